This design comes from an exercise in tuning for small area and a short achievable clock period on the open sky130 flow, not from production work. Where RTL was checked, it was by simulation tests only, not by an equivalence proof against the original. The runs stand in the order in which they began. Some may have run side by side, so a run need not build on the results above it, and the first need not be the original design. The series may have gaps, and a smaller design here may also do less where the tests do not look. No functional check of the RTL was part of run 3.

### flow/run.sh
#!/bin/bash
# synth_recipe.tcl (not shown) runs the flow's synth.tcl, then flattens the netlist and writes it again
# the make line also repeats each setting of config.mk as NAME=value (left out here)
make -C /OpenROAD-flow-scripts/flow DESIGN_CONFIG=/design/flow/config.mk WORK_HOME=/design/flow/orfs CLKGATE_MAP_FILE= SYNTH_SCRIPT=/design/flow/synth_recipe.tcl finish
### flow/config.mk
export PLATFORM = sky130hd
export DESIGN_NAME = Posit_Multiplier
export DESIGN_NICKNAME = Posit_Multiplier
export VERILOG_FILES = /design/flow/design.v
export SDC_FILE = /design/flow/constraint.sdc
export NUM_CORES = 4
export LEC_CHECK = 0
export CAP_MARGIN = 20
export CORE_MARGIN = 2
export CORE_UTILIZATION = 40
export SLEW_MARGIN = 20
### flow/constraint.sdc
create_clock -name core_clock -period 60.0 [get_ports {clk}]
set_input_delay 12.0000 -clock core_clock [delete_from_list [all_inputs] [get_ports {clk}]]
set_output_delay 12.0000 -clock core_clock [all_outputs]
set_load 0.01 [all_outputs]
### flow/design.v
module twoscompl(a,out);
  parameter N = 16;
  input [N-1:0] a;
  output reg [N-1:0] out;
  reg [N-2:0]pseudo ;
  reg [N-2:0]pseudo2 ;
  always @*
    begin
      pseudo2 = a[N-2:0];
      pseudo = ~pseudo2+1'b1 ;
      if ( a[N-1] )
        begin
          out = { a[N-1] , pseudo };
        end
      else 
        out = a;
    end
endmodule
module twoscompl_k(a,out);
  parameter N = 32;  
  input [N-1:0] a;
  output reg [N-1:0] out;
  reg [N-2:0]pseudo ;
  reg [N-2:0]pseudo2 ;
  always @*
    begin
      pseudo2 = a[N-2:0];
      pseudo = ~pseudo2+1'b1 ;
      if ( a[N-1] )
        begin
          out = { a[N-1] , pseudo };
        end
      else 
        out = a;
    end
endmodule
module operand(expo_a,expo_b, k_a,k_b,carryx, final_expo,final_k);
  parameter N=16, ES=2;
  input [0:ES-1] expo_a;
  input [0:ES-1] expo_b;
  input [0:31]k_a;
  input [0:31]k_b;
  input carryx;
  output [0:ES-1]final_expo;
  output [0:31]final_k;
  wire [0:31]final_operand;
  wire [0:31] k_final ;
  wire [0:31] k_interim, k_interim2 , k_interim3 , k_interim5;
  wire [0:32] k_interim4 ;
  wire k_sign ;
  assign final_operand = expo_a+expo_b+carryx+(2**ES)*(k_a+k_b);
  assign final_expo = final_operand%(2**ES);
  twoscompl_k a1( final_operand , k_interim );
  assign k_sign = k_interim[0] ;
  assign k_interim2 = k_interim << 1'b1 ; 
  assign k_interim3 = k_interim2 >> (ES) ;
  assign k_interim4 = { k_sign , k_interim3}>> 1'b1 ;
  assign k_interim5 = k_interim4 [1:32] ;
  twoscompl_k a2(k_interim5, k_final);  
  assign final_k = { {ES{final_operand[0]}} , final_operand[0:31-ES] } ;
endmodule
module regime_bit_detector(inp, k, arr);
  parameter N=16;
  input [N-1:0]inp;
  output reg [31:0]k;
  output reg [9:0]arr;
  integer flag;
  integer count;
  integer i;
  always @*
    begin
      flag = 0;
      count = 0;
      arr = N-1;
      for(i=N-2; i>0; i=i-1)
        begin
          if (inp[i]==1'b1)
            begin
              if (flag==0)
                begin
                  count=count+1;
                  if (inp[i-1]==1'b0)
                    begin
                      flag=1;
                      arr=count+1'b1;                     
                    end
                end
            end
          else if (inp[i]==1'b0)
            begin
              if (flag==0)
                begin
                  count=count+1;
                  if (inp[i-1]==1'b1)
                    begin
                      flag=1;
                      arr=count+1'b1;
                    end
                end
            end
        end
      if (flag==0)
        count = count+1;
      if (inp[N-2]==1'b1)
        k = {1'b0,count-1'b1};
      else if (inp[N-2]==1'b0)
        k = {1'b1,~count+1'b1}; 
      else
        k = 32'b0;
    end
endmodule 
module mantisa(mantisa_a, mantisa_b, carryx, mantisa_out);
  parameter N=16 , ES=2 ;
  input [0:N-1]mantisa_a, mantisa_b;
  output carryx;
  output reg [0:N-1]mantisa_out;
  wire [0:N]x;
  wire [0:N]y;
  wire [0:2*N+1]z;
  assign x = {1'b1, mantisa_a[0:N-1] };
  assign y = {1'b1, mantisa_b[0:N-1] };
  assign z = x*y;
  assign carryx = z[0] ;
  always @*
    begin
      case (carryx)
        1'b1 : mantisa_out = z[1:N] ;
        default : mantisa_out = z[2:N+1]  ; 
      endcase
    end
endmodule
module k_to_regime(k,regime);
  parameter N= 16 ;
  input [0:31]k;
  output [0:N-1]regime ; 
  wire sign ;
  wire [0:31]magnitude ;
  wire [0:31]magnitude2 ;
  wire [0:31]magnitude3 ;
  reg [0:N-1]r ;
  assign sign =  k [0] ;
  twoscompl_k a1(k , magnitude3 );
  assign magnitude = magnitude3<<1;
  assign magnitude2 = magnitude>>1; 
  integer i;
  always @*
    begin
      for (i =0 ; i<N ; i=i+1)
        begin
          if (sign)
            r[i] = (magnitude2 == i) ;
          else
            r[i] = (i < magnitude2+1) ;
        end
    end
  assign regime = r  ;
endmodule
module sub_Posit_Multiplier(sign_a, sign_b,expo_a,expo_b, k_a,k_b,mantisa_a, mantisa_b, Final_posit);
  parameter N=16, ES =2;
  input sign_a,sign_b;
  input [0:ES-1] expo_a;
  input [0:ES-1] expo_b;
  input [0:31]k_a;
  input [0:31]k_b;
  input [0:N-1]mantisa_a, mantisa_b;
  wire carryx;
  wire sign_out;
  wire [0:ES-1]final_expo;
  wire [0:31]final_k;
  wire [0:N-1]mantisa_out;
  wire [0:N-1]regime_out ;
  wire [0:9]   final_regime_len ;
  wire [0:31]   dummy_k ;
  wire [0:N-1] A ;
  wire [0:N-1] A_rshift ;
  wire [0: 2*N +ES] A_big ;
  wire [0:2*N +ES] A_reqd ;
  output [0:N-1]Final_posit;
  xor x11(sign_out,sign_a,sign_b);
  mantisa     a1 (mantisa_a, mantisa_b, carryx, mantisa_out);
  operand     a2 (expo_a,expo_b, k_a,k_b,carryx, final_expo,final_k);
  k_to_regime a3 (final_k , regime_out) ;
  assign A = { sign_out , regime_out[0:N-2] } ;
  regime_bit_detector a4(A, dummy_k , final_regime_len) ;
  assign A_rshift = A>>(N - final_regime_len - 1'b1 );
  assign A_big = { A_rshift , final_expo , mantisa_out } ;
  assign A_reqd = A_big<<(N - final_regime_len ) ;
  assign Final_posit = A_reqd[0:N-1] ;
endmodule
module extraction(inpt, r, sign, exp,frac);
  parameter N=16,ES=2 ;
  input [N-1:0]inpt;
  input [9:0]r ;
  output sign;
  output [ES-1:0]exp;
  output [N-1:0]frac;
  wire [N-1:0]inpt1,inpt2 ;
  assign sign = inpt[N-1];
  assign inpt1 = inpt<<(1+r) ;
  assign exp = inpt1[N-1:N-ES];
  assign inpt2 = inpt1<<ES ;
  assign frac = inpt2;
endmodule 
module Posit_Multiplier(A1,B1,clk, reset,OUT);
  parameter N=16,ES=2;
  input [0:N-1] A1,B1 ;
  input clk, reset;
  output reg [0: N-1] OUT ;
  reg [0:N-1] a,b ;
  reg [0: N-1] out ;
  always@(posedge clk) begin
    if(reset) begin
      a<=32'b0;
      b<=32'b0;
      OUT<=32'b0;
    end
    else begin
      a<=A1;
      b<=B1;
      OUT<=out;
    end
  end
  wire sign_a,sign_b;
  wire [0:ES-1] expo_a;
  wire [0:ES-1] expo_b;
  wire [0:31] k_a;
  wire [0:31] k_b;
  wire [0:N-1] mantisa_a, mantisa_b;
  wire [0:N-1]Final_posit ;
  wire [0:N-1]Final_posit_perfect ;
  wire [0:N-1]A;
  wire [0:N-1]B;
  wire [0:9]r_a, r_b ;
  twoscompl a1(a,A);
  twoscompl a2(b,B);
  regime_bit_detector a3(A, k_a , r_a); 
  regime_bit_detector a4(B, k_b , r_b); 
  extraction a5(A, r_a, sign_a, expo_a, mantisa_a);
  extraction a6(B, r_b, sign_b, expo_b, mantisa_b);
  sub_Posit_Multiplier  a7(sign_a, sign_b,expo_a,expo_b, k_a,k_b,mantisa_a, mantisa_b, Final_posit);
  twoscompl a12(Final_posit,Final_posit_perfect);
    always @(*)
    begin
      if(a=='b0 || b=='b0)
        out = 'b0;
      else if((a[0]==1 && a[1:N-1]=='b0) || (b[0]==1 && b[1:N-1]=='b0) )
        out = 1'b1 << (N-1);  
      else
        begin
          out = Final_posit_perfect;
        end
    end
endmodule
==> results_dict.tcl, run 1 <==
set metrics [dict create \
    grt-ovfl-total 0 \
    grt_use_met3_pct 3.26 \
    yosysTopAreaCell "fa_1" \
    cts_tree "built" \
    dr.first_iter.drc_count 3758 \
    hold_path.class "reg2reg" \
    startpoint_type "flip-flop" \
    core_um2 79000 \
    die_w_um 286 \
    antenna_found_initial 1 \
    cpMaxStageDelayCell "xor2_4" \
    syn_inst 4662 \
    final_core_util_pct 42.4 \
    globalRouteMet2Util_pct 45.0 \
    hold_buffers 0 \
    drive_gt1_share_pct 4.91 \
    synth-seq-cells 48 \
    htreeDepth 2 \
    grt_pass1_vias 32934 \
    relSlewSlack_pct 21.1 \
    drc 0 \
    arrival_ns 43.92 \
    synth_edf_count 0 \
    finalWirelength_um 117000 \
    port_buffers 49 \
    fin_setup_tns_ns 0 \
    cts_buffers 5 \
    critical_path_class "reg2reg" \
    required_ns 60.18 \
    dp_cells 5585 \
    num_antenna_cells 0 \
    clock_path_buffers 2 \
    synth_common_cells "nand2_1 (544), nor2_1 (470), inv_1 (325)" \
    fillers 8473 \
    first_pass_iters 6 \
    max_freq_mhz 22.9 \
    worst_pin_slew_ns 1.18 \
    clock-sinks 48 \
    grt_max_degree 49 \
    io_pins 50 \
    area_growth_pct 4.92 \
    place_hpwl_um 93500 \
    setup_viol 0 \
    cts_root_buf "clkbuf_16" \
    avgSynthCellArea_um2 6.85 \
    die_h_um 286 \
    busiest_layer "met2" \
    post-synth-top-count-cell "nand2_1" \
    synth_area_leaders "fa_1 (11%), ha_1 (8.3%), xnor2_1 (7.5%)" \
    fp.dieArea_um2 82100 \
    holdWs_ns 0.783 \
    grtUsageMet1_pct 37.6 \
    max_stage_delay_ns 0.89 \
    path_clk_slew_ns 0.08 \
    vias 35281 \
    yosys.area.top_type_share_pct 10.5 \
    crit_top_cell "ha_1" \
    fin_nets 4957 \
    yosysWarnings 6 \
    post-cts-setup-buffers 0 \
    critical_path_peak_fanout 37 \
    num_rows 103 \
    status "complete, no violations" \
    min_period_over_period_pct 72.9 \
    fin_crit_ns 43.74 \
    cts_resized 0 \
    post_drt_wl_per_cell_um 20.9 \
    gp_congestion 0.994 \
    ys.flop_type "dfxtp_1" \
    end_kind "flip-flop" \
    start_util_pct 40.4 \
    grt_pass1_wl_um 185000 \
    maxCapViolations 0 \
    hold_viol 0 \
    insertion_delay_ns 0.31 \
    avgViaCountPerCell 6.31 \
    report.final.slew_viol_count 0 \
    syn_area_um2 31900 \
    rsz0062_at_grt "no" \
    postRouteAntennaNets 0 \
    fin_cells 5594 \
    fin_worst_skew_ns 0.0162 \
    seq_area_frac_synth_pct 3.01 \
    synth_async_sr_flop_share_pct 0 \
    synth.distinct_cells 122 \
    grt_use_total_pct 27.4 \
]
[sequential cells by signal (all words and copies together), names as in the netlist]
signal and count:
OUT 16, a 16, b 16
[per-layer routing]
metal  up-vias  share of wire (%)
met3       212                7.1
met4         0                3.1
li1      16638                  -
met1     16911                 44
met2      1520                 46
met5         -                  0
[placed cells by master (no fill, tap or decap), types with 76 or more instances in the layout]
| master | n |
|---|---|
| ha_1 | 212 |
| nand3_1 | 151 |
| inv_1 | 325 |
| a31oi_1 | 76 |
| nor3_1 | 146 |
| nor2_1 | 469 |
| a21oi_1 | 268 |
| nand2_1 | 544 |
| xor2_1 | 92 |
| xnor2_1 | 273 |
| o21ai_0 | 247 |
| fa_1 | 168 |
[stage by stage]
stage / instance area [um^2] / setup slack, ns
4_1_cts: 33500 / 16.88
2_1_floorplan: 31900 / 23.21
3_3_place_gp: 33300 / 18.08
3_5_place_dp: 33300 / 17.08
6_report: 33500 / 16.26
5_1_grt: 33500 / 13.07
[final timing paths]
| check | startpoint | endpoint | slack (ns) | depth (start not counted) |
|---|---|---|---|---|
| setup / recovery | b[15] | OUT[3] | 16.26 | 154 |
| hold / removal | a[1] | OUT[0] | 0.78 | 4 |
| setup reg to reg | b[15] | OUT[3] | 16.26 | 154 |
| hold reg to reg | a[1] | OUT[0] | 0.78 | 4 |
[critical path: cells and delay by family, from the launching register on]
kind / cells / cell delay (ns)
fa+ha+maj: 29 / 10.41
flops: 1 / 0.43
xor+xnor: 6 / 1.91
compound gates: 45 / 12.04
simple gates: 52 / 13.80
mux: 6 / 2.08
buf+inv: 16 / 2.85
[cells by family (layout without fill, tap and decap cells)]
group	count (synthesis)	in the layout	synth area share, %
flops	48	48	3.01
mux	113	113	3.87
xor+xnor	383	383	11.2
fa+ha+maj	384	384	19.0
simple gates	1889	1889	28.8
buf+inv	569	448	6.92
compound gates	1275	1275	27.2
other cells	1	4	0.0117
[cell type report]
cell class | count | area [um^2] | share of cell area, %
Sequential cell | 48 | 961 | 2.87
Multi-Input combinational cell | 4048 | 28800 | 86.2
Tap cell | 1050 | 1310 | 3.92
Inverter | 335 | 1260 | 3.76
Clock inverter | 3 | 68.8 | 0.206
Clock buffer | 5 | 125 | 0.374
Timing Repair Buffer | 105 | 911 | 2.72
Power of run 1 is not shown: default switching activity piles up to over one toggle a cycle in this logic, so the estimate is an artifact.
==> run 2, diff against run 1 <==
==> flow/design.v (replaced) <==
module pabs(input s, input [14:0] x, output reg [14:0] m);
  reg o;
  integer i;
  always @* begin
    o = 1'b0;
    for (i = 0; i < 15; i = i + 1) begin
      m[i] = x[i] ^ (s & o);
      o = o | x[i];
    end
  end
endmodule
module pdec(input [14:0] m, output [3:0] sh, output [1:0] e, output [10:0] f);
  wire [13:0] d = m[13:0] ^ {14{m[14]}};
  reg [3:0] n;
  integer i;
  always @* begin
    n = 4'd14;
    for (i = 0; i < 14; i = i + 1)
      if (d[i]) n = 13 - i;
  end
  wire [12:0] t = m[12:0] << n;
  assign sh = n;
  assign e = t[12:11];
  assign f = t[10:0];
endmodule
module prip #(parameter W = 8) (input [W-1:0] x, input [W-1:0] y, input ci, output [W-1:0] s);
  wire [W:0] c;
  assign c[0] = ci;
  genvar i;
  generate for (i = 0; i < W; i = i + 1) begin : g
    assign s[i] = x[i] ^ y[i] ^ c[i];
    assign c[i+1] = (x[i] & y[i]) | (x[i] & c[i]) | (y[i] & c[i]);
  end endgenerate
endmodule
module Posit_Multiplier(A1, B1, clk, reset, OUT);
  input [0:15] A1, B1;
  input clk, reset;
  output reg [0:15] OUT;
  reg [15:0] a, b;
  reg rst_d;
  wire [15:0] res;
  always @(posedge clk) begin
    a <= A1;
    b <= B1;
    rst_d <= reset;
    OUT <= res;
  end
  wire sa = a[15], sb = b[15];
  wire [14:0] ma, mb;
  pabs u_aa(sa, a[14:0], ma);
  pabs u_ab(sb, b[14:0], mb);
  wire [3:0] sha, shb;
  wire [1:0] ea, eb;
  wire [10:0] fa, fb;
  pdec u_da(ma, sha, ea, fa);
  pdec u_db(mb, shb, eb, fb);
  wire [12:0] r;
  pmul_core u_m(fa, fb, r);
  wire c = r[12] | r[11];                  
  wire p22 = ~r[11];                       
  wire [10:0] mant = c ? {p22, r[10:1]} : r[10:0];
  wire [3:0] sha_c = {sha[3:1], sha[0] & ~(&sha[3:1])};
  wire [3:0] shb_c = {shb[3:1], shb[0] & ~(&shb[3:1])};
  wire [6:0] sca = ma[14] ? {1'b0, sha_c, ea} : {1'b1, ~sha, ea};
  wire [6:0] scb = mb[14] ? {1'b0, shb_c, eb} : {1'b1, ~shb, eb};
  wire [7:0] sc;
  prip #(8) u_sc({sca[6], sca}, {scb[6], scb}, c, sc);
  wire neg = sc[7];                        
  wire [4:0] q = sc[6:2] ^ {5{neg}};       
  wire [1:0] fe = sc[1:0];
  wire za = ~|a[14:0];
  wire zb = ~|b[14:0];
  wire z = (za & ~sa) | (zb & ~sb) | reset | rst_d;
  wire n = ((za & sa) | (zb & sb)) & ~z;
  wire so = ~z & (n | (sa ^ sb));
  wire rb = ~neg & ~z & ~n;                
  wire frc = z | n | q[4];
  wire [14:0] vs = {~neg, neg, fe, mant};
  reg [14:0] body;
  always @* begin
    body = vs >> q[3:0];
    body = body | ({15{~neg}} & ~({15{1'b1}} >> q[3:0]));
    if (frc) body = {15{rb}};
  end
  wire [14:0] ob;
  pabs u_on(so, body, ob);
  assign res = {so, ob};
endmodule
module pmul_core(input [10:0] fa, input [10:0] fb, output [12:0] r);
  wire [120:0] pp;
  genvar gi, gj;
  generate for (gi = 0; gi < 11; gi = gi + 1) begin : g_i
    for (gj = 0; gj < 11; gj = gj + 1) begin : g_j
      assign pp[gi*11+gj] = fa[gi] & fb[gj];
    end
  end endgenerate
  wire n1, n2, n3, n4, n5, n6, n7, n8, n9, n10, n11, n12, n13, n14, n15, n16, n17, n18, n19, n20, n21, n22, n23, n24, n25, n26, n27, n28, n29, n30, n31, n32, n33, n34, n35, n36, n37, n38, n39, n40, n41, n42, n43, n44, n45, n46, n47, n48, n49, n50, n51, n52, n53, n54, n55, n56, n57, n58, n59, n60, n61, n62, n63, n64, n65, n66, n67, n68, n69, n70, n71, n72, n73, n74, n75, n76, n77, n78, n79, n80, n81, n82, n83, n84, n85, n86, n87, n88, n89, n90, n91, n92, n93, n94, n95, n96, n97, n98, n99, n100, n101, n102, n103, n104, n105, n106, n107, n108, n109, n110, n111, n112, n113, n114, n115, n116, n117, n118, n119, n120, n121, n122, n123, n124, n125, n126, n127, n128, n129, n130, n131, n132, n133, n134, n135, n136, n137, n138, n139, n140, n141, n142, n143, n144, n145, n146, n147, n148, n149, n150, n151, n152, n153, n154, n155, n156, n157, n158, n159, n160, n161, n162, n163, n164, n165, n166, n167, n168, n169, n170, n171, n172, n173, n174, n175, n176, n177, n178, n179, n180, n181, n182, n183, n184, n185, n186, n187, n188, n189, n190, n191, n192, n193, n194, n195, n196, n197, n198, n199, n200, n201, n202, n203, n204, n205, n206, n207, n208, n209, n210, n211, n212, n213, n214, n215, n216, n217, n218, n219, n220, n221, n222, n223, n224, n225, n226, n227, n228, n229, n230, n231, n232, n233, n234, n235, n236, n237, n238, n239, n240, n241, n242, n243, n244, n245, n246, n247, n248, n249, n250, n251, n252, n253, n254;
  assign n1 = pp[9] ^ pp[19];
  assign n2 = pp[9] & pp[19];
  assign n3 = pp[10] ^ pp[20] ^ pp[30];
  assign n4 = (pp[10] & pp[20]) | (pp[10] & pp[30]) | (pp[20] & pp[30]);
  assign n5 = pp[40] ^ pp[50];
  assign n6 = pp[40] & pp[50];
  assign n7 = pp[21] ^ pp[31] ^ pp[41];
  assign n8 = (pp[21] & pp[31]) | (pp[21] & pp[41]) | (pp[31] & pp[41]);
  assign n9 = pp[51] ^ pp[61] ^ pp[71];
  assign n10 = (pp[51] & pp[61]) | (pp[51] & pp[71]) | (pp[61] & pp[71]);
  assign n11 = pp[81] ^ pp[91];
  assign n12 = pp[81] & pp[91];
  assign n13 = pp[32] ^ pp[42] ^ pp[52];
  assign n14 = (pp[32] & pp[42]) | (pp[32] & pp[52]) | (pp[42] & pp[52]);
  assign n15 = pp[62] ^ pp[72] ^ pp[82];
  assign n16 = (pp[62] & pp[72]) | (pp[62] & pp[82]) | (pp[72] & pp[82]);
  assign n17 = pp[92] ^ pp[102];
  assign n18 = pp[92] & pp[102];
  assign n19 = pp[43] ^ pp[53] ^ pp[63];
  assign n20 = (pp[43] & pp[53]) | (pp[43] & pp[63]) | (pp[53] & pp[63]);
  assign n21 = pp[73] ^ pp[83] ^ pp[93];
  assign n22 = (pp[73] & pp[83]) | (pp[73] & pp[93]) | (pp[83] & pp[93]);
  assign n23 = pp[54] ^ pp[64] ^ pp[74];
  assign n24 = (pp[54] & pp[64]) | (pp[54] & pp[74]) | (pp[64] & pp[74]);
  assign n25 = pp[6] ^ pp[16];
  assign n26 = pp[6] & pp[16];
  assign n27 = pp[7] ^ pp[17] ^ pp[27];
  assign n28 = (pp[7] & pp[17]) | (pp[7] & pp[27]) | (pp[17] & pp[27]);
  assign n29 = pp[37] ^ pp[47];
  assign n30 = pp[37] & pp[47];
  assign n31 = pp[8] ^ pp[18] ^ pp[28];
  assign n32 = (pp[8] & pp[18]) | (pp[8] & pp[28]) | (pp[18] & pp[28]);
  assign n33 = pp[38] ^ pp[48] ^ pp[58];
  assign n34 = (pp[38] & pp[48]) | (pp[38] & pp[58]) | (pp[48] & pp[58]);
  assign n35 = pp[68] ^ pp[78];
  assign n36 = pp[68] & pp[78];
  assign n37 = n1 ^ pp[29] ^ pp[39];
  assign n38 = (n1 & pp[29]) | (n1 & pp[39]) | (pp[29] & pp[39]);
  assign n39 = pp[49] ^ pp[59] ^ pp[69];
  assign n40 = (pp[49] & pp[59]) | (pp[49] & pp[69]) | (pp[59] & pp[69]);
  assign n41 = pp[79] ^ pp[89] ^ pp[99];
  assign n42 = (pp[79] & pp[89]) | (pp[79] & pp[99]) | (pp[89] & pp[99]);
  assign n43 = n3 ^ n5 ^ pp[60];
  assign n44 = (n3 & n5) | (n3 & pp[60]) | (n5 & pp[60]);
  assign n45 = pp[70] ^ pp[80] ^ pp[90];
  assign n46 = (pp[70] & pp[80]) | (pp[70] & pp[90]) | (pp[80] & pp[90]);
  assign n47 = pp[100] ^ pp[110] ^ n2;
  assign n48 = (pp[100] & pp[110]) | (pp[100] & n2) | (pp[110] & n2);
  assign n49 = n7 ^ n9 ^ n11;
  assign n50 = (n7 & n9) | (n7 & n11) | (n9 & n11);
  assign n51 = pp[101] ^ pp[111] ^ fa[0];
  assign n52 = (pp[101] & pp[111]) | (pp[101] & fa[0]) | (pp[111] & fa[0]);
  assign n53 = fb[0] ^ n4 ^ n6;
  assign n54 = (fb[0] & n4) | (fb[0] & n6) | (n4 & n6);
  assign n55 = n13 ^ n15 ^ n17;
  assign n56 = (n13 & n15) | (n13 & n17) | (n15 & n17);
  assign n57 = pp[112] ^ fa[1] ^ fb[1];
  assign n58 = (pp[112] & fa[1]) | (pp[112] & fb[1]) | (fa[1] & fb[1]);
  assign n59 = n8 ^ n10 ^ n12;
  assign n60 = (n8 & n10) | (n8 & n12) | (n10 & n12);
  assign n61 = n19 ^ n21 ^ pp[103];
  assign n62 = (n19 & n21) | (n19 & pp[103]) | (n21 & pp[103]);
  assign n63 = pp[113] ^ fa[2] ^ fb[2];
  assign n64 = (pp[113] & fa[2]) | (pp[113] & fb[2]) | (fa[2] & fb[2]);
  assign n65 = n14 ^ n16 ^ n18;
  assign n66 = (n14 & n16) | (n14 & n18) | (n16 & n18);
  assign n67 = n23 ^ pp[84] ^ pp[94];
  assign n68 = (n23 & pp[84]) | (n23 & pp[94]) | (pp[84] & pp[94]);
  assign n69 = pp[104] ^ pp[114] ^ fa[3];
  assign n70 = (pp[104] & pp[114]) | (pp[104] & fa[3]) | (pp[114] & fa[3]);
  assign n71 = fb[3] ^ n20 ^ n22;
  assign n72 = (fb[3] & n20) | (fb[3] & n22) | (n20 & n22);
  assign n73 = pp[65] ^ pp[75] ^ pp[85];
  assign n74 = (pp[65] & pp[75]) | (pp[65] & pp[85]) | (pp[75] & pp[85]);
  assign n75 = pp[95] ^ pp[105] ^ pp[115];
  assign n76 = (pp[95] & pp[105]) | (pp[95] & pp[115]) | (pp[105] & pp[115]);
  assign n77 = fa[4] ^ fb[4] ^ n24;
  assign n78 = (fa[4] & fb[4]) | (fa[4] & n24) | (fb[4] & n24);
  assign n79 = pp[76] ^ pp[86] ^ pp[96];
  assign n80 = (pp[76] & pp[86]) | (pp[76] & pp[96]) | (pp[86] & pp[96]);
  assign n81 = pp[106] ^ pp[116] ^ fa[5];
  assign n82 = (pp[106] & pp[116]) | (pp[106] & fa[5]) | (pp[116] & fa[5]);
  assign n83 = pp[87] ^ pp[97] ^ pp[107];
  assign n84 = (pp[87] & pp[97]) | (pp[87] & pp[107]) | (pp[97] & pp[107]);
  assign n85 = pp[4] ^ pp[14];
  assign n86 = pp[4] & pp[14];
  assign n87 = pp[5] ^ pp[15] ^ pp[25];
  assign n88 = (pp[5] & pp[15]) | (pp[5] & pp[25]) | (pp[15] & pp[25]);
  assign n89 = pp[35] ^ pp[45];
  assign n90 = pp[35] & pp[45];
  assign n91 = n25 ^ pp[26] ^ pp[36];
  assign n92 = (n25 & pp[26]) | (n25 & pp[36]) | (pp[26] & pp[36]);
  assign n93 = pp[46] ^ pp[56] ^ pp[66];
  assign n94 = (pp[46] & pp[56]) | (pp[46] & pp[66]) | (pp[56] & pp[66]);
  assign n95 = n27 ^ n29 ^ pp[57];
  assign n96 = (n27 & n29) | (n27 & pp[57]) | (n29 & pp[57]);
  assign n97 = pp[67] ^ pp[77] ^ n26;
  assign n98 = (pp[67] & pp[77]) | (pp[67] & n26) | (pp[77] & n26);
  assign n99 = n31 ^ n33 ^ n35;
  assign n100 = (n31 & n33) | (n31 & n35) | (n33 & n35);
  assign n101 = pp[88] ^ n28 ^ n30;
  assign n102 = (pp[88] & n28) | (pp[88] & n30) | (n28 & n30);
  assign n103 = n37 ^ n39 ^ n41;
  assign n104 = (n37 & n39) | (n37 & n41) | (n39 & n41);
  assign n105 = n32 ^ n34 ^ n36;
  assign n106 = (n32 & n34) | (n32 & n36) | (n34 & n36);
  assign n107 = n43 ^ n45 ^ n47;
  assign n108 = (n43 & n45) | (n43 & n47) | (n45 & n47);
  assign n109 = n38 ^ n40 ^ n42;
  assign n110 = (n38 & n40) | (n38 & n42) | (n40 & n42);
  assign n111 = n49 ^ n51 ^ n53;
  assign n112 = (n49 & n51) | (n49 & n53) | (n51 & n53);
  assign n113 = n44 ^ n46 ^ n48;
  assign n114 = (n44 & n46) | (n44 & n48) | (n46 & n48);
  assign n115 = n55 ^ n57 ^ n59;
  assign n116 = (n55 & n57) | (n55 & n59) | (n57 & n59);
  assign n117 = n50 ^ n52 ^ n54;
  assign n118 = (n50 & n52) | (n50 & n54) | (n52 & n54);
  assign n119 = n61 ^ n63 ^ n65;
  assign n120 = (n61 & n63) | (n61 & n65) | (n63 & n65);
  assign n121 = n56 ^ n58 ^ n60;
  assign n122 = (n56 & n58) | (n56 & n60) | (n58 & n60);
  assign n123 = n67 ^ n69 ^ n71;
  assign n124 = (n67 & n69) | (n67 & n71) | (n69 & n71);
  assign n125 = n62 ^ n64 ^ n66;
  assign n126 = (n62 & n64) | (n62 & n66) | (n64 & n66);
  assign n127 = n73 ^ n75 ^ n77;
  assign n128 = (n73 & n75) | (n73 & n77) | (n75 & n77);
  assign n129 = n68 ^ n70 ^ n72;
  assign n130 = (n68 & n70) | (n68 & n72) | (n70 & n72);
  assign n131 = n79 ^ n81 ^ fb[5];
  assign n132 = (n79 & n81) | (n79 & fb[5]) | (n81 & fb[5]);
  assign n133 = n74 ^ n76 ^ n78;
  assign n134 = (n74 & n76) | (n74 & n78) | (n76 & n78);
  assign n135 = n83 ^ pp[117] ^ fa[6];
  assign n136 = (n83 & pp[117]) | (n83 & fa[6]) | (pp[117] & fa[6]);
  assign n137 = fb[6] ^ n80 ^ n82;
  assign n138 = (fb[6] & n80) | (fb[6] & n82) | (n80 & n82);
  assign n139 = pp[98] ^ pp[108] ^ pp[118];
  assign n140 = (pp[98] & pp[108]) | (pp[98] & pp[118]) | (pp[108] & pp[118]);
  assign n141 = fa[7] ^ fb[7] ^ n84;
  assign n142 = (fa[7] & fb[7]) | (fa[7] & n84) | (fb[7] & n84);
  assign n143 = pp[109] ^ pp[119] ^ fa[8];
  assign n144 = (pp[109] & pp[119]) | (pp[109] & fa[8]) | (pp[119] & fa[8]);
  assign n145 = pp[3] ^ pp[13];
  assign n146 = pp[3] & pp[13];
  assign n147 = n85 ^ pp[24] ^ pp[34];
  assign n148 = (n85 & pp[24]) | (n85 & pp[34]) | (pp[24] & pp[34]);
  assign n149 = n87 ^ n89 ^ pp[55];
  assign n150 = (n87 & n89) | (n87 & pp[55]) | (n89 & pp[55]);
  assign n151 = n91 ^ n93 ^ n88;
  assign n152 = (n91 & n93) | (n91 & n88) | (n93 & n88);
  assign n153 = n95 ^ n97 ^ n92;
  assign n154 = (n95 & n97) | (n95 & n92) | (n97 & n92);
  assign n155 = n99 ^ n101 ^ n96;
  assign n156 = (n99 & n101) | (n99 & n96) | (n101 & n96);
  assign n157 = n103 ^ n105 ^ n100;
  assign n158 = (n103 & n105) | (n103 & n100) | (n105 & n100);
  assign n159 = n107 ^ n109 ^ n104;
  assign n160 = (n107 & n109) | (n107 & n104) | (n109 & n104);
  assign n161 = n111 ^ n113 ^ n108;
  assign n162 = (n111 & n113) | (n111 & n108) | (n113 & n108);
  assign n163 = n115 ^ n117 ^ n112;
  assign n164 = (n115 & n117) | (n115 & n112) | (n117 & n112);
  assign n165 = n119 ^ n121 ^ n116;
  assign n166 = (n119 & n121) | (n119 & n116) | (n121 & n116);
  assign n167 = n123 ^ n125 ^ n120;
  assign n168 = (n123 & n125) | (n123 & n120) | (n125 & n120);
  assign n169 = n127 ^ n129 ^ n124;
  assign n170 = (n127 & n129) | (n127 & n124) | (n129 & n124);
  assign n171 = n131 ^ n133 ^ n128;
  assign n172 = (n131 & n133) | (n131 & n128) | (n133 & n128);
  assign n173 = n135 ^ n137 ^ n132;
  assign n174 = (n135 & n137) | (n135 & n132) | (n137 & n132);
  assign n175 = n139 ^ n141 ^ n136;
  assign n176 = (n139 & n141) | (n139 & n136) | (n141 & n136);
  assign n177 = n143 ^ fb[8] ^ n140;
  assign n178 = (n143 & fb[8]) | (n143 & n140) | (fb[8] & n140);
  assign n179 = pp[120] ^ fa[9] ^ fb[9];
  assign n180 = (pp[120] & fa[9]) | (pp[120] & fb[9]) | (fa[9] & fb[9]);
  assign n181 = pp[2] ^ pp[12];
  assign n182 = pp[2] & pp[12];
  assign n183 = n145 ^ pp[23] ^ pp[33];
  assign n184 = (n145 & pp[23]) | (n145 & pp[33]) | (pp[23] & pp[33]);
  assign n185 = n147 ^ pp[44] ^ n146;
  assign n186 = (n147 & pp[44]) | (n147 & n146) | (pp[44] & n146);
  assign n187 = n149 ^ n86 ^ n148;
  assign n188 = (n149 & n86) | (n149 & n148) | (n86 & n148);
  assign n189 = n151 ^ n90 ^ n150;
  assign n190 = (n151 & n90) | (n151 & n150) | (n90 & n150);
  assign n191 = n153 ^ n94 ^ n152;
  assign n192 = (n153 & n94) | (n153 & n152) | (n94 & n152);
  assign n193 = n155 ^ n98 ^ n154;
  assign n194 = (n155 & n98) | (n155 & n154) | (n98 & n154);
  assign n195 = n157 ^ n102 ^ n156;
  assign n196 = (n157 & n102) | (n157 & n156) | (n102 & n156);
  assign n197 = n159 ^ n106 ^ n158;
  assign n198 = (n159 & n106) | (n159 & n158) | (n106 & n158);
  assign n199 = n161 ^ n110 ^ n160;
  assign n200 = (n161 & n110) | (n161 & n160) | (n110 & n160);
  assign n201 = n163 ^ n114 ^ n162;
  assign n202 = (n163 & n114) | (n163 & n162) | (n114 & n162);
  assign n203 = n165 ^ n118 ^ n164;
  assign n204 = (n165 & n118) | (n165 & n164) | (n118 & n164);
  assign n205 = n167 ^ n122 ^ n166;
  assign n206 = (n167 & n122) | (n167 & n166) | (n122 & n166);
  assign n207 = n169 ^ n126 ^ n168;
  assign n208 = (n169 & n126) | (n169 & n168) | (n126 & n168);
  assign n209 = n171 ^ n130 ^ n170;
  assign n210 = (n171 & n130) | (n171 & n170) | (n130 & n170);
  assign n211 = n173 ^ n134 ^ n172;
  assign n212 = (n173 & n134) | (n173 & n172) | (n134 & n172);
  assign n213 = n175 ^ n138 ^ n174;
  assign n214 = (n175 & n138) | (n175 & n174) | (n138 & n174);
  assign n215 = n177 ^ n142 ^ n176;
  assign n216 = (n177 & n142) | (n177 & n176) | (n142 & n176);
  assign n217 = n179 ^ n144 ^ n178;
  assign n218 = (n179 & n144) | (n179 & n178) | (n144 & n178);
  assign n219 = fa[10] ^ fb[10] ^ n180;
  assign n220 = (fa[10] & fb[10]) | (fa[10] & n180) | (fb[10] & n180);
  assign n221 = pp[1] & pp[11];
  assign n222 = (n181 & pp[22]) | (n181 & n221) | (pp[22] & n221);
  assign n223 = (n183 & n182) | (n183 & n222) | (n182 & n222);
  assign n224 = (n185 & n184) | (n185 & n223) | (n184 & n223);
  assign n225 = (n187 & n186) | (n187 & n224) | (n186 & n224);
  assign n226 = (n189 & n188) | (n189 & n225) | (n188 & n225);
  assign n227 = (n191 & n190) | (n191 & n226) | (n190 & n226);
  assign n228 = (n193 & n192) | (n193 & n227) | (n192 & n227);
  assign n229 = (n195 & n194) | (n195 & n228) | (n194 & n228);
  assign n230 = (n197 & n196) | (n197 & n229) | (n196 & n229);
  assign n231 = n199 ^ n198 ^ n230;
  assign n232 = (n199 & n198) | (n199 & n230) | (n198 & n230);
  assign n233 = n201 ^ n200 ^ n232;
  assign n234 = (n201 & n200) | (n201 & n232) | (n200 & n232);
  assign n235 = n203 ^ n202 ^ n234;
  assign n236 = (n203 & n202) | (n203 & n234) | (n202 & n234);
  assign n237 = n205 ^ n204 ^ n236;
  assign n238 = (n205 & n204) | (n205 & n236) | (n204 & n236);
  assign n239 = n207 ^ n206 ^ n238;
  assign n240 = (n207 & n206) | (n207 & n238) | (n206 & n238);
  assign n241 = n209 ^ n208 ^ n240;
  assign n242 = (n209 & n208) | (n209 & n240) | (n208 & n240);
  assign n243 = n211 ^ n210 ^ n242;
  assign n244 = (n211 & n210) | (n211 & n242) | (n210 & n242);
  assign n245 = n213 ^ n212 ^ n244;
  assign n246 = (n213 & n212) | (n213 & n244) | (n212 & n244);
  assign n247 = n215 ^ n214 ^ n246;
  assign n248 = (n215 & n214) | (n215 & n246) | (n214 & n246);
  assign n249 = n217 ^ n216 ^ n248;
  assign n250 = (n217 & n216) | (n217 & n248) | (n216 & n248);
  assign n251 = n219 ^ n218 ^ n250;
  assign n252 = (n219 & n218) | (n219 & n250) | (n218 & n250);
  assign n253 = n220 ^ n252;
  assign n254 = n220 & n252;
  assign r[0] = n231;
  assign r[1] = n233;
  assign r[2] = n235;
  assign r[3] = n237;
  assign r[4] = n239;
  assign r[5] = n241;
  assign r[6] = n243;
  assign r[7] = n245;
  assign r[8] = n247;
  assign r[9] = n249;
  assign r[10] = n251;
  assign r[11] = n253;
  assign r[12] = n254;
endmodule
--- a/flow/config.mk
+++ b/flow/config.mk
@@ -5,6 +5,7 @@
 export SDC_FILE = /design/flow/constraint.sdc
 export NUM_CORES = 4
 export LEC_CHECK = 0
+export ABC_AREA = 1
 export CAP_MARGIN = 20
 export CORE_MARGIN = 2
 export CORE_UTILIZATION = 40
==> run 2 against run 1 <==
Compared with the run above:
- count of clock-buffer cells in the layout unchanged
- cell area is 72% lower
- sequential share of layout area is 7.8 points higher
- synthesized area decreased by 74%
- maximum frequency increased to 2.5 times the previous value
- synthesized cell count down 75%
- still clean on timing, DRC and antenna
- first-iteration DRC count is 84% lower
- sequential cell count is 1 higher
==> results_dict.tcl, run 2 <==
set metrics [dict create \
    fin_nets 1368 \
    cts_root_buf "clkbuf_16" \
    multi_input_area_um2 6320 \
    cpMaxStageDelayCell "ha_1" \
    grt-ovfl-total 0 \
    path_clk_slew_ns 0.08 \
    drive_gt1_share_pct 6.99 \
    fin_worst_skew_ns 0.0103 \
    final_area_um2 9230 \
    max_stage_delay_ns 0.62 \
    avgSynthCellArea_um2 7.16 \
    synth_area_leaders "fa_1 (28%), nand2_1 (13%), dfxtp_1 (12%)" \
    grt_use_total_pct 18.9 \
    fin_crit_ns 17.19 \
    critical_path_peak_fanout 19 \
    cts_buffers 5 \
    critical_path_class "reg2reg" \
    num_antenna_cells 0 \
    drc 0 \
    start_util_pct 41.1 \
    clock_path_buffers 2 \
    hold_path.class "reg2reg" \
    fillers 2062 \
    hold_buffers 0 \
    worst_pin_slew_ns 0.615 \
    grt_max_degree 20 \
    grt_pass1_wl_um 33700 \
    syn_inst 1170 \
    vias 7150 \
    post_drt_wl_per_cell_um 13.5 \
    largestRegisters "OUT x16, a x16, b x16" \
    layout_commonest_cell "nand2_1" \
    antenna_found_initial 0 \
    avgViaCountPerCell 4.86 \
    syn_area_um2 8380 \
    fin_setup_tns_ns 0 \
    synth.distinct_cells 60 \
    report.final.slew_viol_count 0 \
    die_h_um 149 \
    layout_common_cells "nand2_1 (285), inv_1 (215), fa_1 (117)" \
    seq_area_frac_synth_pct 11.7 \
    synth-seq-cells 49 \
    ys.flop_type "dfxtp_1" \
    clock-sinks 49 \
    required_ns 60.20 \
    status "complete, no violations" \
    fp.dieArea_um2 22100 \
    hold_viol 0 \
    cts_resized 0 \
    arrival_ns 17.39 \
    cts_tree "built" \
    relSlewSlack_pct 58.7 \
    min_period_over_period_pct 28.7 \
    yosys.area.top_type_share_pct 28.0 \
    place_hpwl_um 16700 \
    maxCapViolations 0 \
    dr.first_iter.drc_count 603 \
    insertion_delay_ns 0.31 \
    gp_congestion 0.904 \
    core_um2 20400 \
    area_growth_pct 10.2 \
    synth_common_cells "nand2_1 (285), inv_1 (215), fa_1 (117)" \
    fin_ws_ns 42.81 \
    yosysTopAreaCell "fa_1" \
    num_rows 52 \
    htreeDepth 2 \
    max_freq_mhz 58.2 \
    seqCellArea_um2 981 \
    rsz0062_at_grt "no" \
    setup_viol 0 \
    port_buffers 49 \
    first_pass_iters 5 \
    io_pins 50 \
    startpoint_type "flip-flop" \
    end_kind "flip-flop" \
    synth_async_sr_flop_share_pct 0 \
    yosysWarnings 3 \
    grt_pass1_vias 6889 \
    die_w_um 149 \
    post_dp_cell_area_um2 9050 \
    finalWirelength_um 19900 \
    postRouteAntennaNets 0 \
    post-synth-top-count-cell "nand2_1" \
    synth_edf_count 0 \
    holdWs_ns 0.872 \
    dp_slack_ns 42.86 \
    crit_top_cell "fa_1" \
    post-cts-setup-buffers 0 \
]
run 2: cell types whose count changed in the layout (fill, tap and decap cells not counted), moves of 67 or more:
cell	change
nor2_1	-355
mux2i_1	-67
inv_1	-110
o21ai_0	-169
nor2b_1	-69
nor3_1	-141
ha_1	-196
nand3_1	-121
a21oi_1	-248
nand2_1	-259
xnor2_1	-257
a31oi_1	-71
run 2: stage by stage:
stage / instances / util [%]
finish: 1472 / 45.3
global route: 1472 / 45.3
CTS: 1472 / 45.3
detailed placement: 1464 / 44.5
global placement: 1464 / 44.5
floorplan: 1170 / -
run 2: cell families (layout without fill, tap and decap cells):
| kind of cell | count (synthesis) | in the layout | share of synthesized area, % |
|---|---|---|---|
| and+or+nand+nor | 490 | 490 | 25.9 |
| buffers and inverters | 268 | 300 | 12.8 |
| AOI/OAI and AO/OA | 156 | 156 | 10.7 |
| adders and majority gates | 133 | 133 | 30.4 |
| xor gates and xnor gates | 68 | 68 | 7.81 |
| DFF | 49 | 49 | 11.7 |
| muxes | 6 | 6 | 0.717 |
run 2: final timing paths:
| kind | startpoint | endpoint | slack [ns] | cells after the start |
|---|---|---|---|---|
| hold / removal | rst_d | OUT[7] | 0.87 | 7 |
| hold reg to reg | rst_d | OUT[7] | 0.87 | 7 |
| setup reg to reg | b[0] | OUT[1] | 42.81 | 83 |
| setup / recovery | b[0] | OUT[1] | 42.81 | 83 |
run 2: area by class of cell:
class,count,area share [%]
timing repair buffer,50,5.40
clock inverter,3,0.542
sequential,49,10.6
tap,270,3.66
multi-input combinational,853,68.5
inverter,242,9.90
clock buffer,5,1.36
run 2: critical path, delay by kind of cell (launching register included):
kind | cells | cell delay [ns]
DFF | 1 | 0.39
buffers and inverters | 9 | 0.93
xor gates and xnor gates | 1 | 0.15
muxes | 1 | 0.28
and+or+nand+nor | 36 | 3.72
adders and majority gates | 25 | 9.78
AOI/OAI and AO/OA | 11 | 1.80
run 2: routing by layer:
metal / wire, um / track usage (%) / vias to the layer above / part of all wire [%]
li1: - / - / 3609 / -
met3: 897 / 2.36 / 23 / 4.5
met4: 247 / 3.48 / 0 / 1.2
met5: 0 / 0 / - / 0
met1: 9780 / 27.3 / 3324 / 49
met2: 8950 / 30.6 / 194 / 45
Power of run 2 is left out for the same reason.
==> run 3, diff against run 2 <==
--- a/flow/design.v
+++ b/flow/design.v
@@ -1,27 +1,34 @@
-module pabs(input s, input [14:0] x, output reg [14:0] m);
-  reg o;
-  integer i;
+module pabs(input s, input [14:0] x, output [14:0] m);
+  reg [14:0] p;
+  integer k;
   always @* begin
-    o = 1'b0;
-    for (i = 0; i < 15; i = i + 1) begin
-      m[i] = x[i] ^ (s & o);
-      o = o | x[i];
-    end
+    p = x;
+    for (k = 1; k < 15; k = k * 2)
+      p = p | (p << k);
   end
+  assign m = x ^ ({15{s}} & {p[13:0], 1'b0});
 endmodule
 module pdec(input [14:0] m, output [3:0] sh, output [1:0] e, output [10:0] f);
-  wire [13:0] d = m[13:0] ^ {14{m[14]}};
-  reg [3:0] n;
-  integer i;
-  always @* begin
-    n = 4'd14;
-    for (i = 0; i < 14; i = i + 1)
-      if (d[i]) n = 13 - i;
-  end
-  wire [12:0] t = m[12:0] << n;
-  assign sh = n;
-  assign e = t[12:11];
-  assign f = t[10:0];
+  wire [15:0] d = {m[13:0] ^ {14{m[14]}}, 2'b11};
+  wire [3:0] z4;
+  wire [1:0] c4 [0:3];
+  genvar i;
+  generate for (i = 0; i < 4; i = i + 1) begin : g4
+    wire [3:0] v = d[4*i+3:4*i];
+    assign z4[i] = ~|v;
+    assign c4[i] = v[3] ? 2'd0 : v[2] ? 2'd1 : v[1] ? 2'd2 : 2'd3;
+  end endgenerate
+  wire n3 = z4[3] & z4[2];
+  wire n2 = n3 ? z4[1] : z4[3];
+  wire [1:0] lo = n3 ? (z4[1] ? c4[0] : c4[1]) : (z4[3] ? c4[2] : c4[3]);
+  assign sh = {n3, n2, lo};
+  wire [12:0] t0 = m[12:0];
+  wire [12:0] t1 = sh[3] ? {t0[4:0], 8'b0} : t0;
+  wire [12:0] t2 = sh[2] ? {t1[8:0], 4'b0} : t1;
+  wire [12:0] t3 = sh[1] ? {t2[10:0], 2'b0} : t2;
+  wire [12:0] t4 = sh[0] ? {t3[11:0], 1'b0} : t3;
+  assign e = t4[12:11];
+  assign f = t4[10:0];
 endmodule
 module prip #(parameter W = 8) (input [W-1:0] x, input [W-1:0] y, input ci, output [W-1:0] s);
   wire [W:0] c;
@@ -36,19 +43,21 @@
   input [0:15] A1, B1;
   input clk, reset;
   output reg [0:15] OUT;
-  reg [15:0] a, b;
+  wire [14:0] ma_in, mb_in;
+  pabs u_aa(A1[0], A1[1:15], ma_in);
+  pabs u_ab(B1[0], B1[1:15], mb_in);
+  reg sa, sb;
+  reg [14:0] ma, mb;
   reg rst_d;
   wire [15:0] res;
   always @(posedge clk) begin
-    a <= A1;
-    b <= B1;
+    sa <= A1[0];
+    sb <= B1[0];
+    ma <= ma_in;
+    mb <= mb_in;
     rst_d <= reset;
-    OUT <= res;
+    OUT <= res & {16{~reset}};
   end
-  wire sa = a[15], sb = b[15];
-  wire [14:0] ma, mb;
-  pabs u_aa(sa, a[14:0], ma);
-  pabs u_ab(sb, b[14:0], mb);
   wire [3:0] sha, shb;
   wire [1:0] ea, eb;
   wire [10:0] fa, fb;
@@ -59,29 +68,28 @@
   wire c = r[12] | r[11];                  
   wire p22 = ~r[11];                       
   wire [10:0] mant = c ? {p22, r[10:1]} : r[10:0];
-  wire [3:0] sha_c = {sha[3:1], sha[0] & ~(&sha[3:1])};
-  wire [3:0] shb_c = {shb[3:1], shb[0] & ~(&shb[3:1])};
-  wire [6:0] sca = ma[14] ? {1'b0, sha_c, ea} : {1'b1, ~sha, ea};
-  wire [6:0] scb = mb[14] ? {1'b0, shb_c, eb} : {1'b1, ~shb, eb};
-  wire [7:0] sc;
-  prip #(8) u_sc({sca[6], sca}, {scb[6], scb}, c, sc);
+  wire [6:0] sca = {~ma[14], sha ^ {4{~ma[14]}}, ea};
+  wire [6:0] scb = {~mb[14], shb ^ {4{~mb[14]}}, eb};
+  wire [7:0] s0, s1;
+  prip #(8) u_sc({sca[6], sca}, {scb[6], scb}, 1'b0, s0);
+  assign s1 = s0 + 8'd1;
+  wire [7:0] sc = c ? s1 : s0;
   wire neg = sc[7];                        
   wire [4:0] q = sc[6:2] ^ {5{neg}};       
   wire [1:0] fe = sc[1:0];
-  wire za = ~|a[14:0];
-  wire zb = ~|b[14:0];
-  wire z = (za & ~sa) | (zb & ~sb) | reset | rst_d;
+  wire za = ~|ma;
+  wire zb = ~|mb;
+  wire z = (za & ~sa) | (zb & ~sb) | rst_d;
   wire n = ((za & sa) | (zb & sb)) & ~z;
   wire so = ~z & (n | (sa ^ sb));
   wire rb = ~neg & ~z & ~n;                
   wire frc = z | n | q[4];
-  wire [14:0] vs = {~neg, neg, fe, mant};
-  reg [14:0] body;
-  always @* begin
-    body = vs >> q[3:0];
-    body = body | ({15{~neg}} & ~({15{1'b1}} >> q[3:0]));
-    if (frc) body = {15{rb}};
-  end
+  wire [14:0] v0 = {~neg, neg, fe, mant};
+  wire [14:0] v1 = q[3] ? {{8{~neg}}, v0[14:8]} : v0;
+  wire [14:0] v2 = q[2] ? {{4{~neg}}, v1[14:4]} : v1;
+  wire [14:0] v3 = q[1] ? {{2{~neg}}, v2[14:2]} : v2;
+  wire [14:0] v4 = q[0] ? {~neg, v3[14:1]} : v3;
+  wire [14:0] body = frc ? {15{rb}} : v4;
   wire [14:0] ob;
   pabs u_on(so, body, ob);
   assign res = {so, ob};
@@ -94,7 +102,21 @@
       assign pp[gi*11+gj] = fa[gi] & fb[gj];
     end
   end endgenerate
-  wire n1, n2, n3, n4, n5, n6, n7, n8, n9, n10, n11, n12, n13, n14, n15, n16, n17, n18, n19, n20, n21, n22, n23, n24, n25, n26, n27, n28, n29, n30, n31, n32, n33, n34, n35, n36, n37, n38, n39, n40, n41, n42, n43, n44, n45, n46, n47, n48, n49, n50, n51, n52, n53, n54, n55, n56, n57, n58, n59, n60, n61, n62, n63, n64, n65, n66, n67, n68, n69, n70, n71, n72, n73, n74, n75, n76, n77, n78, n79, n80, n81, n82, n83, n84, n85, n86, n87, n88, n89, n90, n91, n92, n93, n94, n95, n96, n97, n98, n99, n100, n101, n102, n103, n104, n105, n106, n107, n108, n109, n110, n111, n112, n113, n114, n115, n116, n117, n118, n119, n120, n121, n122, n123, n124, n125, n126, n127, n128, n129, n130, n131, n132, n133, n134, n135, n136, n137, n138, n139, n140, n141, n142, n143, n144, n145, n146, n147, n148, n149, n150, n151, n152, n153, n154, n155, n156, n157, n158, n159, n160, n161, n162, n163, n164, n165, n166, n167, n168, n169, n170, n171, n172, n173, n174, n175, n176, n177, n178, n179, n180, n181, n182, n183, n184, n185, n186, n187, n188, n189, n190, n191, n192, n193, n194, n195, n196, n197, n198, n199, n200, n201, n202, n203, n204, n205, n206, n207, n208, n209, n210, n211, n212, n213, n214, n215, n216, n217, n218, n219, n220, n221, n222, n223, n224, n225, n226, n227, n228, n229, n230, n231, n232, n233, n234, n235, n236, n237, n238, n239, n240, n241, n242, n243, n244, n245, n246, n247, n248, n249, n250, n251, n252, n253, n254;
+  wire n1, n2, n3, n4, n5, n6, n7, n8, n9, n10, n11, n12, n13, n14, n15, n16, n17, n18, n19, n20;
+  wire n21, n22, n23, n24, n25, n26, n27, n28, n29, n30, n31, n32, n33, n34, n35, n36, n37, n38, n39, n40;
+  wire n41, n42, n43, n44, n45, n46, n47, n48, n49, n50, n51, n52, n53, n54, n55, n56, n57, n58, n59, n60;
+  wire n61, n62, n63, n64, n65, n66, n67, n68, n69, n70, n71, n72, n73, n74, n75, n76, n77, n78, n79, n80;
+  wire n81, n82, n83, n84, n85, n86, n87, n88, n89, n90, n91, n92, n93, n94, n95, n96, n97, n98, n99, n100;
+  wire n101, n102, n103, n104, n105, n106, n107, n108, n109, n110, n111, n112, n113, n114, n115, n116, n117, n118, n119, n120;
+  wire n121, n122, n123, n124, n125, n126, n127, n128, n129, n130, n131, n132, n133, n134, n135, n136, n137, n138, n139, n140;
+  wire n141, n142, n143, n144, n145, n146, n147, n148, n149, n150, n151, n152, n153, n154, n155, n156, n157, n158, n159, n160;
+  wire n161, n162, n163, n164, n165, n166, n167, n168, n169, n170, n171, n172, n173, n174, n175, n176, n177, n178, n179, n180;
+  wire n181, n182, n183, n184, n185, n186, n187, n188, n189, n190, n191, n192, n193, n194, n195, n196, n197, n198, n199, n200;
+  wire n201, n202, n203, n204, n205, n206, n207, n208, n209, n210, n211, n212, n213, n214, n215, n216, n217, n218, n219, n220;
+  wire n221, n222, n223, n224, n225, n226, n227, n228, n229, n230, n231, n232, n233, n234, n235, n236, n237, n238, n239, n240;
+  wire n241, n242, n243, n244, n245, n246, n247, n248, n249, n250, n251, n252, n253, n254, n255, n256, n257, n258, n259, n260;
+  wire n261, n262, n263, n264, n265, n266, n267, n268, n269, n270, n271, n272, n273, n274, n275, n276, n277, n278, n279, n280;
+  wire n281, n282, n283, n284, n285, n286, n287, n288, n289, n290, n291, n292;
   assign n1 = pp[9] ^ pp[19];
   assign n2 = pp[9] & pp[19];
   assign n3 = pp[10] ^ pp[20] ^ pp[30];
@@ -324,42 +346,80 @@
   assign n227 = (n191 & n190) | (n191 & n226) | (n190 & n226);
   assign n228 = (n193 & n192) | (n193 & n227) | (n192 & n227);
   assign n229 = (n195 & n194) | (n195 & n228) | (n194 & n228);
-  assign n230 = (n197 & n196) | (n197 & n229) | (n196 & n229);
-  assign n231 = n199 ^ n198 ^ n230;
-  assign n232 = (n199 & n198) | (n199 & n230) | (n198 & n230);
-  assign n233 = n201 ^ n200 ^ n232;
-  assign n234 = (n201 & n200) | (n201 & n232) | (n200 & n232);
-  assign n235 = n203 ^ n202 ^ n234;
-  assign n236 = (n203 & n202) | (n203 & n234) | (n202 & n234);
-  assign n237 = n205 ^ n204 ^ n236;
-  assign n238 = (n205 & n204) | (n205 & n236) | (n204 & n236);
-  assign n239 = n207 ^ n206 ^ n238;
-  assign n240 = (n207 & n206) | (n207 & n238) | (n206 & n238);
-  assign n241 = n209 ^ n208 ^ n240;
-  assign n242 = (n209 & n208) | (n209 & n240) | (n208 & n240);
-  assign n243 = n211 ^ n210 ^ n242;
-  assign n244 = (n211 & n210) | (n211 & n242) | (n210 & n242);
-  assign n245 = n213 ^ n212 ^ n244;
-  assign n246 = (n213 & n212) | (n213 & n244) | (n212 & n244);
-  assign n247 = n215 ^ n214 ^ n246;
-  assign n248 = (n215 & n214) | (n215 & n246) | (n214 & n246);
-  assign n249 = n217 ^ n216 ^ n248;
-  assign n250 = (n217 & n216) | (n217 & n248) | (n216 & n248);
-  assign n251 = n219 ^ n218 ^ n250;
-  assign n252 = (n219 & n218) | (n219 & n250) | (n218 & n250);
-  assign n253 = n220 ^ n252;
-  assign n254 = n220 & n252;
-  assign r[0] = n231;
-  assign r[1] = n233;
-  assign r[2] = n235;
-  assign r[3] = n237;
-  assign r[4] = n239;
-  assign r[5] = n241;
-  assign r[6] = n243;
-  assign r[7] = n245;
-  assign r[8] = n247;
-  assign r[9] = n249;
-  assign r[10] = n251;
-  assign r[11] = n253;
-  assign r[12] = n254;
+  assign n230 = n197 ^ n196;
+  assign n231 = n197 & n196;
+  assign n232 = n199 ^ n198;
+  assign n233 = n199 & n198;
+  assign n234 = n201 ^ n200;
+  assign n235 = n201 & n200;
+  assign n236 = n203 ^ n202;
+  assign n237 = n203 & n202;
+  assign n238 = n205 ^ n204;
+  assign n239 = n205 & n204;
+  assign n240 = n207 ^ n206;
+  assign n241 = n207 & n206;
+  assign n242 = n209 ^ n208;
+  assign n243 = n209 & n208;
+  assign n244 = n211 ^ n210;
+  assign n245 = n211 & n210;
+  assign n246 = n213 ^ n212;
+  assign n247 = n213 & n212;
+  assign n248 = n215 ^ n214;
+  assign n249 = n215 & n214;
+  assign n250 = n217 ^ n216;
+  assign n251 = n217 & n216;
+  assign n252 = n219 ^ n218;
+  assign n253 = n219 & n218;
+  assign n254 = n231 | (n230 & n229);
+  assign n255 = n233 | (n232 & n254);
+  assign n256 = n237 | (n236 & n235);
+  assign n257 = n236 & n234;
+  assign n258 = n241 | (n240 & n239);
+  assign n259 = n240 & n238;
+  assign n260 = n245 | (n244 & n243);
+  assign n261 = n244 & n242;
+  assign n262 = n249 | (n248 & n247);
+  assign n263 = n248 & n246;
+  assign n264 = n253 | (n252 & n251);
+  assign n265 = n252 & n250;
+  assign n266 = n256 | (n257 & n255);
+  assign n267 = n260 | (n261 & n258);
+  assign n268 = n261 & n259;
+  assign n269 = n264 | (n265 & n262);
+  assign n270 = n265 & n263;
+  assign n271 = n267 | (n268 & n266);
+  assign n272 = n269 | (n270 & n271);
+  assign n273 = n258 | (n259 & n266);
+  assign n274 = n262 | (n263 & n271);
+  assign n275 = n235 | (n234 & n255);
+  assign n276 = n239 | (n238 & n266);
+  assign n277 = n243 | (n242 & n273);
+  assign n278 = n247 | (n246 & n271);
+  assign n279 = n251 | (n250 & n274);
+  assign n280 = 1'b0 | (n220 & n272);
+  assign n281 = n232 ^ n254;
+  assign n282 = n234 ^ n255;
+  assign n283 = n236 ^ n275;
+  assign n284 = n238 ^ n266;
+  assign n285 = n240 ^ n276;
+  assign n286 = n242 ^ n273;
+  assign n287 = n244 ^ n277;
+  assign n288 = n246 ^ n271;
+  assign n289 = n248 ^ n278;
+  assign n290 = n250 ^ n274;
+  assign n291 = n252 ^ n279;
+  assign n292 = n220 ^ n272;
+  assign r[0] = n281;
+  assign r[1] = n282;
+  assign r[2] = n283;
+  assign r[3] = n284;
+  assign r[4] = n285;
+  assign r[5] = n286;
+  assign r[6] = n287;
+  assign r[7] = n288;
+  assign r[8] = n289;
+  assign r[9] = n290;
+  assign r[10] = n291;
+  assign r[11] = n292;
+  assign r[12] = n280;
 endmodule
==> flow/flow/run.sh (new file) <==
#!/bin/bash
# Layout flow: the standard flow (standard.sh) with three changes.
#  1. Synthesis skips Yosys's internal "abc -fast" before extract_fa, so the
#     full adders written in the RTL are extracted as written.
#  2. The final abc mapping uses flow/abc.script (area mapping under a delay
#     target) instead of ORFS's abc_area/abc_speed script.
#  3. Ports are buffered with sky130_fd_sc_hd__buf_1 cells.
# Registers and their names are those of the standard synthesis.
set -euo pipefail
here=$(pwd)
{
  head -n 1 synth_recipe.tcl
  cat flow/synth_overrides.tcl
  tail -n +2 synth_recipe.tcl
} > flow_synth.tcl
export ABC_SCRIPT_OVERRIDE="$here/flow/abc.script"
bash standard.sh SYNTH_SCRIPT="$here/flow_synth.tcl" \
  "BUFFER_PORTS_ARGS=-buffer_cell sky130_fd_sc_hd__buf_1" finish > flow_standard.log 2>&1
==> flow/flow/abc.script (new file) <==
strash
dch
map -D 1500
topo
==> flow/flow/synth_overrides.tcl (new file) <==
# Overrides for the standard flow's synthesis script (see run.sh).
proc synth {args} {
  if {[lsearch -exact $args "fine:"] >= 0} {
    yosys synth -nofsm -noshare -noabc {*}$args
  } else {
    yosys synth -nofsm -noshare {*}$args
  }
}
proc abc {args} {
  set i [lsearch -exact $args "-script"]
  if {$i >= 0 && [info exists ::env(ABC_SCRIPT_OVERRIDE)]} {
    lset args [expr {$i + 1}] $::env(ABC_SCRIPT_OVERRIDE)
  }
  yosys abc {*}$args
}
==> flow/standard.sh (new file) <==
#!/bin/bash
# synth_recipe.tcl (not shown) runs the flow's synth.tcl, then flattens the netlist and writes it again
# the make line also repeats each setting of config.mk as NAME=value (left out here)
make -C /OpenROAD-flow-scripts/flow DESIGN_CONFIG=/design/flow/config.mk WORK_HOME=/design/flow/orfs CLKGATE_MAP_FILE= SYNTH_SCRIPT=/design/flow/synth_recipe.tcl "${@:-finish}"
--- a/flow/config.mk
+++ b/flow/config.mk
@@ -5,7 +5,6 @@
 export SDC_FILE = /design/flow/constraint.sdc
 export NUM_CORES = 4
 export LEC_CHECK = 0
-export ABC_AREA = 1
 export CAP_MARGIN = 20
 export CORE_MARGIN = 2
 export CORE_UTILIZATION = 40
removed: flow/run.sh
==> run 3 against run 2 <==
Compared with the run above:
- critical endpoint is now mb[12]
- critical path depth down 72
- synthesized area up 2.7%
- largest cell class unchanged
- count of clock-buffer cells in the layout up 2
- via count up 20%
==> results_dict.tcl, run 3 <==
set metrics [dict create \
    status "complete, no violations" \
    fp.dieArea_um2 22700 \
    die_h_um 151 \
    hold_path.class "reg2reg" \
    start_util_pct 40.8 \
    relSlewSlack_pct 32.2 \
    synth_edf_count 0 \
    cts_root_buf "clkbuf_16" \
    syn_inst 1239 \
    fin_crit_ns 13.40 \
    num_rows 53 \
    min_period_over_period_pct 22.3 \
    fin_setup_tns_ns 0 \
    fin_nets 1480 \
    gp_congestion 0.901 \
    setup.worst_path.start "B1[14]" \
    place_hpwl_um 18600 \
    clock_path_buffers 2 \
    hold_viol 0 \
    whs_path_depth 4 \
    largestRegisters "OUT x16, ma x15, mb x15" \
    grt_use_total_pct 21.2 \
    avgSynthCellArea_um2 6.94 \
    end_kind "flip-flop" \
    met3_length_um 733 \
    largest_reg_flops 16 \
    cts_resized 0 \
    r2r-end "OUT[1]" \
    reg2reg_slack_ns 46.99 \
    layout_commonest_cell "nand2_1" \
    antenna_found_initial 0 \
    cts_tree "built" \
    worst_pin_slew_ns 1.01 \
    layout_common_cells "nand2_1 (262), nor2_1 (210), nand3_1 (134)" \
    grt_pass1_wl_um 39400 \
    r2r-start "ma[14]" \
    arrival_ns 13.62 \
    post_drt_wl_per_cell_um 14.5 \
    finalWirelength_um 22900 \
    required_ns 60.22 \
    die_w_um 151 \
    synth.distinct_cells 35 \
    top_register "OUT" \
    synth_common_cells "nand2_1 (262), nor2_1 (210), nand3_1 (134)" \
    avgViaCountPerCell 5.44 \
    fin_worst_skew_ns 0.00813 \
    yosysTopAreaCell "fa_1" \
    synth-seq-cells 49 \
    port_buffers 49 \
    grt_max_degree 34 \
    setup_viol 0 \
    ys.flop_type "dfxtp_1" \
    post-synth-top-count-cell "nand2_1" \
    core_um2 21100 \
    vias 8605 \
    critical_path_peak_fanout 3 \
    path_clk_slew_ns 0.06 \
    yosysWarnings 3 \
    synth_async_sr_flop_share_pct 0 \
    num_antenna_cells 0 \
    htreeDepth 2 \
    clock-sinks 49 \
    grt-ovfl-total 0 \
    first_pass_iters 7 \
    wl_met2_um 10800 \
    critical_path_class "in2reg" \
    postRouteAntennaNets 0 \
    report.final.slew_viol_count 0 \
    area_growth_pct 9.20 \
    yosys.area.top_type_share_pct 25.8 \
    syn_area_um2 8600 \
    cts_buffers 5 \
    ff2ff_path_depth 40 \
    dr.first_iter.drc_count 668 \
    wl_met1_um 10800 \
    whs_endpoint "OUT[1]" \
    maxCapViolations 0 \
    post-cts-setup-buffers 0 \
    insertion_delay_ns 0.30 \
    io_pins 50 \
    startpoint_type "input port" \
    max_freq_mhz 74.6 \
    hold_buffers 0 \
    fillers 2231 \
    drive_gt1_share_pct 2.68 \
    seq_area_frac_synth_pct 11.4 \
    synth_area_leaders "fa_1 (26%), nand2_1 (11%), dfxtp_1 (11%)" \
    hp-start "rst_d" \
    drc 0 \
    top_layer_used "met4" \
    grt_pass1_vias 8346 \
    rsz0062_at_grt "no" \
]
## run 3: changes by cell type after synthesis, sizes merged, moves of 7 or more
cell    delta
nand2     -36
clkinv    +98
nor4       +7
xor2      -24
o21ai     -20
clkbuf    -11
nor2      +77
buf       -15
nand4     +54
a21oi     +28
nand3     +99
ha        +12
a22oi     +14
inv      -238
## run 3: worst max-delay path: stages
cell      delay, ns
buf_1          0.09
nor2_1         0.15
clkinv_1       0.09
nor3_1         0.19
nand2_1        0.11
nor2_1         0.18
nand2_1        0.11
nor4_1         0.29
nor2_1         0.11
a21oi_1        0.16
xnor2_1        0.13
## run 3: cells by family after synthesis
group           Yosys count  synth area share [%]
compound gates          193                  13.1
flops                    49                  11.4
mux                       9                  1.05
buf+inv                 102                  4.45
fa+ha+maj               139                  29.9
simple gates            700                  35.3
xor+xnor                 47                  4.78
## run 3: worst max path at each step
stage,to,slack [ns],cells past startpoint
2_1_floorplan,ma[12],46.63,10
3_3_place_gp,ma[12],46.30,11
3_5_place_dp,mb[12],46.27,11
4_1_cts,OUT[1],46.49,40
5_1_grt,OUT[2],45.66,40
6_report,mb[12],46.60,11
## run 3: layout make-up
type,count,area [um^2],area share (%)
Sequential cell,49,982,10.5
Timing Repair Buffer,61,274,2.92
Multi-Input combinational cell,1088,7240,77.1
Clock inverter,1,30.0,0.320
Tap cell,275,344,3.66
Clock buffer,7,143,1.52
Inverter,102,383,4.07
## run 3: stage by stage
step | worst slack, ns | hold WS (ns) | instances | util (%) | area, um^2
after floorplan | 46.63 | 0.676 | 1239 | - | 8600
after CTS | 46.49 | 0.776 | 1583 | 44.6 | 9400
after detailed placement | 46.27 | 0.748 | 1575 | 43.7 | 9220
after global routing | 45.66 | 0.865 | 1583 | 44.6 | 9400
after global placement | 46.30 | 0.749 | 1575 | 43.7 | 9220
final | 46.60 | 0.756 | 1583 | 44.6 | 9400
## run 3: layer usage
layer  track usage (%)  vias up
li1                  -     4363
met1              28.6     4039
met2              36.3      172
met3              1.67       31
met4              6.03        0
met5                 0        -
Power of run 3 is left out for the same reason.
==> run 4, diff against run 3 <==
--- a/flow/design.v
+++ b/flow/design.v
@@ -8,6 +8,16 @@
   end
   assign m = x ^ ({15{s}} & {p[13:0], 1'b0});
 endmodule
+module pneg(input s, input [14:0] x, output [14:0] m);
+  reg [14:0] p;
+  integer k;
+  always @* begin
+    p = x;
+    for (k = 1; k < 15; k = k * 2)
+      p = p | (p << k);
+  end
+  assign m = x ^ ({15{s}} & {p[13:0], 1'b0});
+endmodule
 module pdec(input [14:0] m, output [3:0] sh, output [1:0] e, output [10:0] f);
   wire [15:0] d = {m[13:0] ^ {14{m[14]}}, 2'b11};
   wire [3:0] z4;
@@ -67,16 +77,15 @@
   pmul_core u_m(fa, fb, r);
   wire c = r[12] | r[11];                  
   wire p22 = ~r[11];                       
-  wire [10:0] mant = c ? {p22, r[10:1]} : r[10:0];
   wire [6:0] sca = {~ma[14], sha ^ {4{~ma[14]}}, ea};
   wire [6:0] scb = {~mb[14], shb ^ {4{~mb[14]}}, eb};
-  wire [7:0] s0, s1;
+  wire [7:0] s0;
   prip #(8) u_sc({sca[6], sca}, {scb[6], scb}, 1'b0, s0);
-  assign s1 = s0 + 8'd1;
-  wire [7:0] sc = c ? s1 : s0;
-  wire neg = sc[7];                        
-  wire [4:0] q = sc[6:2] ^ {5{neg}};       
-  wire [1:0] fe = sc[1:0];
+  wire neg = s0[7];                        
+  wire [4:0] q = s0[6:2] ^ {5{neg}};       
+  wire [1:0] fe = s0[1:0];
+  wire f3 = &fe;                           
+  wire m1 = &s0[7:2];                      
   wire za = ~|ma;
   wire zb = ~|mb;
   wire z = (za & ~sa) | (zb & ~sb) | rst_d;
@@ -84,14 +93,26 @@
   wire so = ~z & (n | (sa ^ sb));
   wire rb = ~neg & ~z & ~n;                
   wire frc = z | n | q[4];
-  wire [14:0] v0 = {~neg, neg, fe, mant};
+  reg [14:0] v0;
+  always @* begin
+    if (!c)
+      v0 = {~neg, neg, fe, r[10:0]};
+    else if (!f3)
+      v0 = {~neg, neg, fe[1] ^ fe[0], ~fe[0], p22, r[10:1]};
+    else if (!neg)
+      v0 = {5'b11000, p22, r[10:2]};
+    else if (m1)
+      v0 = {4'b1000, p22, r[10:1]};
+    else
+      v0 = {3'b100, p22, r[10:0]};
+  end
   wire [14:0] v1 = q[3] ? {{8{~neg}}, v0[14:8]} : v0;
   wire [14:0] v2 = q[2] ? {{4{~neg}}, v1[14:4]} : v1;
   wire [14:0] v3 = q[1] ? {{2{~neg}}, v2[14:2]} : v2;
   wire [14:0] v4 = q[0] ? {~neg, v3[14:1]} : v3;
   wire [14:0] body = frc ? {15{rb}} : v4;
   wire [14:0] ob;
-  pabs u_on(so, body, ob);
+  pneg u_on(so, body, ob);
   assign res = {so, ob};
 endmodule
 module pmul_core(input [10:0] fa, input [10:0] fb, output [12:0] r);
==> flow/flow/run.sh (replaced) <==
#!/bin/bash
# Layout flow: the standard flow (standard.sh) with these changes.
#  1. Synthesis skips Yosys's internal "abc -fast" before extract_fa, so the
#     full adders written in the RTL are extracted as written.
#  2. The final abc mapping uses flow/abc_area.script (area mapping), except
#     for the modules in FLOW_FAST_MODULES, which keep their hierarchy until
#     the standard flow's script flattens the design and are mapped with
#     flow/abc_fast.script (delay mapping).
#  3. Ports are buffered with sky130_fd_sc_hd__buf_1 cells.
# Registers and their names are those of the standard synthesis.
set -euo pipefail
here=$(pwd)
{
  head -n 1 synth_recipe.tcl
  cat flow/synth_overrides.tcl
  tail -n +2 synth_recipe.tcl
} > flow_synth.tcl
export FLOW_ABC_AREA="$here/flow/abc_area.script"
export FLOW_ABC_FAST="$here/flow/abc_fast.script"
export FLOW_FAST_MODULES="pabs"
bash standard.sh SYNTH_SCRIPT="$here/flow_synth.tcl" \
  "BUFFER_PORTS_ARGS=-buffer_cell sky130_fd_sc_hd__buf_1" finish > flow_standard.log 2>&1
==> flow/flow/abc_area.script (new file) <==
strash
dch
map -a
topo
==> flow/flow/abc_fast.script (new file) <==
strash
map
topo
==> flow/flow/synth_overrides.tcl (replaced) <==
# Overrides for the standard flow's synthesis script (see run.sh).
# synth: the fine stage runs without Yosys's internal "abc -fast", so that
# extract_fa sees the full adders as the RTL writes them.  Modules listed in
# FLOW_FAST_MODULES keep their hierarchy until the end of synthesis (the standard flow's
# script flattens everything before writing the netlist).
proc synth {args} {
  if {[lsearch -exact $args "fine:"] >= 0} {
    yosys synth -nofsm -noshare -noabc {*}$args
  } else {
    if {[info exists ::env(FLOW_FAST_MODULES)]} {
      foreach m $::env(FLOW_FAST_MODULES) {
        yosys setattr -mod -set keep_hierarchy 1 $m
      }
    }
    yosys synth -nofsm -noshare {*}$args
  }
}
# abc: modules in FLOW_FAST_MODULES are mapped with FLOW_ABC_FAST, the rest
# with FLOW_ABC_AREA.
proc abc {args} {
  set i [lsearch -exact $args "-script"]
  if {$i < 0 || ![info exists ::env(FLOW_ABC_AREA)]} {
    yosys abc {*}$args
    return
  }
  set rest [list]
  if {[info exists ::env(FLOW_FAST_MODULES)]} {
    foreach m $::env(FLOW_FAST_MODULES) {
      if {[lindex [yosys select -count $m] 0] == 0} { continue }
      set a $args
      lset a [expr {$i + 1}] $::env(FLOW_ABC_FAST)
      yosys abc {*}$a $m
    }
    set rest [list $::env(DESIGN_NAME)]
  }
  set a $args
  lset a [expr {$i + 1}] $::env(FLOW_ABC_AREA)
  yosys abc {*}$a {*}$rest
}
removed: flow/flow/abc.script
==> run 4 against run 3 <==
Compared with the run above:
- die area decreased by 7.2%
- utilization decreased by 0.29 points
- count of clock-buffer cells in the layout shrank 2
- sequential share of layout area increased by 0.90 points
- first-iteration DRC count down 37%
- hold slack better by 0.11 ns
- highest routed layer unchanged
- critical path type is now reg2reg
- largest cell class unchanged
==> results_dict.tcl, run 4 <==
set metrics [dict create \
    dp_slack_ns 46.55 \
    largest_reg_flops 16 \
    cts_tree "built" \
    layout_common_cells "nor2_1 (245), nand2_1 (220), clkinv_1 (111), fa_1 (111), o21ai_0 (91)" \
    place_hpwl_um 16900 \
    max_stage_delay_ns 0.82 \
    synth_area_leaders "fa_1 (28%), dfxtp_1 (12%), nor2_1 (12%)" \
    grt_max_degree 23 \
    yosysTopAreaCell "fa_1" \
    drive_gt1_share_pct 1.53 \
    hold_path.class "reg2reg" \
    yosys.area.top_type_share_pct 27.9 \
    cts_buffers 5 \
    hold_viol 0 \
    synth-seq-cells 49 \
    num_rows 51 \
    first_pass_iters 5 \
    cts_resized 0 \
    io_pins 50 \
    finalWirelength_um 20800 \
    setup_viol 0 \
    r2r-start "mb[14]" \
    htreeDepth 2 \
    drc 0 \
    hp-start "rst_d" \
    cts_root_buf "clkbuf_16" \
    post_drt_wl_per_cell_um 14.4 \
    r2r-end "OUT[1]" \
    max_freq_mhz 75.0 \
    insertion_delay_ns 0.29 \
    vias 7597 \
    die_w_um 145 \
    synth_async_sr_flop_share_pct 0 \
    die_h_um 145 \
    report.final.slew_viol_count 0 \
    path_clk_slew_ns 0.07 \
    arrival_ns 13.56 \
    area_growth_pct 8.51 \
    largestRegisters "OUT x16, ma x15, mb x15" \
    post-synth-top-count-cell "nor2_1" \
    post_dp_cell_area_um2 8500 \
    reg2reg_slack_ns 46.68 \
    avgSynthCellArea_um2 7.14 \
    hold_buffers 0 \
    holdWs_ns 0.867 \
    fin_ws_ns 46.68 \
    num_antenna_cells 0 \
    syn_area_um2 7970 \
    critical_path_peak_fanout 17 \
    grt_use_total_pct 20.3 \
    worst_pin_slew_ns 0.921 \
    crit_top_cell "nand2_1" \
    gp_congestion 0.904 \
    start_util_pct 40.8 \
    top_register "OUT" \
    fin_worst_skew_ns 0.0101 \
    final_area_um2 8640 \
    status "complete, no violations" \
    fp.dieArea_um2 21100 \
    relSlewSlack_pct 38.4 \
    synth_edf_count 0 \
    port_buffers 49 \
    syn_inst 1115 \
    dr.first_iter.drc_count 419 \
    yosysWarnings 4 \
    grt_pass1_wl_um 36200 \
    min_period_over_period_pct 22.2 \
    synth.distinct_cells 35 \
    startpoint_type "flip-flop" \
    cpMaxStageDelayCell "dfxtp_1" \
    grt-ovfl-total 0 \
    core_um2 19500 \
    ff2ff_path_depth 56 \
    avgViaCountPerCell 5.28 \
    rsz0062_at_grt "no" \
    fin_setup_tns_ns 0 \
    whs_endpoint "OUT[9]" \
    layout_commonest_cell "nor2_1" \
    clock-sinks 49 \
    critical_path_class "reg2reg" \
    ys.flop_type "dfxtp_1" \
    maxCapViolations 0 \
    fin_nets 1347 \
    grt_pass1_vias 7482 \
    antenna_found_initial 0 \
    fin_crit_ns 13.32 \
    seq_area_frac_synth_pct 12.3 \
    post-cts-setup-buffers 0 \
    whs_path_depth 6 \
    required_ns 60.24 \
    end_kind "flip-flop" \
    clock_path_buffers 2 \
    postRouteAntennaNets 0 \
    synth_common_cells "nor2_1 (245), nand2_1 (220), clkinv_1 (111), fa_1 (111), o21ai_0 (92)" \
]
run 4: modules after synthesis, one instance, submodules excluded:
| module | flops+latches | cell area, um^2 |
|---|---|---|
| Posit_Multiplier | 49 | 7130 |
| pabs | 0 | 417 |
run 4: routing by layer:
metal	track usage, %	routed length (um)	vias to the layer above
met5	0	0	-
met3	0.818	743	37
li1	-	-	3826
met4	7.70	684	0
met2	34.1	9600	182
met1	27.9	9730	3552
run 4: cells by family after synthesis:
kind of cell | synth area share, %
simple gates | 26.4
flops | 12.3
xor+xnor | 5.06
mux | 1.01
fa+ha+maj | 32.5
compound gates | 17.4
buf+inv | 5.42
run 4: through the flow:
step	std cells	util, %
2_1_floorplan	1115	-
3_3_place_gp	1431	43.5
3_5_place_dp	1431	43.5
4_1_cts	1439	44.3
5_1_grt	1439	44.3
6_report	1439	44.3
run 4: area by class of cell:
class	instances	area, um^2
clock inverters	3	22.5
repair buffers	53	214
well taps	265	332
clock buffers	5	125
flip-flops and latches	49	981
inverters	111	417
fillers	2126	10900
multi-input cells	953	6550
run 4: worst max path at each step:
stage                     slack [ns]  endpoint  startpoint
final                          46.68    OUT[1]      mb[14]
after floorplan                47.30    ma[14]      A1[14]
after CTS                      46.77    OUT[1]      mb[14]
after detailed placement       46.55     ma[5]       A1[0]
after global placement         46.56     ma[5]       A1[0]
after global routing           45.19    OUT[1]      mb[14]
run 4: critical path, delay by kind of cell, from the launching register on:
family          cells  cell delay (ns)
simple gates       21             3.84
fa+ha+maj           8             3.54
compound gates     19             2.83
buf+inv             8             2.21
flops               1             0.82
Power of run 4 is left out for the same reason.
==> run 5, diff against run 4 <==
--- a/flow/config.mk
+++ b/flow/config.mk
@@ -5,7 +5,7 @@
 export SDC_FILE = /design/flow/constraint.sdc
 export NUM_CORES = 4
 export LEC_CHECK = 0
-export CAP_MARGIN = 20
+export CAP_MARGIN = 90
 export CORE_MARGIN = 2
 export CORE_UTILIZATION = 40
-export SLEW_MARGIN = 20
+export SLEW_MARGIN = 90
==> run 5 against run 4 <==
Compared with the run above:
- the run now fails in global routing
- synthesized area unchanged
- synthesized cell count unchanged
==> results_dict.tcl, run 5 <==
set metrics [dict create \
    status "did not finish" \
    synth-simple-area-share_pct 26.4 \
    cts_resized 0 \
    synth_compound_area_share_pct 17.4 \
    post-cts-setup-buffers 0 \
    synth_common_cells "nor2_1 (245), nand2_1 (220), clkinv_1 (111), fa_1 (111), o21ai_0 (92)" \
    grt_max_degree 19 \
    seq_area_frac_synth_pct 12.3 \
    post_dp_cell_area_um2 16500 \
    synth.distinct_cells 35 \
    synth_async_sr_flop_share_pct 0 \
    synth_xor_area_share_pct 5.06 \
    stop_error "[ERROR DPL-0038] Utilization greater than 100%, impossible to legalize" \
    syn_inst 1115 \
    haltStage "global routing" \
    synth_area_leaders "fa_1 (28%), dfxtp_1 (12%), nor2_1 (12%)" \
    clock-sinks 49 \
    yosysWarnings 4 \
    gp_congestion 0.904 \
    start_util_pct 40.8 \
    avgSynthCellArea_um2 7.14 \
    num_rows 51 \
    place_hpwl_um 40700 \
    htreeDepth 2 \
    syn_area_um2 7970 \
    port_buffers 49 \
    ys.flop_type "dfxtp_1" \
    synth-seq-cells 49 \
    cts_buffers 5 \
    die_h_um 145 \
    clock_path_buffers 2 \
    hold_buffers 0 \
    synth_edf_count 0 \
    cts_root_buf "clkbuf_16" \
    io_pins 50 \
    post-synth-top-count-cell "nor2_1" \
    die_w_um 145 \
    yosys.area.top_type_share_pct 27.9 \
    synth_top_family_by_area "adder cells" \
    yosys-mux-area-fraction_pct 1.01 \
    yosysTopAreaCell "fa_1" \
    yosys.area_share.adder_pct 32.5 \
]
-- run 5: kinds of logic after synthesis --
group / Yosys count
AOI/OAI and AO/OA: 233
and+or+nand+nor: 526
buffers and inverters: 113
muxes: 8
adders and majority gates: 140
DFF: 49
xor gates and xnor gates: 46
-- run 5: worst max path at each step --
stage,startpoint,endpoint,slack (ns)
after global placement,A1[0],ma[5],46.56
after CTS,mb[14],OUT[1],34.10
after floorplan,A1[14],ma[14],47.30
after detailed placement,mb[14],OUT[1],34.45
-- run 5: Yosys stat by module (local to each module, per instance) --
| module | flops+latches | times used | area [um^2] |
|---|---|---|---|
| Posit_Multiplier | 49 | 1 | 7130 |
| pabs | 0 | 2 | 417 |
-- run 5: through the flow --
step	setup WS [ns]	hold slack (ns)	instances	util, %
global placement	46.56	0.871	1431	43.5
CTS	34.10	1.17	1911	85.4
detailed placement	34.45	1.14	1903	84.6
floorplan	47.30	0.703	1115	-
==> run 6, diff against run 5 <==
--- a/flow/config.mk
+++ b/flow/config.mk
@@ -5,7 +5,7 @@
 export SDC_FILE = /design/flow/constraint.sdc
 export NUM_CORES = 4
 export LEC_CHECK = 0
-export CAP_MARGIN = 90
+export CAP_MARGIN = 60
 export CORE_MARGIN = 2
 export CORE_UTILIZATION = 40
-export SLEW_MARGIN = 90
+export SLEW_MARGIN = 60
==> run 6 against run 5 <==
Compared with the run above:
- the run now finishes clean
- synthesized cell count stayed put
- synthesized area stayed put
==> results_dict.tcl, run 6 <==
set metrics [dict create \
    synth_top_family_by_area "adder cells" \
    clock_path_buffers 2 \
    path_clk_slew_ns 0.06 \
    synth.distinct_cells 35 \
    fin_ws_ns 47.23 \
    core_um2 19500 \
    whs_path_depth 5 \
    synth_compound_area_share_pct 17.4 \
    place_hpwl_um 16800 \
    vias 7638 \
    reg2reg_slack_ns 47.58 \
    port_buffers 49 \
    area_growth_pct 9.55 \
    required_ns 48.00 \
    fin_nets 1348 \
    synth_common_cells "nor2_1 (245), nand2_1 (220), clkinv_1 (111), fa_1 (111), o21ai_0 (92)" \
    grt_use_total_pct 20.4 \
    dp_cells 1431 \
    globalRouteMet2Util_pct 33.8 \
    num_antenna_cells 0 \
    r2r-end "OUT[1]" \
    grtUsageMet1_pct 27.8 \
    r2r-start "mb[14]" \
    fin_cells 1440 \
    status "complete, no violations" \
    syn_inst 1115 \
    synth_area_leaders "fa_1 (28%), dfxtp_1 (12%), nor2_1 (12%)" \
    ys.flop_type "dfxtp_1" \
    postRouteAntennaNets 0 \
    whs_endpoint "OUT[0]" \
    max_freq_mhz 78.3 \
    hold_path.class "reg2reg" \
    busiest_layer "met2" \
    gp_congestion 0.904 \
    num_rows 51 \
    ff2ff_path_depth 53 \
    rsz0062_at_grt "no" \
    startpoint_type "flip-flop" \
    fin_crit_ns 12.77 \
    min_period_over_period_pct 21.3 \
    grt-ovfl-total 0 \
    cts_buffers 5 \
    final_area_um2 8730 \
    yosys.area.top_type_share_pct 27.9 \
    yosys.area_share.adder_pct 32.5 \
    hold_buffers 0 \
    post-cts-setup-buffers 0 \
    die_w_um 145 \
    finalWirelength_um 20800 \
    post_drt_wl_per_cell_um 14.5 \
    io_pins 50 \
    htreeDepth 2 \
    grt_max_degree 23 \
    antenna_found_initial 0 \
    largestRegisters "OUT x16, ma x15, mb x15" \
    avgViaCountPerCell 5.30 \
    first_pass_iters 5 \
    cpLargestDelayFamily "flip-flops" \
    relSlewSlack_pct 65.7 \
    end_kind "output pin" \
    avgSynthCellArea_um2 7.14 \
    drive_gt1_share_pct 2.47 \
    yosysTopAreaCell "fa_1" \
    largest_reg_flops 16 \
    cpMaxStageDelayCell "dfxtp_1" \
    top_register "OUT" \
    fin_worst_skew_ns 0.00811 \
    synth-simple-area-share_pct 26.4 \
    post-synth-top-count-cell "nor2_1" \
    dr.first_iter.drc_count 520 \
    worst_pin_slew_ns 0.510 \
    drc 0 \
    cts_root_buf "clkbuf_16" \
    max_stage_delay_ns 0.33 \
    yosys-mux-area-fraction_pct 1.01 \
    crit_buf_inv 1 \
    fin_setup_tns_ns 0 \
    layout_commonest_cell "nor2_1" \
    grt_use_met3_pct 1.54 \
    critical_path_peak_fanout 1 \
    arrival_ns 0.77 \
    maxCapViolations 0 \
    synth_xor_area_share_pct 5.06 \
    crit_chain "buf_1" \
    hp-start "rst_d" \
    yosysWarnings 4 \
    insertion_delay_ns 0.29 \
    synth-seq-cells 49 \
    synth_async_sr_flop_share_pct 0 \
    fp.dieArea_um2 21100 \
    synth_edf_count 0 \
    setup_viol 0 \
    critical_path_class "reg2out" \
    syn_area_um2 7970 \
    die_h_um 145 \
    hold_viol 0 \
    fillers 2108 \
    report.final.slew_viol_count 0 \
    cts_tree "built" \
    layout_common_cells "nor2_1 (241), nand2_1 (220), clkinv_1 (111), fa_1 (111), o21ai_0 (88)" \
    seq_area_frac_synth_pct 12.3 \
    grt_pass1_wl_um 36300 \
    grt_pass1_vias 7552 \
    cts_resized 0 \
    post_dp_cell_area_um2 8510 \
    clock-sinks 49 \
    dp_slack_ns 46.92 \
    start_util_pct 40.8 \
]
[run 6: cell counts after synthesis]
No cell type changed its count.
[run 6: stage by stage]
step | util, % | hold slack [ns]
2_1_floorplan | - | 0.703
3_3_place_gp | 43.5 | 0.871
3_5_place_dp | 43.6 | 0.847
4_1_cts | 44.6 | 0.868
5_1_grt | 44.7 | 0.909
6_report | 44.7 | 0.838
[run 6: how the worst max path moves through the flow]
stage,startpoint,end,cells after the start
after global placement,A1[0],ma[5],4
after CTS,reset,OUT[13],4
after global routing,mb[14],OUT[1],56
after detailed placement,reset,OUT[13],4
after floorplan,A1[14],ma[14],4
final,OUT[3],OUT[3],1
[run 6: area by class of cell]
| cell class | instances | area, um^2 | share of cell area (%) |
|---|---|---|---|
| clock inverter | 3 | 65.1 | 0.746 |
| tap | 265 | 332 | 3.80 |
| sequential | 49 | 983 | 11.3 |
| inverter | 111 | 417 | 4.77 |
| multi-input combinational | 953 | 6580 | 75.4 |
| clock buffer | 5 | 125 | 1.43 |
| timing repair buffer | 54 | 221 | 2.54 |
[run 6: Yosys stat by module, one instance, submodules excluded]
module            cells inside  flops+latches  cell area (um^2)  times used
Posit_Multiplier           951             49              7130           1
pabs                        82              0               417           2
[run 6: routing by layer]
metal	share of wire (%)	up-vias
met2	46	225
met4	3.7	0
li1	-	3834
met5	0	-
met1	46	3533
met3	4.7	46
[run 6: logic make-up (layout without fill, tap and decap cells)]
kind of cell               Yosys count  count (layout)
xor gates and xnor gates            46              46
muxes                                8               8
adders and majority gates          140             140
and+or+nand+nor                    526             526
DFF                                 49              49
AOI/OAI and AO/OA                  233             233
buffers and inverters              113             173
Power of run 6 is left out for the same reason.
==> run 7, diff against run 6 <==
==> flow/flow/abc_area.script (replaced) <==
strash
dch
amap
strash
dch
amap
topo
==> run 7 against run 6 <==
Compared with the run above:
- still clean on timing, DRC and antenna
- sequential share of layout area grew 0.56 points
- routed wire length shrank 3.4%
- via count shrank 5.1%
- register-to-register slack lost 0.52 ns
- non-clock buffer count grew 1
- hold slack lost 0.12 ns
- critical path depth grew 51
- cell count shrank 11%
- global-route usage grew 0.69 points
- maximum frequency shrank 1.3%
- cell area shrank 4.7%
- die area shrank 4.8%
- highest routed layer unchanged
==> results_dict.tcl, run 7 <==
set metrics [dict create \
    antenna_found_initial 0 \
    min_period_over_period_pct 21.6 \
    post_drt_wl_per_cell_um 15.8 \
    first_pass_iters 5 \
    final_area_um2 8310 \
    hp-start "rst_d" \
    syn_inst 982 \
    max_freq_mhz 77.3 \
    cts_buffers 5 \
    cts_root_buf "clkbuf_16" \
    fin_nets 1216 \
    fin_setup_tns_ns 0 \
    post-synth-top-count-cell "nor2_1" \
    post-cts-setup-buffers 0 \
    synth_async_sr_flop_share_pct 0 \
    largest_reg_flops 16 \
    cts_resized 0 \
    setup_viol 0 \
    layout_commonest_cell "nor2_1" \
    core_um2 18600 \
    rsz0062_at_grt "no" \
    layout_common_cells "nor2_1 (256), fa_1 (111), clkinv_1 (102)" \
    cts_tree "built" \
    hold_buffers 0 \
    worst_pin_slew_ns 0.543 \
    synth_edf_count 0 \
    report.final.slew_viol_count 0 \
    status "complete, no violations" \
    avgViaCountPerCell 5.68 \
    insertion_delay_ns 0.29 \
    drc 0 \
    synth-seq-cells 49 \
    hold_viol 0 \
    clock-sinks 49 \
    grt_pass1_wl_um 34800 \
    arrival_ns 13.14 \
    ys.flop_type "dfxtp_1" \
    cpMaxStageDelayCell "dfxtp_2" \
    postRouteAntennaNets 0 \
    die_h_um 142 \
    grt_max_degree 21 \
    num_rows 50 \
    critical_path_peak_fanout 20 \
    yosys.area.top_type_share_pct 29.4 \
    required_ns 60.20 \
    die_w_um 142 \
    clock_path_buffers 2 \
    port_buffers 49 \
    place_hpwl_um 16300 \
    area_growth_pct 9.82 \
    seq_area_frac_synth_pct 13.0 \
    reg2reg_slack_ns 47.06 \
    fin_worst_skew_ns 0.00906 \
    end_kind "flip-flop" \
    synth_area_leaders "fa_1 (29%), dfxtp_1 (13%), nor2_1 (13%)" \
    gp_congestion 0.890 \
    dr.first_iter.drc_count 424 \
    drive_gt1_share_pct 2.49 \
    relSlewSlack_pct 63.8 \
    start_util_pct 40.6 \
    fin_crit_ns 12.95 \
    top_register "OUT" \
    vias 7252 \
    critical_path_class "reg2reg" \
    r2r-start "mb[14]" \
    grt_use_total_pct 21.1 \
    holdWs_ns 0.720 \
    yosysWarnings 4 \
    maxCapViolations 0 \
    path_clk_slew_ns 0.07 \
    synth.distinct_cells 45 \
    hold_path.class "reg2reg" \
    finalWirelength_um 20100 \
    startpoint_type "flip-flop" \
    grt_pass1_vias 7035 \
    setup.worst_path.start "mb[14]" \
    fp.dieArea_um2 20000 \
    grt-ovfl-total 0 \
    yosysTopAreaCell "fa_1" \
    io_pins 50 \
    post_dp_cell_area_um2 8110 \
    largestRegisters "OUT x16, ma x15, mb x15" \
    avgSynthCellArea_um2 7.71 \
    num_antenna_cells 0 \
    max_stage_delay_ns 0.56 \
    synth_common_cells "nor2_1 (258), fa_1 (111), clkinv_1 (102)" \
    syn_area_um2 7570 \
    htreeDepth 2 \
]
run 7: changes by cell type after synthesis, sizes merged, moves of 9 or more:
cell	before	now
nor2	245	258
a22oi	8	21
clkinv	111	102
o22ai	5	80
xor2	35	4
o21ai	92	34
o32a	0	9
nand2	220	82
o22a	1	14
a21oi	53	39
a211oi	2	16
run 7: final cells by class:
class / count / area [um^2]
fill: 1926 / 10300
multi-input combinational: 829 / 6250
sequential: 49 / 983
inverter: 102 / 383
tap: 234 / 293
timing repair buffer: 55 / 230
clock buffer: 7 / 143
clock inverter: 1 / 30.0
run 7: per-module statistics from Yosys, one instance, submodules excluded:
| module | area, um^2 | copies in the design | flops+latches |
|---|---|---|---|
| Posit_Multiplier | 6740 | 1 | 49 |
| pabs | 417 | 2 | 0 |
run 7: cells by family after synthesis:
family                   after synthesis  share of synthesized area [%]
flip-flops                            49                           13.0
adder cells (fa/ha/maj)              140                           34.1
AND/OR/NAND/NOR                      398                           21.5
XOR/XNOR                              10                           1.16
buffers and inverters                104                           5.26
AO/OA/AOI/OAI                        281                           25.0
run 7: worst max-delay path: cells and delay by family (launching register included):
kind | cells | cell delay (ns)
adders and majority gates | 8 | 3.51
and+or+nand+nor | 12 | 1.91
DFF | 1 | 0.56
AOI/OAI and AO/OA | 24 | 4.67
buffers and inverters | 8 | 2.20
run 7: through the flow:
stage               setup WS [ns]  util [%]  std cells
detailed placement          46.85      43.5       1268
floorplan                   47.30         -        982
CTS                         46.76      44.4       1276
global placement            46.41      43.3       1268
global route                45.64      44.6       1277
finish                      47.06      44.6       1277
run 7: routing by layer:
layer	GRT usage (%)	up-vias	part of all wire (%)
li1	-	3608	-
met1	28.8	3449	46
met2	36.4	166	48
met3	1.65	29	3.3
met4	5.58	0	2.2
met5	0	-	0
run 7: final timing paths:
path | to | cells after the start
min reg2reg | OUT[0] | 4
max | OUT[1] | 52
min | OUT[0] | 4
max reg2reg | OUT[1] | 52
Power of run 7 is left out for the same reason.
==> run 8, diff against run 7 <==
--- a/flow/flow/run.sh
+++ b/flow/flow/run.sh
@@ -17,6 +17,6 @@
 } > flow_synth.tcl
 export FLOW_ABC_AREA="$here/flow/abc_area.script"
 export FLOW_ABC_FAST="$here/flow/abc_fast.script"
-export FLOW_FAST_MODULES="pabs"
+export FLOW_FAST_MODULES="pabs pdec"
 bash standard.sh SYNTH_SCRIPT="$here/flow_synth.tcl" \
   "BUFFER_PORTS_ARGS=-buffer_cell sky130_fd_sc_hd__buf_1" finish > flow_standard.log 2>&1
==> run 8 against run 7 <==
Compared with the run above:
- sequential share of layout area down 0.88 points
- maximum frequency grew 1.1%
- register-to-register slack gained 0.23 ns
- synthesized cell count up 17%
- setup slack better by 0.15 ns
- first-iteration DRC count is 12% higher
- utilization fell by 0.32 points
- global-route usage decreased by 0.46 points
- cell count rose by 16%
- routed wire length grew 7.4%
- count of clock-buffer cells in the layout unchanged
- clock skew shrank 0.0026 ns
- critical endpoint is now OUT[1]
- highest routed layer unchanged
==> results_dict.tcl, run 8 <==
set metrics [dict create \
    grt_pass1_vias 7719 \
    crit_chain "buf_1" \
    startpoint_type "flip-flop" \
    io_pins 50 \
    fp.dieArea_um2 21700 \
    post-synth-top-count-cell "nor2_1" \
    antenna_found_initial 0 \
    vias 8037 \
    clock_path_buffers 2 \
    grt_max_degree 34 \
    rsz0062_at_grt "no" \
    clock-sinks 49 \
    synth_edf_count 0 \
    setup_viol 0 \
    fillers 2083 \
    die_w_um 147 \
    yosysWarnings 4 \
    finalWirelength_um 21600 \
    fin_setup_tns_ns 0 \
    cts_tree "built" \
    seq_area_frac_synth_pct 11.9 \
    critical_path_peak_fanout 1 \
    hold_viol 0 \
    grt_use_total_pct 20.7 \
    arrival_ns 0.80 \
    post_drt_wl_per_cell_um 14.6 \
    hold_path.class "reg2reg" \
    port_buffers 49 \
    synth.distinct_cells 44 \
    fin_nets 1381 \
    status "complete, no violations" \
    largest_reg_flops 16 \
    relSlewSlack_pct 64.9 \
    insertion_delay_ns 0.29 \
    postRouteAntennaNets 0 \
    hold_buffers 0 \
    synth_area_leaders "fa_1 (27%), dfxtp_1 (12%), nor2_1 (11%)" \
    max_stage_delay_ns 0.35 \
    drc 0 \
    min_period_over_period_pct 21.3 \
    cts_buffers 5 \
    grt-ovfl-total 0 \
    grt_pass1_wl_um 37400 \
    ys.flop_type "dfxtp_1" \
    post-cts-setup-buffers 0 \
    dr.first_iter.drc_count 473 \
    max_freq_mhz 78.1 \
    yosysTopAreaCell "fa_1" \
    start_util_pct 40.7 \
    avgViaCountPerCell 5.44 \
    end_kind "output pin" \
    cpMaxStageDelayCell "dfxtp_1" \
    crit_buf_inv 1 \
    core_um2 20200 \
    maxCapViolations 0 \
    worst_pin_slew_ns 0.522 \
    required_ns 48.00 \
    fin_crit_ns 12.80 \
    largestRegisters "OUT x16, ma x15, mb x15" \
    report.final.slew_viol_count 0 \
    num_antenna_cells 0 \
    top_register "OUT" \
    layout_commonest_cell "nor2_1" \
    drive_gt1_share_pct 2.32 \
    yosys.area.top_type_share_pct 27.0 \
    path_clk_slew_ns 0.06 \
    fin_worst_skew_ns 0.00651 \
    die_h_um 147 \
    gp_congestion 0.860 \
    area_growth_pct 8.80 \
    syn_area_um2 8230 \
    synth_async_sr_flop_share_pct 0 \
    place_hpwl_um 17600 \
    cts_root_buf "clkbuf_16" \
    htreeDepth 2 \
    num_rows 52 \
    critical_path_class "reg2out" \
    first_pass_iters 5 \
    layout_common_cells "nor2_1 (229), nand2_1 (224), fa_1 (111)" \
    syn_inst 1151 \
    synth-seq-cells 49 \
    synth_common_cells "nor2_1 (236), nand2_1 (224), fa_1 (111)" \
    cts_resized 0 \
    avgSynthCellArea_um2 7.15 \
    cpLargestDelayFamily "flip-flops" \
]
==> run 8: per-module statistics from Yosys, one instance, submodules excluded <==
module | times used | cell area (um^2) | flops+latches
pdec | 2 | 886 | 0
pabs | 2 | 417 | 0
Posit_Multiplier | 1 | 5630 | 49
==> run 8: per-stage QoR <==
stage	std cells	hold slack, ns	setup slack, ns	utilization, %	area [um^2]
CTS	1478	0.786	47.18	44.3	8960
global placement	1468	0.836	46.61	43.2	8740
detailed placement	1470	0.776	46.98	43.4	8790
floorplan	1151	0.731	47.30	-	8230
global route	1478	0.909	45.82	44.3	8960
finish	1478	0.790	47.20	44.3	8960
==> run 8: final cells by class <==
cell class,instances,area [um^2],share of cell area [%]
clock inverter,1,30.0,0.335
timing repair buffer,55,230,2.57
inverter,105,394,4.40
sequential,49,981,10.9
clock buffer,7,143,1.59
tap,270,338,3.77
multi-input combinational,991,6840,76.4
==> run 8: cell families after synthesis <==
logic type | count (synthesis) | share of synthesized area, %
buffers and inverters | 111 | 5.33
XOR/XNOR | 38 | 4.04
AO/OA/AOI/OAI | 258 | 19.6
AND/OR/NAND/NOR | 555 | 27.7
adder cells (fa/ha/maj) | 140 | 31.4
flip-flops | 49 | 11.9
==> run 8: final timing paths <==
kind	end	start	slack [ns]	depth (start not counted)
worst max-delay path	OUT[1]	OUT[1]	47.20	1
worst min-delay path	OUT[11]	rst_d	0.79	5
worst max register to register	OUT[1]	mb[14]	47.28	50
worst min register to register	OUT[11]	rst_d	0.79	5
==> run 8: layer usage <==
| metal | track usage, % | wire, um | vias to the layer above |
|---|---|---|---|
| li1 | - | - | 4046 |
| met1 | 28.1 | 9820 | 3761 |
| met2 | 35.5 | 10400 | 196 |
| met3 | 0.895 | 797 | 34 |
| met4 | 6.92 | 603 | 0 |
| met5 | 0 | 0 | - |
Power of run 8 is left out for the same reason.
==> run 9, diff against run 8 <==
--- a/flow/flow/run.sh
+++ b/flow/flow/run.sh
@@ -17,6 +17,6 @@
 } > flow_synth.tcl
 export FLOW_ABC_AREA="$here/flow/abc_area.script"
 export FLOW_ABC_FAST="$here/flow/abc_fast.script"
-export FLOW_FAST_MODULES="pabs pdec"
+export FLOW_FAST_MODULES="pabs"
 bash standard.sh SYNTH_SCRIPT="$here/flow_synth.tcl" \
-  "BUFFER_PORTS_ARGS=-buffer_cell sky130_fd_sc_hd__buf_1" finish > flow_standard.log 2>&1
+  "BUFFER_PORTS_ARGS=-buffer_cell sky130_fd_sc_hd__buf_1" SETUP_SLACK_MARGIN=47.1 finish > flow_standard.log 2>&1
--- a/flow/config.mk
+++ b/flow/config.mk
@@ -5,7 +5,7 @@
 export SDC_FILE = /design/flow/constraint.sdc
 export NUM_CORES = 4
 export LEC_CHECK = 0
-export CAP_MARGIN = 60
+export CAP_MARGIN = 20
 export CORE_MARGIN = 2
 export CORE_UTILIZATION = 40
-export SLEW_MARGIN = 60
+export SLEW_MARGIN = 20
==> run 9 against run 8 <==
Compared with the run above:
- hold slack worse by 0.072 ns
- count of clock-buffer cells in the layout up 1
- largest cell class unchanged
- synthesized area down 8.1%
- clock skew up 0.0032 ns
- critical path type unchanged
- critical path depth unchanged
- first-iteration DRC count down 16%
==> results_dict.tcl, run 9 <==
set metrics [dict create \
    cts_tree "built" \
    core_um2 18600 \
    synth_xor_area_share_pct 1.16 \
    port_buffers 49 \
    fp.dieArea_um2 20000 \
    synth-simple-area-share_pct 21.5 \
    fin_worst_skew_ns 0.00967 \
    num_antenna_cells 0 \
    synth-seq-cells 49 \
    crit_buf_inv 1 \
    largestRegisters "OUT x16, ma x15, mb x15" \
    gp_congestion 0.890 \
    max_freq_mhz 78.3 \
    grt_max_degree 21 \
    syn_area_um2 7570 \
    worst_pin_slew_ns 0.977 \
    avgViaCountPerCell 5.72 \
    largest_reg_flops 16 \
    yosys.area_share.adder_pct 34.1 \
    post_dp_cell_area_um2 8070 \
    die_h_um 142 \
    grt_use_total_pct 21.0 \
    ys.flop_type "dfxtp_1" \
    antenna_found_initial 0 \
    max_stage_delay_ns 0.34 \
    grt_pass1_wl_um 34600 \
    arrival_ns 0.78 \
    syn_inst 982 \
    setup_viol 0 \
    yosys.area.top_type_share_pct 29.4 \
    fin_crit_ns 12.78 \
    post_drt_wl_per_cell_um 15.9 \
    num_rows 50 \
    postRouteAntennaNets 0 \
    min_period_over_period_pct 21.3 \
    critical_path_class "reg2out" \
    yosysTopAreaCell "fa_1" \
    dp_cells 1268 \
    status "complete, no violations" \
    clock_path_buffers 2 \
    vias 7339 \
    clock-sinks 49 \
    htreeDepth 2 \
    die_w_um 142 \
    synth_common_cells "nor2_1 (258), fa_1 (111), clkinv_1 (102)" \
    hold_viol 0 \
    critical_path_peak_fanout 1 \
    yosys-mux-area-fraction_pct 0 \
    required_ns 48.00 \
    cts_root_buf "clkbuf_16" \
    synth_async_sr_flop_share_pct 0 \
    end_kind "output pin" \
    rsz0062_at_grt "no" \
    grt_pass1_vias 7011 \
    synth.distinct_cells 45 \
    cts_buffers 5 \
    crit_chain "buf_1" \
    report.final.slew_viol_count 0 \
    maxCapViolations 0 \
    area_growth_pct 11.3 \
    start_util_pct 40.6 \
    layout_common_cells "nor2_1 (255), fa_1 (111), nand2_1 (82)" \
    grt-ovfl-total 0 \
    fin_cells 1283 \
    synth_top_family_by_area "adder cells" \
    relSlewSlack_pct 34.8 \
    hold_buffers 0 \
    layout_commonest_cell "nor2_1" \
    drive_gt1_share_pct 6.39 \
    seq_area_frac_synth_pct 13.0 \
    synth_area_leaders "fa_1 (29%), dfxtp_1 (13%), nor2_1 (13%)" \
    fillers 1952 \
    synth_edf_count 0 \
    post-synth-top-count-cell "nor2_1" \
    path_clk_slew_ns 0.07 \
    top_register "OUT" \
    drc 0 \
    hold_path.class "reg2reg" \
    fin_nets 1222 \
    dr.first_iter.drc_count 396 \
    cpLargestDelayFamily "flip-flops" \
    io_pins 50 \
    fin_setup_tns_ns 0 \
    cpMaxStageDelayCell "dfxtp_1" \
    final_area_um2 8420 \
    insertion_delay_ns 0.29 \
    startpoint_type "flip-flop" \
    place_hpwl_um 16300 \
    synth_compound_area_share_pct 25.0 \
    finalWirelength_um 20400 \
    first_pass_iters 5 \
    avgSynthCellArea_um2 7.71 \
    yosysWarnings 4 \
]
## run 9: cell count changes in the layout (fill, tap and decap cells not counted), moves of 12 or more
cell	delta
nand2_1	-142
clkinv_1	-30
o22ai_1	+50
nor2_1	+26
nand3_1	-12
o21ai_0	-54
xnor2_1	-24
inv_2	+18
nand4_1	-17
## run 9: stage by stage
stage | utilization (%) | hold WS, ns | setup slack (ns)
6_report | 45.2 | 0.719 | 47.22
5_1_grt | 45.2 | 0.819 | 47.11
4_1_cts | 44.2 | 0.726 | 47.20
3_5_place_dp | 43.3 | 0.712 | 46.32
3_3_place_gp | 43.3 | 0.722 | 46.41
2_1_floorplan | - | 0.823 | 47.30
## run 9: final cells by class
cell class                      instances  area, um^2  share of cell area [%]
Clock buffer                            8         136                    1.62
Timing Repair Buffer                   61         277                    3.28
Tap cell                              234         293                    3.48
Inverter                              102         423                    5.02
Sequential cell                        49         986                    11.7
Multi-Input combinational cell        829        6310                    74.9
## run 9: worst reg2reg max path, delay by kind of cell (launching register included)
| kind | cells | cell delay [ns] |
|---|---|---|
| adders and majority gates | 8 | 3.48 |
| buffers and inverters | 7 | 1.58 |
| DFF | 1 | 0.49 |
| AOI/OAI and AO/OA | 25 | 4.64 |
| and+or+nand+nor | 13 | 1.41 |
## run 9: what timing repair did
action                                  4_1_cts  5_1_grt
endpoints found under the setup margin       29       15
resized for setup                            13       49
setup buffers                                 0        7
pin swaps                                     0        1
## run 9: final timing paths
| check | start | endpoint | slack [ns] | cells past startpoint |
|---|---|---|---|---|
| setup / recovery | OUT[1] | OUT[1] | 47.22 | 1 |
| hold / removal | rst_d | OUT[0] | 0.72 | 4 |
| setup reg to reg | mb[14] | OUT[1] | 48.32 | 53 |
| hold reg to reg | rst_d | OUT[0] | 0.72 | 4 |
## run 9: logic make-up (layout without fill, tap and decap cells)
group | Yosys count | count (layout)
AOI/OAI and AO/OA | 281 | 281
xor gates and xnor gates | 10 | 10
adders and majority gates | 140 | 140
buffers and inverters | 104 | 171
DFF | 49 | 49
and+or+nand+nor | 398 | 398
## run 9: layer usage
layer  GRT usage [%]  wire, um
met1            28.9      9450
met2            36.1      9800
met3            1.32       697
met4            5.95       476
met5               0         0
## run 9: per-module statistics from Yosys (local to each module, per instance)
module            copies in the design  area, um^2  cells
pabs                                 2         417     82
Posit_Multiplier                     1        6740    818
Power of run 9 is left out for the same reason.
==> run 10, diff against run 9 <==
--- a/flow/config.mk
+++ b/flow/config.mk
@@ -5,7 +5,10 @@
 export SDC_FILE = /design/flow/constraint.sdc
 export NUM_CORES = 4
 export LEC_CHECK = 0
-export CAP_MARGIN = 20
+export CAP_MARGIN = 60
 export CORE_MARGIN = 2
 export CORE_UTILIZATION = 40
-export SLEW_MARGIN = 20
+export CTS_BUF_LIST = sky130_fd_sc_hd__clkbuf_8
+export CTS_CLUSTER_DIAMETER = 300
+export CTS_CLUSTER_SIZE = 50
+export SLEW_MARGIN = 60
==> run 10 against run 9 <==
Compared with the run above:
- still clean
- non-clock buffer count fell by 1
- die area did not move
- first-iteration DRC count fell by 4.5%
- sequential share of layout area rose by 0.073 points
- cell area fell by 0.37%
- clock skew rose by 0.0048 ns
- global-route usage rose by 0.14 points
- utilization fell by 0.17 points
- hold slack improved by 0.0092 ns
- critical path type unchanged
- highest routed layer unchanged
==> results_dict.tcl, run 10 <==
set metrics [dict create \
    clock_path_buffers 2 \
    synth_area_leaders "fa_1 (29%), dfxtp_1 (13%), nor2_1 (13%)" \
    postRouteAntennaNets 0 \
    critical_path_depth 1 \
    drc 0 \
    grt-ovfl-total 0 \
    min_period_over_period_pct 21.3 \
    largestRegisters "OUT x16, ma x15, mb x15" \
    critical_path_class "reg2out" \
    top_register "OUT" \
    grt_max_degree 21 \
    first_pass_iters 5 \
    seq_area_frac_synth_pct 13.0 \
    core_um2 18600 \
    rsz0062_at_grt "no" \
    reg2reg_slack_ns 48.30 \
    hold_viol 0 \
    endpoint "OUT[7]" \
    post_dp_cell_area_um2 8110 \
    cts_root_buf "clkbuf_8" \
    fin_crit_ns 12.79 \
    r2r-start "mb[14]" \
    post_drt_wl_per_cell_um 15.7 \
    worst_pin_slew_ns 0.498 \
    grt_use_total_pct 21.2 \
    dp_cells 1268 \
    syn_area_um2 7570 \
    avgSynthCellArea_um2 7.71 \
    ff2ff_path_depth 51 \
    ys.flop_type "dfxtp_1" \
    status "complete, no violations" \
    maxCapViolations 0 \
    crit_chain "buf_1" \
    gp_congestion 0.890 \
    startpoint_type "flip-flop" \
    htreeDepth 2 \
    start_util_pct 40.6 \
    cts_buffers 5 \
    whs_path_depth 4 \
    antenna_found_initial 0 \
    syn_inst 982 \
    clock-sinks 49 \
    area_growth_pct 10.9 \
    yosysWarnings 4 \
    arrival_ns 0.79 \
    synth.distinct_cells 45 \
    fin_worst_skew_ns 0.0144 \
    fin_cells 1282 \
    final_area_um2 8390 \
    post-synth-top-count-cell "nor2_1" \
    fin_nets 1221 \
    max_stage_delay_ns 0.33 \
    fillers 1932 \
    num_rows 50 \
    synth-seq-cells 49 \
    port_buffers 49 \
    crit_buf_inv 1 \
    cpLargestDelayFamily "flip-flops" \
    yosysTopAreaCell "fa_1" \
    avgViaCountPerCell 5.69 \
    cts_tree "built" \
    report.final.slew_viol_count 0 \
    io_pins 50 \
    yosys.area.top_type_share_pct 29.4 \
    required_ns 48.00 \
    hold_path.class "reg2reg" \
    setup_viol 0 \
    drive_gt1_share_pct 6.20 \
    die_h_um 142 \
    grt_pass1_vias 7057 \
    setup.worst_path.start "OUT[7]" \
    critical_path_peak_fanout 1 \
    fp.dieArea_um2 20000 \
    synth_edf_count 0 \
    insertion_delay_ns 0.31 \
    relSlewSlack_pct 66.5 \
    end_kind "output pin" \
    r2r-end "OUT[1]" \
    fin_setup_tns_ns 0 \
    cpMaxStageDelayCell "dfxtp_1" \
    place_hpwl_um 16300 \
    die_w_um 142 \
    vias 7290 \
    layout_commonest_cell "nor2_1" \
    largest_reg_flops 16 \
    path_clk_slew_ns 0.09 \
    final_core_util_pct 45.0 \
    layout_common_cells "nor2_1 (255), fa_1 (111), nand2_1 (82)" \
    synth_async_sr_flop_share_pct 0 \
    grt_pass1_wl_um 34900 \
    max_freq_mhz 78.2 \
    synth_common_cells "nor2_1 (258), fa_1 (111), clkinv_1 (102)" \
    finalWirelength_um 20200 \
    num_antenna_cells 0 \
    dr.first_iter.drc_count 378 \
]
==> run 10: cell types whose count changed in the layout (fill, tap and decap cells not counted), moves of 2 or more <==
cell / change
inv_4: -2
o22ai_1: +2
buf_4: -2
clkbuf_8: +6
a21oi_4: +2
clkbuf_16: -5
a21oi_1: -2
o22ai_2: -2
clkinv_1: +4
clkbuf_1: -3
==> run 10: metal layers <==
layer	vias to the layer above	GRT usage, %	wire length, um
met2	201	36.6	9770
met3	29	1.75	814
met4	0	5.58	437
met5	-	0	0
met1	3448	28.8	9150
li1	3612	-	-
==> run 10: worst min-delay path by stage <==
stage | to | slack (ns) | from
2_1_floorplan | OUT[0] | 0.82 | rst_d
3_3_place_gp | OUT[0] | 0.72 | rst_d
3_5_place_dp | OUT[0] | 0.72 | rst_d
4_1_cts | OUT[0] | 0.73 | rst_d
5_1_grt | OUT[0] | 0.82 | rst_d
6_report | OUT[0] | 0.73 | rst_d
==> run 10: cells by family (layout without fill, tap and decap cells) <==
group / after synthesis / after routing / synth area share [%]
XOR/XNOR: 10 / 10 / 1.16
AND/OR/NAND/NOR: 398 / 398 / 21.5
adder cells (fa/ha/maj): 140 / 140 / 34.1
AO/OA/AOI/OAI: 281 / 281 / 25.0
flip-flops: 49 / 49 / 13.0
buffers and inverters: 104 / 170 / 5.26
==> run 10: final cells by class <==
class | count | area [um^2] | area share (%)
Multi-Input combinational cell | 829 | 6320 | 75.4
Sequential cell | 49 | 988 | 11.8
Inverter | 102 | 402 | 4.79
Tap cell | 234 | 293 | 3.49
Timing Repair Buffer | 60 | 268 | 3.19
Clock buffer | 6 | 82.6 | 0.984
Clock inverter | 2 | 33.8 | 0.403
==> run 10: metrics by stage <==
stage	hold WS, ns	worst slack (ns)
final	0.728	47.21
after global routing	0.823	47.09
after CTS	0.731	47.18
after detailed placement	0.715	46.85
after global placement	0.722	46.41
after floorplan	0.823	47.30
==> run 10: what timing repair did <==
item | 4_1_cts | 5_1_grt
hold buffers | 0 | 0
endpoints found under the setup margin | 6 | 14
resized for setup | 4 | 40
setup buffers | 0 | 5
pin swaps | 0 | 2
==> run 10: per-module statistics from Yosys (local to each module, per instance) <==
module | area, um^2 | cells | copies in the design
Posit_Multiplier | 6740 | 818 | 1
pabs | 417 | 82 | 2
==> run 10: worst register-to-register path, delay by kind of cell, from the launching register on <==
kind	cells	cell delay, ns
simple gates	12	1.39
flops	1	0.50
buf+inv	7	1.81
fa+ha+maj	6	2.78
compound gates	26	5.15
Power of run 10 is left out for the same reason.
==> run 11, diff against run 10 <==
--- a/flow/config.mk
+++ b/flow/config.mk
@@ -8,7 +8,4 @@
 export CAP_MARGIN = 60
 export CORE_MARGIN = 2
 export CORE_UTILIZATION = 40
-export CTS_BUF_LIST = sky130_fd_sc_hd__clkbuf_8
-export CTS_CLUSTER_DIAMETER = 300
-export CTS_CLUSTER_SIZE = 50
 export SLEW_MARGIN = 60
==> run 11 against run 10 <==
Compared with the run above:
- maximum frequency is 0.16% higher
- global-route usage hardly changed
- first-iteration DRC count is 0.26% higher
- still clean on timing, DRC and antenna
- synthesized cell count stayed put
- sequential cell count stayed put
- critical path depth stayed put
- routed wire length is 0.63% higher
==> results_dict.tcl, run 11 <==
set metrics [dict create \
    report.final.slew_viol_count 0 \
    insertion_delay_ns 0.29 \
    reg2reg_slack_ns 48.30 \
    first_pass_iters 5 \
    crit_chain "buf_1" \
    synth-seq-cells 49 \
    area_growth_pct 11.6 \
    synth_common_cells "nor2_1 (258), fa_1 (111), clkinv_1 (102)" \
    port_buffers 49 \
    ys.flop_type "dfxtp_1" \
    start_util_pct 40.6 \
    place_hpwl_um 16300 \
    grt_use_total_pct 21.2 \
    hold_buffers 0 \
    maxCapViolations 0 \
    synth_area_leaders "fa_1 (29%), dfxtp_1 (13%), nor2_1 (13%)" \
    crit_buf_inv 1 \
    largest_reg_flops 16 \
    cts_tree "built" \
    path_clk_slew_ns 0.07 \
    setup_viol 0 \
    startpoint_type "flip-flop" \
    post_drt_wl_per_cell_um 15.8 \
    grt-ovfl-total 0 \
    layout_common_cells "nor2_1 (254), fa_1 (111), nand2_1 (82)" \
    finalWirelength_um 20300 \
    syn_area_um2 7570 \
    hold_path.class "reg2reg" \
    cpMaxStageDelayCell "dfxtp_1" \
    fin_worst_skew_ns 0.00842 \
    hp-start "rst_d" \
    critical_path_class "reg2out" \
    status "complete, no violations" \
    drive_gt1_share_pct 6.30 \
    gp_congestion 0.890 \
    num_rows 50 \
    dr.first_iter.drc_count 379 \
    yosys.area.top_type_share_pct 29.4 \
    critical_path_peak_fanout 1 \
    whs_endpoint "OUT[0]" \
    cts_buffers 5 \
    grt_max_degree 21 \
    synth_async_sr_flop_share_pct 0 \
    worst_pin_slew_ns 0.496 \
    arrival_ns 0.77 \
    relSlewSlack_pct 66.7 \
    synth.distinct_cells 45 \
    fillers 1922 \
    avgSynthCellArea_um2 7.71 \
    seq_area_frac_synth_pct 13.0 \
    clock-sinks 49 \
    vias 7262 \
    r2r-end "OUT[1]" \
    synth_edf_count 0 \
    fin_crit_ns 12.77 \
    fin_setup_tns_ns 0 \
    yosysTopAreaCell "fa_1" \
    drc 0 \
    top_register "OUT" \
    postRouteAntennaNets 0 \
    die_w_um 142 \
    grt_pass1_wl_um 34900 \
    hold_viol 0 \
    fp.dieArea_um2 20000 \
    layout_commonest_cell "nor2_1" \
    rsz0062_at_grt "no" \
    yosysWarnings 4 \
    clock_path_buffers 2 \
    max_stage_delay_ns 0.32 \
    core_um2 18600 \
    cts_root_buf "clkbuf_16" \
    whs_path_depth 4 \
    post-synth-top-count-cell "nor2_1" \
    r2r-start "mb[14]" \
    cpLargestDelayFamily "flip-flops" \
    end_kind "output pin" \
    htreeDepth 2 \
    required_ns 48.00 \
    antenna_found_initial 0 \
    max_freq_mhz 78.3 \
    io_pins 50 \
    fin_nets 1221 \
    min_period_over_period_pct 21.3 \
    largestRegisters "OUT x16, ma x15, mb x15" \
    avgViaCountPerCell 5.66 \
    syn_inst 982 \
    grt_pass1_vias 7052 \
    die_h_um 142 \
    num_antenna_cells 0 \
    ff2ff_path_depth 51 \
]
==> run 11: cell counts after synthesis <==
Identical to the previous run, type by type.
==> run 11: layout make-up <==
class | count | area, um^2 | area share [%]
inverters | 102 | 402 | 4.75
flip-flops and latches | 49 | 988 | 11.7
repair buffers | 60 | 268 | 3.17
well taps | 234 | 293 | 3.46
multi-input cells | 829 | 6330 | 74.9
clock buffers | 7 | 143 | 1.69
clock inverters | 1 | 30.0 | 0.355
==> run 11: through the flow <==
| step | utilization (%) | worst slack [ns] | instance area (um^2) | cells | hold slack, ns |
|---|---|---|---|---|---|
| after floorplan | - | 47.30 | 7570 | 982 | 0.823 |
| after detailed placement | 43.5 | 46.85 | 8110 | 1268 | 0.715 |
| final | 45.3 | 47.23 | 8450 | 1282 | 0.715 |
| after global routing | 45.3 | 47.09 | 8450 | 1282 | 0.818 |
| after CTS | 44.5 | 47.18 | 8300 | 1276 | 0.727 |
| after global placement | 43.3 | 46.41 | 8070 | 1268 | 0.722 |
==> run 11: how the worst max path moves through the flow <==
stage,depth (start not counted),endpoint,start
2_1_floorplan,4,ma[14],A1[14]
3_3_place_gp,50,OUT[1],mb[14]
3_5_place_dp,53,OUT[1],ma[14]
4_1_cts,55,OUT[1],ma[14]
5_1_grt,58,OUT[1],ma[14]
6_report,1,OUT[7],OUT[7]
==> run 11: kinds of logic (layout without fill, tap and decap cells) <==
group / Yosys count / after routing / share of synthesized area (%)
compound gates: 281 / 281 / 25.0
xor+xnor: 10 / 10 / 1.16
fa+ha+maj: 140 / 140 / 34.1
buf+inv: 104 / 170 / 5.26
flops: 49 / 49 / 13.0
simple gates: 398 / 398 / 21.5
==> run 11: per-layer routing <==
| metal | global-route usage, % | up-vias | part of all wire (%) |
|---|---|---|---|
| met5 | 0 | - | 0 |
| met2 | 36.6 | 181 | 48 |
| met4 | 5.58 | 0 | 2.3 |
| li1 | - | 3617 | - |
| met3 | 1.65 | 35 | 3.4 |
| met1 | 28.8 | 3429 | 46 |
==> run 11: what timing repair did <==
item                       4_1_cts  5_1_grt
resized for setup                4       41
hold endpoints to repair         0        0
setup buffers                    0        5
pin swaps                        0        2
setup endpoints to repair        6       15
==> run 11: per-module statistics from Yosys (local to each module, per instance) <==
module | copies in the design | flops+latches | cell area, um^2
pabs | 2 | 0 | 417
Posit_Multiplier | 1 | 49 | 6740
Power of run 11 is left out for the same reason.
==> run 12, diff against run 11 <==
--- a/flow/config.mk
+++ b/flow/config.mk
@@ -5,7 +5,10 @@
 export SDC_FILE = /design/flow/constraint.sdc
 export NUM_CORES = 4
 export LEC_CHECK = 0
-export CAP_MARGIN = 60
+export CAP_MARGIN = 20
 export CORE_MARGIN = 2
 export CORE_UTILIZATION = 40
-export SLEW_MARGIN = 60
+export CTS_BUF_LIST = sky130_fd_sc_hd__clkbuf_8
+export CTS_CLUSTER_DIAMETER = 300
+export CTS_CLUSTER_SIZE = 50
+export SLEW_MARGIN = 20
==> run 12 against run 11 <==
Compared with the run above:
- still clean
- cell count about the same
- sequential share of layout area grew 0.087 points
- global-route usage shrank 0.15 points
- critical path depth is the same
- count of clock-buffer cells in the layout fell by 2
- synthesized area unchanged
- cell area is 0.99% lower
- die area is the same
- synthesized cell count unchanged
- sequential cell count unchanged
- setup slack got worse by 0.031 ns
- hold slack improved by 0.012 ns
- critical endpoint is now OUT[1]
==> results_dict.tcl, run 12 <==
set metrics [dict create \
    worst_pin_slew_ns 0.974 \
    num_antenna_cells 0 \
    crit_chain "buf_1" \
    hold_buffers 0 \
    fin_worst_skew_ns 0.0147 \
    hp-start "rst_d" \
    top_register "OUT" \
    r2r-start "mb[14]" \
    fin_setup_tns_ns 0 \
    grt_max_degree 21 \
    cts_tree "built" \
    dp_slack_ns 46.32 \
    wl_met1_um 9440 \
    yosysWarnings 4 \
    path_clk_slew_ns 0.09 \
    synth_edf_count 0 \
    largestRegisters "OUT x16, ma x15, mb x15" \
    status "complete, no violations" \
    cts_buffers 5 \
    num_rows 50 \
    cpMaxStageDelayCell "dfxtp_1" \
    met3_length_um 731 \
    fin_nets 1222 \
    post_drt_wl_per_cell_um 15.9 \
    startpoint_type "flip-flop" \
    fin_crit_ns 12.80 \
    setup.worst_path.start "OUT[1]" \
    gp_congestion 0.890 \
    end_kind "output pin" \
    hold_path.class "reg2reg" \
    clock-sinks 49 \
    max_stage_delay_ns 0.35 \
    maxCapViolations 0 \
    crit_buf_inv 1 \
    clock_path_buffers 2 \
    max_freq_mhz 78.1 \
    core_um2 18600 \
    grt_use_total_pct 21.0 \
    cpLargestDelayFamily "flip-flops" \
    final_core_util_pct 44.9 \
    layout_commonest_cell "nor2_1" \
    avgSynthCellArea_um2 7.71 \
    drive_gt1_share_pct 6.39 \
    io_pins 50 \
    synth_area_leaders "fa_1 (29%), dfxtp_1 (13%), nor2_1 (13%)" \
    synth.distinct_cells 45 \
    relSlewSlack_pct 35.1 \
    fp.dieArea_um2 20000 \
    grt-ovfl-total 0 \
    ys.flop_type "dfxtp_1" \
    rsz0062_at_grt "no" \
    yosys.area.top_type_share_pct 29.4 \
    synth_async_sr_flop_share_pct 0 \
    seq_area_frac_synth_pct 13.0 \
    grt_pass1_vias 7012 \
    avgViaCountPerCell 5.73 \
    place_hpwl_um 16300 \
    die_w_um 142 \
    htreeDepth 2 \
    post-synth-top-count-cell "nor2_1" \
    drc 0 \
    cts_root_buf "clkbuf_8" \
    synth_common_cells "nor2_1 (258), fa_1 (111), clkinv_1 (102)" \
    die_h_um 142 \
    start_util_pct 40.6 \
    grt_pass1_wl_um 34600 \
    antenna_found_initial 0 \
    port_buffers 49 \
    postRouteAntennaNets 0 \
    layout_common_cells "nor2_1 (255), fa_1 (111), nand2_1 (82)" \
    required_ns 48.00 \
    finalWirelength_um 20500 \
    top_layer_used "met4" \
    wl_met2_um 9840 \
    syn_inst 982 \
    fin_ws_ns 47.20 \
    syn_area_um2 7570 \
    min_period_over_period_pct 21.3 \
    yosysTopAreaCell "fa_1" \
    area_growth_pct 10.5 \
    report.final.slew_viol_count 0 \
    critical_path_class "reg2out" \
    dr.first_iter.drc_count 430 \
    synth-seq-cells 49 \
    hold_viol 0 \
    setup_viol 0 \
    arrival_ns 0.80 \
    critical_path_peak_fanout 1 \
    first_pass_iters 5 \
    insertion_delay_ns 0.31 \
    largest_reg_flops 16 \
    vias 7356 \
]
run 12: cell counts after synthesis:
No cell type changed its count.
run 12: kinds of logic after synthesis:
| family | Yosys count | synth area share (%) |
|---|---|---|
| and+or+nand+nor | 398 | 21.5 |
| AOI/OAI and AO/OA | 281 | 25.0 |
| adders and majority gates | 140 | 34.1 |
| buffers and inverters | 104 | 5.26 |
| DFF | 49 | 13.0 |
| xor gates and xnor gates | 10 | 1.16 |
run 12: final timing paths:
path              endpoint  slack [ns]  cells past startpoint
setup / recovery    OUT[1]       47.20                      1
hold / removal      OUT[0]        0.73                      4
setup reg to reg    OUT[1]       48.30                     53
hold reg to reg     OUT[0]        0.73                      4
run 12: cell type report:
type | instances | area, um^2
Inverter | 102 | 423
Clock inverter | 3 | 11.3
Sequential cell | 49 | 986
Timing Repair Buffer | 61 | 277
Clock buffer | 5 | 68.8
Multi-Input combinational cell | 829 | 6310
Fill cell | 1963 | 10300
Tap cell | 234 | 293
run 12: through the flow:
step	area (um^2)	hold slack (ns)	instances
final	8370	0.727	1283
after CTS	8180	0.733	1276
after detailed placement	8070	0.712	1268
after global placement	8070	0.722	1268
after floorplan	7570	0.823	982
after global routing	8370	0.828	1283
run 12: what timing repair did:
item,4_1_cts,5_1_grt
setup endpoints to repair,29,15
gates resized for setup,13,49
buffers inserted,0,7
pin swaps,0,1
run 12: routing by layer:
metal | vias to the layer above | track usage, %
li1 | 3628 | -
met2 | 193 | 36.1
met5 | - | 0
met1 | 3505 | 28.8
met3 | 30 | 1.32
met4 | 0 | 5.95
run 12: modules after synthesis, one instance, submodules excluded:
module            cells inside  flip-flops and latches
Posit_Multiplier           818                      49
pabs                        82                       0
Power of run 12 is left out for the same reason.
==> run 13, diff against run 12 <==
--- a/flow/flow/run.sh
+++ b/flow/flow/run.sh
@@ -19,4 +19,4 @@
 export FLOW_ABC_FAST="$here/flow/abc_fast.script"
 export FLOW_FAST_MODULES="pabs"
 bash standard.sh SYNTH_SCRIPT="$here/flow_synth.tcl" \
-  "BUFFER_PORTS_ARGS=-buffer_cell sky130_fd_sc_hd__buf_1" SETUP_SLACK_MARGIN=47.1 finish > flow_standard.log 2>&1
+  "BUFFER_PORTS_ARGS=-buffer_cell sky130_fd_sc_hd__buf_1" SETUP_SLACK_MARGIN=46.9 finish > flow_standard.log 2>&1
==> run 13 against run 12 <==
Compared with the run above:
- maximum frequency is essentially flat
- first-iteration DRC count shrank 8.4%
- clock skew is essentially flat
- cell area shrank 0.55%
- register-to-register slack lost 0.17 ns
- largest cell class unchanged
- utilization shrank 0.25 points
- global-route usage is essentially flat
- via count is essentially flat
- hold slack gained 0.0055 ns
- non-clock buffer count is the same
==> results_dict.tcl, run 13 <==
set metrics [dict create \
    postRouteAntennaNets 0 \
    grt_pass1_wl_um 34600 \
    ys.flop_type "dfxtp_1" \
    top_register "OUT" \
    hold_buffers 0 \
    relSlewSlack_pct 35.0 \
    synth_async_sr_flop_share_pct 0 \
    required_ns 48.00 \
    layout_commonest_cell "nor2_1" \
    grt_use_total_pct 21.0 \
    dr.first_iter.drc_count 394 \
    critical_path_class "reg2out" \
    layout_common_cells "nor2_1 (255), fa_1 (111), nand2_1 (82)" \
    hp-start "rst_d" \
    crit_chain "buf_1" \
    num_antenna_cells 0 \
    fin_nets 1222 \
    first_pass_iters 5 \
    cts_root_buf "clkbuf_8" \
    fp.dieArea_um2 20000 \
    htreeDepth 2 \
    synth_common_cells "nor2_1 (258), fa_1 (111), clkinv_1 (102)" \
    largest_reg_flops 16 \
    seq_area_frac_synth_pct 13.0 \
    port_buffers 49 \
    yosysWarnings 4 \
    fin_setup_tns_ns 0 \
    yosysTopAreaCell "fa_1" \
    cts_buffers 5 \
    post_drt_wl_per_cell_um 15.9 \
    worst_pin_slew_ns 0.975 \
    area_growth_pct 9.92 \
    largestRegisters "OUT x16, ma x15, mb x15" \
    finalWirelength_um 20400 \
    min_period_over_period_pct 21.3 \
    clock-sinks 49 \
    drc 0 \
    avgSynthCellArea_um2 7.71 \
    whs_path_depth 4 \
    grt-ovfl-total 0 \
    cts_tree "built" \
    clock_path_buffers 2 \
    fin_crit_ns 12.80 \
    fin_worst_skew_ns 0.0149 \
    drive_gt1_share_pct 5.72 \
    antenna_found_initial 0 \
    setup.worst_path.start "OUT[1]" \
    num_rows 50 \
    max_freq_mhz 78.1 \
    ff2ff_path_depth 53 \
    synth_edf_count 0 \
    whs_endpoint "OUT[0]" \
    r2r-start "mb[14]" \
    hold_path.class "reg2reg" \
    place_hpwl_um 16300 \
    max_stage_delay_ns 0.35 \
    hold_viol 0 \
    cpLargestDelayFamily "flip-flops" \
    arrival_ns 0.80 \
    grt_pass1_vias 7012 \
    die_h_um 142 \
    critical_path_peak_fanout 1 \
    grt_max_degree 21 \
    r2r-end "OUT[1]" \
    insertion_delay_ns 0.31 \
    maxCapViolations 0 \
    synth.distinct_cells 45 \
    reg2reg_slack_ns 48.13 \
    fillers 1967 \
    vias 7360 \
    yosys.area.top_type_share_pct 29.4 \
    crit_buf_inv 1 \
    core_um2 18600 \
    synth-seq-cells 49 \
    rsz0062_at_grt "yes" \
    startpoint_type "flip-flop" \
    synth_area_leaders "fa_1 (29%), dfxtp_1 (13%), nor2_1 (13%)" \
    syn_area_um2 7570 \
    post-synth-top-count-cell "nor2_1" \
    cpMaxStageDelayCell "dfxtp_1" \
    syn_inst 982 \
    end_kind "output pin" \
    die_w_um 142 \
    avgViaCountPerCell 5.74 \
    path_clk_slew_ns 0.09 \
    start_util_pct 40.6 \
    report.final.slew_viol_count 0 \
    gp_congestion 0.890 \
    setup_viol 0 \
    io_pins 50 \
    status "complete, no violations" \
]
[run 13: worst max path at each step]
stage | cells past startpoint | to | slack [ns]
after floorplan | 4 | ma[14] | 47.30
after global routing | 53 | OUT[1] | 46.89
after detailed placement | 50 | OUT[1] | 46.32
after global placement | 50 | OUT[1] | 46.41
after CTS | 4 | mb[5] | 46.90
final | 1 | OUT[1] | 47.20
[run 13: cells by family after synthesis]
logic type,after synthesis,share of synthesized area (%)
AO/OA/AOI/OAI,281,25.0
AND/OR/NAND/NOR,398,21.5
flip-flops,49,13.0
XOR/XNOR,10,1.16
buffers and inverters,104,5.26
adder cells (fa/ha/maj),140,34.1
[run 13: metrics by stage]
stage	cell area, um^2	instances	hold WS [ns]	util (%)	setup slack (ns)
6_report	8320	1283	0.732	44.6	47.20
5_1_grt	8320	1283	0.828	44.6	46.89
4_1_cts	8170	1276	0.733	43.8	46.90
3_3_place_gp	8070	1268	0.722	43.3	46.41
3_5_place_dp	8070	1268	0.712	43.3	46.32
2_1_floorplan	7570	982	0.823	-	47.30
[run 13: Yosys stat by module (local to each module, per instance)]
module            flops+latches  cells  cell area, um^2  times used
pabs                          0     82              417           2
Posit_Multiplier             49    818             6740           1
[run 13: cell type report]
type	count	area (um^2)	share of cell area, %
flip-flops and latches	49	986	11.8
inverters	102	402	4.83
clock inverters	3	11.3	0.135
multi-input cells	829	6280	75.5
repair buffers	61	277	3.32
clock buffers	5	68.8	0.827
well taps	234	293	3.52
[run 13: repair_timing]
item                                    4_1_cts  5_1_grt
pin swaps                                     0        1
gates cloned                                  0        0
buffers inserted                              0        7
gates resized for setup                       9       41
endpoints found under the setup margin       11       23
hold endpoints to repair                      0        0
[run 13: routing by layer]
layer	vias up	global-route usage [%]	share of wire [%]
met5	-	0	0
met4	0	5.95	2.4
met3	34	1.32	3.1
met2	199	36.1	48
met1	3502	28.8	47
li1	3625	-	-
Power of run 13 is left out for the same reason.
==> run 14, diff against run 13 <==
--- a/flow/flow/run.sh
+++ b/flow/flow/run.sh
@@ -19,4 +19,4 @@
 export FLOW_ABC_FAST="$here/flow/abc_fast.script"
 export FLOW_FAST_MODULES="pabs"
 bash standard.sh SYNTH_SCRIPT="$here/flow_synth.tcl" \
-  "BUFFER_PORTS_ARGS=-buffer_cell sky130_fd_sc_hd__buf_1" SETUP_SLACK_MARGIN=46.9 finish > flow_standard.log 2>&1
+  "BUFFER_PORTS_ARGS=-buffer_cell sky130_fd_sc_hd__buf_1" SETUP_SLACK_MARGIN=47.1 finish > flow_standard.log 2>&1
--- a/flow/config.mk
+++ b/flow/config.mk
@@ -8,7 +8,7 @@
 export CAP_MARGIN = 20
 export CORE_MARGIN = 2
 export CORE_UTILIZATION = 40
-export CTS_BUF_LIST = sky130_fd_sc_hd__clkbuf_8
-export CTS_CLUSTER_DIAMETER = 300
+export CTS_BUF_LIST = sky130_fd_sc_hd__clkbuf_16
+export CTS_CLUSTER_DIAMETER = 500
 export CTS_CLUSTER_SIZE = 50
 export SLEW_MARGIN = 20
==> run 14 against run 13 <==
Compared with the run above:
- setup slack better by 0.025 ns
- cell area rose by 1.2%
- first-iteration DRC count down 0.51%
- register-to-register slack gained 0.19 ns
- cell count did not move
- via count decreased by 0.38%
- die area is the same
- non-clock buffer count is the same
==> results_dict.tcl, run 14 <==
set metrics [dict create \
    top_register "OUT" \
    core_um2 18600 \
    avgViaCountPerCell 5.71 \
    syn_area_um2 7570 \
    path_clk_slew_ns 0.07 \
    fin_nets 1222 \
    clock-sinks 49 \
    whs_endpoint "OUT[0]" \
    cpLargestDelayFamily "flip-flops" \
    drive_gt1_share_pct 6.39 \
    die_h_um 142 \
    first_pass_iters 5 \
    setup_viol 0 \
    max_stage_delay_ns 0.34 \
    critical_path_depth 1 \
    grt-ovfl-total 0 \
    drc 0 \
    cpMaxStageDelayCell "dfxtp_1" \
    hold_buffers 0 \
    maxCapViolations 0 \
    synth_common_cells "nor2_1 (258), fa_1 (111), clkinv_1 (102)" \
    ff2ff_path_depth 53 \
    dr.first_iter.drc_count 392 \
    vias 7332 \
    avgSynthCellArea_um2 7.71 \
    finalWirelength_um 20400 \
    clock_path_buffers 2 \
    cts_tree "built" \
    cts_root_buf "clkbuf_16" \
    final_core_util_pct 45.2 \
    r2r-start "mb[14]" \
    grt_pass1_vias 7011 \
    synth_area_leaders "fa_1 (29%), dfxtp_1 (13%), nor2_1 (13%)" \
    relSlewSlack_pct 35.1 \
    gp_congestion 0.890 \
    seq_area_frac_synth_pct 13.0 \
    crit_chain "buf_1" \
    insertion_delay_ns 0.29 \
    synth-seq-cells 49 \
    hold_viol 0 \
    end_kind "output pin" \
    rsz0062_at_grt "no" \
    layout_commonest_cell "nor2_1" \
    yosysWarnings 4 \
    num_rows 50 \
    final_area_um2 8420 \
    cts_buffers 5 \
    grt_pass1_wl_um 34600 \
    critical_path_peak_fanout 1 \
    ys.flop_type "dfxtp_1" \
    post_drt_wl_per_cell_um 15.9 \
    hp-start "rst_d" \
    layout_common_cells "nor2_1 (255), fa_1 (111), nand2_1 (82)" \
    synth.distinct_cells 45 \
    whs_path_depth 4 \
    synth_async_sr_flop_share_pct 0 \
    port_buffers 49 \
    largest_reg_flops 16 \
    arrival_ns 0.78 \
    required_ns 48.00 \
    critical_path_class "reg2out" \
    min_period_over_period_pct 21.3 \
    htreeDepth 2 \
    synth_edf_count 0 \
    antenna_found_initial 0 \
    startpoint_type "flip-flop" \
    status "complete, no violations" \
    fin_setup_tns_ns 0 \
    yosys.area.top_type_share_pct 29.4 \
    fin_crit_ns 12.78 \
    report.final.slew_viol_count 0 \
    area_growth_pct 11.3 \
    max_freq_mhz 78.3 \
    yosysTopAreaCell "fa_1" \
    post_dp_cell_area_um2 8070 \
    hold_path.class "reg2reg" \
    num_antenna_cells 0 \
    largestRegisters "OUT x16, ma x15, mb x15" \
    grt_max_degree 21 \
    io_pins 50 \
    syn_inst 982 \
    start_util_pct 40.6 \
    post-synth-top-count-cell "nor2_1" \
    postRouteAntennaNets 0 \
    fin_worst_skew_ns 0.00972 \
    worst_pin_slew_ns 0.974 \
    place_hpwl_um 16300 \
    crit_buf_inv 1 \
    grt_use_total_pct 21.0 \
    reg2reg_slack_ns 48.32 \
    die_w_um 142 \
    fp.dieArea_um2 20000 \
    r2r-end "OUT[1]" \
]
[run 14: logic make-up (layout without fill, tap and decap cells)]
| logic type | count (synthesis) | in the layout | share of synthesized area, % |
|---|---|---|---|
| adder cells (fa/ha/maj) | 140 | 140 | 34.1 |
| AND/OR/NAND/NOR | 398 | 398 | 21.5 |
| flip-flops | 49 | 49 | 13.0 |
| buffers and inverters | 104 | 171 | 5.26 |
| AO/OA/AOI/OAI | 281 | 281 | 25.0 |
| XOR/XNOR | 10 | 10 | 1.16 |
[run 14: per-layer routing]
metal / up-vias / GRT usage, % / part of all wire [%]
met4: 0 / 5.95 / 2.3
met5: - / 0 / 0
met1: 3502 / 28.9 / 46
li1: 3628 / - / -
met3: 30 / 1.32 / 3.3
met2: 172 / 36.1 / 48
[run 14: modules after synthesis (local to each module, per instance)]
module	cells	area [um^2]	flops+latches	copies in the design
Posit_Multiplier	818	6740	49	1
pabs	82	417	0	2
[run 14: worst max-delay path by stage]
| stage | start | slack (ns) | end |
|---|---|---|---|
| floorplan | A1[14] | 47.30 | ma[14] |
| global placement | mb[14] | 46.41 | OUT[1] |
| detailed placement | mb[14] | 46.32 | OUT[1] |
| CTS | ma[14] | 47.20 | OUT[1] |
| global route | B1[15] | 47.11 | mb[14] |
| finish | OUT[1] | 47.22 | OUT[1] |
[run 14: repair_timing]
item	in CTS	in global routing
resized for setup	13	49
buffers inserted	0	7
setup endpoints to repair	29	15
pin swaps	0	1
[run 14: cell type report]
class	instances	area, um^2
clock buffers	5	125
clock inverters	3	11.3
fillers	1952	10200
inverters	102	423
multi-input cells	829	6310
flip-flops and latches	49	986
well taps	234	293
repair buffers	61	277
[run 14: through the flow]
step,cells,hold WS [ns],setup WS [ns]
finish,1283,0.724,47.22
global route,1283,0.819,47.11
CTS,1276,0.726,47.20
detailed placement,1268,0.712,46.32
global placement,1268,0.722,46.41
floorplan,982,0.823,47.30
Power of run 14 is left out for the same reason.
==> run 15, diff against run 14 <==
--- a/flow/flow/run.sh
+++ b/flow/flow/run.sh
@@ -19,4 +19,4 @@
 export FLOW_ABC_FAST="$here/flow/abc_fast.script"
 export FLOW_FAST_MODULES="pabs"
 bash standard.sh SYNTH_SCRIPT="$here/flow_synth.tcl" \
-  "BUFFER_PORTS_ARGS=-buffer_cell sky130_fd_sc_hd__buf_1" SETUP_SLACK_MARGIN=47.1 finish > flow_standard.log 2>&1
+  "BUFFER_PORTS_ARGS=-buffer_cell sky130_fd_sc_hd__buf_1" SETUP_SLACK_MARGIN=46.5 finish > flow_standard.log 2>&1
--- a/flow/config.mk
+++ b/flow/config.mk
@@ -8,7 +8,7 @@
 export CAP_MARGIN = 20
 export CORE_MARGIN = 2
 export CORE_UTILIZATION = 40
-export CTS_BUF_LIST = sky130_fd_sc_hd__clkbuf_16
-export CTS_CLUSTER_DIAMETER = 500
+export CTS_BUF_LIST = sky130_fd_sc_hd__clkbuf_8
+export CTS_CLUSTER_DIAMETER = 300
 export CTS_CLUSTER_SIZE = 50
 export SLEW_MARGIN = 20
==> run 15 against run 14 <==
Compared with the run above:
- still clean on timing, DRC and antenna
- non-clock buffer count increased by 9
- synthesized area is the same
- via count increased by 0.79%
- sequential share of layout area increased by 0.12 points
- hold slack improved by 0.0071 ns
- count of clock-buffer cells in the layout did not move
- global-route usage down 0.094 points
- register-to-register slack got worse by 0.51 ns
- utilization decreased by 0.46 points
- die area unchanged
- critical path type is now in2reg
- highest routed layer unchanged
==> results_dict.tcl, run 15 <==
set metrics [dict create \
    dr.first_iter.drc_count 452 \
    cts_root_buf "clkbuf_8" \
    vias 7390 \
    post_drt_wl_per_cell_um 15.7 \
    worst_pin_slew_ns 0.976 \
    path_clk_slew_ns 0.09 \
    reg2reg_slack_ns 47.81 \
    gp_congestion 0.890 \
    syn_area_um2 7570 \
    crit_chain "buf_1 > clkinv_1 > a31oi_1 > xor2_1" \
    syn_inst 982 \
    rsz0062_at_grt "no" \
    drive_gt1_share_pct 5.67 \
    largestRegisters "OUT x16, ma x15, mb x15" \
    top_register "OUT" \
    startpoint_type "input port" \
    r2r-end "OUT[1]" \
    critical_path_class "in2reg" \
    drc 0 \
    ff2ff_path_depth 52 \
    max_stage_delay_ns 0.50 \
    clock_path_buffers 2 \
    finalWirelength_um 20300 \
    cts_buffers 5 \
    synth.distinct_cells 45 \
    fin_setup_tns_ns 0 \
    ys.flop_type "dfxtp_1" \
    die_h_um 142 \
    fillers 1961 \
    setup_viol 0 \
    post_dp_cell_area_um2 8070 \
    critical_path_peak_fanout 17 \
    end_kind "flip-flop" \
    synth_edf_count 0 \
    place_hpwl_um 16300 \
    endpoint "ma[5]" \
    r2r-start "mb[14]" \
    relSlewSlack_pct 34.9 \
    clock-sinks 49 \
    fin_crit_ns 13.11 \
    report.final.slew_viol_count 0 \
    avgSynthCellArea_um2 7.71 \
    avgViaCountPerCell 5.72 \
    grt_use_total_pct 21.0 \
    first_pass_iters 5 \
    synth_async_sr_flop_share_pct 0 \
    final_core_util_pct 44.7 \
    required_ns 60.23 \
    cts_tree "built" \
    area_growth_pct 10.1 \
    seq_area_frac_synth_pct 13.0 \
    fin_nets 1231 \
    num_antenna_cells 0 \
    hold_viol 0 \
    layout_common_cells "nor2_1 (256), fa_1 (111), nand2_1 (82)" \
    num_rows 50 \
    cpMaxStageDelayCell "buf_1" \
    synth-seq-cells 49 \
    grt_pass1_wl_um 34500 \
    min_period_over_period_pct 21.9 \
    largest_reg_flops 16 \
    postRouteAntennaNets 0 \
    layout_commonest_cell "nor2_1" \
    antenna_found_initial 0 \
    status "complete, no violations" \
    max_freq_mhz 76.3 \
    port_buffers 49 \
    htreeDepth 2 \
    synth_common_cells "nor2_1 (258), fa_1 (111), clkinv_1 (102)" \
    maxCapViolations 0 \
    grt_max_degree 21 \
    grt_pass1_vias 6991 \
    io_pins 50 \
    synth_area_leaders "fa_1 (29%), dfxtp_1 (13%), nor2_1 (13%)" \
    yosys.area.top_type_share_pct 29.4 \
    fp.dieArea_um2 20000 \
    insertion_delay_ns 0.31 \
    die_w_um 142 \
    final_area_um2 8340 \
    start_util_pct 40.6 \
    post-synth-top-count-cell "nor2_1" \
    arrival_ns 13.34 \
    yosysWarnings 4 \
    fin_worst_skew_ns 0.0154 \
    hold_buffers 0 \
    hold_path.class "reg2reg" \
    setup.worst_path.start "A1[0]" \
    grt-ovfl-total 0 \
    yosysTopAreaCell "fa_1" \
    core_um2 18600 \
]
[run 15: cell counts after synthesis]
Identical to the previous run, type by type.
[run 15: through the flow]
step / hold slack (ns) / worst slack, ns / cells
floorplan: 0.823 / 47.30 / 982
global placement: 0.722 / 46.41 / 1268
detailed placement: 0.712 / 46.32 / 1268
CTS: 0.733 / 46.52 / 1276
global route: 0.828 / 46.55 / 1292
finish: 0.731 / 46.89 / 1292
[run 15: cells by family (layout without fill, tap and decap cells)]
group	after synthesis	count (layout)	share of synthesized area, %
DFF	49	49	13.0
AOI/OAI and AO/OA	281	281	25.0
and+or+nand+nor	398	398	21.5
buffers and inverters	104	180	5.26
adders and majority gates	140	140	34.1
xor gates and xnor gates	10	10	1.16
[run 15: cell type report]
type / instances / area, um^2 / area share, %
Tap cell: 234 / 293 / 3.51
Multi-Input combinational cell: 829 / 6230 / 74.8
Sequential cell: 49 / 986 / 11.8
Timing Repair Buffer: 70 / 342 / 4.10
Inverter: 102 / 403 / 4.83
Clock buffer: 5 / 68.8 / 0.825
Clock inverter: 3 / 11.3 / 0.135
[run 15: how the worst min path moves through the flow]
stage                      from  endpoint  slack [ns]  cells after the start
after CTS                 rst_d    OUT[0]        0.73                      4
after floorplan           rst_d    OUT[0]        0.82                      3
after detailed placement  rst_d    OUT[0]        0.71                      4
final                     rst_d    OUT[0]        0.73                      4
after global routing      rst_d    OUT[0]        0.83                      4
after global placement    rst_d    OUT[0]        0.72                      4
[run 15: repair_timing]
action | 4_1_cts | 5_1_grt
pin swaps | 0 | 1
endpoints found under the setup margin | 5 | 15
buffers inserted | 0 | 16
resized for setup | 2 | 35
[run 15: Yosys stat by module, one instance, submodules excluded]
module | cells | flip-flops and latches | cell area, um^2 | copies in the design
Posit_Multiplier | 818 | 49 | 6740 | 1
pabs | 82 | 0 | 417 | 2
[run 15: critical path: cells and delay by family]
family	cells	cell delay (ns)
AOI/OAI and AO/OA	1	0.28
xor gates and xnor gates	1	0.17
buffers and inverters	2	0.89
[run 15: layer usage]
metal / up-vias / GRT usage, % / part of all wire (%)
li1: 3647 / - / -
met1: 3505 / 28.9 / 46
met2: 210 / 35.8 / 48
met3: 28 / 1.32 / 3.8
met4: 0 / 5.95 / 2.2
met5: - / 0 / 0
Power of run 15 is left out for the same reason.
==> run 16, diff against run 15 <==
--- a/flow/flow/run.sh
+++ b/flow/flow/run.sh
@@ -19,4 +19,4 @@
 export FLOW_ABC_FAST="$here/flow/abc_fast.script"
 export FLOW_FAST_MODULES="pabs"
 bash standard.sh SYNTH_SCRIPT="$here/flow_synth.tcl" \
-  "BUFFER_PORTS_ARGS=-buffer_cell sky130_fd_sc_hd__buf_1" SETUP_SLACK_MARGIN=46.5 finish > flow_standard.log 2>&1
+  "BUFFER_PORTS_ARGS=-buffer_cell sky130_fd_sc_hd__buf_1" SETUP_SLACK_MARGIN=46.0 finish > flow_standard.log 2>&1
==> run 16 against run 15 <==
Compared with the run above:
- critical path depth did not move
- non-clock buffer count is 12 lower
- sequential cell count unchanged
- clock skew down 0.00071 ns
- routed wire length decreased by 0.56%
- global-route usage about the same
- count of clock-buffer cells in the layout unchanged
- critical endpoint unchanged
==> results_dict.tcl, run 16 <==
set metrics [dict create \
    largestRegisters "OUT x16, ma x15, mb x15" \
    critical_path_class "in2reg" \
    top_register "OUT" \
    port_buffers 49 \
    maxCapViolations 0 \
    grt_pass1_wl_um 34500 \
    end_kind "flip-flop" \
    fin_setup_tns_ns 0 \
    vias 7324 \
    critical_path_depth 4 \
    largest_reg_flops 16 \
    yosysWarnings 4 \
    hold_buffers 0 \
    startpoint_type "input port" \
    area_growth_pct 8.58 \
    io_pins 50 \
    crit_buf_inv 2 \
    hp-start "rst_d" \
    gp_congestion 0.890 \
    antenna_found_initial 0 \
    clock_path_buffers 2 \
    start_util_pct 40.6 \
    cpMaxStageDelayCell "buf_1" \
    yosys.area.top_type_share_pct 29.4 \
    first_pass_iters 5 \
    reg2reg_slack_ns 47.40 \
    ff2ff_path_depth 54 \
    syn_inst 982 \
    dr.first_iter.drc_count 391 \
    synth-seq-cells 49 \
    seq_area_frac_synth_pct 13.0 \
    die_h_um 142 \
    crit_chain "buf_1 > clkinv_1 > a31oi_1 > xor2_1" \
    path_clk_slew_ns 0.09 \
    relSlewSlack_pct 34.9 \
    whs_endpoint "OUT[0]" \
    htreeDepth 2 \
    layout_commonest_cell "nor2_1" \
    synth_area_leaders "fa_1 (29%), dfxtp_1 (13%), nor2_1 (13%)" \
    hold_path.class "reg2reg" \
    grt_max_degree 21 \
    max_stage_delay_ns 0.50 \
    cts_root_buf "clkbuf_8" \
    seqCellArea_um2 983 \
    synth_async_sr_flop_share_pct 0 \
    critical_path_peak_fanout 17 \
    layout_common_cells "nor2_1 (257), fa_1 (111), clkinv_1 (90)" \
    fin_nets 1219 \
    hold_viol 0 \
    core_um2 18600 \
    num_rows 50 \
    fin_worst_skew_ns 0.0147 \
    synth.distinct_cells 45 \
    synth_edf_count 0 \
    min_period_over_period_pct 21.9 \
    worst_pin_slew_ns 0.977 \
    max_freq_mhz 76.2 \
    finalWirelength_um 20200 \
    status "complete, no violations" \
    cpLargestDelayFamily "buffers and inverters" \
    avgSynthCellArea_um2 7.71 \
    clock-sinks 49 \
    report.final.slew_viol_count 0 \
    fillers 1964 \
    avgViaCountPerCell 5.72 \
    cts_buffers 5 \
    grt_use_total_pct 20.9 \
    post-synth-top-count-cell "nor2_1" \
    post_drt_wl_per_cell_um 15.8 \
    r2r-start "mb[14]" \
    whs_path_depth 4 \
    synth_common_cells "nor2_1 (258), fa_1 (111), clkinv_1 (102)" \
    fin_crit_ns 13.12 \
    yosysTopAreaCell "fa_1" \
    ys.flop_type "dfxtp_1" \
    multi_input_area_um2 6220 \
    syn_area_um2 7570 \
    num_antenna_cells 0 \
    required_ns 60.23 \
    insertion_delay_ns 0.31 \
    r2r-end "OUT[1]" \
    arrival_ns 13.35 \
    setup_viol 0 \
    grt-ovfl-total 0 \
    rsz0062_at_grt "no" \
    drc 0 \
    die_w_um 142 \
    place_hpwl_um 16300 \
    postRouteAntennaNets 0 \
    fp.dieArea_um2 20000 \
    grt_pass1_vias 6995 \
    drive_gt1_share_pct 3.15 \
    cts_tree "built" \
]
run 16: Yosys stat by module, one instance, submodules excluded:
module / area, um^2 / flip-flops and latches / times used / cells
Posit_Multiplier: 6740 / 49 / 1 / 818
pabs: 417 / 0 / 2 / 82
run 16: logic make-up (layout without fill, tap and decap cells):
logic type | Yosys count | after routing | share of synthesized area (%)
compound gates | 281 | 281 | 25.0
buf+inv | 104 | 168 | 5.26
simple gates | 398 | 398 | 21.5
fa+ha+maj | 140 | 140 | 34.1
xor+xnor | 10 | 10 | 1.16
flops | 49 | 49 | 13.0
run 16: final cells by class:
class	instances	share of cell area [%]
clock buffers	5	0.837
clock inverters	3	0.137
inverters	102	4.80
multi-input cells	829	75.6
flip-flops and latches	49	12.0
well taps	234	3.56
repair buffers	58	3.06
run 16: layer usage:
layer	GRT usage, %	wire length [um]	vias to the layer above
li1	-	-	3625
met3	1.32	708	28
met5	0	0	-
met4	5.95	438	0
met1	28.8	9400	3479
met2	35.8	9690	192
run 16: worst register-to-register path, delay by kind of cell, from the launching register on:
family / cells / cell delay (ns)
adder cells (fa/ha/maj): 8 / 3.52
AND/OR/NAND/NOR: 13 / 1.96
flip-flops: 1 / 0.59
AO/OA/AOI/OAI: 25 / 4.48
buffers and inverters: 8 / 1.99
run 16: worst max path at each step:
stage / from / endpoint / slack [ns]
after detailed placement: mb[14] / OUT[1] / 46.32
final: A1[0] / ma[5] / 46.88
after global placement: mb[14] / OUT[1] / 46.41
after CTS: mb[14] / OUT[1] / 46.27
after floorplan: A1[14] / ma[14] / 47.30
after global routing: ma[14] / OUT[1] / 45.98
run 16: stage by stage:
| stage | std cells | hold WS (ns) | worst slack, ns | area (um^2) | util [%] |
|---|---|---|---|---|---|
| after floorplan | 982 | 0.823 | 47.30 | 7570 | - |
| after global placement | 1268 | 0.722 | 46.41 | 8070 | 43.3 |
| after detailed placement | 1268 | 0.712 | 46.32 | 8070 | 43.3 |
| after CTS | 1276 | 0.733 | 46.27 | 8150 | 43.7 |
| after global routing | 1280 | 0.829 | 45.98 | 8220 | 44.1 |
| final | 1280 | 0.733 | 46.88 | 8220 | 44.1 |
run 16: timing repair:
action	in CTS	in global routing
setup endpoints to repair	0	14
endpoints found under the hold margin	0	0
gates resized for setup	0	19
buffers inserted	0	4
Power of run 16 is left out for the same reason.
==> run 17, diff against run 16 <==
--- a/flow/design.v
+++ b/flow/design.v
@@ -1,12 +1,21 @@
 module pabs(input s, input [14:0] x, output [14:0] m);
-  reg [14:0] p;
-  integer k;
-  always @* begin
-    p = x;
-    for (k = 1; k < 15; k = k * 2)
-      p = p | (p << k);
-  end
-  assign m = x ^ ({15{s}} & {p[13:0], 1'b0});
+  wire [15:0] xx = {1'b0, x};
+  wire [3:0] g;
+  wire [15:0] w;    
+  genvar i;
+  generate for (i = 0; i < 4; i = i + 1) begin : gg
+    assign g[i] = |xx[4*i+3:4*i];
+    assign w[4*i] = 1'b0;
+    assign w[4*i+1] = xx[4*i];
+    assign w[4*i+2] = xx[4*i] | xx[4*i+1];
+    assign w[4*i+3] = xx[4*i] | xx[4*i+1] | xx[4*i+2];
+  end endgenerate
+  wire [3:0] pg = {g[0] | g[1] | g[2], g[0] | g[1], g[0], 1'b0};
+  wire [15:0] o;
+  generate for (i = 0; i < 16; i = i + 1) begin : go
+    assign o[i] = s & (pg[i/4] | w[i]);
+  end endgenerate
+  assign m = x ^ o[14:0];
 endmodule
 module pneg(input s, input [14:0] x, output [14:0] m);
   reg [14:0] p;
--- a/flow/flow/run.sh
+++ b/flow/flow/run.sh
@@ -19,4 +19,4 @@
 export FLOW_ABC_FAST="$here/flow/abc_fast.script"
 export FLOW_FAST_MODULES="pabs"
 bash standard.sh SYNTH_SCRIPT="$here/flow_synth.tcl" \
-  "BUFFER_PORTS_ARGS=-buffer_cell sky130_fd_sc_hd__buf_1" SETUP_SLACK_MARGIN=46.0 finish > flow_standard.log 2>&1
+  "BUFFER_PORTS_ARGS=-buffer_cell sky130_fd_sc_hd__buf_1" SETUP_SLACK_MARGIN=47.3 finish > flow_standard.log 2>&1
==> run 17 against run 16 <==
Compared with the run above:
- largest cell class unchanged
- global-route usage shrank 0.60 points
- routed wire length shrank 2.9%
- hold slack worse by 0.025 ns
- maximum frequency grew 2.8%
- register-to-register slack improved by 0.94 ns
- critical path depth decreased by 3
- via count decreased by 3.3%
- first-iteration DRC count rose by 13%
- synthesized area fell by 2.4%
- cell area increased by 3.5%
- count of clock-buffer cells in the layout is the same
==> results_dict.tcl, run 17 <==
set metrics [dict create \
    clock-sinks 49 \
    insertion_delay_ns 0.32 \
    vias 7080 \
    synth-seq-cells 49 \
    r2r-start "mb[14]" \
    grt_use_total_pct 20.3 \
    setup_viol 0 \
    final_area_um2 8510 \
    synth_async_sr_flop_share_pct 0 \
    multi_input_area_um2 6230 \
    antenna_found_initial 0 \
    io_pins 50 \
    min_period_over_period_pct 21.3 \
    cts_tree "built" \
    fp.dieArea_um2 19600 \
    synth.distinct_cells 44 \
    avgViaCountPerCell 5.70 \
    largest_reg_flops 16 \
    syn_area_um2 7390 \
    yosysWarnings 3 \
    num_rows 49 \
    ys.flop_type "dfxtp_1" \
    clock_path_buffers 2 \
    cpLargestDelayFamily "flip-flops" \
    dr.first_iter.drc_count 441 \
    largestRegisters "OUT x16, ma x15, mb x15" \
    post_dp_cell_area_um2 7920 \
    max_freq_mhz 78.4 \
    synth_common_cells "nor2_1 (242), fa_1 (111), clkinv_1 (100)" \
    post-synth-top-count-cell "nor2_1" \
    hold_buffers 0 \
    grt_max_degree 21 \
    grt_pass1_vias 6795 \
    hp-start "rst_d" \
    reg2reg_slack_ns 48.34 \
    rsz0062_at_grt "yes" \
    die_w_um 140 \
    gp_congestion 0.915 \
    relSlewSlack_pct 39.0 \
    place_hpwl_um 15400 \
    start_util_pct 41.0 \
    port_buffers 49 \
    maxCapViolations 0 \
    required_ns 48.00 \
    first_pass_iters 7 \
    setup.worst_path.start "OUT[8]" \
    layout_commonest_cell "nor2_1" \
    fillers 1803 \
    fin_crit_ns 12.76 \
    critical_path_peak_fanout 1 \
    hold_path.class "reg2reg" \
    drc 0 \
    seq_area_frac_synth_pct 13.3 \
    yosysTopAreaCell "fa_1" \
    fin_setup_tns_ns 0 \
    top_register "OUT" \
    critical_path_class "reg2out" \
    area_growth_pct 15.2 \
    path_clk_slew_ns 0.10 \
    report.final.slew_viol_count 0 \
    htreeDepth 2 \
    startpoint_type "flip-flop" \
    postRouteAntennaNets 0 \
    die_h_um 140 \
    fin_cells 1242 \
    seqCellArea_um2 993 \
    core_um2 18000 \
    drive_gt1_share_pct 12.1 \
    num_antenna_cells 0 \
    crit_chain "buf_2" \
    avgSynthCellArea_um2 7.86 \
    cpMaxStageDelayCell "dfxtp_1" \
    hold_viol 0 \
    fin_worst_skew_ns 0.0148 \
    max_stage_delay_ns 0.33 \
    fin_nets 1186 \
    end_kind "output pin" \
    synth_edf_count 0 \
    dp_cells 1222 \
    synth_area_leaders "fa_1 (30%), dfxtp_1 (13%), nor2_1 (12%)" \
    status "complete, no violations" \
    finalWirelength_um 19600 \
    layout_common_cells "nor2_1 (230), fa_1 (111), o22ai_1 (74)" \
    cts_root_buf "clkbuf_8" \
    post_drt_wl_per_cell_um 15.8 \
    grt-ovfl-total 0 \
    arrival_ns 0.76 \
    cts_buffers 5 \
    crit_buf_inv 1 \
    grt_pass1_wl_um 33200 \
    worst_pin_slew_ns 0.915 \
    syn_inst 940 \
    yosys.area.top_type_share_pct 30.1 \
]
==> run 17: cell types whose count changed in the layout (fill, tap and decap cells not counted), sizes merged, moves of 6 or more <==
| cell | previous run | this run |
|---|---|---|
| nand2 | 82 | 62 |
| nor2 | 258 | 242 |
| clkinv | 90 | 77 |
| nand4 | 19 | 7 |
| o21ai | 34 | 42 |
| o21bai | 16 | 8 |
| clkbuf | 5 | 11 |
| inv | 12 | 18 |
| nor3 | 8 | 14 |
| o211ai | 14 | 8 |
==> run 17: final cells by class <==
class                      instances  share of cell area (%)
sequential                        49                    11.7
clock inverter                     3                   0.809
inverter                         100                    5.10
timing repair buffer              67                    4.98
multi-input combinational        789                    73.3
clock buffer                       5                   0.809
tap                              229                    3.37
==> run 17: what timing repair did <==
item / 4_1_cts / 5_1_grt
buffers inserted: 5 / 5
pin swaps: 5 / 16
gates cloned: 0 / 2
endpoints found under the setup margin: 52 / 41
resized for setup: 42 / 95
==> run 17: path summary, 6_finish.rpt <==
kind | depth (start not counted) | endpoint
max | 1 | OUT[8]
min | 4 | OUT[0]
max reg2reg | 52 | OUT[1]
min reg2reg | 4 | OUT[0]
==> run 17: tightest hold or removal path, delay by kind of cell, from the launching register on <==
kind	cells	cell delay [ns]
simple gates	2	0.10
flops	1	0.31
compound gates	1	0.06
buf+inv	1	0.20
==> run 17: modules after synthesis, one instance, submodules excluded <==
module	cell area (um^2)	flops+latches
Posit_Multiplier	6740	49
pabs	325	0
==> run 17: logic make-up after synthesis <==
family	synth area share [%]
AO/OA/AOI/OAI	25.5
flip-flops	13.3
buffers and inverters	5.28
AND/OR/NAND/NOR	19.0
XOR/XNOR	1.90
adder cells (fa/ha/maj)	35.0
==> run 17: through the flow <==
stage / setup WS, ns / hold WS, ns / utilization [%]
after floorplan: 47.03 / 0.823 / -
after global placement: 46.34 / 0.720 / 43.9
after detailed placement: 46.24 / 0.718 / 43.9
after CTS: 47.22 / 0.713 / 45.4
after global routing: 47.20 / 0.817 / 47.2
final: 47.24 / 0.708 / 47.2
==> run 17: routing by layer <==
metal | part of all wire, % | track usage, %
met5 | 0 | 0
met4 | 3.0 | 7.00
met3 | 3.6 | 1.50
met2 | 48 | 34.0
met1 | 45 | 28.0
Power of run 17 is left out for the same reason.
==> run 18, diff against run 17 <==
--- a/flow/flow/run.sh
+++ b/flow/flow/run.sh
@@ -19,4 +19,4 @@
 export FLOW_ABC_FAST="$here/flow/abc_fast.script"
 export FLOW_FAST_MODULES="pabs"
 bash standard.sh SYNTH_SCRIPT="$here/flow_synth.tcl" \
-  "BUFFER_PORTS_ARGS=-buffer_cell sky130_fd_sc_hd__buf_1" SETUP_SLACK_MARGIN=47.3 finish > flow_standard.log 2>&1
+  "BUFFER_PORTS_ARGS=-buffer_cell sky130_fd_sc_hd__buf_1" SETUP_SLACK_MARGIN=47.15 finish > flow_standard.log 2>&1
==> run 18 against run 17 <==
Compared with the run above:
- critical endpoint is now OUT[3]
- utilization is 1.7 points lower
- non-clock buffer count fell by 9
- first-iteration DRC count fell by 3.9%
- routed wire length fell by 1.7%
- count of clock-buffer cells in the layout rose by 1
- via count decreased by 1.3%
- highest routed layer unchanged
- setup slack got worse by 0.025 ns
==> results_dict.tcl, run 18 <==
set metrics [dict create \
    io_pins 50 \
    insertion_delay_ns 0.31 \
    num_antenna_cells 0 \
    synth_common_cells "nor2_1 (242), fa_1 (111), clkinv_1 (100)" \
    place_hpwl_um 15400 \
    path_clk_slew_ns 0.09 \
    syn_area_um2 7390 \
    grt-ovfl-total 0 \
    final_core_util_pct 45.5 \
    crit_chain "buf_1" \
    end_kind "output pin" \
    start_util_pct 41.0 \
    report.final.slew_viol_count 0 \
    reg2reg_slack_ns 48.22 \
    layout_commonest_cell "nor2_1" \
    synth.distinct_cells 44 \
    rsz0062_at_grt "yes" \
    min_period_over_period_pct 21.3 \
    syn_inst 940 \
    avgViaCountPerCell 5.67 \
    synth-seq-cells 49 \
    critical_path_depth 1 \
    yosysWarnings 3 \
    r2r-end "OUT[1]" \
    dp_cells 1222 \
    finalWirelength_um 19300 \
    num_rows 49 \
    die_w_um 140 \
    critical_path_class "reg2out" \
    cpLargestDelayFamily "flip-flops" \
    required_ns 48.00 \
    vias 6988 \
    synth_area_leaders "fa_1 (30%), dfxtp_1 (13%), nor2_1 (12%)" \
    grt_pass1_wl_um 32900 \
    largestRegisters "OUT x16, ma x15, mb x15" \
    yosys.area.top_type_share_pct 30.1 \
    hold_path.class "reg2reg" \
    avgSynthCellArea_um2 7.86 \
    cts_root_buf "clkbuf_8" \
    setup.worst_path.start "OUT[3]" \
    synth_async_sr_flop_share_pct 0 \
    grt_max_degree 21 \
    hold_buffers 0 \
    synth_edf_count 0 \
    antenna_found_initial 0 \
    dr.first_iter.drc_count 424 \
    arrival_ns 0.79 \
    setup_viol 0 \
    relSlewSlack_pct 35.6 \
    postRouteAntennaNets 0 \
    cpMaxStageDelayCell "dfxtp_1" \
    grt_pass1_vias 6844 \
    cts_tree "built" \
    clock_path_buffers 2 \
    post-synth-top-count-cell "nor2_1" \
    die_h_um 140 \
    seq_area_frac_synth_pct 13.3 \
    fin_worst_skew_ns 0.00830 \
    status "complete, no violations" \
    endpoint "OUT[3]" \
    dp_slack_ns 46.22 \
    first_pass_iters 5 \
    fin_cells 1233 \
    cts_buffers 5 \
    layout_common_cells "nor2_1 (234), fa_1 (111), clkinv_1 (75)" \
    post_drt_wl_per_cell_um 15.7 \
    yosysTopAreaCell "fa_1" \
    drive_gt1_share_pct 6.77 \
    ff2ff_path_depth 53 \
    fillers 1852 \
    r2r-start "mb[14]" \
    crit_buf_inv 1 \
    hold_viol 0 \
    max_stage_delay_ns 0.33 \
    largest_reg_flops 16 \
    fin_ws_ns 47.21 \
    critical_path_peak_fanout 1 \
    max_freq_mhz 78.2 \
    maxCapViolations 0 \
    grt_use_total_pct 20.3 \
    fin_nets 1177 \
    fp.dieArea_um2 19600 \
    top_register "OUT" \
    worst_pin_slew_ns 0.966 \
    gp_congestion 0.908 \
    fin_setup_tns_ns 0 \
    port_buffers 49 \
    area_growth_pct 11.1 \
    clock-sinks 49 \
    fin_crit_ns 12.79 \
    drc 0 \
    startpoint_type "flip-flop" \
    ys.flop_type "dfxtp_1" \
    core_um2 18000 \
    htreeDepth 2 \
]
==> run 18: cell counts after synthesis <==
No cell type changed its count.
==> run 18: metrics by stage <==
stage          hold slack, ns  area [um^2]
3_5_place_dp            0.714         7920
4_1_cts                 0.720         8090
3_3_place_gp            0.718         7920
2_1_floorplan           0.823         7420
6_report                0.719         8210
5_1_grt                 0.814         8210
==> run 18: cell type report <==
type | count | area (um^2) | share of cell area, %
clock buffers | 6 | 82.6 | 1.01
clock inverters | 2 | 37.5 | 0.457
inverters | 100 | 407 | 4.96
multi-input cells | 789 | 6150 | 75.0
flip-flops and latches | 49 | 986 | 12.0
well taps | 229 | 287 | 3.49
repair buffers | 58 | 254 | 3.09
==> run 18: per-module statistics from Yosys (local to each module, per instance) <==
module            flip-flops and latches  cells  copies in the design  area, um^2
pabs                                   0     61                     2         325
Posit_Multiplier                      49    818                     1        6740
==> run 18: how the worst min path moves through the flow <==
stage	slack (ns)	end	cells past startpoint	from
2_1_floorplan	0.82	OUT[0]	3	rst_d
3_3_place_gp	0.72	OUT[0]	4	rst_d
3_5_place_dp	0.71	OUT[0]	4	rst_d
4_1_cts	0.72	OUT[0]	4	rst_d
5_1_grt	0.81	OUT[0]	4	rst_d
6_report	0.72	OUT[0]	4	rst_d
==> run 18: repair_timing <==
action | in CTS | in global routing
endpoints found under the setup margin | 32 | 17
pin swaps | 2 | 0
buffers inserted | 3 | 0
resized for setup | 13 | 46
endpoints found under the hold margin | 0 | 0
==> run 18: kinds of logic after synthesis <==
| group | Yosys count | share of synthesized area [%] |
|---|---|---|
| fa+ha+maj | 140 | 35.0 |
| simple gates | 350 | 19.0 |
| flops | 49 | 13.3 |
| xor+xnor | 16 | 1.90 |
| compound gates | 283 | 25.5 |
| buf+inv | 102 | 5.28 |
==> run 18: tightest hold or removal path, stage by stage (launching register included) <==
cell     delay (ns)
dfxtp_1        0.31
nor2_1         0.05
o21ai_0        0.06
buf_4          0.21
nor2_1         0.05
==> run 18: layer usage <==
metal	part of all wire, %	vias up	global-route usage, %
li1	-	3480	-
met1	45	3288	27.3
met2	48	180	34.1
met3	3.7	40	1.78
met4	3.4	0	8.16
met5	0	-	0
Power of run 18 is left out for the same reason.
==> run 19, diff against run 18 <==
--- a/flow/flow/run.sh
+++ b/flow/flow/run.sh
@@ -19,4 +19,4 @@
 export FLOW_ABC_FAST="$here/flow/abc_fast.script"
 export FLOW_FAST_MODULES="pabs"
 bash standard.sh SYNTH_SCRIPT="$here/flow_synth.tcl" \
-  "BUFFER_PORTS_ARGS=-buffer_cell sky130_fd_sc_hd__buf_1" SETUP_SLACK_MARGIN=47.15 finish > flow_standard.log 2>&1
+  "BUFFER_PORTS_ARGS=-buffer_cell sky130_fd_sc_hd__buf_1" SETUP_SLACK_MARGIN=46.9 finish > flow_standard.log 2>&1
==> run 19 against run 18 <==
Compared with the run above:
- still clean
- sequential share of layout area is 0.17 points higher
- cell area is 1.4% lower
- first-iteration DRC count is 16% higher
- maximum frequency is 0.79% lower
- via count is 0.79% higher
- count of clock-buffer cells in the layout is 1 lower
- critical path type is now in2reg
- critical endpoint is now ma[14]
==> results_dict.tcl, run 19 <==
set metrics [dict create \
    end_kind "flip-flop" \
    layout_common_cells "nor2_1 (241), fa_1 (111), o22ai_1 (77)" \
    largestRegisters "OUT x16, ma x15, mb x15" \
    synth_edf_count 0 \
    postRouteAntennaNets 0 \
    vias 7043 \
    min_period_over_period_pct 21.5 \
    synth_common_cells "nor2_1 (242), fa_1 (111), clkinv_1 (100)" \
    reg2reg_slack_ns 48.03 \
    yosys.area_share.adder_pct 35.0 \
    grt_pass1_wl_um 32900 \
    yosys-mux-area-fraction_pct 0 \
    maxCapViolations 0 \
    rsz0062_at_grt "yes" \
    num_antenna_cells 0 \
    dr.first_iter.drc_count 493 \
    seq_area_frac_synth_pct 13.3 \
    antenna_found_initial 0 \
    post-synth-top-count-cell "nor2_1" \
    synth.distinct_cells 44 \
    setup_viol 0 \
    top_register "OUT" \
    path_clk_slew_ns 0.10 \
    whs_path_depth 4 \
    io_pins 50 \
    htreeDepth 2 \
    hold_buffers 0 \
    clock_path_buffers 2 \
    synth_area_leaders "fa_1 (30%), dfxtp_1 (13%), nor2_1 (12%)" \
    startpoint_type "input port" \
    gp_congestion 0.891 \
    core_um2 18000 \
    hold_viol 0 \
    finalWirelength_um 19000 \
    cts_buffers 5 \
    yosysTopAreaCell "fa_1" \
    max_freq_mhz 77.6 \
    layout_commonest_cell "nor2_1" \
    drc 0 \
    fin_nets 1177 \
    grt_use_total_pct 20.1 \
    port_buffers 49 \
    hp-start "rst_d" \
    required_ns 60.20 \
    status "complete, no violations" \
    post_drt_wl_per_cell_um 15.4 \
    area_growth_pct 9.59 \
    avgSynthCellArea_um2 7.86 \
    fin_worst_skew_ns 0.00747 \
    critical_path_peak_fanout 12 \
    start_util_pct 41.0 \
    critical_path_class "in2reg" \
    drive_gt1_share_pct 5.48 \
    place_hpwl_um 15300 \
    cts_tree "built" \
    cts_root_buf "clkbuf_8" \
    yosys.area.top_type_share_pct 30.1 \
    synth-seq-cells 49 \
    grt_pass1_vias 6920 \
    final_core_util_pct 44.9 \
    setup.worst_path.start "A1[15]" \
    final_area_um2 8100 \
    grt-ovfl-total 0 \
    post_dp_cell_area_um2 7890 \
    synth_top_family_by_area "adder cells" \
    syn_inst 940 \
    avgViaCountPerCell 5.71 \
    synth_async_sr_flop_share_pct 0 \
    die_w_um 140 \
    first_pass_iters 5 \
    relSlewSlack_pct 36.9 \
    hold_path.class "reg2reg" \
    fin_setup_tns_ns 0 \
    report.final.slew_viol_count 0 \
    fin_crit_ns 12.89 \
    worst_pin_slew_ns 0.946 \
    fillers 1848 \
    grt_max_degree 21 \
    syn_area_um2 7390 \
    synth-simple-area-share_pct 19.0 \
    clock-sinks 49 \
    yosysWarnings 3 \
    largest_reg_flops 16 \
    ys.flop_type "dfxtp_1" \
    fp.dieArea_um2 19600 \
    insertion_delay_ns 0.31 \
    r2r-start "mb[14]" \
    arrival_ns 13.09 \
    die_h_um 140 \
    num_rows 49 \
    ff2ff_path_depth 55 \
    synth_compound_area_share_pct 25.5 \
    synth_xor_area_share_pct 1.90 \
]
run 19: path summary, 6_finish.rpt:
kind	endpoint
hold / removal	OUT[0]
setup / recovery	ma[14]
setup reg to reg	OUT[3]
hold reg to reg	OUT[0]
run 19: cell type report:
type                       instances  area [um^2]  area share (%)
multi-input combinational        789         6070            75.0
sequential                        49          986            12.2
inverter                         100          387            4.78
tap                              229          287            3.54
timing repair buffer              58          254            3.14
clock buffer                       5         68.8           0.850
clock inverter                     3         43.8           0.541
run 19: cell families (layout without fill, tap and decap cells):
kind of cell | count (synthesis) | count (layout)
and+or+nand+nor | 350 | 350
xor gates and xnor gates | 16 | 16
AOI/OAI and AO/OA | 283 | 283
adders and majority gates | 140 | 140
DFF | 49 | 49
buffers and inverters | 102 | 166
run 19: layer usage:
layer	GRT usage [%]	part of all wire (%)	up-vias
met3	1.23	3.4	39
met2	34.0	48	186
met5	0	0	-
met4	7.16	3.1	0
met1	27.5	46	3331
li1	-	-	3487
run 19: critical path, stage by stage:
cell and delay, ns:
buf_1 0.09, nor2_1 0.31, nand4_1 0.13, buf_4 0.19
o311ai_0 0.27, nand2_1 0.09
run 19: timing repair:
item	4_1_cts	5_1_grt
pin swaps	2	0
resized for setup	7	36
setup endpoints to repair	14	21
cloned	0	0
buffers inserted	3	0
run 19: modules after synthesis, one instance, submodules excluded:
module	flops+latches	cell area [um^2]	copies in the design	cells inside
pabs	0	325	2	61
Posit_Multiplier	49	6740	1	818
run 19: stage by stage:
step                      hold WS, ns  setup WS, ns  cells
final                           0.731         47.11   1233
after global routing            0.773         46.87   1233
after CTS                       0.732         46.96   1233
after detailed placement        0.720         46.36   1222
after global placement          0.719         46.35   1222
after floorplan                 0.823         46.88    940
Power of run 19 is left out for the same reason.
==> run 20, diff against run 19 <==
==> flow/flow/abc_fast.script (replaced) <==
strash
map -D 600
topo
==> run 20 against run 19 <==
Compared with the run above:
- routed wire length is 2.5% higher
- cell area is 0.12% lower
- synthesized area is 0.58% lower
- hold slack better by 0.0016 ns
- global-route usage is 0.61 points higher
- non-clock buffer count stayed put
- register-to-register slack worse by 0.02 ns
- first-iteration DRC count is 8.3% lower
- critical path type unchanged
- critical endpoint unchanged
- largest cell class unchanged
==> results_dict.tcl, run 20 <==
set metrics [dict create \
    final_core_util_pct 45.0 \
    arrival_ns 13.07 \
    post_drt_wl_per_cell_um 15.9 \
    path_clk_slew_ns 0.09 \
    core_um2 18000 \
    yosysTopAreaCell "fa_1" \
    cts_tree "built" \
    dr.first_iter.drc_count 452 \
    num_rows 49 \
    synth_area_leaders "fa_1 (30%), dfxtp_1 (13%), nor2_1 (13%)" \
    cts_root_buf "clkbuf_8" \
    port_buffers 49 \
    area_growth_pct 10.1 \
    fin_setup_tns_ns 0 \
    start_util_pct 40.9 \
    rsz0062_at_grt "no" \
    critical_path_class "in2reg" \
    htreeDepth 2 \
    clock-sinks 49 \
    max_stage_delay_ns 0.30 \
    maxCapViolations 0 \
    synth_common_cells "nor2_1 (246), fa_1 (111), clkinv_1 (104)" \
    syn_inst 936 \
    grt_max_degree 21 \
    postRouteAntennaNets 0 \
    ys.flop_type "dfxtp_1" \
    syn_area_um2 7340 \
    avgSynthCellArea_um2 7.85 \
    cpMaxStageDelayCell "nand4_1" \
    startpoint_type "input port" \
    grt_pass1_vias 6777 \
    drc 0 \
    place_hpwl_um 15800 \
    synth-seq-cells 49 \
    largest_reg_flops 16 \
    report.final.slew_viol_count 0 \
    num_antenna_cells 0 \
    layout_commonest_cell "nor2_1" \
    cts_buffers 5 \
    top_register "OUT" \
    min_period_over_period_pct 21.5 \
    relSlewSlack_pct 36.8 \
    die_h_um 140 \
    largestRegisters "OUT x16, ma x15, mb x15" \
    yosysWarnings 3 \
    gp_congestion 0.916 \
    worst_pin_slew_ns 0.948 \
    required_ns 60.20 \
    status "complete, no violations" \
    yosys.area.top_type_share_pct 30.3 \
    max_freq_mhz 77.7 \
    grt_use_total_pct 20.7 \
    first_pass_iters 6 \
    layout_common_cells "nor2_1 (243), fa_1 (111), clkinv_1 (79)" \
    post-synth-top-count-cell "nor2_1" \
    hold_viol 0 \
    clock_path_buffers 2 \
    vias 6969 \
    grt-ovfl-total 0 \
    critical_path_peak_fanout 7 \
    synth_edf_count 0 \
    end_kind "flip-flop" \
    finalWirelength_um 19500 \
    fin_crit_ns 12.88 \
    fp.dieArea_um2 19500 \
    setup_viol 0 \
    synth.distinct_cells 43 \
    die_w_um 140 \
    hold_path.class "reg2reg" \
    synth_async_sr_flop_share_pct 0 \
    seq_area_frac_synth_pct 13.4 \
    crit_chain "buf_1 > nor2_1 > nand4_1 > nor3_1 > nor2_1 > nand2_1 > nand2_1" \
    insertion_delay_ns 0.31 \
    avgViaCountPerCell 5.67 \
    io_pins 50 \
    fin_nets 1173 \
    drive_gt1_share_pct 5.70 \
    fin_worst_skew_ns 0.00539 \
    grt_pass1_wl_um 33400 \
    antenna_found_initial 0 \
]
[run 20: changes by cell type in the layout (fill, tap and decap cells not counted), sizes merged, moves of 4 or more]
cell / change
clkinv: +4
o21ai: +6
o311ai: -4
o211ai: -8
nand2: -6
o21bai: -4
nor2: +4
a31oi: -4
xor2: +8
[run 20: what timing repair did]
item / 4_1_cts / 5_1_grt
setup buffers: 0 / 2
hold buffers: 0 / 0
endpoints found under the setup margin: 13 / 13
gates resized for setup: 9 / 37
[run 20: path summary, 6_finish.rpt]
check,start,endpoint,slack (ns),depth (start not counted)
worst min-delay path,rst_d,OUT[0],0.73,4
worst max-delay path,A1[15],ma[14],47.12,7
worst max register to register,mb[14],OUT[1],48.01,53
worst min register to register,rst_d,OUT[0],0.73,4
[run 20: area by class of cell]
cell class,instances,area [um^2]
clock inverters,3,42.5
well taps,229,287
clock buffers,5,68.8
fillers,1848,9880
flip-flops and latches,49,986
multi-input cells,781,6030
inverters,104,409
repair buffers,58,264
[run 20: logic make-up after synthesis]
family | after synthesis | share of synthesized area (%)
simple gates | 348 | 19.1
compound gates | 271 | 24.2
fa+ha+maj | 140 | 35.2
buf+inv | 106 | 5.52
flops | 49 | 13.4
xor+xnor | 22 | 2.62
[run 20: Yosys stat by module, one instance, submodules excluded]
module            cells  flops+latches
Posit_Multiplier    818             49
pabs                 59              0
[run 20: critical path: cells and delay by family]
family | cells | cell delay [ns]
buf+inv | 1 | 0.09
simple gates | 6 | 0.98
[run 20: layer usage]
metal	vias to the layer above	wire length (um)	GRT usage (%)
li1	3435	-	-
met1	3316	8990	29.2
met2	198	9180	34.2
met3	20	823	1.34
met4	0	478	6.59
met5	-	0	0
[run 20: per-stage QoR]
step	hold WS [ns]	area, um^2	std cells	setup slack [ns]
after floorplan	0.823	7340	936	47.16
after global placement	0.727	7850	1218	46.01
after detailed placement	0.735	7850	1218	46.07
after CTS	0.738	7980	1226	47.00
after global routing	0.805	8090	1229	46.91
final	0.733	8090	1229	47.12
Power of run 20 is left out for the same reason.
==> run 21, diff against run 20 <==
--- a/flow/flow/run.sh
+++ b/flow/flow/run.sh
@@ -19,4 +19,4 @@
 export FLOW_ABC_FAST="$here/flow/abc_fast.script"
 export FLOW_FAST_MODULES="pabs"
 bash standard.sh SYNTH_SCRIPT="$here/flow_synth.tcl" \
-  "BUFFER_PORTS_ARGS=-buffer_cell sky130_fd_sc_hd__buf_1" SETUP_SLACK_MARGIN=46.9 finish > flow_standard.log 2>&1
+  "BUFFER_PORTS_ARGS=-buffer_cell sky130_fd_sc_hd__buf_1" SETUP_SLACK_MARGIN=47.05 finish > flow_standard.log 2>&1
==> run 21 against run 20 <==
Compared with the run above:
- largest cell class unchanged
- still clean
- critical endpoint is now OUT[3]
- register-to-register slack improved by 0.03 ns
- setup slack better by 0.068 ns
- sequential share of layout area fell by 0.11 points
- synthesized cell count unchanged
- cell area rose by 0.88%
- cell count rose by 0.41%
- utilization grew 0.40 points
- sequential cell count unchanged
- first-iteration DRC count shrank 6.6%
- hold slack hardly changed
- via count increased by 0.16%
- critical path type is now reg2out
==> results_dict.tcl, run 21 <==
set metrics [dict create \
    status "complete, no violations" \
    first_pass_iters 5 \
    min_period_over_period_pct 21.3 \
    cpLargestDelayFamily "flip-flops" \
    cts_root_buf "clkbuf_8" \
    yosysTopAreaCell "fa_1" \
    syn_area_um2 7340 \
    final_core_util_pct 45.4 \
    post_dp_cell_area_um2 7850 \
    ff2ff_path_depth 52 \
    layout_common_cells "nor2_1 (242), fa_1 (111), clkinv_1 (77)" \
    start_util_pct 40.9 \
    yosysWarnings 3 \
    finalWirelength_um 19600 \
    synth_top_family_by_area "adder cells" \
    fp.dieArea_um2 19500 \
    crit_buf_inv 1 \
    hold_buffers 0 \
    fin_ws_ns 47.19 \
    synth-simple-area-share_pct 19.1 \
    seqCellArea_um2 986 \
    largestRegisters "OUT x16, ma x15, mb x15" \
    synth-seq-cells 49 \
    seq_area_frac_synth_pct 13.4 \
    synth_edf_count 0 \
    num_rows 49 \
    final_area_um2 8160 \
    insertion_delay_ns 0.31 \
    vias 6980 \
    grt_use_total_pct 20.7 \
    layout_commonest_cell "nor2_1" \
    synth_common_cells "nor2_1 (246), fa_1 (111), clkinv_1 (104)" \
    arrival_ns 0.81 \
    multi_input_area_um2 6060 \
    die_w_um 140 \
    critical_path_class "reg2out" \
    io_pins 50 \
    max_freq_mhz 78.1 \
    whs_endpoint "OUT[0]" \
    avgSynthCellArea_um2 7.85 \
    rsz0062_at_grt "yes" \
    required_ns 48.00 \
    port_buffers 49 \
    yosys.area_share.adder_pct 35.2 \
    maxCapViolations 0 \
    fin_setup_tns_ns 0 \
    report.final.slew_viol_count 0 \
    antenna_found_initial 0 \
    grt_pass1_wl_um 33500 \
    startpoint_type "flip-flop" \
    htreeDepth 2 \
    max_stage_delay_ns 0.34 \
    relSlewSlack_pct 36.9 \
    avgViaCountPerCell 5.66 \
    post_drt_wl_per_cell_um 15.9 \
    fin_worst_skew_ns 0.00505 \
    top_register "OUT" \
    core_um2 18000 \
    place_hpwl_um 15800 \
    hold_path.class "reg2reg" \
    cpMaxStageDelayCell "dfxtp_1" \
    gp_congestion 0.916 \
    setup.worst_path.start "OUT[3]" \
    yosys-mux-area-fraction_pct 0 \
    worst_pin_slew_ns 0.946 \
    synth_compound_area_share_pct 24.2 \
    crit_chain "buf_1" \
    clock-sinks 49 \
    syn_inst 936 \
    dp_slack_ns 46.07 \
    fin_nets 1178 \
    grt-ovfl-total 0 \
    ys.flop_type "dfxtp_1" \
    setup_viol 0 \
    end_kind "output pin" \
    fin_crit_ns 12.81 \
    critical_path_peak_fanout 1 \
    synth_xor_area_share_pct 2.62 \
    hold_viol 0 \
    drc 0 \
    cts_buffers 5 \
    grt_pass1_vias 6791 \
    largest_reg_flops 16 \
    synth.distinct_cells 43 \
    reg2reg_slack_ns 48.04 \
    cts_tree "built" \
    grt_max_degree 21 \
    path_clk_slew_ns 0.09 \
    area_growth_pct 11.1 \
    post-synth-top-count-cell "nor2_1" \
    synth_async_sr_flop_share_pct 0 \
    dr.first_iter.drc_count 422 \
    r2r-start "mb[14]" \
    drive_gt1_share_pct 6.67 \
    fillers 1849 \
    die_h_um 140 \
    clock_path_buffers 2 \
    synth_area_leaders "fa_1 (30%), dfxtp_1 (13%), nor2_1 (13%)" \
    num_antenna_cells 0 \
    postRouteAntennaNets 0 \
    r2r-end "OUT[1]" \
    hp-start "rst_d" \
    whs_path_depth 4 \
    yosys.area.top_type_share_pct 30.3 \
]
-- run 21: cell count changes in the layout (fill, tap and decap cells not counted), sizes merged --
cell and change:
buf +5, bufinv +1, inv -1
-- run 21: logic make-up after synthesis --
logic type | Yosys count
AND/OR/NAND/NOR | 348
adder cells (fa/ha/maj) | 140
flip-flops | 49
XOR/XNOR | 22
buffers and inverters | 106
AO/OA/AOI/OAI | 271
-- run 21: stage by stage --
step,hold slack [ns],instances
floorplan,0.823,936
global placement,0.727,1218
global route,0.805,1234
CTS,0.738,1226
detailed placement,0.735,1218
finish,0.733,1234
-- run 21: worst max path at each step --
stage / end / slack (ns) / cells past startpoint
floorplan: ma[11] / 47.16 / 6
global placement: OUT[1] / 46.01 / 53
detailed placement: OUT[1] / 46.07 / 49
CTS: OUT[1] / 47.08 / 49
global route: OUT[1] / 46.96 / 53
finish: OUT[3] / 47.19 / 1
-- run 21: area by class of cell --
cell class | count | share of cell area [%]
Multi-Input combinational cell | 781 | 74.3
Clock buffer | 5 | 0.844
Clock inverter | 3 | 0.522
Sequential cell | 49 | 12.1
Inverter | 104 | 5.22
Timing Repair Buffer | 63 | 3.54
Tap cell | 229 | 3.51
-- run 21: routing by layer --
| metal | vias to the layer above | track usage [%] | part of all wire [%] |
|---|---|---|---|
| met5 | - | 0 | 0 |
| li1 | 3436 | - | - |
| met4 | 0 | 6.75 | 2.5 |
| met2 | 205 | 34.3 | 47 |
| met1 | 3317 | 29.2 | 46 |
| met3 | 22 | 1.24 | 4.1 |
-- run 21: timing repair --
item | 4_1_cts | 5_1_grt
resized for setup | 12 | 42
pin swaps | 0 | 2
buffers inserted | 0 | 7
gates cloned | 0 | 0
setup endpoints to repair | 14 | 26
-- run 21: Yosys stat by module, one instance, submodules excluded --
module	cells inside	area, um^2	flip-flops and latches
Posit_Multiplier	818	6740	49
pabs	59	304	0
Power of run 21 is left out for the same reason.
==> run 22, diff against run 21 <==
--- a/flow/flow/run.sh
+++ b/flow/flow/run.sh
@@ -19,4 +19,4 @@
 export FLOW_ABC_FAST="$here/flow/abc_fast.script"
 export FLOW_FAST_MODULES="pabs"
 bash standard.sh SYNTH_SCRIPT="$here/flow_synth.tcl" \
-  "BUFFER_PORTS_ARGS=-buffer_cell sky130_fd_sc_hd__buf_1" SETUP_SLACK_MARGIN=47.05 finish > flow_standard.log 2>&1
+  "BUFFER_PORTS_ARGS=-buffer_cell sky130_fd_sc_hd__buf_1" SETUP_SLACK_MARGIN=47.0 finish > flow_standard.log 2>&1
==> run 22 against run 21 <==
Compared with the run above:
- still clean on timing, DRC and antenna
- first-iteration DRC count rose by 5.7%
- routed wire length down 0.62%
- sequential cell count is the same
- cell area down 0.69%
- synthesized area is the same
- maximum frequency is essentially flat
- clock skew barely moved
- via count fell by 0.52%
- hold slack worse by 0.0011 ns
- utilization decreased by 0.31 points
- critical endpoint unchanged
- highest routed layer unchanged
==> results_dict.tcl, run 22 <==
set metrics [dict create \
    max_stage_delay_ns 0.34 \
    gp_congestion 0.916 \
    yosysTopAreaCell "fa_1" \
    drive_gt1_share_pct 5.99 \
    setup_viol 0 \
    synth.distinct_cells 43 \
    rsz0062_at_grt "yes" \
    post_drt_wl_per_cell_um 15.8 \
    layout_commonest_cell "nor2_1" \
    synth_async_sr_flop_share_pct 0 \
    start_util_pct 40.9 \
    num_antenna_cells 0 \
    fin_ws_ns 47.19 \
    synth-seq-cells 49 \
    synth_compound_area_share_pct 24.2 \
    final_area_um2 8100 \
    grt_max_degree 21 \
    crit_chain "buf_1" \
    fin_cells 1231 \
    grt_use_met3_pct 1.34 \
    cpLargestDelayFamily "flip-flops" \
    synth_edf_count 0 \
    arrival_ns 0.81 \
    relSlewSlack_pct 36.9 \
    ys.flop_type "dfxtp_1" \
    syn_area_um2 7340 \
    report.final.slew_viol_count 0 \
    top_register "OUT" \
    vias 6944 \
    place_hpwl_um 15800 \
    dp_cells 1218 \
    clock-sinks 49 \
    dp_slack_ns 46.07 \
    cts_root_buf "clkbuf_8" \
    largest_reg_flops 16 \
    core_um2 18000 \
    dr.first_iter.drc_count 446 \
    worst_pin_slew_ns 0.947 \
    cpMaxStageDelayCell "dfxtp_1" \
    area_growth_pct 10.3 \
    die_w_um 140 \
    fin_setup_tns_ns 0 \
    hold_path.class "reg2reg" \
    synth_common_cells "nor2_1 (246), fa_1 (111), clkinv_1 (104)" \
    grt_pass1_vias 6777 \
    clock_path_buffers 2 \
    yosys.area_share.adder_pct 35.2 \
    finalWirelength_um 19500 \
    yosys-mux-area-fraction_pct 0 \
    die_h_um 140 \
    critical_path_class "reg2out" \
    synth_xor_area_share_pct 2.62 \
    required_ns 48.00 \
    layout_common_cells "nor2_1 (243), fa_1 (111), clkinv_1 (78)" \
    fin_crit_ns 12.81 \
    num_rows 49 \
    path_clk_slew_ns 0.09 \
    synth_top_family_by_area "adder cells" \
    startpoint_type "flip-flop" \
    hold_buffers 0 \
    end_kind "output pin" \
    maxCapViolations 0 \
    synth-simple-area-share_pct 19.1 \
    post-synth-top-count-cell "nor2_1" \
    htreeDepth 2 \
    cts_buffers 5 \
    critical_path_peak_fanout 1 \
    port_buffers 49 \
    min_period_over_period_pct 21.3 \
    synth_area_leaders "fa_1 (30%), dfxtp_1 (13%), nor2_1 (13%)" \
    status "complete, no violations" \
    grt_pass1_wl_um 33400 \
    largestRegisters "OUT x16, ma x15, mb x15" \
    insertion_delay_ns 0.31 \
    drc 0 \
    postRouteAntennaNets 0 \
    fin_nets 1175 \
    globalRouteMet2Util_pct 34.2 \
    fp.dieArea_um2 19500 \
    hold_viol 0 \
    antenna_found_initial 0 \
    first_pass_iters 5 \
    yosys.area.top_type_share_pct 30.3 \
    post_dp_cell_area_um2 7850 \
    max_freq_mhz 78.1 \
    avgViaCountPerCell 5.64 \
    yosysWarnings 3 \
    busiest_layer "met2" \
    grtUsageMet1_pct 29.2 \
    seq_area_frac_synth_pct 13.4 \
    grt_use_total_pct 20.7 \
    avgSynthCellArea_um2 7.85 \
    io_pins 50 \
    crit_buf_inv 1 \
    syn_inst 936 \
    cts_tree "built" \
    grt-ovfl-total 0 \
    fin_worst_skew_ns 0.00525 \
]
-- run 22: changes by cell type in the layout (fill, tap and decap cells not counted), sizes merged --
cell / change
bufinv: -1
buf: -3
inv: +2
clkinv: -1
-- run 22: worst register-to-register path: cells and delay by family (launching register included) --
family / cells / cell delay [ns]
buf+inv: 10 / 1.97
flops: 1 / 0.53
compound gates: 23 / 3.89
fa+ha+maj: 8 / 3.47
simple gates: 13 / 2.02
-- run 22: final timing paths --
path          start  endpoint  slack, ns  cells after the start
min reg2reg   rst_d    OUT[0]       0.73                      4
max reg2reg  ma[14]    OUT[1]      48.02                     54
min           rst_d    OUT[0]       0.73                      4
max          OUT[3]    OUT[3]      47.19                      1
-- run 22: cells by family after synthesis --
family,after synthesis
AND/OR/NAND/NOR,348
AO/OA/AOI/OAI,271
adder cells (fa/ha/maj),140
buffers and inverters,106
flip-flops,49
XOR/XNOR,22
-- run 22: modules after synthesis, one instance, submodules excluded --
module	flops+latches	cells	copies in the design	area [um^2]
Posit_Multiplier	49	818	1	6740
pabs	0	59	2	304
-- run 22: final cells by class --
class                   instances  area (um^2)
fillers                      1847         9860
multi-input cells             781         6030
flip-flops and latches         49          986
inverters                     104          409
well taps                     229          287
repair buffers                 60          279
clock buffers                   5         68.8
clock inverters                 3         42.5
-- run 22: timing repair --
| item | CTS | global route |
|---|---|---|
| pin swaps | 0 | 1 |
| resized for setup | 9 | 38 |
| endpoints found under the setup margin | 14 | 20 |
| setup buffers | 0 | 4 |
-- run 22: routing by layer --
| layer | vias to the layer above | wire, um |
|---|---|---|
| met5 | - | 0 |
| met4 | 0 | 507 |
| met2 | 201 | 9180 |
| met1 | 3287 | 9000 |
| li1 | 3431 | - |
| met3 | 25 | 789 |
-- run 22: stage by stage --
step	util [%]	hold WS [ns]
6_report	45.1	0.731
4_1_cts	44.4	0.738
5_1_grt	45.1	0.805
3_5_place_dp	43.7	0.735
2_1_floorplan	-	0.823
3_3_place_gp	43.7	0.727
Power of run 22 is left out for the same reason.
==> run 23, diff against run 22 <==
--- a/flow/flow/run.sh
+++ b/flow/flow/run.sh
@@ -7,6 +7,11 @@
 #     the standard flow's script flattens the design and are mapped with
 #     flow/abc_fast.script (delay mapping).
 #  3. Ports are buffered with sky130_fd_sc_hd__buf_1 cells.
+#  4. ORFS's repair_timing runs with a setup margin of 47 ns, so that it
+#     works on paths longer than about 13 ns (the clock period and the SDC are
+#     unchanged: the layout is built and signed off at the design's 60 ns).
+# The flow's own output goes to flow_standard.log; each tool's log is under
+# orfs/logs/.
 # Registers and their names are those of the standard synthesis.
 set -euo pipefail
 here=$(pwd)
==> run 23 against run 22 <==
Compared with the run above:
- still clean
- setup slack did not move
- count of clock-buffer cells in the layout did not move
- critical path depth did not move
- synthesized cell count did not move
- die area did not move
- clock skew did not move
==> results_dict.tcl, run 23 <==
set metrics [dict create \
    grt_pass1_vias 6777 \
    grt-ovfl-total 0 \
    whs_path_depth 4 \
    finalWirelength_um 19500 \
    hold_path.class "reg2reg" \
    grt_max_degree 21 \
    reg2reg_slack_ns 48.02 \
    cpMaxStageDelayCell "dfxtp_1" \
    max_freq_mhz 78.1 \
    synth_compound_area_share_pct 24.2 \
    yosys-mux-area-fraction_pct 0 \
    grt_use_total_pct 20.7 \
    clock-sinks 49 \
    layout_commonest_cell "nor2_1" \
    clock_path_buffers 2 \
    yosysTopAreaCell "fa_1" \
    fin_crit_ns 12.81 \
    status "complete, no violations" \
    dr.first_iter.drc_count 446 \
    avgViaCountPerCell 5.64 \
    vias 6944 \
    yosys.area.top_type_share_pct 30.3 \
    setup.worst_path.start "OUT[3]" \
    antenna_found_initial 0 \
    drc 0 \
    cts_root_buf "clkbuf_8" \
    avgSynthCellArea_um2 7.85 \
    synth-seq-cells 49 \
    syn_area_um2 7340 \
    fin_setup_tns_ns 0 \
    insertion_delay_ns 0.31 \
    seq_area_frac_synth_pct 13.4 \
    synth-simple-area-share_pct 19.1 \
    synth_top_family_by_area "adder cells" \
    first_pass_iters 5 \
    num_rows 49 \
    yosys.area_share.adder_pct 35.2 \
    io_pins 50 \
    num_antenna_cells 0 \
    gp_congestion 0.916 \
    fin_worst_skew_ns 0.00525 \
    ys.flop_type "dfxtp_1" \
    top_register "OUT" \
    rsz0062_at_grt "yes" \
    synth_common_cells "nor2_1 (246), fa_1 (111), clkinv_1 (104)" \
    path_clk_slew_ns 0.09 \
    post_drt_wl_per_cell_um 15.8 \
    synth.distinct_cells 43 \
    synth_area_leaders "fa_1 (30%), dfxtp_1 (13%), nor2_1 (13%)" \
    crit_buf_inv 1 \
    largestRegisters "OUT x16, ma x15, mb x15" \
    htreeDepth 2 \
    critical_path_peak_fanout 1 \
    cpLargestDelayFamily "flip-flops" \
    postRouteAntennaNets 0 \
    fin_nets 1175 \
    yosysWarnings 3 \
    arrival_ns 0.81 \
    worst_pin_slew_ns 0.947 \
    syn_inst 936 \
    hp-start "rst_d" \
    critical_path_class "reg2out" \
    startpoint_type "flip-flop" \
    ff2ff_path_depth 54 \
    synth_edf_count 0 \
    post-synth-top-count-cell "nor2_1" \
    setup_viol 0 \
    hold_buffers 0 \
    min_period_over_period_pct 21.3 \
    cts_buffers 5 \
    maxCapViolations 0 \
    start_util_pct 40.9 \
    fp.dieArea_um2 19500 \
    required_ns 48.00 \
    area_growth_pct 10.3 \
    hold_viol 0 \
    end_kind "output pin" \
    place_hpwl_um 15800 \
    r2r-start "ma[14]" \
    max_stage_delay_ns 0.34 \
    synth_async_sr_flop_share_pct 0 \
    grt_pass1_wl_um 33400 \
    r2r-end "OUT[1]" \
    cts_tree "built" \
    port_buffers 49 \
    crit_chain "buf_1" \
    die_h_um 140 \
    layout_common_cells "nor2_1 (243), fa_1 (111), clkinv_1 (78)" \
    fillers 1847 \
    largest_reg_flops 16 \
    die_w_um 140 \
    core_um2 18000 \
    synth_xor_area_share_pct 2.62 \
    report.final.slew_viol_count 0 \
    whs_endpoint "OUT[0]" \
    drive_gt1_share_pct 5.99 \
    relSlewSlack_pct 36.9 \
]
run 23: cell counts in the layout (fill, tap and decap cells not counted):
Identical to the previous run, type by type.
run 23: worst max path at each step:
stage / end / cells past startpoint
after CTS: OUT[1] / 54
after floorplan: ma[11] / 6
after global placement: OUT[1] / 53
final: OUT[3] / 1
after global routing: OUT[1] / 53
after detailed placement: OUT[1] / 49
run 23: repair_timing:
| item | 4_1_cts | 5_1_grt |
|---|---|---|
| buffers inserted | 0 | 4 |
| setup endpoints to repair | 14 | 20 |
| gates resized for setup | 9 | 38 |
| pin swaps | 0 | 1 |
run 23: layer usage:
metal | share of wire [%] | GRT usage (%) | up-vias
li1 | - | - | 3431
met1 | 46 | 29.2 | 3287
met2 | 47 | 34.2 | 201
met3 | 4.1 | 1.34 | 25
met4 | 2.6 | 6.59 | 0
met5 | 0 | 0 | -
run 23: logic make-up after synthesis:
group	count (synthesis)
xor+xnor	22
fa+ha+maj	140
flops	49
simple gates	348
buf+inv	106
compound gates	271
run 23: tightest hold or removal path, stage by stage, from the launching register on:
cell     delay [ns]
dfxtp_1        0.32
nor2_1         0.05
o21ai_0        0.06
buf_4          0.20
nor2_1         0.05
run 23: through the flow:
step | worst slack [ns] | cell area, um^2 | std cells | hold slack [ns] | utilization, %
3_3_place_gp | 46.01 | 7850 | 1218 | 0.727 | 43.7
6_report | 47.19 | 8100 | 1231 | 0.731 | 45.1
3_5_place_dp | 46.07 | 7850 | 1218 | 0.735 | 43.7
4_1_cts | 47.00 | 7980 | 1226 | 0.738 | 44.4
2_1_floorplan | 47.16 | 7340 | 936 | 0.823 | -
5_1_grt | 46.93 | 8100 | 1231 | 0.805 | 45.1
run 23: final cells by class:
cell class | count | area, um^2 | area share (%)
tap | 229 | 287 | 3.54
sequential | 49 | 986 | 12.2
multi-input combinational | 781 | 6030 | 74.4
inverter | 104 | 409 | 5.05
clock buffer | 5 | 68.8 | 0.850
timing repair buffer | 60 | 279 | 3.44
clock inverter | 3 | 42.5 | 0.525
run 23: modules after synthesis (local to each module, per instance):
module | cell area (um^2) | flip-flops and latches
Posit_Multiplier | 6740 | 49
pabs | 304 | 0
Power of run 23 is left out for the same reason.
==> run 24, diff against run 23 <==
--- a/flow/config.mk
+++ b/flow/config.mk
@@ -7,7 +7,7 @@
 export LEC_CHECK = 0
 export CAP_MARGIN = 20
 export CORE_MARGIN = 2
-export CORE_UTILIZATION = 40
+export CORE_UTILIZATION = 60
 export CTS_BUF_LIST = sky130_fd_sc_hd__clkbuf_8
 export CTS_CLUSTER_DIAMETER = 300
 export CTS_CLUSTER_SIZE = 50
==> run 24 against run 23 <==
Compared with the run above:
- non-clock buffer count down 1
- still clean
- synthesized cell count unchanged
- register-to-register slack lost 0.04 ns
- synthesized area stayed put
- global-route usage grew 10 points
- highest routed layer unchanged
- critical path type is now in2reg
- critical path depth increased by 3
- count of clock-buffer cells in the layout is 1 higher
- utilization is 22 points higher
- routed wire length up 0.46%
==> results_dict.tcl, run 24 <==
set metrics [dict create \
    holdWs_ns 0.728 \
    drive_gt1_share_pct 5.89 \
    seq_area_frac_synth_pct 13.4 \
    synth_async_sr_flop_share_pct 0 \
    layout_commonest_cell "nor2_1" \
    largest_reg_flops 16 \
    cts_tree "built" \
    critical_path_class "in2reg" \
    grtUsageMet1_pct 39.6 \
    post-synth-top-count-cell "nor2_1" \
    path_clk_slew_ns 0.08 \
    ys.flop_type "dfxtp_1" \
    first_pass_iters 6 \
    hold_buffers 0 \
    antenna_found_initial 0 \
    fp.dieArea_um2 13100 \
    drc 0 \
    fin_nets 1174 \
    hold_path.class "reg2reg" \
    layout_common_cells "nor2_1 (244), fa_1 (111), clkinv_1 (81)" \
    grt-ovfl-total 0 \
    largestRegisters "OUT x16, ma x15, mb x15" \
    io_pins 50 \
    relSlewSlack_pct 39.4 \
    yosysWarnings 3 \
    gp_congestion 0.959 \
    num_rows 40 \
    cpMaxStageDelayCell "buf_1" \
    synth_edf_count 0 \
    yosys.area.top_type_share_pct 30.3 \
    required_ns 60.22 \
    endpoint "mb[3]" \
    place_hpwl_um 15800 \
    insertion_delay_ns 0.31 \
    finalWirelength_um 19600 \
    maxCapViolations 0 \
    dr.first_iter.drc_count 610 \
    min_period_over_period_pct 21.4 \
    cts_root_buf "clkbuf_8" \
    hold_viol 0 \
    r2r-end "OUT[1]" \
    area_growth_pct 9.06 \
    clock_path_buffers 2 \
    report.final.slew_viol_count 0 \
    yosysTopAreaCell "fa_1" \
    port_buffers 49 \
    avgSynthCellArea_um2 7.85 \
    fin_setup_tns_ns 0 \
    fin_crit_ns 12.86 \
    r2r-start "mb[14]" \
    setup_viol 0 \
    synth_area_leaders "fa_1 (30%), dfxtp_1 (13%), nor2_1 (13%)" \
    htreeDepth 2 \
    die_h_um 115 \
    max_stage_delay_ns 0.32 \
    avgViaCountPerCell 6.32 \
    globalRouteMet2Util_pct 53.7 \
    grt_use_total_pct 31.2 \
    end_kind "flip-flop" \
    reg2reg_slack_ns 47.98 \
    grt_pass1_vias 7056 \
    die_w_um 115 \
    start_util_pct 61.4 \
    crit_chain "buf_1 > clkinv_1 > a21oi_1 > xor2_1" \
    synth.distinct_cells 43 \
    postRouteAntennaNets 0 \
    post_drt_wl_per_cell_um 17.0 \
    rsz0062_at_grt "yes" \
    synth-seq-cells 49 \
    vias 7259 \
    cts_buffers 5 \
    critical_path_peak_fanout 11 \
    ff2ff_path_depth 54 \
    setup.worst_path.start "B1[0]" \
    grt_use_met3_pct 3.23 \
    worst_pin_slew_ns 0.908 \
    status "complete, no violations" \
    max_freq_mhz 77.7 \
    grt_pass1_wl_um 33100 \
    fin_worst_skew_ns 0.00949 \
    syn_area_um2 7340 \
    syn_inst 936 \
    grt_max_degree 21 \
    core_um2 12000 \
    clock-sinks 49 \
    post_dp_cell_area_um2 7730 \
    num_antenna_cells 0 \
    arrival_ns 13.09 \
    startpoint_type "input port" \
    top_register "OUT" \
    final_area_um2 8010 \
    synth_common_cells "nor2_1 (246), fa_1 (111), clkinv_1 (104)" \
    busiest_layer "met2" \
]
[run 24: cell counts after synthesis]
Identical to the previous run, type by type.
[run 24: what timing repair did]
action	4_1_cts	5_1_grt
gates resized for setup	13	37
buffers inserted	0	5
endpoints found under the setup margin	13	22
pin swaps	0	3
[run 24: cells by family after synthesis]
| logic type | count (synthesis) | share of synthesized area, % |
|---|---|---|
| and+or+nand+nor | 348 | 19.1 |
| buffers and inverters | 106 | 5.52 |
| adders and majority gates | 140 | 35.2 |
| xor gates and xnor gates | 22 | 2.62 |
| DFF | 49 | 13.4 |
| AOI/OAI and AO/OA | 271 | 24.2 |
[run 24: worst max-delay path: cells and delay by family]
kind | cells | cell delay (ns)
XOR/XNOR | 1 | 0.20
AO/OA/AOI/OAI | 1 | 0.24
buffers and inverters | 2 | 0.64
[run 24: layout make-up]
type,count,area [um^2]
clock buffer,6,82.6
clock inverter,2,37.5
fill,1009,3950
inverter,104,413
multi-input combinational,781,6050
sequential,49,988
tap,147,184
timing repair buffer,59,259
[run 24: how the worst min path moves through the flow]
stage	to	slack, ns	depth (start not counted)	startpoint
after CTS	OUT[0]	0.73	4	rst_d
after floorplan	OUT[0]	0.82	3	rst_d
final	OUT[0]	0.73	4	rst_d
after global placement	OUT[0]	0.71	4	rst_d
after global routing	OUT[0]	0.82	4	rst_d
after detailed placement	OUT[0]	0.72	4	rst_d
[run 24: modules after synthesis (local to each module, per instance)]
| module | copies in the design | cells inside | flip-flops and latches |
|---|---|---|---|
| Posit_Multiplier | 1 | 818 | 49 |
| pabs | 2 | 59 | 0 |
[run 24: metal layers]
metal,vias up,share of wire (%)
li1,3435,-
met4,0,4.5
met3,81,5.9
met5,-,0
met1,3396,41
met2,347,48
[run 24: through the flow]
stage / std cells / worst slack, ns / util [%]
after CTS: 1143 / 47.03 / 65.9
after global placement: 1135 / 46.43 / 64.7
after detailed placement: 1135 / 46.28 / 64.7
after global routing: 1148 / 46.88 / 67.0
final: 1148 / 47.14 / 67.0
after floorplan: 936 / 47.16 / -
Power of run 24 is left out for the same reason.
==> run 25, diff against run 24 <==
--- a/flow/config.mk
+++ b/flow/config.mk
@@ -7,8 +7,9 @@
 export LEC_CHECK = 0
 export CAP_MARGIN = 20
 export CORE_MARGIN = 2
-export CORE_UTILIZATION = 60
+export CORE_UTILIZATION = 70
 export CTS_BUF_LIST = sky130_fd_sc_hd__clkbuf_8
 export CTS_CLUSTER_DIAMETER = 300
 export CTS_CLUSTER_SIZE = 50
+export PLACE_DENSITY = 0.8
 export SLEW_MARGIN = 20
==> run 25 against run 24 <==
Compared with the run above:
- maximum frequency is essentially flat
- sequential share of layout area shrank 0.069 points
- global-route usage grew 6.4 points
- synthesized cell count is the same
- first-iteration DRC count grew 44%
- sequential cell count is the same
- routed wire length grew 7.1%
- via count grew 3.5%
- critical path type unchanged
- still clean on timing, DRC and antenna
- clock skew grew 0.0040 ns
- register-to-register slack lost 0.03 ns
- hold slack gained 0.023 ns
==> results_dict.tcl, run 25 <==
set metrics [dict create \
    report.final.slew_viol_count 0 \
    seq_area_frac_synth_pct 13.4 \
    fin_crit_ns 12.86 \
    critical_path_peak_fanout 7 \
    fin_worst_skew_ns 0.0134 \
    insertion_delay_ns 0.31 \
    gp_congestion 1.04 \
    rsz0062_at_grt "yes" \
    cts_root_buf "clkbuf_8" \
    postRouteAntennaNets 0 \
    required_ns 60.20 \
    finalWirelength_um 21000 \
    first_pass_iters 6 \
    avgSynthCellArea_um2 7.85 \
    grt_pass1_wl_um 34200 \
    htreeDepth 2 \
    num_rows 37 \
    syn_inst 936 \
    avgViaCountPerCell 6.62 \
    die_h_um 106 \
    drc 0 \
    die_w_um 106 \
    place_hpwl_um 16300 \
    post-synth-top-count-cell "nor2_1" \
    grt_use_total_pct 37.6 \
    hold_path.class "reg2reg" \
    post_dp_cell_area_um2 7710 \
    relSlewSlack_pct 36.9 \
    synth_async_sr_flop_share_pct 0 \
    fp.dieArea_um2 11300 \
    grt_pass1_vias 7254 \
    layout_common_cells "nor2_1 (243), fa_1 (111), clkinv_1 (78)" \
    hold_viol 0 \
    synth_area_leaders "fa_1 (30%), dfxtp_1 (13%), nor2_1 (13%)" \
    critical_path_class "in2reg" \
    port_buffers 49 \
    cts_tree "built" \
    grt-ovfl-total 0 \
    largest_reg_flops 16 \
    dp_slack_ns 46.11 \
    drive_gt1_share_pct 6.51 \
    synth_common_cells "nor2_1 (246), fa_1 (111), clkinv_1 (104)" \
    arrival_ns 13.06 \
    io_pins 50 \
    grt_max_degree 21 \
    cts_buffers 5 \
    holdWs_ns 0.751 \
    top_register "OUT" \
    yosysWarnings 3 \
    clock_path_buffers 2 \
    dr.first_iter.drc_count 877 \
    layout_commonest_cell "nor2_1" \
    synth_edf_count 0 \
    setup_viol 0 \
    area_growth_pct 9.68 \
    min_period_over_period_pct 21.4 \
    post_drt_wl_per_cell_um 18.4 \
    fin_ws_ns 47.14 \
    final_area_um2 8060 \
    antenna_found_initial 1 \
    syn_area_um2 7340 \
    ys.flop_type "dfxtp_1" \
    clock-sinks 49 \
    status "complete, no violations" \
    vias 7515 \
    largestRegisters "OUT x16, ma x15, mb x15" \
    maxCapViolations 0 \
    startpoint_type "input port" \
    worst_pin_slew_ns 0.947 \
    yosys.area.top_type_share_pct 30.3 \
    end_kind "flip-flop" \
    fin_nets 1172 \
    start_util_pct 71.5 \
    core_um2 10300 \
    synth-seq-cells 49 \
    fin_setup_tns_ns 0 \
    yosysTopAreaCell "fa_1" \
    max_freq_mhz 77.8 \
    path_clk_slew_ns 0.09 \
    synth.distinct_cells 43 \
]
run 25: per-module statistics from Yosys, one instance, submodules excluded:
module / flops+latches / times used / cells inside / cell area [um^2]
Posit_Multiplier: 49 / 1 / 818 / 6740
pabs: 0 / 2 / 59 / 304
run 25: kinds of logic (layout without fill, tap and decap cells):
family | Yosys count | count (layout) | share of synthesized area, %
buffers and inverters | 106 | 169 | 5.52
AND/OR/NAND/NOR | 348 | 348 | 19.1
XOR/XNOR | 22 | 22 | 2.62
AO/OA/AOI/OAI | 271 | 271 | 24.2
other | 0 | 1 | 0
flip-flops | 49 | 49 | 13.4
adder cells (fa/ha/maj) | 140 | 140 | 35.2
run 25: layout make-up:
class / instances / area (um^2)
repair buffers: 57 / 244
clock buffers: 6 / 82.6
fillers: 674 / 2220
inverters: 104 / 435
flip-flops and latches: 49 / 988
multi-input cells: 781 / 6100
clock inverters: 2 / 33.8
diodes: 1 / 2.50
well taps: 136 / 170
run 25: critical path: stages:
cell and delay (ns):
buf_1 0.10, nor2_1 0.23, nand4_1 0.13, buf_4 0.17
nor3_1 0.22, nor2_1 0.08, nand2_1 0.07, nand2_1 0.05
run 25: through the flow:
step	std cells	utilization, %
finish	1136	78.4
global route	1135	78.4
CTS	1131	76.6
detailed placement	1123	75.1
global placement	1123	75.1
floorplan	936	-
run 25: timing repair:
action	CTS	global route
gates resized for setup	18	48
buffers inserted	0	4
pin swaps	0	2
hold buffers	0	0
setup endpoints to repair	14	17
run 25: routing by layer:
layer / global-route usage (%) / vias to the layer above / part of all wire (%)
li1: - / 3421 / -
met1: 45.7 / 3480 / 38
met2: 65.8 / 501 / 49
met3: 4.97 / 113 / 8.1
met4: 18.6 / 0 / 5.5
met5: 0 / - / 0
run 25: path summary, 6_finish.rpt:
kind                             start      to  slack [ns]  depth (start not counted)
worst max-delay path            B1[15]  mb[11]       47.14                          8
worst min-delay path             rst_d  OUT[0]        0.75                          4
worst max register to register  ma[14]  OUT[1]       47.95                         48
worst min register to register   rst_d  OUT[0]        0.75                          4
Power of run 25 is left out for the same reason.

-- static timing again, ports no longer ideal --
The results above use ideal ports. As a check the final layouts listed here were re-extracted and re-timed, cells and wires unchanged. Step 1 sets driving cells, clkbuf_16 on the clock port and buf_2 on the other inputs (assumed; they add their load-dependent delay and slew). Step 2 moves the port delays by t, midway between the first and last clock arrival at a register: inputs arrive t later, outputs are due t later. That takes back most of the time a late clock gives input paths. a / b / c = ideal / step 1 / step 2; a / b = the first two.
run	shift t [ns]	setup slack, ns	worst register clock-pin slew, ns
run 1	0.344	16.265 / 16.265 / 16.265	0.08 / 0.08
run 2	0.347	42.810 / 42.810 / 42.810	0.08 / 0.08
run 3	0.338	46.601 / 46.624 / 46.286	0.07 / 0.07
run 4	0.326	46.675 / 46.675 / 46.521	0.07 / 0.07
run 6	0.325	47.228 / 47.191 / 46.932	0.07 / 0.07
run 7	0.330	47.055 / 47.055 / 46.945	0.07 / 0.07
run 8	0.322	47.200 / 47.165 / 46.975	0.06 / 0.06
run 9	0.329	47.221 / 47.179 / 46.953	0.07 / 0.07
run 10	0.343	47.205 / 47.166 / 46.942	0.09 / 0.09
run 11	0.329	47.226 / 47.185 / 46.941	0.07 / 0.07
run 12	0.336	47.195 / 47.161 / 46.952	0.09 / 0.09
run 13	0.337	47.196 / 47.160 / 46.957	0.09 / 0.09
run 14	0.329	47.221 / 47.178 / 46.949	0.07 / 0.07
run 15	0.338	46.886 / 46.899 / 46.561	0.09 / 0.09
run 16	0.337	46.882 / 46.895 / 46.558	0.09 / 0.09
run 17	0.343	47.238 / 47.205 / 46.965	0.10 / 0.10
run 18	0.342	47.212 / 47.180 / 46.937	0.09 / 0.09
run 19	0.342	47.111 / 47.123 / 46.781	0.10 / 0.10
run 20	0.342	47.124 / 47.131 / 46.789	0.09 / 0.09
run 21	0.342	47.192 / 47.159 / 46.902	0.09 / 0.09
run 22	0.342	47.192 / 47.159 / 46.872	0.09 / 0.09
run 23	0.342	47.192 / 47.159 / 46.872	0.09 / 0.09
run 24	0.330	47.137 / 47.143 / 46.813	0.09 / 0.09
run 25	0.329	47.141 / 47.146 / 46.817	0.09 / 0.09
After both steps setup and hold are still met in every run listed. The setup slack of run 20, which loses most, moves by +0.007 ns with the drivers and by -0.335 ns with both steps.
